What follows belongs to an exercise in optimizing a design on an open flow for small area, a short achievable clock period and few clock cycles per item; a production flow would make more cautious choices.
Only simulation tests tie the RTL to the original design; equivalence was not proved.
Runs are listed by start time; runs that overlapped did not see each other's results, and the first one shown may already differ from the original design.
The series may have gaps, and a smaller design here may also do less where the tests do not look.

===== flow/config.mk =====
export PLATFORM = sky130hd
export DESIGN_NAME = DT
export DESIGN_NICKNAME = DT
export VERILOG_FILES = /design/flow/design.v
export SDC_FILE = /design/flow/constraint.sdc
export NUM_CORES = 4
export LEC_CHECK = 0
export CAP_MARGIN = 20
export CORE_MARGIN = 2
export CORE_UTILIZATION = 40
export SLEW_MARGIN = 20

===== flow/constraint.sdc =====
create_clock -name core_clock -period 9.0 [get_ports {clk}]
set_input_delay 1.8000 -clock core_clock [delete_from_list [all_inputs] [get_ports {clk}]]
set_output_delay 1.8000 -clock core_clock [all_outputs]
set_load 0.01 [all_outputs]

===== flow/design.v =====
module ctrl(
        input                   clk,
        input                   reset,
        input                   init_en_2,
        input                   init_done,
        input                   for_load_done,
        input                   for_done,
        input                   for_op_done,
        input                   back_load_done,
        input                   back_done,
        output reg              init_en,
        output reg              for_en,
        output reg              for_load_en,
        output reg              back_en,
        output reg              back_load_en,
        output reg              sti_rd,
        output reg              res_wr,
        output reg              res_rd
        );
        parameter IDLE = 3'b000,  INIT = 3'b001, LOAD = 3'b010, FOR = 3'b011, BACK = 3'b100;
        reg [2:0] cstate, nstate;
        always@(posedge clk)begin
                if(!reset)
                        cstate <= 3'b0;
                else
                        cstate <= nstate;
        end
        always@*begin
                case(cstate)
                        IDLE:begin
                                if(!reset) nstate = IDLE;
                                else nstate = INIT;
                        end
                        INIT:begin
                                if(init_done)
                                        nstate = LOAD;
                                else
                                        nstate = INIT;
                        end
                        LOAD:begin
                                if(for_load_done)
                                        nstate = FOR;
                                else if(back_load_done)
                                        nstate = BACK;
                                else
                                        nstate = LOAD;
                        end
                        FOR:begin
                                if(for_done)
                                        nstate = LOAD;
                                else
                                        nstate = FOR;
                        end
                        BACK:begin
                                if(back_done)
                                        nstate = LOAD;
                                else
                                        nstate = BACK;
                        end
                        default: nstate = IDLE;
                endcase
        end
        always@*begin
                case(cstate)
                        IDLE:begin
                                init_en = 1'b0;
                                for_load_en = 1'b0;
                                for_en = 1'b0;
                                back_load_en = 1'b0;
                                back_en = 1'b0;
                                sti_rd = 1'b0;
                                res_wr = 1'b0;
                                res_rd = 1'b0;
                        end
                        INIT:begin
                                init_en = 1'b1;
                                for_load_en = 1'b0;
                                for_en = 1'b0;
                                back_load_en = 1'b0;
                                back_en = 1'b0;
                                sti_rd = 1'b1;   
                                res_wr = init_en_2;
                                res_rd = 1'b0;
                        end
                        LOAD:begin
                                init_en = 1'b0;
                                for_load_en = (!for_op_done);
                                for_en = 1'b0;
                                back_load_en = for_op_done;
                                back_en = 1'b0;
                                sti_rd = 1'b0;
                                res_wr = 1'b0;
                                res_rd = 1'b1;
                        end
                        FOR:begin
                                init_en = 1'b0;
                                for_load_en = 1'b1;
                                for_en = 1'b1;
                                back_load_en = 1'b0;
                                back_en = 1'b0;
                                sti_rd = 1'b0;
                                res_wr = 1'b1;
                                res_rd = 1'b0;
                        end
                        BACK:begin
                                init_en = 1'b0;
                                for_load_en = 1'b0;
                                for_en = 1'b0;
                                back_load_en = 1'b1;
                                back_en = 1'b1;
                                sti_rd = 1'b0;
                                res_wr = 1'b1;
                                res_rd = 1'b0;
                        end
                        default:begin
                                init_en = 1'b0;
                                for_load_en = 1'b0;
                                for_en = 1'b0;
                                back_load_en = 1'b0;
                                back_en = 1'b0;
                                sti_rd = 1'b0;
                                res_wr = 1'b0;
                                res_rd = 1'b0;
                        end
                endcase
        end
endmodule
module init(
        input                   clk,
        input                   reset,
        input                   init_en,
        input                   for_en,
        output  reg             init_en_2,
        output                  init_done,
        output  reg     [9:0]   sti_addr ,
        input           [15:0]  sti_di,
        output  reg     [13:0]  res_addr_init ,
        output  reg     [7:0]   res_do_init
        );
        reg [9:0]       cnt_sti;   
        reg [3:0]       cnt_ini;   
        reg [13:0]      cnt_res;   
        reg [7:0]       sti_tmp15;
        wire [9:0]      sti_addr_tmp;
        assign  init_done = (cnt_res == 14'h3FFF);
        always@(posedge clk)begin
                if(!reset)
                        cnt_ini <= 4'd15;
                else if(init_en)
                        cnt_ini <= cnt_ini - 1;   
        end
        always@(posedge clk)begin
                if(!reset)
                        cnt_sti <= 10'b0;
                else if(init_en && (cnt_ini == 4'd0))
                        cnt_sti <= cnt_sti + 1;
        end
        always@*begin
                if(init_en)
                        sti_addr = cnt_sti;
                else
                        sti_addr = 10'd0;
        end
        always@(posedge clk)begin
                if(init_en)
                        sti_tmp15 <= {6'b0, sti_di[0]};
        end
        always@(posedge clk)begin
                init_en_2 <= init_en;
        end
        always@(posedge clk)begin
                if(!reset)
                        cnt_res <= 14'b0;
                else if(init_en_2)
                        cnt_res <= cnt_res + 1;
        end
        always@*begin
                res_addr_init = cnt_res;
        end
        assign sti_addr_tmp = cnt_ini+1;
        always@*begin
                if(init_en_2)begin
                        if(cnt_ini == 4'hF)
                                res_do_init = 8'h00 | sti_tmp15;   
                        else
                                res_do_init = 8'h00 | {7'b0, sti_di[sti_addr_tmp]};   
                end
                else
                        res_do_init = 8'h00;
        end
endmodule
module forward(
        input                   clk,
        input                   reset,
        input                   for_load_en,
        input                   for_en,
        output                  for_load_done,
        output                  for_done,
        output  reg             for_op_done,
        output  reg     [13:0]  res_addr_for,
        output  reg     [7:0]   res_do_for,
        input           [7:0]   res_di
        );
        reg [13:0]      cur;    
        reg [2:0]       cnt_for;   
        reg [7:0]       pixel_tmp[4:0];
        reg [7:0]      min_tmp0, min_tmp1, for_out;
        assign pass = (cur[6:0] == 7'b0) || (cur[6:0] == 7'h7F) || (cur>= 14'h3F80) || (for_load_en && (cnt_for == 3'd0) && (res_di == 8'd0));
        assign for_load_done = (cnt_for == 4'd4);
        assign for_done = (cnt_for == 3'd5);
        always@(posedge clk)begin
                if(!reset)
                        cur <= 14'd128;   
                else if(pass ||(for_load_en && for_done))
                        cur <= cur + 1;
        end
        always@(posedge clk)begin
                if(!reset)
                        cnt_for <= 3'd0;
                else if(pass || (cnt_for == 3'd6))   
                        cnt_for <= 3'd0;
                else if((!pass) && for_load_en && (!for_op_done))
                        cnt_for <= cnt_for + 1;
        end
        always@(posedge clk)begin
                if(!reset)
                        for_op_done <= 1'b0;
                else if(for_load_en && (cur == 14'h3FFF))
                        for_op_done <= 1'b1;   
        end
        always@*begin
                case(cnt_for)
                        3'd0: res_addr_for = cur;
                        3'd1: res_addr_for = cur - 14'd129;
                        3'd2: res_addr_for = cur - 14'd128;
                        3'd3: res_addr_for = cur - 14'd127;
                        3'd4: res_addr_for = cur - 14'd1;
                        3'd5: res_addr_for = cur;   
                        default: res_addr_for = 14'd0;
                endcase
        end
        always@(posedge clk)begin
                if(!reset)begin
                        pixel_tmp[0] <= 8'hFF;
                        pixel_tmp[1] <= 8'hFF;
                        pixel_tmp[2] <= 8'hFF;
                        pixel_tmp[3] <= 8'hFF;
                        pixel_tmp[4] <= 8'hFF;
                end
                else if(  for_load_en && (!for_op_done))begin
                        pixel_tmp[cnt_for] <= res_di;
                end
        end
        always@*begin
                if(cnt_for == 3'd5)begin
                        min_tmp0 = (pixel_tmp[1] <= pixel_tmp[2])? pixel_tmp[1] : pixel_tmp[2];
                        min_tmp1 = (pixel_tmp[3] <= pixel_tmp[4])? pixel_tmp[3] : pixel_tmp[4];
                        for_out = (min_tmp0 <= min_tmp1)? min_tmp0+1 : min_tmp1+1;
                end
                else begin
                        min_tmp0 = 7'd0;
                        min_tmp1 = 7'd0;
                        for_out = 7'd0;
                end
        end
        always@*begin
                if(cnt_for >= 3'd5)
                        res_do_for = for_out;
                else
                        res_do_for = 7'd0;
        end
endmodule
module backward(
        input                   clk,
        input                   reset,
        input                   back_load_en,
        input                   back_en,
        output                  back_load_done,
        output                  back_done,
        output                  done,
        output  reg     [13:0]  res_addr_back,
        output  reg     [7:0]   res_do_back,
        input           [7:0]   res_di
        );
        reg [13:0]      cur;    
        reg [2:0]       cnt_back;   
        reg [7:0]       pixel_tmp[4:0];
        reg             back_op_done;
        reg [7:0]      min_tmp0, min_tmp1, min_tmp2, back_out;
        assign pass = (cur[6:0] == 7'b0) || (cur[6:0] == 7'h7F);
        assign back_load_done = (cnt_back == 4'd4);
        assign back_done = (cnt_back == 3'd5);
        assign done = back_op_done;
        always@(posedge clk)begin
                if(!reset)
                        cur <= 14'h3F7E;   
                else if(pass || (back_load_en && back_done))
                        cur <= cur - 1;
        end
        always@(posedge clk)begin
                if(!reset)
                        cnt_back <= 3'd0;
                else if(pass || (cnt_back == 3'd6))
                        cnt_back <= 3'd0;
                else if((!pass) && back_load_en && (!back_op_done))
                        cnt_back <= cnt_back + 1;
        end
        always@(posedge clk)begin
                if(!reset)
                        back_op_done <= 1'b0;
                else if(cur == 14'h0001)
                        back_op_done <= 1'b1;
        end
        always@*begin
                case(cnt_back)
                        3'd0: res_addr_back = cur;
                        3'd1: res_addr_back = cur + 1;
                        3'd2: res_addr_back = cur + 127;
                        3'd3: res_addr_back = cur + 128;
                        3'd4: res_addr_back = cur + 129;
                        3'd5: res_addr_back = cur;   
                        default: res_addr_back = 14'd0;
                endcase
        end
        always@(posedge clk)begin
                if(!reset)begin
                        pixel_tmp[0] <= 8'hFF;
                        pixel_tmp[1] <= 8'hFF;
                        pixel_tmp[2] <= 8'hFF;
                        pixel_tmp[3] <= 8'hFF;
                        pixel_tmp[4] <= 8'hFF;
                end
                else if(back_load_en && (!back_op_done))
                        pixel_tmp[cnt_back] <= res_di;
        end
        always@*begin
                if(cnt_back == 3'd5)begin
                        min_tmp0 = (pixel_tmp[0] <= (pixel_tmp[1]+1))? pixel_tmp[0] : (pixel_tmp[1] + 1);
                        min_tmp1 = ((pixel_tmp[2]+1) <= (pixel_tmp[3]+1))? (pixel_tmp[2]+1) : (pixel_tmp[3]+1);
                        min_tmp2 = ((pixel_tmp[4]+1) <= min_tmp1)? (pixel_tmp[4]+1) : min_tmp1;
                        back_out = (min_tmp0 <= min_tmp2)? min_tmp0 : min_tmp2;
                end
                else begin
                        min_tmp0 = 7'd0;
                        min_tmp1 = 7'd0;
                        min_tmp2 = 7'd0;
                        back_out = 7'd0;
                end
        end
        always@*begin
                if(cnt_back >= 3'd5)
                        res_do_back = back_out;
                else
                        res_do_back = 7'd0;
        end
endmodule
module DT(
        input                   clk,
        input                   reset,
        output                  done,
        output                  sti_rd,
        output  [9:0]           sti_addr,
        input   [15:0]          sti_di,
        output                  res_wr,
        output                  res_rd,
        output  reg [13:0]      res_addr,
        output  reg [7:0]       res_do,
        input   [7:0]           res_di
        );
        wire [7:0] res_do_init, res_do_for, res_do_back;
        wire [13:0] res_addr_init, res_addr_for, res_addr_back;
        wire init_en, init_en_2, load_en, for_load_en, for_en, back_load_en, back_en;
        wire init_done, for_load_done, back_load_done, for_done, for_op_done, back_done;
        always@*begin
                case({init_en_2, for_en, back_en})
                        3'b100: res_do = res_do_init;
                        3'b010: res_do = res_do_for;
                        3'b001: res_do = res_do_back;
                        default:res_do = 8'd0;
                endcase
        end
        always@*begin
                case({init_en_2, for_load_en, back_load_en})
                        3'b100: res_addr = res_addr_init;
                        3'b010: res_addr = res_addr_for;
                        3'b001: res_addr = res_addr_back;
                        default:res_addr = 14'b0;
                endcase
        end
        init u_init(.clk(clk),
                    .reset(reset),
                    .init_en(init_en),
                    .for_en(for_en),
                    .init_done(init_done),
                    .init_en_2(init_en_2),
                    .sti_addr(sti_addr),
                    .sti_di(sti_di),
                    .res_addr_init(res_addr_init),
                    .res_do_init(res_do_init)
                    );
        forward u_for(.clk(clk),
                      .reset(reset),
                      .for_load_en(for_load_en),
                      .for_en(for_en),
                      .for_load_done(for_load_done),
                      .for_done(for_done),
                      .for_op_done(for_op_done),
                      .res_addr_for(res_addr_for),
                      .res_do_for(res_do_for),
                      .res_di(res_di)
                      );
        backward u_back(.clk(clk),
                        .reset(reset),
                        .back_load_en(back_load_en),
                        .back_en(back_en),
                        .back_load_done(back_load_done),
                        .back_done(back_done),
                        .done(done),
                        .res_addr_back(res_addr_back),
                        .res_do_back(res_do_back),
                        .res_di(res_di)
                        );
        ctrl u_ctrl(.clk(clk),
                    .reset(reset),
                    .init_en_2(init_en_2),
                    .init_done(init_done),
                    .for_load_done(for_load_done),
                    .for_done(for_done),
                    .for_op_done(for_op_done),
                    .back_load_done(back_load_done),
                    .back_done(back_done),
                    .init_en(init_en),
                    .for_en(for_en),
                    .for_load_en(for_load_en),
                    .back_en(back_en),
                    .back_load_en(back_load_en),
                    .sti_rd(sti_rd),
                    .res_wr(res_wr),
                    .res_rd(res_rd)
                    );
endmodule

===== flow/run.sh =====
#!/bin/bash
# synth_recipe.tcl (not shown) runs the flow's synth.tcl, then flattens the netlist and writes it again
# the make line also repeats each setting of config.mk as NAME=value (left out here)
make -C /OpenROAD-flow-scripts/flow DESIGN_CONFIG=/design/flow/config.mk WORK_HOME=/design/flow/orfs CLKGATE_MAP_FILE= SYNTH_SCRIPT=/design/flow/synth_recipe.tcl finish

==> results.toml, run 1 <==
[floorplan]
die_h_um = 168
core_area_um2 = 26700
core.rowCount = 60
die_x_um = 168
io_pins = 62
initial_utilization_pct = 40.3
die_area_um2 = 28200

[synth]
async_flop_share_pct = 0
yosys.area.top_type = "edfxtp_1"
syn_inst = 1222
yosysWarnings = 7
synth_edf_count = 73
ys_seq_area_share_pct = 33.0
ys_types = 78
ys_ff_latch = 141
synth_area_per_cell_um2 = 8.80
synth_area_leaders = "edfxtp_1 20%, dfxtp_1 13%, ha_1 12%"
yosys.area.top_type_share_pct = 20.4
yosys_most_used_dff = "edfxtp_1"
synth.cell_area_um2 = 10800

[worst_setup_path]
ff2ff_setup_slack_ns = 5.69
critPathLaunchType = "register"
critPathMaxFanout = 5
crit_path_frequent_cell = "ha_1"
cp-end-kind = "output port"
crit_type = "register to output port"
crit_required_ns = 7.20
crit_path_max_incr_delay_ns = 0.48
cpMaxStageDelayCell = "clkdlybuf4s50_1"
critical_path_arrival_ns = 6.86

[sta]
maxSlewViolCount = 0
period_share_pct = 96.2
fmax_mhz = 116
setup_viol = 0
hold_viol_final = 0
period_needed_ns = 8.66
worst-slew-pin-transition_ns = 1.12
clock_skew_ns = 0.0101
fin_ws_ns = 0.343
relSlewSlack_pct = 24.8

[finish]
n_fill_cell = 2547
layout_common_cells = "108 x nand2_1, 100 x ha_1, 78 x nor2_1, 76 x inv_1, 73 x edfxtp_1"
synthToLayoutAreaGrowth_pct = 14.8
fin_nets = 1397
final_cells = 1623
final_common_cell = "nand2_1"
drive_above_1_share_pct = 9.36
antenna_cells = 0
design_area_um2 = 12300

[route]
viasPerCell = 5.53
drc = 0
finalWirelength_um = 27200
drt_iter0_drc = 704
detail-route-antenna-nets = 0
wl_per_cell_um = 16.8
dr.pass1.iters = 6
num_vias = 8969

[placed_design]
portBuffers = 61
dp_cells = 1586
hpwlAfterDp_um = 20400
post_dp_cell_area_um2 = 11700
gp_congestion = 0.869
pre_cts_slack_ns = 0.618

[global_route]
grt_pass1_wl_um = 44600
grtUsageTotal_pct = 19.6
grt_max_degree = 75
grt-ovfl-total = 0
first_global_vias = 8633
antenna_found_initial = 0

[clock_network]
clk_path_buf_depth = 2
clk_latency_ns = 0.43
cts_root_buffer = "clkbuf_16"
cts_tree = "done"
clk_pin_slew_ns = 0.07
clock_sinks = 141
h-tree-depth = 4
cts_buffers = 17

[outcome]
status = "no timing/DRC/antenna violations"

[hold_path]
hp-class = "register to register"

[job]
max_cap_violations = 0
final cells by class:
cell class                 instances  area (µm²)  share of cell area (%)
sequential                       141        3550                    28.8
multi-input combinational        954        6770                    54.8
tap                              341         427                    3.46
inverter                          77         289                    2.34
clock inverter                    15         146                    1.19
clock buffer                      17         425                    3.45
timing repair buffer              78         733                    5.94
timing repair:
action / CTS / global route
hold buffers: 0 / 0
endpoints found under the setup margin: 0 / 6
gates resized for setup: 0 / 10
setup buffers: 0 / 5
synth_stat cells (all sizes together) (39+ instances only):
library cell  instances
and2                 41
or2                  41
edfxtp               73
nor2                 78
dfxtp                68
a21oi                50
inv                  76
clkbuf               44
nand2               108
ha                  100
xnor2                59
mux2i                39
o21ai                56
stage by stage:
stage	util [%]	hold WS, ns	setup TNS [ns]
CTS	46.0	0.498	0
global route	46.3	0.521	-0.0360
detailed placement	43.8	0.486	0
global placement	43.8	0.483	0
finish	46.3	0.501	0
floorplan	-	0.460	0
state kept, by name, summed over array words and instances, names as in the netlist:
register,flops
u_init.cnt_res,14
u_init.sti_tmp15,1
u_back.cnt_back,3
u_init.cnt_ini,4
u_for.pixel_tmp,32
u_back.pixel_tmp,40
u_back.cur,14
u_ctrl.cstate,3
u_init.init_en_2,1
u_for.for_op_done,1
u_back.back_op_done,1
u_for.cur,14
u_init.cnt_sti,10
u_for.cnt_for,3
worst max-delay path: cells and delay by family, from the launching register on:
family	cells	cell delay, ns
AOI/OAI and AO/OA	11	2.23
buffers and inverters	3	0.78
and+or+nand+nor	7	1.06
muxes	2	0.55
DFF	1	0.47
adders and majority gates	4	1.09
xor gates and xnor gates	1	0.22
metal layers:
metal	global-route usage [%]	routed length [µm]	part of all wire, %	vias up
met5	0	0	0	-
met4	6.58	651	2.4	0
met3	3.20	1170	4.3	41
met2	32.5	12600	46	225
met1	26.2	12800	47	4224
li1	-	-	-	4479
kinds of logic (layout without fill, tap and decap cells):
family,Yosys count,after routing,share of synthesized area [%]
simple gates,488,488,24.0
buf+inv,127,187,4.56
flops,141,141,33.0
mux,51,51,5.31
xor+xnor,87,87,7.09
compound gates,226,226,14.0
fa+ha+maj,102,102,12.0
worst paths after layout:
check             depth (start not counted)              startpoint                 to
setup reg to reg                         11        u_for.cnt_for[0]      u_for.cur[13]
setup / recovery                         28  u_back.pixel_tmp[2][0]          res_do[7]
hold reg to reg                           2       u_init.cnt_sti[9]  u_init.cnt_sti[9]
hold / removal                            2       u_init.cnt_sti[9]  u_init.cnt_sti[9]
Testbench counts, summed over its fixed seeds: cycles 4,519,458, images 24.
Power of run 1 is not shown: the default activity estimate is doubtful for this run.
==> run 2: changes to the inputs <==
==> flow/design.v (replaced) <==
module DT(
        input                   clk,
        input                   reset,
        output reg              done,
        output reg              sti_rd,
        output reg [9:0]        sti_addr,
        input      [15:0]       sti_di,
        output reg              res_wr,
        output reg              res_rd,
        output reg [13:0]       res_addr,
        output reg [7:0]        res_do,
        input      [7:0]        res_di
        );
        localparam S_W0 = 2'd0, S_W1 = 2'd1, S_RUN = 2'd2, S_END = 2'd3;
        reg        bwd;           
        reg [1:0]  st;
        reg [6:0]  r, ra;         
        reg [2:0]  q;             
        reg [15:0] rem;           
        reg [15:0] acur, bcur;    
        reg [1:0]  ah, bh;        
        reg        la, la_ok;     
        reg [5:0]  u0, u1, u2;    
        reg [2:0]  v;
        reg [5:0]  fo;            
        reg        fv;
        reg [1:0]  rtgt;          
        reg        pend;          
        reg [6:0]  lastp;         
        wire [15:0] di_rev;
        genvar gi;
        generate for (gi = 0; gi < 16; gi = gi + 1) begin : g_rev
                assign di_rev[gi] = sti_di[15-gi];
        end endgenerate
        wire [15:0] di_scan = bwd ? sti_di : di_rev;
        reg  [15:0] cur;
        wire [15:0] oh  = cur;
        wire        pv  = |cur;
        wire [15:0] oh2 = rem & (~rem + 16'd1);
        wire        pv2 = |rem;
        function [3:0] enc;
                input [15:0] x;
                begin
                        enc[0] = |(x & 16'hAAAA);
                        enc[1] = |(x & 16'hCCCC);
                        enc[2] = |(x & 16'hF0F0);
                        enc[3] = |(x & 16'hFF00);
                end
        endfunction
        wire [3:0]  s   = enc(oh);
        wire [3:0]  s2  = enc(oh2);
        wire [6:0]  p   = {q, s};
        wire [2:0]  qm = q - 3'd1;
        wire [2:0]  qp = q + 3'd1;
        wire [6:0]  pm1  = {oh[0]  ? qm : q, enc({oh[0], oh[15:1]})};
        wire [6:0]  pp1  = {oh[15] ? qp : q, enc({oh[14:0], oh[15]})};
        wire [6:0]  p2   = {q, s2};
        wire [6:0]  p2m1 = {oh2[0]  ? qm : q, enc({oh2[0], oh2[15:1]})};
        wire [6:0]  p2p1 = {oh2[15] ? qp : q, enc({oh2[14:0], oh2[15]})};
        wire [18:0] ea = {la, acur, ah[1], ah[0]};
        wire [17:0] eb = {bcur, bh[1], bh[0]};
        wire [15:0] t1v, lt1v;
        generate for (gi = 0; gi < 16; gi = gi + 1) begin : g_fl
                assign t1v[gi]  = ~(eb[gi+1] & ea[gi+1] & ea[gi+2] & ea[gi+3]);
                assign lt1v[gi] = ~(eb[gi] & ea[gi] & ea[gi+1] & ea[gi+2]);
        end endgenerate
        wire t1  = |(t1v & oh);
        wire lt1 = |(lt1v & oh);
        wire bg  = ~|(bcur & oh);
        wire t1b  = |(t1v & oh2);
        wire lt1b = |(lt1v & oh2);
        wire bgb  = ~|(bcur & oh2);
        wire run    = (st == S_RUN);
        wire pready = run & pv & ~(oh[15] & ~la_ok);
        wire needf = bwd & ~bg & ~t1;
        wire needu = bwd ? (needf & ~lt1) : (~t1 & ~lt1);
        wire needfb = bwd & ~bgb & ~t1b;
        wire needub = bwd ? (needfb & ~lt1b) : (~t1b & ~lt1b);
        wire [2:0] vn  = v | ({3{res_rd}} & {rtgt == 2'd2, rtgt == 2'd1, rtgt == 2'd0});
        wire       fvn = fv | (res_rd & (rtgt == 2'd3));
        wire missf  = needf & ~fvn;
        wire [2:0] missu = {3{needu}} & ~vn;
        wire compute = pready & ~res_rd & ~missf & ~(|missu);
        wire [1:0] tgta = missf ? 2'd3 : missu[0] ? 2'd0 : missu[1] ? 2'd1 : 2'd2;
        wire [6:0] rposa = (tgta == 2'd0) ? pm1 : (tgta == 2'd2) ? pp1 : p;
        wire rda = pready & (missf | (|missu));
        wire       nxc = |(rem & {oh[14:0], 1'b0});        
        wire [2:0] vsh = nxc ? {1'b0, v[2], v[1]} : 3'b000;
        wire [2:0] missub = {3{needub}} & ~vsh;
        wire [1:0] tgtb = needfb ? 2'd3 : missub[0] ? 2'd0 : missub[1] ? 2'd1 : 2'd2;
        wire [6:0] rposb = (tgtb == 2'd0) ? p2m1 : (tgtb == 2'd2) ? p2p1 : p2;
        wire rdb = pv2 & (needfb | (|missub));
        wire rd_next = compute ? rdb : rda;
        wire [1:0] tgt_next = compute ? tgtb : tgta;
        wire [6:0] rpos = compute ? rposb : rposa;
        wire [6:0] rrow = (tgt_next == 2'd3) ? r : ra;
        wire [6:0] rcol = bwd ? ~rpos : rpos;
        wire [6:0] pcol = bwd ? ~p : p;
        wire [6:0] lcol = bwd ? ~lastp : lastp;
        wire [5:0] um0 = needu ? u0 : 6'h3F;
        wire [5:0] um1 = needu ? u1 : 6'h3F;
        wire [5:0] um2 = needu ? u2 : 6'h3F;
        wire [5:0] fm1 = bwd ? fo - 6'd1 : 6'h3F;
        wire [5:0] prev = res_do[5:0];
        wire [5:0] a01 = (um0 < um1) ? um0 : um1;
        wire [5:0] a2p = (um2 < prev) ? um2 : prev;
        wire [5:0] a   = (a01 < a2p) ? a01 : a2p;
        wire [5:0] af  = (a < fm1) ? a : fm1;
        wire [5:0] m   = af + 6'd1;
        wire [5:0] val = (bwd & bg) ? 6'd0 : t1 ? 6'd1 : m;
                wire word_end = run & (compute ? ~pv2 : ~pv);
        wire row_end  = word_end & (q == 3'd7);
        wire last_row = bwd ? (r == 7'd0) : (r == 7'd126);
        wire newpend = compute | pend;
        always @(posedge clk) begin
                if (!reset) begin
                        bwd <= 1'b0;
                        st <= S_W0;
                        r <= 7'd1;
                        ra <= 7'd0;
                        q <= 3'd0;
                        rem <= 16'd0;
                        cur <= 16'd0;
                        ah <= 2'b00;
                        bh <= 2'b00;
                        la_ok <= 1'b0;
                        v <= 3'b000;
                        fv <= 1'b0;
                        pend <= 1'b0;
                        done <= 1'b0;
                        res_wr <= 1'b0;
                        res_rd <= 1'b0;
                        sti_rd <= 1'b0;
                end else begin
                        if (res_rd) begin
                                case (rtgt)
                                2'd0: u0 <= res_di[5:0];
                                2'd1: u1 <= res_di[5:0];
                                2'd2: u2 <= res_di[5:0];
                                default: fo <= res_di[5:0];
                                endcase
                        end
                        v <= vn;
                        fv <= fvn;
                        if (compute) begin
                                res_do <= {2'b00, val};
                                u0 <= u1;
                                u1 <= u2;
                                v <= (nxc | (oh[15] & ~pv2)) ? {1'b0, v[2], v[1]} : 3'b000;
                                fv <= 1'b0;
                                lastp <= p;
                                cur <= oh2;
                                rem <= rem & ~oh2;
                        end
                        res_rd <= rd_next;
                        rtgt <= tgt_next;
                        if (rd_next) begin
                                res_wr <= 1'b0;
                                res_addr <= {rrow, rcol};
                                pend <= newpend;
                        end else if (newpend) begin
                                res_wr <= 1'b1;
                                res_addr <= compute ? {r, pcol} : {r, lcol};
                                pend <= 1'b0;
                        end else begin
                                res_wr <= 1'b0;
                        end
                        sti_rd <= 1'b0;
                        case (st)
                        S_W0: begin
                                if (!sti_rd) begin
                                        sti_rd <= 1'b1;
                                        sti_addr <= {ra, bwd ? 3'd7 : 3'd0};
                                end else begin
                                        acur <= di_scan;
                                        sti_rd <= 1'b1;
                                        sti_addr <= {r, bwd ? 3'd7 : 3'd0};
                                        st <= S_W1;
                                end
                        end
                        S_W1: begin
                                bcur <= di_scan;
                                cur <= bwd ? 16'h0001 : (di_scan & (~di_scan + 16'd1));
                                rem <= bwd ? 16'hFFFE : (di_scan & (di_scan - 16'd1));
                                if (!di_scan[0]) v <= 3'b000;
                                sti_rd <= 1'b1;
                                sti_addr <= {ra, bwd ? ~(q + 3'd1) : (q + 3'd1)};
                                la_ok <= 1'b0;
                                st <= S_RUN;
                        end
                        S_RUN: begin
                                if (!la_ok) begin
                                        la <= di_scan[0];
                                        la_ok <= 1'b1;
                                end
                                if (word_end) begin
                                        la_ok <= 1'b0;
                                        ah <= acur[15:14];
                                        bh <= bcur[15:14];
                                        acur <= di_scan;
                                        if (!row_end) begin
                                                q <= q + 3'd1;
                                                sti_rd <= 1'b1;
                                                sti_addr <= {r, bwd ? ~(q + 3'd1) : (q + 3'd1)};
                                                st <= S_W1;
                                        end else begin
                                                q <= 3'd0;
                                                ah <= 2'b00;
                                                bh <= 2'b00;
                                                v <= 3'b000;
                                                if (last_row) begin
                                                        if (bwd) begin
                                                                st <= S_END;
                                                        end else begin
                                                                bwd <= 1'b1;
                                                                r <= 7'd127;
                                                                ra <= 7'd0;
                                                                sti_rd <= 1'b1;
                                                                sti_addr <= {7'd0, 3'd7};
                                                                st <= S_W0;
                                                        end
                                                end else begin
                                                        r <= bwd ? r - 7'd1 : r + 7'd1;
                                                        ra <= bwd ? r : r;
                                                        sti_rd <= 1'b1;
                                                        sti_addr <= {bwd ? r : r, bwd ? 3'd7 : 3'd0};
                                                        st <= S_W0;
                                                end
                                        end
                                end
                        end
                        S_END: begin
                                if (!newpend)
                                        done <= 1'b1;
                        end
                        endcase
                end
        end
endmodule
==> run 2 against run 1 <==
  * Die area is 5.6% lower
  * Sequential cell count is 20 higher
  * Global-route usage is 4.2 points higher
  * Clock skew is 0.0031 ns higher
  * Design area is 6.5% lower
  * Sequential share of layout area is 7.5 points higher
  * Synthesized area is 5.7% lower
  * Clock-buffer cell count is 2 higher
  * Synthesized cell count is 5.5% lower
  * Routed wire length is 15% higher
  * Worst setup slack better by 0.52 ns
==> results.toml, run 2 <==
[outcome]
status = "no timing/DRC/antenna violations"

[synth]
synth_edf_count = 96
ys_types = 82
yosysMostFrequentCell = "nand2_1"
yosysWarnings = 1
synth-simple-area-share_pct = 23.4
synth_top_family_by_area = "simple AND/OR/NAND/NOR gates"
ys_seq_area_share_pct = 41.3
synth_mux_area_share_pct = 4.31
yosys.area.top_type_share_pct = 28.4
synth_area_leaders = "edfxtp_1 28%, dfxtp_1 13%, nand2_1 5.5%"
post_synth_fa_ha_maj_area_fraction_pct = 4.52
async_flop_share_pct = 0
synth_common_cells = "149 x nand2_1, 108 x nor2_1, 96 x edfxtp_1"
yosys.area.top_type = "edfxtp_1"
synth_area_per_cell_um2 = 8.78
synthXorXnorAreaFrac_pct = 1.21
synth.cell_area_um2 = 10100
syn_inst = 1155
synth_compound_area_share_pct = 20.7
ys_ff_latch = 161
yosys_most_used_dff = "edfxtp_1"

[worst_setup_path]
ff2ff_setup_slack_ns = 0.86
crit_cells = 33
crit_buf_inv = 3
critical_path_arrival_ns = 8.43
critPathLaunchType = "register"
cpMaxStageDelayCell = "or4_1"
crit_path_max_incr_delay_ns = 0.52
rr_worst_depth = 33
cp-end-kind = "register"
crit_type = "register to register"
crit_path_frequent_cell = "a21oi_1"
timing.rr.end = "res_do[4]"
reg2reg_from = "bcur[5]"
critPathTopFamily = "compound AO/OA/AOI/OAI gates"
critPathMaxFanout = 16
crit_required_ns = 9.29

[global_route]
first_global_vias = 8701
grtUsageTotal_pct = 23.9
antenna_found_initial = 0
grt_max_degree = 48
grt-ovfl-total = 0
grt_pass1_wl_um = 49100

[floorplan]
core_area_um2 = 25000
die_area_um2 = 26600
die_x_um = 163
io_pins = 62
die_h_um = 163
initial_utilization_pct = 40.5
core.rowCount = 58

[finish]
final_common_cell = "nand2_1"
drive_above_1_share_pct = 8.17
regArea_um2 = 4190
final_cells = 1517
synthToLayoutAreaGrowth_pct = 13.9
reg_top3 = "acur: 16 flops, bcur: 16 flops, cur: 16 flops"
antenna_cells = 0
multi_input_area_um2 = 5520
fin_nets = 1236
n_fill_cell = 2466
layout_common_cells = "149 x nand2_1, 106 x nor2_1, 96 x edfxtp_1, 86 x a21oi_1, 64 x dfxtp_1"

[route]
viasPerCell = 5.97
detail-route-antenna-nets = 0
finalWirelength_um = 31200
dr.pass1.iters = 7
drt_iter0_drc = 877
wl_per_cell_um = 20.5
num_vias = 9053
drc = 0

[clock_network]
cts_buffers = 17
clk_pin_slew_ns = 0.07
cts_post_setup_buffers_inserted = 0
clk_latency_ns = 0.44
cts_tree = "done"
clock_sinks = 161
clk_path_buf_depth = 2
cts_root_buffer = "clkbuf_16"
h-tree-depth = 4

[hold_path]
hold_path_depth = 2
timing.hold.worst_endpoint = "done"
hp-class = "register to register"
holdCritStartpoint = "done"

[sta]
worst-slew-pin-transition_ns = 0.867
rsz0062_at_grt = "false"
period_share_pct = 90.4
clock_skew_ns = 0.0132
period_needed_ns = 8.14
setup_viol = 0
maxSlewViolCount = 0
relSlewSlack_pct = 41.4
fmax_mhz = 123
tns_ns = 0
hold_viol_final = 0

[placed_design]
dp_cells = 1485
gp_congestion = 1.00
portBuffers = 57
hpwlAfterDp_um = 22700

[job]
max_cap_violations = 0
==> run 2: cell count changes after synthesis, sizes merged, moves of 33 or more <==
cell	previous run	this run
a21oi	50	86
ha	100	35
inv	76	41
nand2	108	149
nor2	78	111
or2	41	6
xnor2	59	11
==> run 2: timing repair <==
item / 4_1_cts / 5_1_grt
gates resized for setup: 0 / 2
hold buffers: 0 / 0
endpoints found under the setup margin: 0 / 2
==> run 2: cell families after synthesis <==
group | Yosys count
buffers and inverters | 115
XOR/XNOR | 14
adder cells (fa/ha/maj) | 36
multiplexers | 41
AO/OA/AOI/OAI | 312
other | 1
flip-flops | 161
AND/OR/NAND/NOR | 475
==> run 2: cell type report <==
class | instances | share of cell area, %
clock buffer | 19 | 3.75
clock inverter | 13 | 1.24
inverter | 41 | 1.33
multi-input combinational | 880 | 47.9
sequential | 161 | 36.3
tap | 330 | 3.58
timing repair buffer | 73 | 5.98
==> run 2: worst reg2reg max path: cells and delay by family, from the launching register on <==
family,cells,cell delay [ns]
AO/OA/AOI/OAI,13,3.14
AND/OR/NAND/NOR,12,2.98
adder cells (fa/ha/maj),4,1.04
flip-flops,1,0.43
multiplexers,1,0.24
buffers and inverters,3,0.19
==> run 2: worst max-delay path by stage <==
stage,startpoint,to
3_3_place_gp,bcur[5],res_do[4]
4_1_cts,acur[5],res_do[4]
5_1_grt,acur[5],res_do[4]
3_5_place_dp,acur[5],res_do[4]
6_report,bcur[5],res_do[4]
2_1_floorplan,acur[2],res_do[4]
==> run 2: metal layers <==
layer / global-route usage [%] / vias up / part of all wire [%]
met1: 32.0 / 4338 / 44
met4: 9.25 / 0 / 3.1
li1: - / 4332 / -
met5: 0 / - / 0
met3: 3.73 / 75 / 5.9
met2: 38.7 / 308 / 47
==> run 2: metrics by stage <==
stage	hold WS, ns	instance area, µm²	setup WS, ns	utilization [%]
floorplan	0.455	10100	1.88	-
global placement	0.449	11000	0.856	43.7
detailed placement	0.459	11000	0.686	43.8
CTS	0.473	11500	0.661	46.1
global route	0.505	11500	0.146	46.1
finish	0.468	11500	0.864	46.1
Testbench counts for the RTL of run 2, summed over its fixed seeds: cycles 992,090, images 24.
Power of run 2 is not shown: the default activity estimate is doubtful for this run.
==> run 3: changes to the inputs <==
--- a/flow/config.mk
+++ b/flow/config.mk
@@ -7,2 +7,3 @@
 export LEC_CHECK = 0
+export ABC_CLOCK_PERIOD_IN_PS = 3000
 export CAP_MARGIN = 20
==> run 3 against run 2 <==
  * Still clean
  * Clock-buffer cell count is the same
  * Routed wire length is the same
  * Design area is the same
  * Clock skew is the same
  * Fmax is the same
  * Hold slack is the same
  * First-iteration DRC count is the same
  * Global-route usage is the same
  * Critical endpoint unchanged
  * Largest cell class unchanged
  * Highest routed layer unchanged
==> results.toml, run 3 <==
[worst_setup_path]
crit_path_max_incr_delay_ns = 0.52
crit_required_ns = 9.29
ff2ff_setup_slack_ns = 0.86
rr_worst_depth = 33
crit_path_frequent_cell = "a21oi_1"
reg2reg_from = "bcur[5]"
cp-end-kind = "register"
startpoint = "bcur[5]"
crit_end = "res_do[4]"
critPathLaunchType = "register"
critical_path_arrival_ns = 8.43
critPathMaxFanout = 16
cpMaxStageDelayCell = "or4_1"
crit_type = "register to register"
timing.rr.end = "res_do[4]"

[global_route]
antenna_found_initial = 0
grtUsageTotal_pct = 23.9
met3_usage_pct = 3.73
grt_max_degree = 48
grt-ovfl-total = 0
first_global_vias = 8701
grt_util_met1_pct = 32.0
grt_pass1_wl_um = 49100
grt-busiest-layer = "met2"
grt_use_met2_pct = 38.7

[synth]
yosys.area.top_type = "edfxtp_1"
yosysWarnings = 1
yosys.area.top_type_share_pct = 28.4
synth_area_leaders = "edfxtp_1 28%, dfxtp_1 13%, nand2_1 5.5%"
post_synth_fa_ha_maj_area_fraction_pct = 4.52
synth_top_family_by_area = "simple AND/OR/NAND/NOR gates"
ys_seq_area_share_pct = 41.3
synth_common_cells = "149 x nand2_1, 108 x nor2_1, 96 x edfxtp_1"
ys_ff_latch = 161
synth-simple-area-share_pct = 23.4
syn_inst = 1155
synth.cell_area_um2 = 10100
synthXorXnorAreaFrac_pct = 1.21
synth_area_per_cell_um2 = 8.78
yosysMostFrequentCell = "nand2_1"
synth_mux_area_share_pct = 4.31
synth_edf_count = 96
synth_compound_area_share_pct = 20.7
ys_types = 82
yosys_most_used_dff = "edfxtp_1"
async_flop_share_pct = 0

[sta]
tns_ns = 0
period_needed_ns = 8.14
rsz0062_at_grt = "false"
maxSlewViolCount = 0
setup_viol = 0
period_share_pct = 90.4
relSlewSlack_pct = 41.4
fmax_mhz = 123
worst-slew-pin-transition_ns = 0.867
clock_skew_ns = 0.0132
fin_ws_ns = 0.864
hold_viol_final = 0

[finish]
n_fill_cell = 2466
final_common_cell = "nand2_1"
reg_top3 = "acur: 16 flops, bcur: 16 flops, cur: 16 flops"
synthToLayoutAreaGrowth_pct = 13.9
layout_common_cells = "149 x nand2_1, 106 x nor2_1, 96 x edfxtp_1, 86 x a21oi_1, 64 x dfxtp_1"
antenna_cells = 0
fin_nets = 1236
drive_above_1_share_pct = 8.17

[route]
dr.pass1.iters = 7
finalWirelength_um = 31200
drt_iter0_drc = 877
num_vias = 9053
wl_per_cell_um = 20.5
viasPerCell = 5.97
drc = 0
detail-route-antenna-nets = 0

[clock_network]
cts_root_buffer = "clkbuf_16"
clk_path_buf_depth = 2
cts_tree = "done"
h-tree-depth = 4
cts_buffers = 17
clk_pin_slew_ns = 0.07
cts_hold_buf = 0
cts_post_setup_buffers_inserted = 0
clk_latency_ns = 0.44
post_cts_resized = 0
clock_sinks = 161

[job]
max_cap_violations = 0

[floorplan]
core.rowCount = 58
die_h_um = 163
initial_utilization_pct = 40.5
io_pins = 62
core_area_um2 = 25000
die_x_um = 163
die_area_um2 = 26600

[outcome]
status = "no timing/DRC/antenna violations"

[placed_design]
pre_cts_slack_ns = 0.686
gp_congestion = 1.00
hpwlAfterDp_um = 22700
portBuffers = 57

[hold_path]
hold_path_depth = 2
hp-class = "register to register"
==> run 3: critical path: cells and delay by family (launching register included) <==
| kind | cells | cell delay, ns |
|---|---|---|
| fa+ha+maj | 4 | 1.04 |
| buf+inv | 3 | 0.19 |
| mux | 1 | 0.24 |
| compound gates | 13 | 3.14 |
| flops | 1 | 0.43 |
| simple gates | 12 | 2.96 |
==> run 3: how the worst min path moves through the flow <==
stage | from | to
after floorplan | ra[0] | ra[0]
after global placement | done | done
after detailed placement | done | done
after CTS | done | done
after global routing | done | done
final | done | done
==> run 3: kinds of logic (layout without fill, tap and decap cells) <==
family,count (synthesis),in the layout
buffers and inverters,115,146
muxes,41,41
AOI/OAI and AO/OA,312,312
other,1,2
xor gates and xnor gates,14,14
DFF,161,161
and+or+nand+nor,475,475
adders and majority gates,36,36
==> run 3: stage by stage <==
stage / util, % / std cells / hold slack (ns) / cell area [µm²]
global placement: 43.7 / 1485 / 0.449 / 11000
detailed placement: 43.8 / 1485 / 0.459 / 11000
finish: 46.1 / 1517 / 0.468 / 11500
CTS: 46.1 / 1517 / 0.473 / 11500
global route: 46.1 / 1517 / 0.505 / 11500
floorplan: - / 1156 / 0.455 / 10100
==> run 3: metal layers <==
metal,wire length [µm],up-vias,part of all wire (%)
met5,0,-,0
met2,14500,308,47
met3,1830,75,5.9
met1,13800,4338,44
li1,-,4332,-
met4,966,0,3.1
==> run 3: area by class of cell <==
class	count	area (µm²)	share of cell area (%)
multi-input combinational	880	5520	47.9
sequential	161	4190	36.3
timing repair buffer	73	691	5.98
clock buffer	19	433	3.75
tap	330	413	3.58
inverter	41	154	1.33
clock inverter	13	143	1.24
Power of run 3 is not shown: the default activity estimate is doubtful for this run.
==> run 4: changes to the inputs <==
--- a/flow/config.mk
+++ b/flow/config.mk
@@ -11,2 +11,3 @@
 export CORE_UTILIZATION = 40
+export SETUP_SLACK_MARGIN = 4.5
 export SLEW_MARGIN = 20
==> run 4 against run 3 <==
  * Still clean on timing, DRC and antenna
  * Via count is 3.7% higher
  * Register-to-register slack improved by 1.1 ns
  * Sequential share of layout area shrank 2.4 points
  * Clock skew rose by 0.0033 ns
  * Cell count grew 3.2%
  * Clock-buffer cell count stayed put
  * Largest cell class unchanged
==> results.toml, run 4 <==
[finish]
reg_top3 = "acur: 16 flops, bcur: 16 flops, cur: 16 flops"
regArea_um2 = 4190
final_common_cell = "nand2_1"
synthToLayoutAreaGrowth_pct = 22.1
drive_above_1_share_pct = 16.8
n_fill_cell = 2406
layout_common_cells = "145 x nand2_1, 103 x nor2_1, 96 x edfxtp_1, 76 x a21oi_1, 61 x dfxtp_1"
fin_nets = 1284
multi_input_area_um2 = 5930
fin_util_pct = 49.4
antenna_cells = 0

[route]
wl_per_cell_um = 21.1
dr.pass1.iters = 6
drc = 0
num_vias = 9387
drt_iter0_drc = 952
detail-route-antenna-nets = 0
finalWirelength_um = 33000
viasPerCell = 6.00

[sta]
period_share_pct = 77.9
clock_skew_ns = 0.0165
rsz0062_at_grt = "true"
period_needed_ns = 7.01
maxSlewViolCount = 0
hold_viol_final = 0
setup_viol = 0
worst-slew-pin-transition_ns = 1.06
tns_ns = 0
fmax_mhz = 143
relSlewSlack_pct = 28.8

[synth]
synth_area_leaders = "edfxtp_1 28%, dfxtp_1 13%, nand2_1 5.5%"
ys_seq_area_share_pct = 41.3
synth_edf_count = 96
yosys_most_used_dff = "edfxtp_1"
yosys.area.top_type = "edfxtp_1"
ys_types = 82
yosysWarnings = 1
syn_inst = 1155
synth_area_per_cell_um2 = 8.78
async_flop_share_pct = 0
yosysMostFrequentCell = "nand2_1"
synth_common_cells = "149 x nand2_1, 108 x nor2_1, 96 x edfxtp_1"
synth.cell_area_um2 = 10100
yosys.area.top_type_share_pct = 28.4
ys_ff_latch = 161

[job]
max_cap_violations = 0

[floorplan]
core_area_um2 = 25000
die_x_um = 163
core.rowCount = 58
die_h_um = 163
io_pins = 62
die_area_um2 = 26600
initial_utilization_pct = 40.5

[clock_network]
clock_sinks = 161
clk_latency_ns = 0.44
h-tree-depth = 4
cts_buffers = 17
clk_path_buf_depth = 2
clk_pin_slew_ns = 0.07
cts_root_buffer = "clkbuf_16"
cts_tree = "done"
cts_hold_buf = 0

[global_route]
grt-busiest-layer = "met2"
grt_util_met1_pct = 32.5
first_global_vias = 8963
grtUsageTotal_pct = 24.7
grt_use_met2_pct = 40.3
grt_max_degree = 51
antenna_found_initial = 0
grt_pass1_wl_um = 50500
grt-ovfl-total = 0
met3_usage_pct = 3.86

[placed_design]
gp_congestion = 1.03
hpwlAfterDp_um = 23000
portBuffers = 57

[worst_setup_path]
startpoint = "acur[4]"
critPathLaunchType = "register"
crit_end = "res_do[4]"
rr_worst_depth = 33
cpMaxStageDelayCell = "or4_1"
cp-end-kind = "register"
crit_path_max_incr_delay_ns = 0.50
crit_path_frequent_cell = "nand4_1"
crit_required_ns = 9.29
reg2reg_from = "acur[4]"
critical_path_arrival_ns = 7.30
critPathMaxFanout = 7
timing.rr.end = "res_do[4]"
crit_type = "register to register"
ff2ff_setup_slack_ns = 1.99

[outcome]
status = "no timing/DRC/antenna violations"

[hold_path]
hp-class = "register to register"
run 4: critical path, delay by kind of cell (launching register included):
kind                       cells  cell delay [ns]
muxes                          1             0.19
buffers and inverters          3             0.31
and+or+nand+nor               11             2.34
adders and majority gates      4             0.86
DFF                            1             0.44
AOI/OAI and AO/OA             14             2.71
run 4: layout make-up:
cell class              instances  area share [%]
multi-input cells             881            47.9
flip-flops and latches        161            33.9
repair buffers                120            8.83
clock buffers                  19            3.75
well taps                     330            3.34
inverters                      41            1.24
clock inverters                13            1.06
run 4: stage by stage:
stage	worst slack (ns)	hold WS, ns	cell area [µm²]	instances
2_1_floorplan	2.42	0.455	10200	1156
5_1_grt	1.72	0.522	12400	1565
3_5_place_dp	1.12	0.470	11000	1486
3_3_place_gp	1.19	0.453	11000	1486
6_report	1.99	0.486	12400	1565
4_1_cts	2.06	0.487	12100	1549
run 4: kinds of logic (layout without fill, tap and decap cells):
| kind of cell | count (synthesis) | after routing | share of synthesized area [%] |
|---|---|---|---|
| flops | 161 | 161 | 41.3 |
| xor+xnor | 14 | 14 | 1.21 |
| other cells | 1 | 2 | 0.0370 |
| mux | 41 | 41 | 4.31 |
| buf+inv | 115 | 193 | 4.57 |
| compound gates | 312 | 312 | 20.7 |
| fa+ha+maj | 36 | 36 | 4.52 |
| simple gates | 475 | 476 | 23.4 |
run 4: repair_timing:
item	in CTS	in global routing
resized for setup	52	36
setup endpoints to repair	14	11
cloned	1	0
buffers inserted	30	16
pin swaps	38	31
run 4: layer usage:
layer	vias up	wire length, µm
met5	-	0
met3	80	1990
li1	4431	-
met2	369	15400
met1	4507	14400
met4	0	1200
run 4: how the worst min path moves through the flow:
stage,endpoint,slack (ns),depth (start not counted),startpoint
2_1_floorplan,ra[0],0.45,2,ra[0]
3_3_place_gp,done,0.45,2,done
3_5_place_dp,done,0.47,2,done
4_1_cts,done,0.49,2,done
5_1_grt,lastp[6],0.52,0,q[2]
6_report,done,0.49,2,done
Power of run 4 is not shown: the default activity estimate is doubtful for this run.
==> run 5: changes to the inputs <==
--- a/flow/design.v
+++ b/flow/design.v
@@ -87,3 +87,3 @@
         wire       nxc = |(rem & {oh[14:0], 1'b0});        
-        wire [2:0] vsh = nxc ? {1'b0, v[2], v[1]} : 3'b000;
+        wire [2:0] vsh = ~compute ? v : nxc ? {1'b0, v[2], v[1]} : 3'b000;
         wire [2:0] missub = {3{needub}} & ~vsh;
@@ -92,5 +92,6 @@
         wire rdb = pv2 & (needfb | (|missub));
-        wire rd_next = compute ? rdb : rda;
-        wire [1:0] tgt_next = compute ? tgtb : tgta;
-        wire [6:0] rpos = compute ? rposb : rposa;
+        wire adv = compute | (run & ~pv & pv2);
+        wire rd_next = adv ? rdb : rda;
+        wire [1:0] tgt_next = adv ? tgtb : tgta;
+        wire [6:0] rpos = adv ? rposb : rposa;
         wire [6:0] rrow = (tgt_next == 2'd3) ? r : ra;
@@ -99,14 +100,18 @@
         wire [6:0] lcol = bwd ? ~lastp : lastp;
-        wire [5:0] um0 = needu ? u0 : 6'h3F;
-        wire [5:0] um1 = needu ? u1 : 6'h3F;
-        wire [5:0] um2 = needu ? u2 : 6'h3F;
-        wire [5:0] fm1 = bwd ? fo - 6'd1 : 6'h3F;
-        wire [5:0] prev = res_do[5:0];
-        wire [5:0] a01 = (um0 < um1) ? um0 : um1;
-        wire [5:0] a2p = (um2 < prev) ? um2 : prev;
-        wire [5:0] a   = (a01 < a2p) ? a01 : a2p;
-        wire [5:0] af  = (a < fm1) ? a : fm1;
-        wire [5:0] m   = af + 6'd1;
-        wire [5:0] val = (bwd & bg) ? 6'd0 : t1 ? 6'd1 : m;
-                wire word_end = run & (compute ? ~pv2 : ~pv);
+        reg  [5:0] lm1;                   
+        wire [5:0] L   = res_do[5:0];
+        wire [5:0] Lp1 = L + 6'd1;
+        wire [5:0] u2p1 = u2 + 6'd1;
+        wire [5:0] fom1 = fo - 6'd1;
+        wire e   = needu & ((u0 == lm1) | (u1 == lm1));
+        wire yl  = needu & (e ? (u2 < lm1) : (u2 < L));
+        wire zx  = e ? (fo <= lm1) : (fo <= L);
+        wire zy  = (fo <= u2);
+        wire zl  = bwd & (yl ? zy : zx);
+        wire [5:0] vmin = zl ? fo : yl ? u2p1 : e ? L : Lp1;
+        wire [5:0] lmin = zl ? fom1 : yl ? u2 : e ? lm1 : L;
+        wire force0 = bwd & bg;
+        wire [5:0] val  = force0 ? 6'd0 : t1 ? 6'd1 : vmin;
+        wire [5:0] lval = (force0 | t1) ? 6'd0 : lmin;
+        wire word_end = run & (compute ? ~pv2 : ~pv & ~pv2);
         wire row_end  = word_end & (q == 3'd7);
@@ -146,2 +151,3 @@
                                 res_do <= {2'b00, val};
+                                lm1 <= lval;
                                 u0 <= u1;
@@ -151,2 +157,4 @@
                                 lastp <= p;
+                        end
+                        if (adv) begin
                                 cur <= oh2;
@@ -182,4 +190,4 @@
                                 bcur <= di_scan;
-                                cur <= bwd ? 16'h0001 : (di_scan & (~di_scan + 16'd1));
-                                rem <= bwd ? 16'hFFFE : (di_scan & (di_scan - 16'd1));
+                                cur <= bwd ? 16'h0001 : 16'h0000;
+                                rem <= bwd ? 16'hFFFE : di_scan;
                                 if (!di_scan[0]) v <= 3'b000;
--- a/flow/config.mk
+++ b/flow/config.mk
@@ -7,3 +7,2 @@
 export LEC_CHECK = 0
-export ABC_CLOCK_PERIOD_IN_PS = 3000
 export CAP_MARGIN = 20
@@ -11,3 +10,2 @@
 export CORE_UTILIZATION = 40
-export SETUP_SLACK_MARGIN = 4.5
 export SLEW_MARGIN = 20
==> run 5 against run 4 <==
  * Worst setup slack better by 2.3 ns
  * Still clean
  * Sequential cell count up 7
  * Global-route usage down 1.2 points
  * Synthesized cell count down 2.3%
  * Utilization down 3.3 points
==> results.toml, run 5 <==
[synth]
post_synth_fa_ha_maj_area_fraction_pct = 5.30
syn_inst = 1128
synth_area_per_cell_um2 = 9.33
async_flop_share_pct = 0
synth_edf_count = 102
ys_seq_area_share_pct = 41.7
synth_compound_area_share_pct = 22.3
yosysWarnings = 1
synth_top_family_by_area = "compound AO/OA/AOI/OAI gates"
synth_mux_area_share_pct = 4.21
yosys_most_used_dff = "edfxtp_1"
yosys.area.top_type = "edfxtp_1"
yosys.area.top_type_share_pct = 29.1
yosysMostFrequentCell = "nor2_1"
synth.cell_area_um2 = 10500
ys_types = 95
synth_area_leaders = "edfxtp_1 29%, dfxtp_1 13%, ha_1 5.1%"
synth_common_cells = "104 x nor2_1, 102 x edfxtp_1, 95 x nand2_1"
ys_ff_latch = 168
synth-simple-area-share_pct = 19.1
synthXorXnorAreaFrac_pct = 2.91

[sta]
fmax_mhz = 214
clock_skew_ns = 0.0130
relSlewSlack_pct = 31.4
maxSlewViolCount = 0
tns_ns = 0
period_share_pct = 51.9
hold_viol_final = 0
worst-slew-pin-transition_ns = 1.02
period_needed_ns = 4.67
rsz0062_at_grt = "false"
setup_viol = 0

[global_route]
first_global_vias = 8875
grt-ovfl-total = 0
antenna_found_initial = 0
grtUsageTotal_pct = 23.4
grt_max_degree = 34
grt_pass1_wl_um = 51100

[finish]
synthToLayoutAreaGrowth_pct = 13.6
antenna_cells = 0
final_cells = 1503
n_fill_cell = 2487
final_common_cell = "nor2_1"
drive_above_1_share_pct = 8.90
fin_nets = 1225
layout_common_cells = "104 x nor2_1, 102 x edfxtp_1, 95 x nand2_1, 85 x a21oi_1, 65 x dfxtp_1"

[placed_design]
portBuffers = 57
gp_congestion = 0.979
hpwlAfterDp_um = 23400
dp_cells = 1471

[job]
max_cap_violations = 0

[floorplan]
die_area_um2 = 27600
core_area_um2 = 25900
die_h_um = 166
die_x_um = 166
initial_utilization_pct = 40.6
core.rowCount = 59
io_pins = 62

[route]
drc = 0
dr.pass1.iters = 6
finalWirelength_um = 32700
viasPerCell = 6.09
num_vias = 9159
wl_per_cell_um = 21.7
drt_iter0_drc = 990
detail-route-antenna-nets = 0

[clock_network]
clk_latency_ns = 0.44
clk_pin_slew_ns = 0.07
cts_post_setup_buffers_inserted = 0
cts_tree = "done"
cts_hold_buf = 0
clk_path_buf_depth = 2
cts_root_buffer = "clkbuf_16"
clock_sinks = 168
cts_buffers = 17
h-tree-depth = 4
post_cts_resized = 0

[hold_path]
hp-class = "register to register"

[worst_setup_path]
critPathLaunchType = "register"
critPathMaxFanout = 26
critical_path_arrival_ns = 4.85
crit_type = "register to register"
crit_required_ns = 9.18
cp-end-kind = "register"

[outcome]
status = "no timing/DRC/antenna violations"
-- run 5: cell types whose count changed in the layout (fill, tap and decap cells not counted), sizes merged, moves of 7 or more --
cell,previous run,this run
a211oi,7,24
a31oi,15,8
and2,14,6
buf,63,14
clkdlybuf4s50,50,57
ha,35,43
nand2,149,97
nand2b,15,8
o31ai,16,6
xnor2,11,28
-- run 5: cell type report --
class | instances | area (µm²) | area share (%)
Multi-Input combinational cell | 849 | 5680 | 47.5
Sequential cell | 168 | 4390 | 36.7
Timing Repair Buffer | 71 | 676 | 5.65
Clock buffer | 19 | 464 | 3.88
Tap cell | 335 | 419 | 3.51
Inverter | 48 | 180 | 1.51
Clock inverter | 13 | 146 | 1.22
-- run 5: critical path, stage by stage (launching register included) --
cell,delay (ns)
dfxtp_1,0.45
nor4_2,0.52
nand2_2,0.16
nor2_2,0.27
or3_1,0.30
nor2_1,0.20
nor2_2,0.69
nand2_2,0.59
nor3_1,0.34
a21oi_1,0.14
a21oi_4,0.34
mux2_2,0.40
-- run 5: final timing paths --
check | start | to | slack [ns] | cells past startpoint
max | cur[14] | res_addr[11] | 4.33 | 11
min | done | done | 0.48 | 2
max reg2reg | cur[14] | res_addr[11] | 4.33 | 11
min reg2reg | done | done | 0.48 | 2
-- run 5: per-stage QoR --
stage | area [µm²] | utilization, % | hold slack (ns) | setup slack, ns
2_1_floorplan | 10500 | - | 0.439 | 5.17
3_3_place_gp | 11300 | 43.8 | 0.464 | 4.46
3_5_place_dp | 11300 | 43.8 | 0.465 | 4.43
4_1_cts | 11900 | 46.1 | 0.487 | 4.41
5_1_grt | 12000 | 46.1 | 0.521 | 3.99
6_report | 12000 | 46.1 | 0.478 | 4.33
-- run 5: metal layers --
| layer | vias to the layer above | wire (µm) | GRT usage, % |
|---|---|---|---|
| met5 | - | 0 | 0 |
| li1 | 4319 | - | - |
| met4 | 0 | 978 | 8.92 |
| met3 | 75 | 2050 | 3.34 |
| met2 | 375 | 15200 | 38.8 |
| met1 | 4390 | 14400 | 31.2 |
-- run 5: cells by family after synthesis --
family	after synthesis
xor+xnor	35
simple gates	395
buf+inv	112
other cells	1
compound gates	332
mux	41
flops	168
fa+ha+maj	44
Testbench counts for the RTL of run 5, summed over its fixed seeds: cycles 1,003,161, images 24.
Power of run 5 is not shown: the default activity estimate is doubtful for this run.
==> run 6: changes to the inputs <==
--- a/flow/config.mk
+++ b/flow/config.mk
@@ -10,2 +10,3 @@
 export CORE_UTILIZATION = 40
+export SETUP_SLACK_MARGIN = 4.5
 export SLEW_MARGIN = 20
==> run 6 against run 5 <==
  * Via count increased by 0.62%
  * Critical endpoint is now res_addr[1]
  * Critical path depth unchanged
  * Still clean on timing, DRC and antenna
  * Synthesized area unchanged
==> results.toml, run 6 <==
[outcome]
status = "no timing/DRC/antenna violations"

[finish]
drive_above_1_share_pct = 8.98
fin_nets = 1226
layout_common_cells = "104 x nor2_1, 102 x edfxtp_1, 95 x nand2_1, 85 x a21oi_1, 65 x dfxtp_1"
final_common_cell = "nor2_1"
regArea_um2 = 4390
antenna_cells = 0
multi_input_area_um2 = 5720
final_cells = 1504
synthToLayoutAreaGrowth_pct = 13.9
n_fill_cell = 2480

[sta]
fmax_mhz = 228
rsz0062_at_grt = "false"
period_share_pct = 48.6
period_needed_ns = 4.38
maxSlewViolCount = 0
hold_viol_final = 0
clock_skew_ns = 0.0123
relSlewSlack_pct = 30.8
tns_ns = 0
setup_viol = 0
worst-slew-pin-transition_ns = 1.03

[clock_network]
clk_latency_ns = 0.44
clk_pin_slew_ns = 0.08
h-tree-depth = 4
cts_buffers = 17
clock_sinks = 168
clk_path_buf_depth = 2
cts_root_buffer = "clkbuf_16"
cts_tree = "done"
cts_hold_buf = 0

[floorplan]
die_x_um = 166
core.rowCount = 59
io_pins = 62
core_area_um2 = 25900
die_area_um2 = 27600
die_h_um = 166
initial_utilization_pct = 40.6

[route]
drc = 0
viasPerCell = 6.13
drt_iter0_drc = 985
detail-route-antenna-nets = 0
num_vias = 9216
finalWirelength_um = 32900
dr.pass1.iters = 6
wl_per_cell_um = 21.9

[synth]
ys_seq_area_share_pct = 41.7
yosysWarnings = 1
yosys_most_used_dff = "edfxtp_1"
yosysMostFrequentCell = "nor2_1"
synth_edf_count = 102
yosys.area.top_type = "edfxtp_1"
synth_area_per_cell_um2 = 9.33
ys_ff_latch = 168
syn_inst = 1128
yosys.area.top_type_share_pct = 29.1
async_flop_share_pct = 0
synth_area_leaders = "edfxtp_1 29%, dfxtp_1 13%, ha_1 5.1%"
ys_types = 95
synth_common_cells = "104 x nor2_1, 102 x edfxtp_1, 95 x nand2_1"
synth.cell_area_um2 = 10500

[global_route]
first_global_vias = 8880
grt_pass1_wl_um = 51200
grtUsageTotal_pct = 23.5
grt_max_degree = 34
antenna_found_initial = 0
grt-ovfl-total = 0

[worst_setup_path]
critical_path_arrival_ns = 4.54
crit_type = "register to register"
crit_required_ns = 9.17
critPathMaxFanout = 14
critPathLaunchType = "register"
cp-end-kind = "register"

[placed_design]
portBuffers = 57
dp_cells = 1471
hpwlAfterDp_um = 23400
gp_congestion = 0.979

[hold_path]
hp-class = "register to register"

[job]
max_cap_violations = 0
-- run 6: cell counts after synthesis --
No cell type changed its count.
-- run 6: routing by layer --
metal,up-vias,global-route usage [%],share of wire (%)
met1,4392,31.1,43
met4,0,9.04,3.5
met2,401,38.8,47
met3,99,3.48,6.4
met5,-,0,0
li1,4324,-,-
-- run 6: per-stage QoR --
stage	hold WS [ns]	util [%]	cell area, µm²	setup WS (ns)
5_1_grt	0.521	46.3	12000	4.48
4_1_cts	0.487	46.1	12000	4.55
3_3_place_gp	0.464	43.8	11300	4.46
3_5_place_dp	0.465	43.8	11300	4.43
6_report	0.477	46.3	12000	4.62
2_1_floorplan	0.439	-	10500	5.17
-- run 6: repair_timing --
| item | 4_1_cts | 5_1_grt |
|---|---|---|
| pin swaps | 0 | 1 |
| setup endpoints to repair | 7 | 15 |
| cloned | 0 | 1 |
| buffers inserted | 0 | 0 |
| gates resized for setup | 1 | 2 |
-- run 6: cell type report --
class	count	area share [%]
Clock buffer	19	3.87
Clock inverter	13	1.22
Inverter	48	1.50
Multi-Input combinational cell	850	47.7
Sequential cell	168	36.6
Tap cell	335	3.50
Timing Repair Buffer	71	5.64
-- run 6: worst max-delay path, stage by stage, from the launching register on --
cell	delay, ns
dfxtp_1	0.46
buf_4	0.28
or4_4	0.59
nor4_4	0.55
and3_1	0.36
a2111oi_2	0.12
o2111ai_2	0.17
o21ai_2	0.19
a32oi_4	0.55
mux2_2	0.40
o211ai_1	0.35
xnor2_1	0.11
-- run 6: final timing paths --
path                            depth (start not counted)  startpoint  slack, ns          end
worst max register to register                         11      rem[0]       4.62  res_addr[1]
worst min register to register                          2        done       0.48         done
worst min-delay path                                    2        done       0.48         done
worst max-delay path                                   11      rem[0]       4.62  res_addr[1]
-- run 6: cell families after synthesis --
family | Yosys count | synth area share (%)
muxes | 41 | 4.21
other | 1 | 0.0356
xor gates and xnor gates | 35 | 2.91
DFF | 168 | 41.7
buffers and inverters | 112 | 4.50
and+or+nand+nor | 395 | 19.1
adders and majority gates | 44 | 5.30
AOI/OAI and AO/OA | 332 | 22.3
Power of run 6 is not shown: the default activity estimate is doubtful for this run.
==> run 7: changes to the inputs <==
--- a/flow/design.v
+++ b/flow/design.v
@@ -18,3 +18,2 @@
         reg [2:0]  q;             
-        reg [15:0] rem;           
         reg [15:0] acur, bcur;    
@@ -22,2 +21,8 @@
         reg        la, la_ok;     
+        reg [15:0] cur, nxt;      
+        reg        pvc, pvn;      
+        reg [15:0] rem;           
+        reg        c_t1, c_lt1, c_bg;    
+        reg        n_t1, n_lt1, n_bg;    
+        reg        n_adj;         
         reg [5:0]  u0, u1, u2;    
@@ -29,2 +34,3 @@
         reg [6:0]  lastp;         
+        reg [5:0]  lm1;           
         wire [15:0] di_rev;
@@ -35,7 +41,2 @@
         wire [15:0] di_scan = bwd ? sti_di : di_rev;
-        reg  [15:0] cur;
-        wire [15:0] oh  = cur;
-        wire        pv  = |cur;
-        wire [15:0] oh2 = rem & (~rem + 16'd1);
-        wire        pv2 = |rem;
         function [3:0] enc;
@@ -49,13 +50,3 @@
         endfunction
-        wire [3:0]  s   = enc(oh);
-        wire [3:0]  s2  = enc(oh2);
-        wire [6:0]  p   = {q, s};
-        wire [2:0]  qm = q - 3'd1;
-        wire [2:0]  qp = q + 3'd1;
-        wire [6:0]  pm1  = {oh[0]  ? qm : q, enc({oh[0], oh[15:1]})};
-        wire [6:0]  pp1  = {oh[15] ? qp : q, enc({oh[14:0], oh[15]})};
-        wire [6:0]  p2   = {q, s2};
-        wire [6:0]  p2m1 = {oh2[0]  ? qm : q, enc({oh2[0], oh2[15:1]})};
-        wire [6:0]  p2p1 = {oh2[15] ? qp : q, enc({oh2[14:0], oh2[15]})};
-        wire [18:0] ea = {la, acur, ah[1], ah[0]};
+        wire [18:0] ea = {1'b1, acur, ah[1], ah[0]};
         wire [17:0] eb = {bcur, bh[1], bh[0]};
@@ -66,14 +57,23 @@
         end endgenerate
-        wire t1  = |(t1v & oh);
-        wire lt1 = |(lt1v & oh);
-        wire bg  = ~|(bcur & oh);
-        wire t1b  = |(t1v & oh2);
-        wire lt1b = |(lt1v & oh2);
-        wire bgb  = ~|(bcur & oh2);
+        wire [15:0] oh3  = rem & (~rem + 16'd1);
+        wire        pv3  = |rem;
+        wire        f3_t1  = |(t1v & oh3);
+        wire        f3_lt1 = |(lt1v & oh3);
+        wire        f3_bg  = ~|(bcur & oh3);
         wire run    = (st == S_RUN);
-        wire pready = run & pv & ~(oh[15] & ~la_ok);
-        wire needf = bwd & ~bg & ~t1;
-        wire needu = bwd ? (needf & ~lt1) : (~t1 & ~lt1);
-        wire needfb = bwd & ~bgb & ~t1b;
-        wire needub = bwd ? (needfb & ~lt1b) : (~t1b & ~lt1b);
+        wire pready = run & pvc & ~(cur[15] & ~la_ok);
+        wire t1    = c_t1 | (cur[15] & ~la);
+        wire needf = bwd & ~c_bg & ~t1;
+        wire needu = bwd ? (needf & ~c_lt1) : (~t1 & ~c_lt1);
+        wire t1n    = n_t1 | (nxt[15] & ~la);
+        wire needfn = bwd & ~n_bg & ~t1n;
+        wire needun = bwd ? (needfn & ~n_lt1) : (~t1n & ~n_lt1);
+        wire [2:0]  qm = q - 3'd1;
+        wire [2:0]  qp = q + 3'd1;
+        wire [6:0]  p    = {q, enc(cur)};
+        wire [6:0]  pm1  = {cur[0]  ? qm : q, enc({cur[0], cur[15:1]})};
+        wire [6:0]  pp1  = {cur[15] ? qp : q, enc({cur[14:0], cur[15]})};
+        wire [6:0]  p2   = {q, enc(nxt)};
+        wire [6:0]  p2m1 = {nxt[0]  ? qm : q, enc({nxt[0], nxt[15:1]})};
+        wire [6:0]  p2p1 = {nxt[15] ? qp : q, enc({nxt[14:0], nxt[15]})};
         wire [2:0] vn  = v | ({3{res_rd}} & {rtgt == 2'd2, rtgt == 2'd1, rtgt == 2'd0});
@@ -82,13 +82,12 @@
         wire [2:0] missu = {3{needu}} & ~vn;
-        wire compute = pready & ~res_rd & ~missf & ~(|missu);
+        wire compute = pready & ~res_rd & ~(needf & ~fv) & ~(needu & ~(&v));
         wire [1:0] tgta = missf ? 2'd3 : missu[0] ? 2'd0 : missu[1] ? 2'd1 : 2'd2;
-        wire [6:0] rposa = (tgta == 2'd0) ? pm1 : (tgta == 2'd2) ? pp1 : p;
+        wire [6:0] rposa = (missu[0] & ~missf) ? pm1 : (missf | missu[1]) ? p : pp1;
         wire rda = pready & (missf | (|missu));
-        wire       nxc = |(rem & {oh[14:0], 1'b0});        
-        wire [2:0] vsh = ~compute ? v : nxc ? {1'b0, v[2], v[1]} : 3'b000;
-        wire [2:0] missub = {3{needub}} & ~vsh;
-        wire [1:0] tgtb = needfb ? 2'd3 : missub[0] ? 2'd0 : missub[1] ? 2'd1 : 2'd2;
-        wire [6:0] rposb = (tgtb == 2'd0) ? p2m1 : (tgtb == 2'd2) ? p2p1 : p2;
-        wire rdb = pv2 & (needfb | (|missub));
-        wire adv = compute | (run & ~pv & pv2);
+        wire adv = compute | (run & ~pvc & pvn);
+        wire [2:0] vsh = ~compute ? v : n_adj ? {1'b0, v[2], v[1]} : 3'b000;
+        wire [2:0] missub = {3{needun}} & ~vsh;
+        wire [1:0] tgtb = needfn ? 2'd3 : missub[0] ? 2'd0 : missub[1] ? 2'd1 : 2'd2;
+        wire [6:0] rposb = missub[0] & ~needfn ? p2m1 : (needfn | missub[1]) ? p2 : p2p1;
+        wire rdb = pvn & (needfn | (|missub));
         wire rd_next = adv ? rdb : rda;
@@ -98,5 +97,4 @@
         wire [6:0] rcol = bwd ? ~rpos : rpos;
-        wire [6:0] pcol = bwd ? ~p : p;
-        wire [6:0] lcol = bwd ? ~lastp : lastp;
-        reg  [5:0] lm1;                   
+        wire [6:0] wpos = compute ? p : lastp;
+        wire [6:0] wcol = bwd ? ~wpos : wpos;
         wire [5:0] L   = res_do[5:0];
@@ -112,9 +110,9 @@
         wire [5:0] lmin = zl ? fom1 : yl ? u2 : e ? lm1 : L;
-        wire force0 = bwd & bg;
+        wire force0 = bwd & c_bg;
         wire [5:0] val  = force0 ? 6'd0 : t1 ? 6'd1 : vmin;
         wire [5:0] lval = (force0 | t1) ? 6'd0 : lmin;
-        wire word_end = run & (compute ? ~pv2 : ~pv & ~pv2);
+        wire word_end = run & ~pvn & ~pv3 & (compute | ~pvc);
         wire row_end  = word_end & (q == 3'd7);
         wire last_row = bwd ? (r == 7'd0) : (r == 7'd126);
-        wire newpend = compute | pend;
+        wire newpend  = compute | pend;
         always @(posedge clk) begin
@@ -127,3 +125,4 @@
                         rem <= 16'd0;
-                        cur <= 16'd0;
+                        pvc <= 1'b0;
+                        pvn <= 1'b0;
                         ah <= 2'b00;
@@ -154,3 +153,3 @@
                                 u1 <= u2;
-                                v <= (nxc | (oh[15] & ~pv2)) ? {1'b0, v[2], v[1]} : 3'b000;
+                                v <= (n_adj | (cur[15] & ~pvn)) ? {1'b0, v[2], v[1]} : 3'b000;
                                 fv <= 1'b0;
@@ -159,4 +158,16 @@
                         if (adv) begin
-                                cur <= oh2;
-                                rem <= rem & ~oh2;
+                                cur <= nxt;
+                                pvc <= pvn;
+                                c_t1 <= n_t1;
+                                c_lt1 <= n_lt1;
+                                c_bg <= n_bg;
+                        end
+                        if (adv | ~pvn) begin
+                                nxt <= oh3;
+                                pvn <= pv3;
+                                n_t1 <= f3_t1;
+                                n_lt1 <= f3_lt1;
+                                n_bg <= f3_bg;
+                                n_adj <= adv & |(rem & {nxt[14:0], 1'b0});
+                                rem <= rem & ~oh3;
                         end
@@ -164,12 +175,9 @@
                         rtgt <= tgt_next;
+                        res_addr <= rd_next ? {rrow, rcol} : {r, wcol};
                         if (rd_next) begin
                                 res_wr <= 1'b0;
-                                res_addr <= {rrow, rcol};
                                 pend <= newpend;
-                        end else if (newpend) begin
-                                res_wr <= 1'b1;
-                                res_addr <= compute ? {r, pcol} : {r, lcol};
+                        end else begin
+                                res_wr <= newpend;
                                 pend <= 1'b0;
-                        end else begin
-                                res_wr <= 1'b0;
                         end
@@ -190,5 +198,21 @@
                                 bcur <= di_scan;
-                                cur <= bwd ? 16'h0001 : 16'h0000;
-                                rem <= bwd ? 16'hFFFE : di_scan;
-                                if (!di_scan[0]) v <= 3'b000;
+                                if (bwd) begin
+                                        cur <= 16'h0001;
+                                        nxt <= 16'h0002;
+                                        pvc <= 1'b1;
+                                        pvn <= 1'b1;
+                                        rem <= 16'hFFFC;
+                                        n_adj <= 1'b1;
+                                        c_t1  <= ~(bh[1] & ah[1] & acur[0] & acur[1]);
+                                        c_lt1 <= ~(bh[0] & ah[0] & ah[1] & acur[0]);
+                                        c_bg  <= ~di_scan[0];
+                                        n_t1  <= ~(di_scan[0] & acur[0] & acur[1] & acur[2]);
+                                        n_lt1 <= ~(bh[1] & ah[1] & acur[0] & acur[1]);
+                                        n_bg  <= ~di_scan[1];
+                                end else begin
+                                        pvc <= 1'b0;
+                                        pvn <= 1'b0;
+                                        rem <= di_scan;
+                                        if (!di_scan[0]) v <= 3'b000;
+                                end
                                 sti_rd <= 1'b1;
@@ -231,5 +255,5 @@
                                                         r <= bwd ? r - 7'd1 : r + 7'd1;
-                                                        ra <= bwd ? r : r;
+                                                        ra <= r;
                                                         sti_rd <= 1'b1;
-                                                        sti_addr <= {bwd ? r : r, bwd ? 3'd7 : 3'd0};
+                                                        sti_addr <= {r, bwd ? 3'd7 : 3'd0};
                                                         st <= S_W0;
--- a/flow/config.mk
+++ b/flow/config.mk
@@ -10,3 +10,4 @@
 export CORE_UTILIZATION = 40
-export SETUP_SLACK_MARGIN = 4.5
+export SETUP_SLACK_MARGIN = 5
 export SLEW_MARGIN = 20
+export TNS_END_PERCENT = 100
==> run 7 against run 6 <==
  * Fmax grew 19%
  * Synthesized area increased by 5.5%
  * Register-to-register slack gained 0.69 ns
  * Highest routed layer unchanged
  * Hold slack got worse by 0.016 ns
  * Non-clock buffer count decreased by 1
  * Die area is 5.4% higher
  * Cell count is 4.0% higher
  * Design area grew 4.7%
  * Synthesized cell count grew 2.3%
  * Clock skew grew 0.0060 ns
  * Worst setup slack better by 0.69 ns
  * Largest cell class unchanged
  * Clock-buffer cell count unchanged
==> results.toml, run 7 <==
[floorplan]
die_h_um = 171
core.rowCount = 60
initial_utilization_pct = 41.0
die_area_um2 = 29100
die_x_um = 171
core_area_um2 = 27100
io_pins = 62

[worst_setup_path]
cp_cell_sequence = "nor2b_2 > nor4b_4 > a2111o_2 > a211oi_4 > o31ai_1 > a21o_1 > mux2_1"
crit_buf_inv = 0
critPathTopFamily = "compound AO/OA/AOI/OAI gates"
crit_required_ns = 9.18
critPathMaxFanout = 23
cp-end-kind = "register"
critPathLaunchType = "register"
crit_type = "register to register"
critical_path_arrival_ns = 3.87
cpMaxStageDelayCell = "o31ai_1"
crit_path_max_incr_delay_ns = 0.59

[finish]
fin_util_pct = 46.3
drive_above_1_share_pct = 6.88
layout_common_cells = "147 x nand2_1, 141 x edfxtp_1, 103 x a21oi_1, 83 x nor2_1, 56 x clkdlybuf4s50_1"
n_fill_cell = 2621
design_area_um2 = 12500
synthToLayoutAreaGrowth_pct = 13.1
final_common_cell = "nand2_1"
fin_nets = 1249
antenna_cells = 0

[sta]
clock_skew_ns = 0.0183
period_needed_ns = 3.69
rsz0062_at_grt = "false"
maxSlewViolCount = 0
hold_viol_final = 0
setup_viol = 0
tns_ns = 0
fin_ws_ns = 5.31
period_share_pct = 41.0
worst-slew-pin-transition_ns = 0.997
relSlewSlack_pct = 33.3
fmax_mhz = 271

[global_route]
first_global_vias = 8668
grtUsageTotal_pct = 20.4
grt_max_degree = 47
grt_pass1_wl_um = 47400
antenna_found_initial = 0
grt-ovfl-total = 0

[synth]
synth_area_leaders = "edfxtp_1 38%, dfxtp_1 9.4%, nand2_1 5.0%"
yosysWarnings = 1
ys_types = 74
async_flop_share_pct = 0
yosys.area.top_type_share_pct = 38.1
synth_common_cells = "147 x nand2_1, 141 x edfxtp_1, 103 x a21oi_1"
yosys.area.top_type = "edfxtp_1"
yosysMostFrequentCell = "nand2_1"
synth.cell_area_um2 = 11100
synth_area_per_cell_um2 = 9.62
ys_ff_latch = 193
synth_edf_count = 141
syn_inst = 1154
yosys_most_used_dff = "edfxtp_1"
ys_seq_area_share_pct = 47.5

[clock_network]
clk_pin_slew_ns = 0.08
cts_tree = "done"
clk_latency_ns = 0.44
cts_buffers = 17
cts_root_buffer = "clkbuf_16"
clk_path_buf_depth = 2
h-tree-depth = 4
clock_sinks = 193

[hold_path]
hp-class = "register to register"

[route]
detail-route-antenna-nets = 0
wl_per_cell_um = 18.6
finalWirelength_um = 29000
dr.pass1.iters = 6
num_vias = 8996
drt_iter0_drc = 785
drc = 0
viasPerCell = 5.75

[job]
max_cap_violations = 0

[placed_design]
pre_cts_slack_ns = 4.76
post_dp_cell_area_um2 = 12000
gp_congestion = 0.889
portBuffers = 57
hpwlAfterDp_um = 20600

[outcome]
status = "no timing/DRC/antenna violations"
-- run 7: final cells by class --
cell class | instances | area [µm²] | area share (%)
Multi-Input combinational cell | 856 | 5420 | 43.2
Sequential cell | 193 | 5280 | 42.0
Timing Repair Buffer | 70 | 666 | 5.30
Tap cell | 372 | 465 | 3.71
Clock buffer | 19 | 454 | 3.62
Inverter | 41 | 154 | 1.23
Clock inverter | 13 | 111 | 0.887
-- run 7: kinds of logic (layout without fill, tap and decap cells) --
| group | Yosys count | in the layout | share of synthesized area, % |
|---|---|---|---|
| adder cells (fa/ha/maj) | 44 | 44 | 5.03 |
| multiplexers | 44 | 44 | 4.25 |
| buffers and inverters | 106 | 143 | 3.82 |
| AND/OR/NAND/NOR | 427 | 427 | 18.8 |
| flip-flops | 193 | 193 | 47.5 |
| XOR/XNOR | 34 | 34 | 2.68 |
| AO/OA/AOI/OAI | 305 | 305 | 17.8 |
| other | 1 | 2 | 0.0338 |
-- run 7: worst paths after layout --
check	start	endpoint	slack (ns)	depth (start not counted)
setup / recovery	cur[15]	res_addr[10]	5.31	7
hold / removal	bh[0]	bh[0]	0.46	2
setup reg to reg	cur[15]	res_addr[10]	5.31	7
hold reg to reg	bh[0]	bh[0]	0.46	2
-- run 7: timing repair --
item / CTS / global route
gates cloned: 0 / 0
resized for setup: 1 / 0
endpoints found under the setup margin: 9 / 11
hold buffers: 0 / 0
setup buffers: 0 / 1
pin swaps: 0 / 1
-- run 7: per-stage QoR --
step                hold WS, ns  std cells
finish                    0.461       1564
global route              0.486       1564
CTS                       0.466       1563
detailed placement        0.455       1531
global placement          0.443       1531
floorplan                 0.432       1155
-- run 7: layer usage --
metal | up-vias | part of all wire [%] | global-route usage [%]
met4 | 0 | 1.0 | 4.65
met5 | - | 0 | 0
li1 | 4374 | - | -
met3 | 22 | 4.0 | 2.75
met2 | 222 | 47 | 32.9
met1 | 4378 | 48 | 29.3
-- run 7: worst min-delay path, cell delays in order, from the launching register on --
cell     delay (ns)
dfxtp_1        0.32
nand2_1        0.05
a21oi_1        0.05
Testbench counts for the RTL of run 7, summed over its fixed seeds: cycles 1,019,793, images 24.
Power of run 7 is not shown: the default activity estimate is doubtful for this run.
==> run 8: changes to the inputs <==
==> flow/design.v: back to that of run 5 <==
==> run 8 against run 7 <==
  * Fmax is 6.0% lower
  * Global-route usage rose by 3.4 points
  * Routed wire length rose by 15%
  * Cell count decreased by 3.2%
  * First-iteration DRC count increased by 24%
  * Critical path type unchanged
==> results.toml, run 8 <==
[outcome]
status = "no timing/DRC/antenna violations"

[floorplan]
core_area_um2 = 25900
die_x_um = 166
io_pins = 62
die_area_um2 = 27600
core.rowCount = 59
initial_utilization_pct = 40.6
die_h_um = 166

[hold_path]
timing.hold.worst_endpoint = "done"
holdCritStartpoint = "done"
hold_path_depth = 2
hp-class = "register to register"

[synth]
synth_area_leaders = "edfxtp_1 29%, dfxtp_1 13%, ha_1 5.1%"
yosys_most_used_dff = "edfxtp_1"
yosys.area.top_type = "edfxtp_1"
syn_inst = 1128
ys_types = 95
ys_ff_latch = 168
yosysWarnings = 1
synth_common_cells = "104 x nor2_1, 102 x edfxtp_1, 95 x nand2_1"
async_flop_share_pct = 0
synth_area_per_cell_um2 = 9.33
yosysMostFrequentCell = "nor2_1"
synth.cell_area_um2 = 10500
yosys.area.top_type_share_pct = 29.1
synth_edf_count = 102
ys_seq_area_share_pct = 41.7

[finish]
n_fill_cell = 2461
fin_nets = 1236
antenna_cells = 0
synthToLayoutAreaGrowth_pct = 15.5
drive_above_1_share_pct = 11.1
regArea_um2 = 4400
multi_input_area_um2 = 5770
layout_common_cells = "102 x nor2_1, 102 x edfxtp_1, 94 x nand2_1, 84 x a21oi_1, 59 x dfxtp_1"
fin_util_pct = 46.9

[worst_setup_path]
critical_path_arrival_ns = 4.09
crit_type = "register to register"
critPathLaunchType = "register"
cp_cell_sequence = "or2_2 > nor4_4 > buf_4 > and3_1 > a2111oi_2 > nand4_1 > o21bai_2 > or2_4 > o41a_1 > o31ai_1 > o211ai_1 > xnor2_1"
cp-end-kind = "register"
crit_buf_inv = 1
rr_worst_depth = 12
crit_required_ns = 9.17
reg2reg_from = "rem[4]"
ff2ff_setup_slack_ns = 5.08
crit_path_max_incr_delay_ns = 0.67
timing.rr.end = "res_addr[3]"
critPathTopFamily = "compound AO/OA/AOI/OAI gates"
cpMaxStageDelayCell = "dfxtp_1"
critPathMaxFanout = 13

[sta]
period_needed_ns = 3.92
setup_viol = 0
tns_ns = 0
period_share_pct = 43.6
worst-slew-pin-transition_ns = 0.912
relSlewSlack_pct = 38.4
maxSlewViolCount = 0
fmax_mhz = 255
hold_viol_final = 0
rsz0062_at_grt = "true"
clock_skew_ns = 0.0117

[placed_design]
hpwlAfterDp_um = 23400
gp_congestion = 0.979
portBuffers = 57

[global_route]
first_global_vias = 8978
grt_pass1_wl_um = 51900
grt-ovfl-total = 0
met3_usage_pct = 3.53
grt-busiest-layer = "met2"
grt_max_degree = 34
grt_util_met1_pct = 31.2
grt_use_met2_pct = 39.9
antenna_found_initial = 0
grtUsageTotal_pct = 23.8

[clock_network]
cts_root_buffer = "clkbuf_16"
cts_buffers = 17
cts_tree = "done"
h-tree-depth = 4
clk_latency_ns = 0.44
clk_pin_slew_ns = 0.07
clk_path_buf_depth = 2
clock_sinks = 168

[route]
num_vias = 9325
finalWirelength_um = 33300
detail-route-antenna-nets = 0
dr.pass1.iters = 7
drt_iter0_drc = 973
wl_per_cell_um = 22.0
viasPerCell = 6.16
drc = 0

[job]
max_cap_violations = 0
==> run 8: per-layer routing <==
layer	part of all wire (%)	wire [µm]	up-vias
met3	6.5	2170	102
met2	47	15700	402
met4	3.5	1170	0
li1	-	-	4357
met5	0	0	-
met1	43	14300	4464
==> run 8: metrics by stage <==
step / hold WS [ns] / cells / setup slack, ns / instance area (µm²)
global placement: 0.464 / 1471 / 4.46 / 11300
global route: 0.521 / 1514 / 5.00 / 12200
CTS: 0.487 / 1511 / 5.00 / 12100
detailed placement: 0.465 / 1471 / 4.43 / 11300
finish: 0.477 / 1514 / 5.08 / 12200
floorplan: 0.439 / 1129 / 5.17 / 10500
==> run 8: worst max path at each step <==
stage          startpoint     endpoint  slack, ns  cells past startpoint
2_1_floorplan       reset      acur[0]       5.17                      3
3_3_place_gp      cur[13]  res_addr[9]       4.46                     11
3_5_place_dp      cur[13]  res_addr[9]       4.43                     11
4_1_cts            rem[6]  res_addr[3]       5.00                     12
5_1_grt            rem[4]  res_addr[2]       5.00                     12
6_report           rem[4]  res_addr[3]       5.08                     12
==> run 8: layout make-up <==
class                           instances  share of cell area, %
Clock buffer                           19                   3.82
Tap cell                              335                   3.45
Timing Repair Buffer                   81                   6.41
Sequential cell                       168                   36.2
Clock inverter                         13                   1.20
Inverter                               48                   1.48
Multi-Input combinational cell        850                   47.5
==> run 8: cell families (layout without fill, tap and decap cells) <==
kind of cell             Yosys count  in the layout  share of synthesized area (%)
multiplexers                      41             41                           4.21
AO/OA/AOI/OAI                    332            333                           22.3
XOR/XNOR                          35             35                           2.91
buffers and inverters            112            161                           4.50
flip-flops                       168            168                           41.7
AND/OR/NAND/NOR                  395            395                           19.1
adder cells (fa/ha/maj)           44             44                           5.30
other                              1              2                         0.0356
==> run 8: worst register-to-register path, stage by stage, from the launching register on <==
cell	delay [ns]
dfxtp_1	0.67
or2_2	0.25
nor4_4	0.05
buf_4	0.16
and3_1	0.23
a2111oi_2	0.46
nand4_1	0.24
o21bai_2	0.31
or2_4	0.32
o41a_1	0.42
o31ai_1	0.12
o211ai_1	0.24
xnor2_1	0.17
==> run 8: timing repair <==
item	4_1_cts	5_1_grt
setup endpoints to repair	40	64
gates cloned	1	0
setup buffers	7	3
pin swaps	3	3
hold buffers	0	0
resized for setup	11	15
Testbench counts for the RTL of run 8, summed over its fixed seeds: cycles 1,003,161, images 24.
Power of run 8 is not shown: the default activity estimate is doubtful for this run.
==> run 9: changes to the inputs <==
==> flow/design.v: back to that of run 7 <==
--- a/flow/config.mk
+++ b/flow/config.mk
@@ -10,2 +10,3 @@
 export CORE_UTILIZATION = 40
+export CTS_BUF_LIST = sky130_fd_sc_hd__clkbuf_8
 export SETUP_SLACK_MARGIN = 5
==> run 9 against run 8 <==
  * Still clean on timing, DRC and antenna
  * Design area grew 1.7%
  * Sequential cell count rose by 25
  * Worst setup slack gained 0.21 ns
  * Cell count increased by 3.3%
  * Register-to-register slack better by 0.21 ns
  * Critical endpoint is now res_addr[10]
==> results.toml, run 9 <==
[clock_network]
cts_root_buffer = "clkbuf_8"
clock_sinks = 193
cts_hold_buf = 0
cts_tree = "done"
clk_path_buf_depth = 2
cts_buffers = 17
clk_pin_slew_ns = 0.11
clk_latency_ns = 0.48
h-tree-depth = 4

[worst_setup_path]
critical_path_arrival_ns = 3.94
cp-end-kind = "register"
critPathLaunchType = "register"
reg2reg_from = "cur[15]"
crit_buf_inv = 0
critPathMaxFanout = 23
rr_worst_depth = 7
cpMaxStageDelayCell = "edfxtp_1"
crit_path_max_incr_delay_ns = 0.60
critPathTopFamily = "compound AO/OA/AOI/OAI gates"
timing.rr.end = "res_addr[10]"
ff2ff_setup_slack_ns = 5.29
cp_cell_sequence = "nor2b_2 > nor4b_4 > a2111o_2 > a211oi_4 > o31ai_1 > a21o_1 > mux2_1"
crit_type = "register to register"
crit_required_ns = 9.23

[sta]
relSlewSlack_pct = 33.2
hold_viol_final = 0
clock_skew_ns = 0.0300
fmax_mhz = 269
period_share_pct = 41.2
setup_viol = 0
period_needed_ns = 3.71
tns_ns = 0
rsz0062_at_grt = "false"
worst-slew-pin-transition_ns = 1.00
maxSlewViolCount = 0

[global_route]
grt_max_degree = 47
grt_pass1_wl_um = 47500
grt-ovfl-total = 0
antenna_found_initial = 0
grtUsageTotal_pct = 20.5
first_global_vias = 8659

[hold_path]
hold_path_depth = 2
holdCritStartpoint = "bh[0]"
timing.hold.worst_endpoint = "bh[0]"
hp-class = "register to register"

[finish]
synthToLayoutAreaGrowth_pct = 11.4
fin_util_pct = 45.6
drive_above_1_share_pct = 6.88
n_fill_cell = 2645
fin_nets = 1249
antenna_cells = 0
multi_input_area_um2 = 5420
regArea_um2 = 5280
layout_common_cells = "147 x nand2_1, 141 x edfxtp_1, 103 x a21oi_1, 83 x nor2_1, 56 x clkdlybuf4s50_1"
final_common_cell = "nand2_1"
design_area_um2 = 12400

[synth]
async_flop_share_pct = 0
ys_seq_area_share_pct = 47.5
syn_inst = 1154
synth_area_per_cell_um2 = 9.62
yosys.area.top_type_share_pct = 38.1
ys_types = 74
yosysMostFrequentCell = "nand2_1"
yosys_most_used_dff = "edfxtp_1"
synth.cell_area_um2 = 11100
synth_area_leaders = "edfxtp_1 38%, dfxtp_1 9.4%, nand2_1 5.0%"
yosys.area.top_type = "edfxtp_1"
synth_edf_count = 141
ys_ff_latch = 193
yosysWarnings = 1
synth_common_cells = "147 x nand2_1, 141 x edfxtp_1, 103 x a21oi_1"

[placed_design]
post_dp_cell_area_um2 = 12000
gp_congestion = 0.889
portBuffers = 57
hpwlAfterDp_um = 20600

[floorplan]
die_area_um2 = 29100
io_pins = 62
die_x_um = 171
die_h_um = 171
core_area_um2 = 27100
core.rowCount = 60
initial_utilization_pct = 41.0

[route]
detail-route-antenna-nets = 0
dr.pass1.iters = 5
viasPerCell = 5.75
drc = 0
wl_per_cell_um = 18.6
num_vias = 8993
finalWirelength_um = 29100
drt_iter0_drc = 818

[outcome]
status = "no timing/DRC/antenna violations"

[job]
max_cap_violations = 0
[run 9: cell types whose count changed in the layout (fill, tap and decap cells not counted), moves of 9 or more]
cell       change
a21oi_1       +19
a22oi_1       -18
a31oi_1        +9
clkbuf_16     -18
clkbuf_8      +16
edfxtp_1      +39
nand2_1       +53
nor2_1        -19
nor4_1        +13
[run 9: timing repair]
item / CTS / global route
pin swaps: 0 / 1
setup endpoints to repair: 9 / 13
cloned: 0 / 0
buffers inserted: 0 / 1
gates resized for setup: 1 / 0
[run 9: cells by family after synthesis]
| family | share of synthesized area, % |
|---|---|
| flops | 47.5 |
| fa+ha+maj | 5.03 |
| simple gates | 18.8 |
| other cells | 0.0338 |
| compound gates | 17.8 |
| xor+xnor | 2.68 |
| buf+inv | 3.82 |
| mux | 4.25 |
[run 9: per-stage QoR]
| step | hold slack, ns | setup slack [ns] | cells |
|---|---|---|---|
| global placement | 0.443 | 4.88 | 1531 |
| global route | 0.491 | 5.02 | 1564 |
| floorplan | 0.432 | 5.58 | 1155 |
| CTS | 0.471 | 5.06 | 1563 |
| finish | 0.465 | 5.29 | 1564 |
| detailed placement | 0.455 | 4.76 | 1531 |
[run 9: metal layers]
| metal | GRT usage (%) | routed length, µm |
|---|---|---|
| met5 | 0 | 0 |
| met4 | 4.68 | 354 |
| met3 | 2.71 | 1170 |
| met2 | 33.0 | 13500 |
| met1 | 29.4 | 14000 |
[run 9: worst register-to-register path: stages (launching register included)]
cell and delay (ns):
edfxtp_1 0.60, nor2b_2 0.29, nor4b_4 0.45, a2111o_2 0.55, a211oi_4 0.20, o31ai_1 0.59
a21o_1 0.43, mux2_1 0.38
[run 9: cell type report]
| cell class | count | share of cell area, % |
|---|---|---|
| sequential | 193 | 42.7 |
| multi-input combinational | 856 | 43.9 |
| timing repair buffer | 70 | 5.38 |
| tap | 372 | 3.76 |
| clock inverter | 15 | 1.17 |
| clock buffer | 17 | 1.89 |
| inverter | 41 | 1.24 |
[run 9: how the worst max path moves through the flow]
stage             from           end  cells past startpoint
2_1_floorplan      bwd       acur[0]                      9
3_3_place_gp   cur[15]  res_addr[10]                      7
3_5_place_dp   cur[15]  res_addr[10]                      7
4_1_cts        cur[15]  res_addr[10]                      7
5_1_grt         lm1[3]     res_do[4]                     15
6_report       cur[15]  res_addr[10]                      7
Testbench counts for the RTL of run 9, summed over its fixed seeds: cycles 1,019,793, images 24.
Power of run 9 is not shown: the default activity estimate is doubtful for this run.
==> run 10: changes to the inputs <==
--- a/flow/design.v
+++ b/flow/design.v
@@ -5,3 +5,3 @@
         output reg              sti_rd,
-        output reg [9:0]        sti_addr,
+        output     [9:0]        sti_addr,
         input      [15:0]       sti_di,
@@ -23,3 +23,3 @@
         reg        pvc, pvn;      
-        reg [15:0] rem;           
+        reg        wst;           
         reg        c_t1, c_lt1, c_bg;    
@@ -57,3 +57,13 @@
         end endgenerate
-        wire [15:0] oh3  = rem & (~rem + 16'd1);
+        wire [15:0] nth, rlo;     
+        generate for (gi = 0; gi < 16; gi = gi + 1) begin : g_th
+                assign nth[gi] = |nxt[15:gi];
+        end endgenerate
+        wire [15:0] bsel = bwd ? 16'hFFFF : bcur;
+        wire [15:0] rem  = ~wst ? bsel : pvn ? (bsel & ~nth) : 16'h0000;
+        assign rlo[0] = 1'b0;
+        generate for (gi = 1; gi < 16; gi = gi + 1) begin : g_lo
+                assign rlo[gi] = |rem[gi-1:0];
+        end endgenerate
+        wire [15:0] oh3  = rem & ~rlo;
         wire        pv3  = |rem;
@@ -117,2 +127,52 @@
         wire newpend  = compute | pend;
+        wire [2:0] wq = (st == S_RUN) ? qp : q;
+        assign sti_addr = {(st == S_W1) ? r : ra, bwd ? ~wq : wq};
+        always @(posedge clk) begin
+                if (res_rd) begin
+                        case (rtgt)
+                        2'd0: u0 <= res_di[5:0];
+                        2'd1: u1 <= res_di[5:0];
+                        2'd2: u2 <= res_di[5:0];
+                        default: fo <= res_di[5:0];
+                        endcase
+                end
+                if (compute) begin
+                        res_do <= {2'b00, val};
+                        lm1 <= lval;
+                        u0 <= u1;
+                        u1 <= u2;
+                        lastp <= p;
+                end
+                if (adv) begin
+                        cur <= nxt;
+                        c_t1 <= n_t1;
+                        c_lt1 <= n_lt1;
+                        c_bg <= n_bg;
+                end
+                if (adv | ~pvn) begin
+                        nxt <= oh3;
+                        n_t1 <= f3_t1;
+                        n_lt1 <= f3_lt1;
+                        n_bg <= f3_bg;
+                        n_adj <= adv & |(rem & {nxt[14:0], 1'b0});
+                end
+                rtgt <= tgt_next;
+                res_addr <= rd_next ? {rrow, rcol} : {r, wcol};
+                if (st == S_W0 || (run && word_end))
+                        acur <= di_scan;
+                if (run && !la_ok)
+                        la <= di_scan[0];
+                if (st == S_W1) begin
+                        bcur <= di_scan;
+                        cur <= 16'h0001;
+                        nxt <= 16'h0002;
+                        n_adj <= 1'b1;
+                        c_t1  <= ~(bh[1] & ah[1] & acur[0] & acur[1]);
+                        c_lt1 <= ~(bh[0] & ah[0] & ah[1] & acur[0]);
+                        c_bg  <= ~di_scan[0];
+                        n_t1  <= ~(di_scan[0] & acur[0] & acur[1] & acur[2]);
+                        n_lt1 <= ~(bh[1] & ah[1] & acur[0] & acur[1]);
+                        n_bg  <= ~di_scan[1];
+                end
+        end
         always @(posedge clk) begin
@@ -124,5 +184,5 @@
                         q <= 3'd0;
-                        rem <= 16'd0;
                         pvc <= 1'b0;
                         pvn <= 1'b0;
+                        wst <= 1'b0;
                         ah <= 2'b00;
@@ -138,10 +198,2 @@
                 end else begin
-                        if (res_rd) begin
-                                case (rtgt)
-                                2'd0: u0 <= res_di[5:0];
-                                2'd1: u1 <= res_di[5:0];
-                                2'd2: u2 <= res_di[5:0];
-                                default: fo <= res_di[5:0];
-                                endcase
-                        end
                         v <= vn;
@@ -149,29 +201,12 @@
                         if (compute) begin
-                                res_do <= {2'b00, val};
-                                lm1 <= lval;
-                                u0 <= u1;
-                                u1 <= u2;
                                 v <= (n_adj | (cur[15] & ~pvn)) ? {1'b0, v[2], v[1]} : 3'b000;
                                 fv <= 1'b0;
-                                lastp <= p;
-                        end
-                        if (adv) begin
-                                cur <= nxt;
+                        end
+                        if (adv)
                                 pvc <= pvn;
-                                c_t1 <= n_t1;
-                                c_lt1 <= n_lt1;
-                                c_bg <= n_bg;
-                        end
                         if (adv | ~pvn) begin
-                                nxt <= oh3;
                                 pvn <= pv3;
-                                n_t1 <= f3_t1;
-                                n_lt1 <= f3_lt1;
-                                n_bg <= f3_bg;
-                                n_adj <= adv & |(rem & {nxt[14:0], 1'b0});
-                                rem <= rem & ~oh3;
+                                wst <= 1'b1;
                         end
                         res_rd <= rd_next;
-                        rtgt <= tgt_next;
-                        res_addr <= rd_next ? {rrow, rcol} : {r, wcol};
                         if (rd_next) begin
@@ -186,27 +221,11 @@
                         S_W0: begin
-                                if (!sti_rd) begin
-                                        sti_rd <= 1'b1;
-                                        sti_addr <= {ra, bwd ? 3'd7 : 3'd0};
-                                end else begin
-                                        acur <= di_scan;
-                                        sti_rd <= 1'b1;
-                                        sti_addr <= {r, bwd ? 3'd7 : 3'd0};
+                                sti_rd <= 1'b1;
+                                if (sti_rd)
                                         st <= S_W1;
-                                end
                         end
                         S_W1: begin
-                                bcur <= di_scan;
                                 if (bwd) begin
-                                        cur <= 16'h0001;
-                                        nxt <= 16'h0002;
                                         pvc <= 1'b1;
                                         pvn <= 1'b1;
-                                        rem <= 16'hFFFC;
-                                        n_adj <= 1'b1;
-                                        c_t1  <= ~(bh[1] & ah[1] & acur[0] & acur[1]);
-                                        c_lt1 <= ~(bh[0] & ah[0] & ah[1] & acur[0]);
-                                        c_bg  <= ~di_scan[0];
-                                        n_t1  <= ~(di_scan[0] & acur[0] & acur[1] & acur[2]);
-                                        n_lt1 <= ~(bh[1] & ah[1] & acur[0] & acur[1]);
-                                        n_bg  <= ~di_scan[1];
+                                        wst <= 1'b1;
                                 end else begin
@@ -214,3 +233,3 @@
                                         pvn <= 1'b0;
-                                        rem <= di_scan;
+                                        wst <= 1'b0;
                                         if (!di_scan[0]) v <= 3'b000;
@@ -218,3 +237,2 @@
                                 sti_rd <= 1'b1;
-                                sti_addr <= {ra, bwd ? ~(q + 3'd1) : (q + 3'd1)};
                                 la_ok <= 1'b0;
@@ -223,6 +241,3 @@
                         S_RUN: begin
-                                if (!la_ok) begin
-                                        la <= di_scan[0];
-                                        la_ok <= 1'b1;
-                                end
+                                la_ok <= 1'b1;
                                 if (word_end) begin
@@ -231,3 +246,2 @@
                                         bh <= bcur[15:14];
-                                        acur <= di_scan;
                                         if (!row_end) begin
@@ -235,3 +249,2 @@
                                                 sti_rd <= 1'b1;
-                                                sti_addr <= {r, bwd ? ~(q + 3'd1) : (q + 3'd1)};
                                                 st <= S_W1;
@@ -242,4 +255,7 @@
                                                 v <= 3'b000;
+                                                sti_rd <= 1'b1;
+                                                st <= S_W0;
                                                 if (last_row) begin
                                                         if (bwd) begin
+                                                                sti_rd <= 1'b0;
                                                                 st <= S_END;
@@ -249,5 +265,2 @@
                                                                 ra <= 7'd0;
-                                                                sti_rd <= 1'b1;
-                                                                sti_addr <= {7'd0, 3'd7};
-                                                                st <= S_W0;
                                                         end
@@ -256,5 +269,2 @@
                                                         ra <= r;
-                                                        sti_rd <= 1'b1;
-                                                        sti_addr <= {r, bwd ? 3'd7 : 3'd0};
-                                                        st <= S_W0;
                                                 end
--- a/flow/config.mk
+++ b/flow/config.mk
@@ -10,3 +10,2 @@
 export CORE_UTILIZATION = 40
-export CTS_BUF_LIST = sky130_fd_sc_hd__clkbuf_8
 export SETUP_SLACK_MARGIN = 5
==> run 10 against run 9 <==
  * Routed wire length is 4.1% lower
  * Register-to-register slack better by 0.05 ns
  * Cell count is 5.2% lower
  * Global-route usage is 0.57 points higher
  * First-iteration DRC count is 9.4% lower
  * Fmax is 4.5% lower
  * Clock skew is 0.013 ns lower
  * Synthesized area is 8.3% lower
  * Largest cell class unchanged
==> results.toml, run 10 <==
[route]
wl_met2_um = 12800
dr.pass1.iters = 5
detail-route-antenna-nets = 0
wl_per_cell_um = 18.8
wl_met3_um = 1300
drt-met1-wl_um = 13200
num_vias = 8617
top_layer = "met4"
drt_iter0_drc = 741
viasPerCell = 5.81
finalWirelength_um = 27900
drc = 0

[finish]
final_common_cell = "nand2_1"
design_area_um2 = 11600
drive_above_1_share_pct = 11.3
synthToLayoutAreaGrowth_pct = 13.7
antenna_cells = 0
fin_nets = 1210
fin_util_pct = 46.1
layout_common_cells = "128 x nand2_1, 87 x dfxtp_1, 79 x a21oi_1, 76 x nor2_1, 75 x edfxtp_1"

[synth]
yosysMostFrequentCell = "nand2_1"
ys_seq_area_share_pct = 40.4
async_flop_share_pct = 0
yosys.area.top_type_share_pct = 22.1
synth_area_per_cell_um2 = 9.13
yosys_most_used_dff = "dfxtp_1"
synth_edf_count = 75
synth_common_cells = "128 x nand2_1, 93 x dfxtp_1, 79 x a21oi_1"
yosysWarnings = 1
syn_inst = 1115
yosys.area.top_type = "edfxtp_1"
synth.cell_area_um2 = 10200
ys_ff_latch = 168
synth_area_leaders = "edfxtp_1 22%, dfxtp_1 18%, ha_1 5.3%"
ys_types = 102

[sta]
worst-slew-pin-transition_ns = 0.887
clock_skew_ns = 0.0169
maxSlewViolCount = 0
tns_ns = 0
period_share_pct = 43.2
rsz0062_at_grt = "false"
relSlewSlack_pct = 40.7
fmax_mhz = 257
fin_ws_ns = 5.12
setup_viol = 0
hold_viol_final = 0
period_needed_ns = 3.88

[floorplan]
die_x_um = 164
initial_utilization_pct = 40.5
core.rowCount = 58
die_area_um2 = 26700
die_h_um = 164
io_pins = 62
core_area_um2 = 25100

[clock_network]
cts_buffers = 17
cts_hold_buf = 0
clk_latency_ns = 0.43
clk_path_buf_depth = 2
h-tree-depth = 4
cts_tree = "done"
clock_sinks = 168
clk_pin_slew_ns = 0.07
cts_root_buffer = "clkbuf_16"

[placed_design]
hpwlAfterDp_um = 19800
gp_congestion = 0.872
post_dp_cell_area_um2 = 10900
pre_cts_slack_ns = 4.92
portBuffers = 57

[job]
max_cap_violations = 0

[global_route]
grt_max_degree = 73
grtUsageTotal_pct = 21.1
grt-ovfl-total = 0
antenna_found_initial = 0
grt_pass1_wl_um = 44500
first_global_vias = 8186

[worst_setup_path]
critical_path_arrival_ns = 2.08
ff2ff_setup_slack_ns = 5.34
cp-end-kind = "output port"
reg2reg_from = "st[0]"
crit_required_ns = 7.20
critPathMaxFanout = 13
rr_worst_depth = 11
critPathLaunchType = "register"
crit_type = "register to output port"
startpoint = "st[1]"

[hold_path]
hold_path_depth = 2
holdCritStartpoint = "lastp[6]"
hp-class = "register to register"

[outcome]
status = "no timing/DRC/antenna violations"
[run 10: cell type report]
| type | count | area (µm²) |
|---|---|---|
| repair buffers | 69 | 701 |
| multi-input cells | 839 | 5620 |
| inverters | 45 | 173 |
| well taps | 330 | 413 |
| flip-flops and latches | 168 | 4120 |
| clock buffers | 18 | 439 |
| fillers | 2485 | 13500 |
| clock inverters | 14 | 100 |
[run 10: worst paths after layout]
| path | to |
|---|---|
| max reg2reg | ra[0] |
| min reg2reg | lastp[6] |
| max | sti_addr[7] |
| min | lastp[6] |
[run 10: cells by family after synthesis]
| group | synth area share (%) |
|---|---|
| DFF | 40.4 |
| adders and majority gates | 5.48 |
| AOI/OAI and AO/OA | 18.7 |
| buffers and inverters | 4.99 |
| and+or+nand+nor | 21.8 |
| other | 0.0369 |
| xor gates and xnor gates | 3.44 |
| muxes | 5.18 |
[run 10: critical path: stages, from the launching register on]
cell	delay, ns
dfxtp_1	0.38
inv_1	0.13
ha_4	0.29
mux2_2	0.37
clkdlybuf4s50_1	0.48
[run 10: what timing repair did]
item | CTS | global route
setup buffers | 1 | 2
pin swaps | 1 | 0
setup endpoints to repair | 26 | 10
gates cloned | 0 | 1
gates resized for setup | 17 | 6
[run 10: metal layers]
layer  GRT usage (%)  up-vias
met5               0        -
met4            6.38        0
met3            3.33       40
met2            32.7      274
met1            30.1     4125
li1                -     4178
[run 10: metrics by stage]
step | std cells | hold WS (ns)
after floorplan | 1116 | 0.419
after global placement | 1447 | 0.432
after detailed placement | 1447 | 0.438
after CTS | 1480 | 0.452
after global routing | 1483 | 0.479
final | 1483 | 0.452
Testbench counts for the RTL of run 10, summed over its fixed seeds: cycles 1,019,793, images 24.
Power of run 10 is not shown: the default activity estimate is doubtful for this run.
==> run 11: changes to the inputs <==
--- a/flow/design.v
+++ b/flow/design.v
@@ -5,3 +5,3 @@
         output reg              sti_rd,
-        output     [9:0]        sti_addr,
+        output reg [9:0]        sti_addr,
         input      [15:0]       sti_di,
@@ -127,4 +127,4 @@
         wire newpend  = compute | pend;
-        wire [2:0] wq = (st == S_RUN) ? qp : q;
-        assign sti_addr = {(st == S_W1) ? r : ra, bwd ? ~wq : wq};
+        wire [2:0] w0  = bwd ? 3'd7 : 3'd0;
+        wire [2:0] wq1 = bwd ? ~qp : qp;
         always @(posedge clk) begin
@@ -164,2 +164,8 @@
                         la <= di_scan[0];
+                case (st)
+                S_W0: sti_addr <= {sti_rd ? r : ra, w0};
+                S_W1: sti_addr <= {ra, wq1};
+                S_RUN: sti_addr <= {row_end ? (last_row ? 7'd0 : r) : r, row_end ? (last_row ? 3'd7 : w0) : wq1};
+                default: ;
+                endcase
                 if (st == S_W1) begin
--- a/flow/config.mk
+++ b/flow/config.mk
@@ -10,2 +10,4 @@
 export CORE_UTILIZATION = 40
+export CTS_BUF_LIST = sky130_fd_sc_hd__clkbuf_8
+export CTS_CLUSTER_SIZE = 16
 export SETUP_SLACK_MARGIN = 5
==> run 11 against run 10 <==
  * Routed wire length increased by 2.1%
  * Cell count grew 1.5%
  * Non-clock buffer count fell by 4
  * Via count up 2.6%
  * Synthesized area is 0.31% higher
  * First-iteration DRC count grew 6.6%
  * Sequential share of layout area up 2.8 points
  * Sequential cell count grew 10
  * Clock skew grew 0.0032 ns
==> results.toml, run 11 <==
[clock_network]
clock_sinks = 178
cts_buffers = 17
clk_path_buf_depth = 2
clk_pin_slew_ns = 0.09
h-tree-depth = 4
cts_root_buffer = "clkbuf_8"
clk_latency_ns = 0.47
cts_hold_buf = 0
cts_tree = "done"

[worst_setup_path]
cpMaxStageDelayCell = "nor4b_4"
critPathLaunchType = "register"
cp_cell_sequence = "and2b_1 > nor4b_4 > a2111o_2 > nand2_2 > nor4_1 > a31oi_1 > a21oi_2 > mux2_2"
critPathTopFamily = "simple AND/OR/NAND/NOR gates"
critical_path_arrival_ns = 4.17
crit_required_ns = 9.36
crit_path_max_incr_delay_ns = 0.59
crit_type = "register to register"
critPathMaxFanout = 24
cp-end-kind = "register"
crit_buf_inv = 0

[sta]
clock_skew_ns = 0.0201
rsz0062_at_grt = "false"
period_needed_ns = 3.82
period_share_pct = 42.4
setup_viol = 0
fin_ws_ns = 5.18
tns_ns = 0
worst-slew-pin-transition_ns = 1.02
hold_viol_final = 0
fmax_mhz = 262
hold_ws_ns = 0.452
maxSlewViolCount = 0
relSlewSlack_pct = 31.7

[job]
max_cap_violations = 0

[finish]
antenna_cells = 0
layout_common_cells = "138 x nand2_1, 97 x nor2_1, 96 x a21oi_1, 91 x dfxtp_1, 85 x edfxtp_1"
n_fill_cell = 2483
drive_above_1_share_pct = 8.94
regArea_um2 = 4420
fin_util_pct = 45.8
multi_input_area_um2 = 5440
fin_nets = 1232
final_common_cell = "nand2_1"
synthToLayoutAreaGrowth_pct = 12.6

[outcome]
status = "no timing/DRC/antenna violations"

[route]
detail-route-antenna-nets = 0
drc = 0
dr.pass1.iters = 5
viasPerCell = 5.88
finalWirelength_um = 28400
wl_per_cell_um = 18.9
num_vias = 8844
drt_iter0_drc = 790

[synth]
synth_edf_count = 85
synth_common_cells = "140 x nand2_1, 99 x nor2_1, 97 x a21oi_1"
ys_types = 87
yosysWarnings = 1
yosys_most_used_dff = "dfxtp_1"
yosys.area.top_type = "edfxtp_1"
yosys.area.top_type_share_pct = 25.0
syn_inst = 1138
synth.cell_area_um2 = 10200
synth_area_leaders = "edfxtp_1 25%, dfxtp_1 18%, ha_1 5.3%"
ys_ff_latch = 178
yosysMostFrequentCell = "nand2_1"
async_flop_share_pct = 0
synth_area_per_cell_um2 = 8.97
ys_seq_area_share_pct = 43.2

[global_route]
grt_pass1_wl_um = 46100
antenna_found_initial = 0
first_global_vias = 8538
grt_max_degree = 64
grt-ovfl-total = 0
grtUsageTotal_pct = 21.6

[floorplan]
core_area_um2 = 25100
die_area_um2 = 26800
die_h_um = 164
die_x_um = 164
core.rowCount = 58
initial_utilization_pct = 40.7
io_pins = 62

[placed_design]
gp_congestion = 0.883
hpwlAfterDp_um = 20100
portBuffers = 57
pre_cts_slack_ns = 4.20

[hold_path]
hp-class = "register to register"
-- run 11: cell count changes after synthesis, moves of 13 or more --
cell	before	now
nor2_1	76	99
a21oi_1	79	97
o21ai_0	36	54
nand3_1	59	42
a21boi_0	15	2
-- run 11: layout make-up --
cell class	instances	share of cell area, %
clock buffers	17	2.03
clock inverters	15	1.49
multi-input cells	851	47.3
inverters	49	1.63
well taps	330	3.59
repair buffers	65	5.52
flip-flops and latches	178	38.4
-- run 11: tightest hold or removal path, stage by stage, from the launching register on --
cell	delay, ns
dfxtp_1	0.31
nand2_1	0.05
nand2_1	0.06
-- run 11: worst paths after layout --
kind | from | endpoint | slack, ns | cells after the start
worst max-delay path | cur[15] | res_addr[8] | 5.18 | 8
worst min-delay path | lastp[6] | lastp[6] | 0.45 | 2
worst min register to register | lastp[6] | lastp[6] | 0.45 | 2
worst max register to register | cur[15] | res_addr[8] | 5.18 | 8
-- run 11: stage by stage --
step                      cell area (µm²)  cells
final                               11500   1505
after global routing                11500   1505
after CTS                           11400   1501
after detailed placement            11000   1469
after global placement              11000   1469
after floorplan                     10200   1139
-- run 11: timing repair --
action | in CTS | in global routing
setup buffers | 0 | 3
hold endpoints to repair | 0 | 0
endpoints found under the setup margin | 65 | 54
pin swaps | 0 | 2
resized for setup | 8 | 11
cloned | 0 | 1
-- run 11: cell families (layout without fill, tap and decap cells) --
| logic type | after synthesis | count (layout) | share of synthesized area (%) |
|---|---|---|---|
| AO/OA/AOI/OAI | 291 | 292 | 18.6 |
| XOR/XNOR | 35 | 35 | 3.00 |
| adder cells (fa/ha/maj) | 44 | 44 | 5.47 |
| buffers and inverters | 111 | 146 | 4.38 |
| flip-flops | 178 | 178 | 43.2 |
| multiplexers | 37 | 37 | 3.93 |
| other | 1 | 2 | 0.0367 |
| AND/OR/NAND/NOR | 441 | 441 | 21.3 |
-- run 11: per-layer routing --
layer,routed length [µm],global-route usage (%),vias up
li1,-,-,4274
met1,13100,29.7,4233
met2,13300,34.8,296
met3,1470,3.18,41
met4,551,7.30,0
met5,0,0,-
Testbench counts for the RTL of run 11, summed over its fixed seeds: cycles 1,019,793, images 24.
Power of run 11 is not shown: the default activity estimate is doubtful for this run.
==> run 12: changes to the inputs <==
--- a/flow/design.v
+++ b/flow/design.v
@@ -5,3 +5,3 @@
         output reg              sti_rd,
-        output reg [9:0]        sti_addr,
+        output     [9:0]        sti_addr,
         input      [15:0]       sti_di,
@@ -127,4 +127,4 @@
         wire newpend  = compute | pend;
-        wire [2:0] w0  = bwd ? 3'd7 : 3'd0;
-        wire [2:0] wq1 = bwd ? ~qp : qp;
+        wire [2:0] wq = (st == S_RUN) ? qp : q;
+        assign sti_addr = {(st == S_W1) ? r : ra, bwd ? ~wq : wq};
         always @(posedge clk) begin
@@ -164,8 +164,2 @@
                         la <= di_scan[0];
-                case (st)
-                S_W0: sti_addr <= {sti_rd ? r : ra, w0};
-                S_W1: sti_addr <= {ra, wq1};
-                S_RUN: sti_addr <= {row_end ? (last_row ? 7'd0 : r) : r, row_end ? (last_row ? 3'd7 : w0) : wq1};
-                default: ;
-                endcase
                 if (st == S_W1) begin
==> run 12 against run 11 <==
  * Cell count shrank 1.6%
  * Clock skew down 0.0018 ns
  * Non-clock buffer count rose by 2
  * Critical path type is now register to output port
  * Utilization shrank 0.63 points
  * Via count is 2.8% lower
  * First-iteration DRC count decreased by 7.0%
  * Highest routed layer unchanged
  * Sequential share of layout area is 2.0 points lower
  * Design area fell by 1.4%
  * Largest cell class unchanged
==> results.toml, run 12 <==
[outcome]
status = "no timing/DRC/antenna violations"

[sta]
rsz0062_at_grt = "false"
period_share_pct = 42.6
clock_skew_ns = 0.0183
maxSlewViolCount = 0
period_needed_ns = 3.84
hold_ws_ns = 0.455
tns_ns = 0
setup_viol = 0
worst-slew-pin-transition_ns = 0.826
relSlewSlack_pct = 44.4
fmax_mhz = 261
hold_viol_final = 0

[finish]
layout_common_cells = "128 x nand2_1, 87 x dfxtp_1, 79 x a21oi_1, 76 x nor2_1, 75 x edfxtp_1"
drive_above_1_share_pct = 11.2
design_area_um2 = 11300
fin_nets = 1208
final_cells = 1481
multi_input_area_um2 = 5610
synthToLayoutAreaGrowth_pct = 11.4
n_fill_cell = 2505
antenna_cells = 0
final_common_cell = "nand2_1"
regArea_um2 = 4130

[floorplan]
core.rowCount = 58
die_h_um = 164
initial_utilization_pct = 40.5
die_x_um = 164
die_area_um2 = 26700
core_area_um2 = 25100
io_pins = 62

[route]
num_vias = 8600
detail-route-antenna-nets = 0
finalWirelength_um = 27600
dr.pass1.iters = 5
viasPerCell = 5.81
wl_per_cell_um = 18.6
drt_iter0_drc = 735
drc = 0

[worst_setup_path]
critical_path_arrival_ns = 2.04
reg2reg_from = "pvn"
ff2ff_setup_slack_ns = 5.33
critPathMaxFanout = 8
crit_required_ns = 7.20
rr_worst_depth = 7
timing.rr.end = "acur[3]"
cp-end-kind = "output port"
crit_type = "register to output port"
critPathLaunchType = "register"

[placed_design]
post_dp_cell_area_um2 = 10900
portBuffers = 57
dp_cells = 1447
hpwlAfterDp_um = 19800
gp_congestion = 0.872

[global_route]
grtUsageTotal_pct = 20.8
first_global_vias = 8137
grt-ovfl-total = 0
grt_pass1_wl_um = 44200
grt_max_degree = 73
antenna_found_initial = 0

[synth]
synth_compound_area_share_pct = 18.7
synth_area_per_cell_um2 = 9.13
synth_area_leaders = "edfxtp_1 22%, dfxtp_1 18%, ha_1 5.3%"
synth.cell_area_um2 = 10200
ys_types = 102
synth-simple-area-share_pct = 21.8
synthXorXnorAreaFrac_pct = 3.44
synth_top_family_by_area = "simple AND/OR/NAND/NOR gates"
synth_mux_area_share_pct = 5.18
yosys.area.top_type_share_pct = 22.1
synth_common_cells = "128 x nand2_1, 93 x dfxtp_1, 79 x a21oi_1"
syn_inst = 1115
ys_seq_area_share_pct = 40.4
yosysMostFrequentCell = "nand2_1"
yosys.area.top_type = "edfxtp_1"
post_synth_fa_ha_maj_area_fraction_pct = 5.48
async_flop_share_pct = 0
yosys_most_used_dff = "dfxtp_1"
synth_edf_count = 75
yosysWarnings = 1
ys_ff_latch = 168

[hold_path]
hold_path_depth = 2
timing.hold.worst_endpoint = "lastp[6]"
holdCritStartpoint = "lastp[6]"
hp-class = "register to register"

[clock_network]
cts_tree = "done"
clk_pin_slew_ns = 0.09
clock_sinks = 168
cts_hold_buf = 0
clk_latency_ns = 0.46
clk_path_buf_depth = 2
h-tree-depth = 4
cts_root_buffer = "clkbuf_8"
cts_buffers = 17

[job]
max_cap_violations = 0
## run 12: worst max-delay path by stage
stage | cells past startpoint | from | to
2_1_floorplan | 5 | st[1] | sti_addr[3]
3_3_place_gp | 7 | wst | acur[7]
3_5_place_dp | 7 | wst | acur[8]
4_1_cts | 5 | q[0] | sti_addr[1]
5_1_grt | 4 | st[1] | sti_addr[4]
6_report | 4 | st[1] | sti_addr[7]
## run 12: layer usage
layer / part of all wire, % / vias to the layer above / track usage (%)
met3: 4.7 / 41 / 2.87
met1: 48 / 4099 / 30.0
met4: 2.0 / 0 / 6.42
met2: 45 / 284 / 32.2
met5: 0 / - / 0
li1: - / 4176 / -
## run 12: cell families (layout without fill, tap and decap cells)
kind of cell,after synthesis,in the layout
and+or+nand+nor,432,432
other,1,2
xor gates and xnor gates,40,40
buffers and inverters,109,144
muxes,48,48
DFF,168,168
AOI/OAI and AO/OA,273,273
adders and majority gates,44,44
## run 12: repair_timing
item / CTS / global route
setup buffers: 1 / 1
setup endpoints to repair: 26 / 16
pin swaps: 0 / 1
gates resized for setup: 19 / 5
cloned: 0 / 0
## run 12: through the flow
| stage | setup WS (ns) | util (%) |
|---|---|---|
| floorplan | 5.29 | - |
| detailed placement | 4.92 | 43.4 |
| global route | 5.05 | 45.2 |
| CTS | 4.94 | 45.1 |
| finish | 5.16 | 45.2 |
| global placement | 4.94 | 43.4 |
## run 12: final cells by class
cell class / count / share of cell area (%)
Multi-Input combinational cell: 839 / 49.5
Clock buffer: 18 / 2.18
Inverter: 45 / 1.52
Tap cell: 330 / 3.64
Sequential cell: 168 / 36.4
Timing Repair Buffer: 67 / 5.87
Clock inverter: 14 / 0.883
## run 12: worst max-delay path, cell delays in order (launching register included)
cell	delay [ns]
dfxtp_1	0.39
inv_1	0.13
ha_4	0.23
mux2_2	0.35
clkdlybuf4s50_1	0.48
Testbench counts for the RTL of run 12, summed over its fixed seeds: cycles 1,019,793, images 24.
Power of run 12 is not shown: the default activity estimate is doubtful for this run.
==> run 13: changes to the inputs <==
--- a/flow/config.mk
+++ b/flow/config.mk
@@ -9,5 +9,6 @@
 export CORE_MARGIN = 2
-export CORE_UTILIZATION = 40
+export CORE_UTILIZATION = 60
 export CTS_BUF_LIST = sky130_fd_sc_hd__clkbuf_8
 export CTS_CLUSTER_SIZE = 16
+export PLACE_DENSITY = 0.75
 export SETUP_SLACK_MARGIN = 5
==> run 13 against run 12 <==
  * Still clean
  * Non-clock buffer count up 2
  * Sequential share of layout area up 0.12 points
  * Fmax decreased by 3.4%
  * Clock skew is 0.00079 ns higher
  * Design area down 0.46%
  * Cell count shrank 7.3%
  * Synthesized area unchanged
  * Highest routed layer unchanged
==> results.toml, run 13 <==
[global_route]
grt_max_degree = 73
first_global_vias = 8041
grtUsageTotal_pct = 29.4
grt_pass1_wl_um = 42000
grt-ovfl-total = 0
antenna_found_initial = 0

[synth]
synth_common_cells = "128 x nand2_1, 93 x dfxtp_1, 79 x a21oi_1"
yosysMostFrequentCell = "nand2_1"
yosys.area.top_type_share_pct = 22.1
yosys_most_used_dff = "dfxtp_1"
async_flop_share_pct = 0
syn_inst = 1115
synth_area_per_cell_um2 = 9.13
synth_edf_count = 75
yosys.area.top_type = "edfxtp_1"
synth_area_leaders = "edfxtp_1 22%, dfxtp_1 18%, ha_1 5.3%"
yosysWarnings = 1
ys_types = 102
ys_seq_area_share_pct = 40.4
ys_ff_latch = 168
synth.cell_area_um2 = 10200

[route]
drt_iter0_drc = 882
viasPerCell = 6.35
detail-route-antenna-nets = 0
drc = 0
finalWirelength_um = 26100
num_vias = 8722
wl_per_cell_um = 19.0
dr.pass1.iters = 6

[finish]
multi_input_area_um2 = 5590
drive_above_1_share_pct = 11.0
n_fill_cell = 1363
regArea_um2 = 4120
layout_common_cells = "128 x nand2_1, 89 x dfxtp_1, 79 x a21oi_1, 76 x nor2_1, 75 x edfxtp_1"
antenna_cells = 0
final_common_cell = "nand2_1"
fin_util_pct = 68.1
fin_nets = 1210
synthToLayoutAreaGrowth_pct = 10.9

[sta]
tns_ns = 0
period_share_pct = 44.2
relSlewSlack_pct = 28.2
setup_viol = 0
worst-slew-pin-transition_ns = 1.05
hold_viol_final = 0
maxSlewViolCount = 0
rsz0062_at_grt = "true"
fmax_mhz = 252
clock_skew_ns = 0.0191
period_needed_ns = 3.97

[worst_setup_path]
critical_path_arrival_ns = 2.17
reg2reg_from = "wst"
critPathLaunchType = "register"
cp-end-kind = "output port"
ff2ff_setup_slack_ns = 5.14
timing.rr.end = "acur[4]"
critPathMaxFanout = 4
crit_required_ns = 7.20
crit_type = "register to output port"
rr_worst_depth = 7

[outcome]
status = "no timing/DRC/antenna violations"

[floorplan]
core_area_um2 = 16600
die_x_um = 134
initial_utilization_pct = 61.4
die_h_um = 134
core.rowCount = 47
io_pins = 62
die_area_um2 = 18000

[placed_design]
hpwlAfterDp_um = 18200
portBuffers = 57
gp_congestion = 0.939

[clock_network]
h-tree-depth = 4
clk_path_buf_depth = 2
cts_buffers = 17
clock_sinks = 168
cts_tree = "done"
clk_latency_ns = 0.49
cts_root_buffer = "clkbuf_8"
clk_pin_slew_ns = 0.08
cts_hold_buf = 0

[job]
max_cap_violations = 0

[hold_path]
holdCritStartpoint = "lastp[6]"
timing.hold.worst_endpoint = "lastp[6]"
hp-class = "register to register"
hold_path_depth = 2
==> run 13: cell counts after synthesis <==
No cell type changed its count.
==> run 13: critical path: stages, from the launching register on <==
cell and delay [ns]:
dfxtp_1 0.46, inv_1 0.15, ha_4 0.22, buf_4 0.16, xnor2_1 0.13, xnor2_1 0.27, dlygate4sd2_1 0.31
==> run 13: through the flow <==
stage | instance area [µm²] | cells | setup WS, ns | hold slack, ns
after floorplan | 10200 | 1116 | 5.29 | 0.419
after global placement | 10700 | 1336 | 4.98 | 0.432
after detailed placement | 10700 | 1336 | 4.89 | 0.440
after CTS | 11300 | 1372 | 4.88 | 0.460
after global routing | 11300 | 1373 | 4.95 | 0.481
final | 11300 | 1373 | 5.03 | 0.461
==> run 13: how the worst max path moves through the flow <==
stage | depth (start not counted) | startpoint | slack [ns] | endpoint
5_1_grt | 6 | st[0] | 4.95 | sti_addr[0]
4_1_cts | 5 | st[1] | 4.88 | sti_addr[3]
3_5_place_dp | 9 | st[0] | 4.89 | acur[8]
2_1_floorplan | 5 | st[1] | 5.29 | sti_addr[3]
6_report | 6 | st[0] | 5.03 | sti_addr[0]
3_3_place_gp | 9 | st[0] | 4.98 | acur[8]
==> run 13: metal layers <==
metal / vias up / track usage (%) / wire [µm]
li1: 4187 / - / -
met1: 4111 / 43.5 / 12000
met2: 384 / 44.1 / 11600
met3: 40 / 5.33 / 2020
met4: 0 / 8.65 / 444
met5: - / 0 / 0
==> run 13: cell type report <==
type / instances / share of cell area (%)
clock buffers: 18 / 2.19
clock inverters: 14 / 1.33
inverters: 45 / 1.50
multi-input cells: 839 / 49.6
flip-flops and latches: 168 / 36.5
well taps: 220 / 2.44
repair buffers: 69 / 6.46
==> run 13: kinds of logic after synthesis <==
family | count (synthesis) | share of synthesized area [%]
buf+inv | 109 | 4.99
compound gates | 273 | 18.7
xor+xnor | 40 | 3.44
flops | 168 | 40.4
other cells | 1 | 0.0369
simple gates | 432 | 21.8
mux | 48 | 5.18
fa+ha+maj | 44 | 5.48
==> run 13: timing repair <==
action,in CTS,in global routing
pin swaps,1,0
endpoints found under the setup margin,26,27
gates resized for setup,15,5
setup buffers,2,1
cloned,2,0
Power of run 13 is not shown: the default activity estimate is doubtful for this run.
==> run 14: changes to the inputs <==
--- a/flow/design.v
+++ b/flow/design.v
@@ -21,3 +21,3 @@
         reg        la, la_ok;     
-        reg [15:0] cur, nxt;      
+        reg [3:0]  cs, ns;        
         reg        pvc, pvn;      
@@ -59,3 +59,3 @@
         generate for (gi = 0; gi < 16; gi = gi + 1) begin : g_th
-                assign nth[gi] = |nxt[15:gi];
+                assign nth[gi] = (ns >= gi);
         end endgenerate
@@ -73,7 +73,9 @@
         wire run    = (st == S_RUN);
-        wire pready = run & pvc & ~(cur[15] & ~la_ok);
-        wire t1    = c_t1 | (cur[15] & ~la);
+        wire c15 = (cs == 4'd15);
+        wire n15 = (ns == 4'd15);
+        wire pready = run & pvc & ~(c15 & ~la_ok);
+        wire t1    = c_t1 | (c15 & ~la);
         wire needf = bwd & ~c_bg & ~t1;
         wire needu = bwd ? (needf & ~c_lt1) : (~t1 & ~c_lt1);
-        wire t1n    = n_t1 | (nxt[15] & ~la);
+        wire t1n    = n_t1 | (n15 & ~la);
         wire needfn = bwd & ~n_bg & ~t1n;
@@ -82,8 +84,8 @@
         wire [2:0]  qp = q + 3'd1;
-        wire [6:0]  p    = {q, enc(cur)};
-        wire [6:0]  pm1  = {cur[0]  ? qm : q, enc({cur[0], cur[15:1]})};
-        wire [6:0]  pp1  = {cur[15] ? qp : q, enc({cur[14:0], cur[15]})};
-        wire [6:0]  p2   = {q, enc(nxt)};
-        wire [6:0]  p2m1 = {nxt[0]  ? qm : q, enc({nxt[0], nxt[15:1]})};
-        wire [6:0]  p2p1 = {nxt[15] ? qp : q, enc({nxt[14:0], nxt[15]})};
+        wire [6:0]  p    = {q, cs};
+        wire [6:0]  pm1  = {(cs == 4'd0) ? qm : q, cs - 4'd1};
+        wire [6:0]  pp1  = {c15 ? qp : q, cs + 4'd1};
+        wire [6:0]  p2   = {q, ns};
+        wire [6:0]  p2m1 = {(ns == 4'd0) ? qm : q, ns - 4'd1};
+        wire [6:0]  p2p1 = {n15 ? qp : q, ns + 4'd1};
         wire [2:0] vn  = v | ({3{res_rd}} & {rtgt == 2'd2, rtgt == 2'd1, rtgt == 2'd0});
@@ -146,3 +148,3 @@
                 if (adv) begin
-                        cur <= nxt;
+                        cs <= ns;
                         c_t1 <= n_t1;
@@ -152,3 +154,3 @@
                 if (adv | ~pvn) begin
-                        nxt <= oh3;
+                        ns <= enc(oh3);
                         n_t1 <= f3_t1;
@@ -156,3 +158,3 @@
                         n_bg <= f3_bg;
-                        n_adj <= adv & |(rem & {nxt[14:0], 1'b0});
+                        n_adj <= adv & ~n15 & rem[ns + 4'd1];
                 end
@@ -166,4 +168,4 @@
                         bcur <= di_scan;
-                        cur <= 16'h0001;
-                        nxt <= 16'h0002;
+                        cs <= 4'd0;
+                        ns <= 4'd1;
                         n_adj <= 1'b1;
@@ -201,3 +203,3 @@
                         if (compute) begin
-                                v <= (n_adj | (cur[15] & ~pvn)) ? {1'b0, v[2], v[1]} : 3'b000;
+                                v <= (n_adj | (c15 & ~pvn)) ? {1'b0, v[2], v[1]} : 3'b000;
                                 fv <= 1'b0;
--- a/flow/config.mk
+++ b/flow/config.mk
@@ -9,6 +9,5 @@
 export CORE_MARGIN = 2
-export CORE_UTILIZATION = 60
+export CORE_UTILIZATION = 40
 export CTS_BUF_LIST = sky130_fd_sc_hd__clkbuf_8
 export CTS_CLUSTER_SIZE = 16
-export PLACE_DENSITY = 0.75
 export SETUP_SLACK_MARGIN = 5
==> run 14 against run 13 <==
  * Critical path type unchanged
  * Global-route usage shrank 8.5 points
  * Cell count increased by 1.6%
  * Utilization down 22 points
  * First-iteration DRC count decreased by 44%
  * Clock skew grew 0.0015 ns
  * Still clean
==> results.toml, run 14 <==
[sta]
clock_skew_ns = 0.0206
period_share_pct = 43.2
relSlewSlack_pct = 36.6
fmax_mhz = 257
worst-slew-pin-transition_ns = 0.951
tns_ns = 0
period_needed_ns = 3.89
rsz0062_at_grt = "false"
maxSlewViolCount = 0
setup_viol = 0
hold_viol_final = 0

[route]
wl_per_cell_um = 18.2
num_vias = 7880
drt_iter0_drc = 493
dr.pass1.iters = 5
wl_met3_um = 1230
drc = 0
top_layer = "met4"
wl_met2_um = 12300
detail-route-antenna-nets = 0
viasPerCell = 5.65
finalWirelength_um = 25400
drt-met1-wl_um = 11300

[floorplan]
core.rowCount = 56
io_pins = 62
core_area_um2 = 23300
die_area_um2 = 24700
die_x_um = 157
initial_utilization_pct = 40.4
die_h_um = 157

[finish]
final_common_cell = "nand2_1"
antenna_cells = 0
fin_util_pct = 45.8
n_fill_cell = 2319
fin_nets = 1141
layout_common_cells = "131 x nand2_1, 75 x edfxtp_1, 71 x nor2_1, 65 x dfxtp_1, 59 x a21oi_1"
synthToLayoutAreaGrowth_pct = 13.4
drive_above_1_share_pct = 11.6
reg_top3 = "acur: 16 flops, bcur: 16 flops, res_addr: 14 flops"
design_area_um2 = 10600

[hold_path]
hp-class = "register to register"
hold_path_depth = 2

[synth]
synth-simple-area-share_pct = 19.7
ys_ff_latch = 144
yosysWarnings = 1
post_synth_fa_ha_maj_area_fraction_pct = 7.01
synth.cell_area_um2 = 9390
ys_types = 97
synth_compound_area_share_pct = 19.1
synthXorXnorAreaFrac_pct = 4.01
yosysMostFrequentCell = "nand2_1"
async_flop_share_pct = 0
synth_area_per_cell_um2 = 9.17
synth_mux_area_share_pct = 6.76
syn_inst = 1024
synth_top_family_by_area = "simple AND/OR/NAND/NOR gates"
yosys.area.top_type_share_pct = 24.0
synth_edf_count = 75
ys_seq_area_share_pct = 38.7
yosys.area.top_type = "edfxtp_1"
synth_common_cells = "131 x nand2_1, 75 x edfxtp_1, 72 x nor2_1"
synth_area_leaders = "edfxtp_1 24%, dfxtp_1 15%, ha_1 6.8%"
yosys_most_used_dff = "edfxtp_1"

[worst_setup_path]
rr_worst_depth = 9
cp-end-kind = "output port"
crit_path_max_incr_delay_ns = 0.48
ff2ff_setup_slack_ns = 5.27
crit_type = "register to output port"
cp_cell_sequence = "inv_2 > ha_4 > buf_12 > mux2_2 > clkdlybuf4s50_1"
critPathLaunchType = "register"
critical_path_arrival_ns = 2.09
crit_required_ns = 7.20
cpMaxStageDelayCell = "clkdlybuf4s50_1"
critPathMaxFanout = 22

[clock_network]
cts_tree = "done"
h-tree-depth = 4
cts_root_buffer = "clkbuf_8"
clk_path_buf_depth = 2
clock_sinks = 144
cts_buffers = 17
cts_hold_buf = 0
clk_latency_ns = 0.47
clk_pin_slew_ns = 0.09

[job]
max_cap_violations = 0

[global_route]
grt-ovfl-total = 0
grt_pass1_wl_um = 40800
antenna_found_initial = 0
first_global_vias = 7705
grt_max_degree = 62
grtUsageTotal_pct = 21.0

[placed_design]
portBuffers = 57
post_dp_cell_area_um2 = 10100
gp_congestion = 0.918
hpwlAfterDp_um = 18500

[outcome]
status = "no timing/DRC/antenna violations"
-- run 14: cell count changes after synthesis, moves of 7 or more --
| cell | previous run | this run |
|---|---|---|
| o22ai_1 | 11 | 2 |
| nor3_1 | 23 | 16 |
| dfxtp_1 | 93 | 69 |
| nand4_1 | 30 | 19 |
| ha_1 | 43 | 51 |
| a21boi_0 | 15 | 4 |
| nor4_1 | 21 | 5 |
| a31oi_1 | 11 | 20 |
| a21oi_1 | 79 | 59 |
| clkbuf_1 | 35 | 20 |
-- run 14: critical path: cells and delay by family (launching register included) --
family	cells	cell delay, ns
mux	1	0.35
flops	1	0.37
fa+ha+maj	1	0.15
buf+inv	3	0.74
-- run 14: kinds of logic (layout without fill, tap and decap cells) --
logic type,count (synthesis),in the layout
and+or+nand+nor,375,375
AOI/OAI and AO/OA,257,257
DFF,144,144
buffers and inverters,98,149
muxes,54,54
adders and majority gates,52,52
xor gates and xnor gates,43,43
other,1,2
-- run 14: path summary, 6_finish.rpt --
check           endpoint  startpoint
max          sti_addr[7]       st[1]
max reg2reg      acur[1]       ns[1]
min             lastp[2]    lastp[2]
min reg2reg     lastp[2]    lastp[2]
-- run 14: repair_timing --
action                     4_1_cts  5_1_grt
pin swaps                        1        0
setup endpoints to repair       38       45
setup buffers                    2        4
gates resized for setup         16        7
cloned                           0        0
-- run 14: metrics by stage --
stage	setup slack (ns)	hold WS [ns]	cells
after floorplan	5.31	0.418	1025
after global placement	4.59	0.431	1357
after detailed placement	4.62	0.440	1357
after CTS	4.99	0.461	1391
after global routing	5.01	0.473	1395
final	5.11	0.459	1395
-- run 14: layout make-up --
cell class                      instances  area (µm²)  share of cell area (%)
Inverter                               48         184                    1.73
Clock inverter                         15         141                    1.33
Multi-Input combinational cell        783        5360                    50.3
Clock buffer                           17         234                    2.20
Timing Repair Buffer                   69         693                    6.51
Sequential cell                       144        3640                    34.2
Tap cell                              319         399                    3.75
-- run 14: routing by layer --
metal	global-route usage [%]	vias up
met5	0	-
met4	6.10	0
met3	3.72	40
met2	35.8	233
met1	27.1	3743
li1	-	3864
Testbench counts for the RTL of run 14, summed over its fixed seeds: cycles 1,019,793, images 24.
Power of run 14 is not shown: the default activity estimate is doubtful for this run.
==> run 15: changes to the inputs <==
--- a/flow/config.mk
+++ b/flow/config.mk
@@ -12,4 +12,2 @@
 export CTS_CLUSTER_SIZE = 16
-export SETUP_SLACK_MARGIN = 5
 export SLEW_MARGIN = 20
-export TNS_END_PERCENT = 100
==> run 15 against run 14 <==
  * Still clean
  * Sequential share of layout area is 0.35 points higher
  * First-iteration DRC count decreased by 1.2%
  * Synthesized area did not move
  * Non-clock buffer count decreased by 6
  * Register-to-register slack worse by 0.73 ns
  * Design area down 1.1%
  * Critical path depth is 1 lower
  * Sequential cell count unchanged
  * Critical endpoint unchanged
  * Largest cell class unchanged
==> results.toml, run 15 <==
[floorplan]
core_area_um2 = 23300
die_h_um = 157
initial_utilization_pct = 40.4
die_x_um = 157
die_area_um2 = 24700
core.rowCount = 56
io_pins = 62

[worst_setup_path]
crit_required_ns = 7.20
crit_type = "register to output port"
critical_path_arrival_ns = 2.71
critPathLaunchType = "register"
cp-end-kind = "output port"
critPathMaxFanout = 22

[finish]
synthToLayoutAreaGrowth_pct = 12.1
multi_input_area_um2 = 5320
final_cells = 1389
fin_nets = 1135
regArea_um2 = 3630
drive_above_1_share_pct = 10.2
antenna_cells = 0
reg_top3 = "acur: 16 flops, bcur: 16 flops, res_addr: 14 flops"
layout_common_cells = "131 x nand2_1, 75 x edfxtp_1, 71 x nor2_1, 68 x dfxtp_1, 59 x a21oi_1"
final_common_cell = "nand2_1"
n_fill_cell = 2323

[placed_design]
pre_cts_slack_ns = 4.62
hpwlAfterDp_um = 18500
portBuffers = 57
gp_congestion = 0.918
dp_cells = 1357

[synth]
yosys.area.top_type_share_pct = 24.0
yosys.area.top_type = "edfxtp_1"
synth.cell_area_um2 = 9390
synth_area_leaders = "edfxtp_1 24%, dfxtp_1 15%, ha_1 6.8%"
synth_common_cells = "131 x nand2_1, 75 x edfxtp_1, 72 x nor2_1"
yosys_most_used_dff = "edfxtp_1"
synth_area_per_cell_um2 = 9.17
async_flop_share_pct = 0
yosysMostFrequentCell = "nand2_1"
syn_inst = 1024
synth_edf_count = 75
ys_ff_latch = 144
ys_types = 97
yosysWarnings = 1
ys_seq_area_share_pct = 38.7

[sta]
period_needed_ns = 4.51
setup_viol = 0
fmax_mhz = 222
relSlewSlack_pct = 36.0
rsz0062_at_grt = "false"
tns_ns = 0
clock_skew_ns = 0.0249
maxSlewViolCount = 0
period_share_pct = 50.1
fin_ws_ns = 4.49
hold_viol_final = 0
worst-slew-pin-transition_ns = 0.960

[route]
drc = 0
viasPerCell = 5.69
num_vias = 7902
finalWirelength_um = 25300
detail-route-antenna-nets = 0
drt_iter0_drc = 487
dr.pass1.iters = 5
wl_per_cell_um = 18.2

[clock_network]
cts_buffers = 17
cts_tree = "done"
cts_post_setup_buffers_inserted = 0
clk_path_buf_depth = 2
post_cts_resized = 0
clock_sinks = 144
h-tree-depth = 4
cts_hold_buf = 0
clk_pin_slew_ns = 0.09
cts_root_buffer = "clkbuf_8"
clk_latency_ns = 0.47

[outcome]
status = "no timing/DRC/antenna violations"

[global_route]
grt-ovfl-total = 0
grt_pass1_wl_um = 40500
grt_max_degree = 62
antenna_found_initial = 0
grtUsageTotal_pct = 20.8
first_global_vias = 7686

[job]
max_cap_violations = 0

[hold_path]
hp-class = "register to register"
run 15: path summary, 6_finish.rpt:
path	start	end	slack, ns	cells after the start
max	st[0]	sti_addr[7]	4.49	4
min	lastp[2]	lastp[2]	0.46	2
max reg2reg	ns[0]	acur[1]	4.54	9
min reg2reg	lastp[2]	lastp[2]	0.46	2
run 15: per-layer routing:
layer / up-vias / routed length, µm / part of all wire, % / global-route usage (%)
met4: 0 / 554 / 2.2 / 6.28
met1: 3787 / 11300 / 45 / 27.1
li1: 3854 / - / - / -
met5: - / 0 / 0 / 0
met3: 34 / 1190 / 4.7 / 3.72
met2: 227 / 12200 / 48 / 35.2
run 15: metrics by stage:
step	hold slack [ns]	utilization, %	instance area (µm²)
floorplan	0.418	-	9390
finish	0.457	45.3	10500
global route	0.473	45.3	10500
CTS	0.461	45.2	10500
detailed placement	0.440	43.6	10100
global placement	0.431	43.6	10100
run 15: layout make-up:
type	instances	area share [%]
Sequential cell	144	34.5
Tap cell	319	3.79
Timing Repair Buffer	63	5.85
Clock inverter	15	1.34
Clock buffer	17	2.22
Multi-Input combinational cell	783	50.6
Inverter	48	1.71
run 15: cells by family (layout without fill, tap and decap cells):
| logic type | count (synthesis) | after routing | synth area share [%] |
|---|---|---|---|
| multiplexers | 54 | 54 | 6.76 |
| flip-flops | 144 | 144 | 38.7 |
| adder cells (fa/ha/maj) | 52 | 52 | 7.01 |
| AND/OR/NAND/NOR | 375 | 375 | 19.7 |
| other | 1 | 2 | 0.0399 |
| buffers and inverters | 98 | 143 | 4.72 |
| XOR/XNOR | 43 | 43 | 4.01 |
| AO/OA/AOI/OAI | 257 | 257 | 19.1 |
run 15: worst max-delay path: stages (launching register included):
cell,delay (ns)
dfxtp_1,0.44
ha_2,0.55
buf_4,0.40
mux2_2,0.38
clkdlybuf4s50_1,0.48
Power of run 15 is not shown: the default activity estimate is doubtful for this run.
==> run 16: changes to the inputs <==
--- a/flow/config.mk
+++ b/flow/config.mk
@@ -8,2 +8,4 @@
 export CAP_MARGIN = 20
+export CELL_PAD_IN_SITES_DETAIL_PLACEMENT = 0
+export CELL_PAD_IN_SITES_GLOBAL_PLACEMENT = 0
 export CORE_MARGIN = 2
@@ -12,2 +14,4 @@
 export CTS_CLUSTER_SIZE = 16
+export SETUP_SLACK_MARGIN = 5
 export SLEW_MARGIN = 20
+export TNS_END_PERCENT = 100
==> run 16 against run 15 <==
  * Clock-buffer cell count unchanged
  * Sequential share of layout area decreased by 0.35 points
  * Via count decreased by 0.28%
  * Non-clock buffer count increased by 6
  * Register-to-register slack better by 0.73 ns
  * Largest cell class unchanged
==> results.toml, run 16 <==
[global_route]
grt_max_degree = 62
grt-ovfl-total = 0
met3_usage_pct = 3.72
grtUsageTotal_pct = 21.0
antenna_found_initial = 0
grt_pass1_wl_um = 40800
grt-busiest-layer = "met2"
grt_util_met1_pct = 27.1
first_global_vias = 7705
grt_use_met2_pct = 35.8

[sta]
rsz0062_at_grt = "false"
period_needed_ns = 3.89
setup_viol = 0
maxSlewViolCount = 0
fmax_mhz = 257
clock_skew_ns = 0.0206
fin_ws_ns = 5.11
relSlewSlack_pct = 36.6
tns_ns = 0
worst-slew-pin-transition_ns = 0.951
hold_viol_final = 0
period_share_pct = 43.2

[finish]
synthToLayoutAreaGrowth_pct = 13.4
layout_common_cells = "131 x nand2_1, 75 x edfxtp_1, 71 x nor2_1, 65 x dfxtp_1, 59 x a21oi_1"
n_fill_cell = 2319
drive_above_1_share_pct = 11.6
final_common_cell = "nand2_1"
reg_top3 = "acur: 16 flops, bcur: 16 flops, res_addr: 14 flops"
fin_nets = 1141
fin_util_pct = 45.8
design_area_um2 = 10600
antenna_cells = 0

[route]
finalWirelength_um = 25400
dr.pass1.iters = 5
num_vias = 7880
drt_iter0_drc = 493
detail-route-antenna-nets = 0
wl_per_cell_um = 18.2
drc = 0
viasPerCell = 5.65

[clock_network]
cts_buffers = 17
cts_hold_buf = 0
h-tree-depth = 4
clock_sinks = 144
cts_tree = "done"
clk_path_buf_depth = 2
cts_root_buffer = "clkbuf_8"
clk_latency_ns = 0.47
clk_pin_slew_ns = 0.09

[synth]
yosysMostFrequentCell = "nand2_1"
synth.cell_area_um2 = 9390
yosysWarnings = 1
yosys.area.top_type_share_pct = 24.0
synth_area_per_cell_um2 = 9.17
yosys.area.top_type = "edfxtp_1"
synth_area_leaders = "edfxtp_1 24%, dfxtp_1 15%, ha_1 6.8%"
ys_seq_area_share_pct = 38.7
async_flop_share_pct = 0
synth_common_cells = "131 x nand2_1, 75 x edfxtp_1, 72 x nor2_1"
ys_ff_latch = 144
yosys_most_used_dff = "edfxtp_1"
synth_edf_count = 75
ys_types = 97
syn_inst = 1024

[placed_design]
pre_cts_slack_ns = 4.62
post_dp_cell_area_um2 = 10100
hpwlAfterDp_um = 18500
portBuffers = 57
gp_congestion = 0.918

[outcome]
status = "no timing/DRC/antenna violations"

[floorplan]
io_pins = 62
die_x_um = 157
die_h_um = 157
core.rowCount = 56
core_area_um2 = 23300
die_area_um2 = 24700
initial_utilization_pct = 40.4

[worst_setup_path]
cpMaxStageDelayCell = "clkdlybuf4s50_1"
crit_path_max_incr_delay_ns = 0.48
startpoint = "st[1]"
critPathLaunchType = "register"
cp-end-kind = "output port"
critical_path_arrival_ns = 2.09
cp_cell_sequence = "inv_2 > ha_4 > buf_12 > mux2_2 > clkdlybuf4s50_1"
reg2reg_from = "ns[1]"
crit_required_ns = 7.20
crit_type = "register to output port"
crit_buf_inv = 3
critPathTopFamily = "buffers and inverters"
critPathMaxFanout = 22

[hold_path]
hp-class = "register to register"
holdCritStartpoint = "lastp[2]"

[job]
max_cap_violations = 0
## run 16: cell counts after synthesis
Identical to the previous run, type by type.
## run 16: repair_timing
item | CTS | global route
resized for setup | 16 | 7
endpoints found under the setup margin | 38 | 45
pin swaps | 1 | 0
endpoints found under the hold margin | 0 | 0
buffers inserted | 2 | 4
cloned | 0 | 0
## run 16: cell families after synthesis
| family | count (synthesis) | synth area share, % |
|---|---|---|
| xor+xnor | 43 | 4.01 |
| buf+inv | 98 | 4.72 |
| mux | 54 | 6.76 |
| other cells | 1 | 0.0399 |
| compound gates | 257 | 19.1 |
| simple gates | 375 | 19.7 |
| fa+ha+maj | 52 | 7.01 |
| flops | 144 | 38.7 |
## run 16: cell type report
cell class / instances / area [µm²] / share of cell area (%)
Tap cell: 319 / 399 / 3.75
Multi-Input combinational cell: 783 / 5360 / 50.3
Inverter: 48 / 184 / 1.73
Clock buffer: 17 / 234 / 2.20
Clock inverter: 15 / 141 / 1.33
Timing Repair Buffer: 69 / 693 / 6.51
Sequential cell: 144 / 3640 / 34.2
## run 16: path summary, 6_finish.rpt
path	cells past startpoint	end	slack (ns)
worst max-delay path	5	sti_addr[7]	5.11
worst min-delay path	2	lastp[2]	0.46
worst max register to register	9	acur[1]	5.27
worst min register to register	2	lastp[2]	0.46
## run 16: layer usage
metal,wire length (µm),vias to the layer above
met4,576,0
met1,11300,3743
met2,12300,233
li1,-,3864
met5,0,-
met3,1230,40
## run 16: stage by stage
| stage | hold slack, ns | instances |
|---|---|---|
| final | 0.459 | 1395 |
| after global routing | 0.473 | 1395 |
| after CTS | 0.461 | 1391 |
| after detailed placement | 0.440 | 1357 |
| after global placement | 0.431 | 1357 |
| after floorplan | 0.418 | 1025 |
## run 16: worst reg2reg max path: stages, from the launching register on
cell and delay, ns:
dfxtp_1 0.62, inv_1 0.21, ha_1 0.26, nand2b_1 0.13
o21ai_1 0.22, a2111oi_2 0.54, and2_1 0.36, and4bb_2 0.46
nand2_1 0.30, nand2b_4 0.31
Power of run 16 is not shown: the default activity estimate is doubtful for this run.
==> run 17: changes to the inputs <==
--- a/flow/design.v
+++ b/flow/design.v
@@ -24,3 +24,8 @@
         reg        wst;           
-        reg        c_t1, c_lt1, c_bg;    
+        reg        c_t1, c_bg;    
+        reg        c_needf, c_needu;   
+        reg        more;          
+        reg        anew;          
+        reg        rsel;          
+        reg [2:0]  sw;            
         reg        n_t1, n_lt1, n_bg;    
@@ -75,6 +80,6 @@
         wire n15 = (ns == 4'd15);
-        wire pready = run & pvc & ~(c15 & ~la_ok);
-        wire t1    = c_t1 | (c15 & ~la);
-        wire needf = bwd & ~c_bg & ~t1;
-        wire needu = bwd ? (needf & ~c_lt1) : (~t1 & ~c_lt1);
+        wire pready = run & pvc;
+        wire t1    = c_t1;
+        wire needf = c_needf;
+        wire needu = c_needu;
         wire t1n    = n_t1 | (n15 & ~la);
@@ -125,3 +130,3 @@
         wire [5:0] lval = (force0 | t1) ? 6'd0 : lmin;
-        wire word_end = run & ~pvn & ~pv3 & (compute | ~pvc);
+        wire word_end = run & ~more & (compute | ~pvc);
         wire row_end  = word_end & (q == 3'd7);
@@ -129,4 +134,5 @@
         wire newpend  = compute | pend;
-        wire [2:0] wq = (st == S_RUN) ? qp : q;
-        assign sti_addr = {(st == S_W1) ? r : ra, bwd ? ~wq : wq};
+        assign sti_addr = {rsel ? r : ra, sw};
+        wire [2:0] w0  = bwd ? 3'd7 : 3'd0;
+        wire [2:0] wq1 = bwd ? ~qp : qp;
         always @(posedge clk) begin
@@ -149,4 +155,5 @@
                         cs <= ns;
-                        c_t1 <= n_t1;
-                        c_lt1 <= n_lt1;
+                        c_t1 <= t1n;
+                        c_needf <= needfn;
+                        c_needu <= needun;
                         c_bg <= n_bg;
@@ -162,3 +169,3 @@
                 res_addr <= rd_next ? {rrow, rcol} : {r, wcol};
-                if (st == S_W0 || (run && word_end))
+                if (st == S_W0 || (run && !more && !anew))
                         acur <= di_scan;
@@ -172,3 +179,4 @@
                         c_t1  <= ~(bh[1] & ah[1] & acur[0] & acur[1]);
-                        c_lt1 <= ~(bh[0] & ah[0] & ah[1] & acur[0]);
+                        c_needf <= di_scan[0] & (bh[1] & ah[1] & acur[0] & acur[1]);
+                        c_needu <= di_scan[0] & (bh[1] & ah[1] & acur[0] & acur[1]) & (bh[0] & ah[0] & ah[1] & acur[0]);
                         c_bg  <= ~di_scan[0];
@@ -192,2 +200,6 @@
                         la_ok <= 1'b0;
+                        more <= 1'b0;
+                        anew <= 1'b0;
+                        rsel <= 1'b0;
+                        sw <= 3'd0;
                         v <= 3'b000;
@@ -210,3 +222,8 @@
                                 pvn <= pv3;
+                                more <= pv3;
                                 wst <= 1'b1;
+                        end
+                        if (run && !more && !anew) begin
+                                anew <= 1'b1;
+                                ah <= acur[15:14];
                         end
@@ -224,2 +241,4 @@
                                 sti_rd <= 1'b1;
+                                sw <= w0;
+                                rsel <= sti_rd;
                                 if (sti_rd)
@@ -228,2 +247,5 @@
                         S_W1: begin
+                                anew <= 1'b0;
+                                sw <= wq1;
+                                rsel <= 1'b0;
                                 if (bwd) begin
@@ -231,2 +253,3 @@
                                         pvn <= 1'b1;
+                                        more <= 1'b1;
                                         wst <= 1'b1;
@@ -235,2 +258,3 @@
                                         pvn <= 1'b0;
+                                        more <= |di_scan;
                                         wst <= 1'b0;
@@ -246,4 +270,4 @@
                                         la_ok <= 1'b0;
-                                        ah <= acur[15:14];
                                         bh <= bcur[15:14];
+                                        rsel <= 1'b1;
                                         if (!row_end) begin
@@ -258,2 +282,4 @@
                                                 sti_rd <= 1'b1;
+                                                rsel <= 1'b0;
+                                                sw <= (last_row | bwd) ? 3'd7 : 3'd0;
                                                 st <= S_W0;
--- a/flow/config.mk
+++ b/flow/config.mk
@@ -8,4 +8,2 @@
 export CAP_MARGIN = 20
-export CELL_PAD_IN_SITES_DETAIL_PLACEMENT = 0
-export CELL_PAD_IN_SITES_GLOBAL_PLACEMENT = 0
 export CORE_MARGIN = 2
==> run 17 against run 16 <==
  * Routed wire length shrank 0.80%
  * Fmax is 3.6% higher
  * Worst setup slack better by 0.13 ns
  * Synthesized cell count shrank 1.9%
  * Critical endpoint is now n_bg
  * Largest cell class unchanged
==> results.toml, run 17 <==
[sta]
hold_viol_final = 0
period_needed_ns = 3.75
relSlewSlack_pct = 40.9
period_share_pct = 41.7
setup_viol = 0
tns_ns = 0
fmax_mhz = 267
maxSlewViolCount = 0
rsz0062_at_grt = "false"
clock_skew_ns = 0.0182
worst-slew-pin-transition_ns = 0.874

[route]
drc = 0
dr.pass1.iters = 6
num_vias = 7815
viasPerCell = 5.72
wl_per_cell_um = 18.4
finalWirelength_um = 25200
drt_iter0_drc = 714
detail-route-antenna-nets = 0

[clock_network]
cts_tree = "done"
clk_latency_ns = 0.47
h-tree-depth = 4
clk_pin_slew_ns = 0.09
cts_buffers = 17
clock_sinks = 151
cts_post_setup_buffers_inserted = 0
clk_path_buf_depth = 2
cts_root_buffer = "clkbuf_8"

[finish]
n_fill_cell = 2222
synthToLayoutAreaGrowth_pct = 13.0
antenna_cells = 0
reg_top3 = "acur: 16 flops, bcur: 16 flops, res_addr: 14 flops"
drive_above_1_share_pct = 9.20
fin_util_pct = 46.4
multi_input_area_um2 = 5190
fin_nets = 1119
regArea_um2 = 3780
design_area_um2 = 10600
layout_common_cells = "107 x nand2_1, 76 x edfxtp_1, 74 x dfxtp_1, 69 x nor2_1, 62 x a21oi_1"
final_common_cell = "nand2_1"

[worst_setup_path]
cpMaxStageDelayCell = "dfxtp_1"
cp_cell_sequence = "clkinvlp_4 > ha_1 > nand2b_1 > a21oi_1 > a211oi_4 > nand3_1 > or2_1 > nor3_2 > a22oi_1 > a32o_1"
cp-end-kind = "register"
critical_path_arrival_ns = 3.95
crit_path_max_incr_delay_ns = 0.61
crit_required_ns = 9.20
critPathLaunchType = "register"
crit_type = "register to register"
critPathMaxFanout = 8

[floorplan]
io_pins = 62
core.rowCount = 55
core_area_um2 = 22800
die_x_um = 157
die_area_um2 = 24600
die_h_um = 157
initial_utilization_pct = 41.0

[synth]
synth_area_per_cell_um2 = 9.30
synth_mux_area_share_pct = 6.32
async_flop_share_pct = 0
ys_types = 90
yosys_most_used_dff = "edfxtp_1"
yosys.area.top_type = "edfxtp_1"
post_synth_fa_ha_maj_area_fraction_pct = 7.04
synth_common_cells = "107 x nand2_1, 76 x edfxtp_1, 75 x dfxtp_1"
synth.cell_area_um2 = 9350
synth_compound_area_share_pct = 20.2
synthXorXnorAreaFrac_pct = 3.75
syn_inst = 1005
ys_ff_latch = 151
yosysMostFrequentCell = "nand2_1"
synth_area_leaders = "edfxtp_1 24%, dfxtp_1 16%, ha_1 6.8%"
yosys.area.top_type_share_pct = 24.4
synth_top_family_by_area = "compound AO/OA/AOI/OAI gates"
synth-simple-area-share_pct = 18.1
synth_edf_count = 76
yosysWarnings = 1
ys_seq_area_share_pct = 40.5

[job]
max_cap_violations = 0

[placed_design]
post_dp_cell_area_um2 = 10200
gp_congestion = 0.952
hpwlAfterDp_um = 18400
portBuffers = 57

[global_route]
grtUsageTotal_pct = 21.2
antenna_found_initial = 0
grt_use_met2_pct = 36.1
grt-ovfl-total = 0
met3_usage_pct = 3.85
grt_pass1_wl_um = 40700
grt_max_degree = 65
first_global_vias = 7673
grt-busiest-layer = "met2"
grt_util_met1_pct = 28.0

[outcome]
status = "no timing/DRC/antenna violations"

[hold_path]
hp-class = "register to register"
[run 17: path summary, 6_finish.rpt]
| kind | from | endpoint | slack, ns | depth (start not counted) |
|---|---|---|---|---|
| worst max-delay path | ns[0] | n_bg | 5.25 | 10 |
| worst min register to register | lastp[3] | lastp[3] | 0.45 | 2 |
| worst min-delay path | lastp[3] | lastp[3] | 0.45 | 2 |
| worst max register to register | ns[0] | n_bg | 5.25 | 10 |
[run 17: routing by layer]
layer	up-vias	part of all wire [%]
li1	3822	-
met1	3748	45
met2	219	49
met3	26	4.5
met4	0	1.2
met5	-	0
[run 17: timing repair]
item / 4_1_cts / 5_1_grt
hold buffers: 0 / 0
setup endpoints to repair: 0 / 28
gates resized for setup: 0 / 6
[run 17: cell type report]
class / instances / share of cell area (%)
inverters: 50 / 1.85
repair buffers: 62 / 5.76
flip-flops and latches: 151 / 35.8
clock buffers: 17 / 2.21
clock inverters: 15 / 1.49
well taps: 313 / 3.71
multi-input cells: 759 / 49.2
[run 17: kinds of logic (layout without fill, tap and decap cells)]
family / count (synthesis) / count (layout)
compound gates: 277 / 277
other cells: 1 / 2
xor+xnor: 40 / 40
mux: 52 / 52
simple gates: 336 / 336
flops: 151 / 151
fa+ha+maj: 52 / 52
buf+inv: 96 / 144
[run 17: per-stage QoR]
step,hold slack [ns],worst slack (ns),instances
2_1_floorplan,0.418,5.88,1006
6_report,0.452,5.25,1367
4_1_cts,0.454,5.10,1367
3_5_place_dp,0.433,4.68,1335
3_3_place_gp,0.434,4.70,1335
5_1_grt,0.487,5.05,1367
[run 17: critical path: cells and delay by family, from the launching register on]
kind	cells	cell delay [ns]
and+or+nand+nor	4	1.09
DFF	1	0.61
buffers and inverters	1	0.37
AOI/OAI and AO/OA	4	1.05
adders and majority gates	1	0.39
Testbench counts for the RTL of run 17, summed over its fixed seeds: cycles 1,019,793, images 24.
Power of run 17 is not shown: the default activity estimate is doubtful for this run.
==> run 18: changes to the inputs <==
==> flow/design.v: back to that of run 14 <==
--- a/flow/config.mk
+++ b/flow/config.mk
@@ -7,2 +7,3 @@
 export LEC_CHECK = 0
+export ABC_AREA = 1
 export CAP_MARGIN = 20
==> run 18 against run 17 <==
  * Clock-buffer cell count rose by 1
  * Synthesized area about the same
  * Highest routed layer unchanged
  * Routed wire length decreased by 0.20%
  * Clock skew is 0.0060 ns lower
  * Sequential share of layout area down 1.5 points
  * Still clean on timing, DRC and antenna
==> results.toml, run 18 <==
[clock_network]
cts_root_buffer = "clkbuf_8"
clk_pin_slew_ns = 0.09
clock_sinks = 144
cts_buffers = 17
clk_path_buf_depth = 2
cts_post_setup_buffers_inserted = 0
clk_latency_ns = 0.45
cts_tree = "done"
h-tree-depth = 4

[synth]
synth_compound_area_share_pct = 14.0
synth_area_leaders = "edfxtp_1 24%, dfxtp_1 15%, nand2_1 13%"
synth_mux_area_share_pct = 0.107
synth_edf_count = 75
yosys_most_used_dff = "edfxtp_1"
synth.cell_area_um2 = 9340
synth_common_cells = "325 x nand2_1, 137 x inv_1, 103 x o21ai_0"
synthXorXnorAreaFrac_pct = 3.75
synth-simple-area-share_pct = 27.8
ys_ff_latch = 144
synth_area_per_cell_um2 = 7.45
syn_inst = 1255
async_flop_share_pct = 0
yosys.area.top_type_share_pct = 24.1
ys_seq_area_share_pct = 38.9
yosysWarnings = 1
synth_top_family_by_area = "simple AND/OR/NAND/NOR gates"
ys_types = 53
yosys.area.top_type = "edfxtp_1"
yosysMostFrequentCell = "nand2_1"
post_synth_fa_ha_maj_area_fraction_pct = 7.04

[placed_design]
post_dp_cell_area_um2 = 10100
hpwlAfterDp_um = 18700
gp_congestion = 0.929
pre_cts_slack_ns = 4.80
portBuffers = 57

[worst_setup_path]
cp-end-kind = "output port"
critPathMaxFanout = 8
crit_type = "register to output port"
ff2ff_setup_slack_ns = 5.38
critPathLaunchType = "register"
critical_path_arrival_ns = 2.25
crit_required_ns = 7.20

[floorplan]
initial_utilization_pct = 41.0
die_x_um = 157
die_area_um2 = 24600
core.rowCount = 55
die_h_um = 157
io_pins = 62
core_area_um2 = 22800

[sta]
period_needed_ns = 4.05
relSlewSlack_pct = 40.1
period_share_pct = 45.0
worst-slew-pin-transition_ns = 0.889
tns_ns = 0
fmax_mhz = 247
clock_skew_ns = 0.0122
rsz0062_at_grt = "true"
maxSlewViolCount = 0
fin_ws_ns = 4.95
setup_viol = 0
hold_viol_final = 0

[finish]
final_common_cell = "nand2_1"
n_fill_cell = 2321
fin_util_pct = 46.6
layout_common_cells = "325 x nand2_1, 137 x inv_1, 101 x o21ai_0, 96 x nor2_1, 86 x nand3_1"
reg_top3 = "acur: 16 flops, bcur: 16 flops, res_addr: 14 flops"
regArea_um2 = 3640
fin_nets = 1378
drive_above_1_share_pct = 7.16
synthToLayoutAreaGrowth_pct = 13.6
multi_input_area_um2 = 4960
design_area_um2 = 10600
antenna_cells = 0

[global_route]
grt-ovfl-total = 0
first_global_vias = 7927
grt_max_degree = 59
antenna_found_initial = 0
grtUsageTotal_pct = 20.9
grt_pass1_wl_um = 40300

[route]
num_vias = 8426
detail-route-antenna-nets = 0
drc = 0
drt_iter0_drc = 608
dr.pass1.iters = 5
wl_per_cell_um = 15.5
viasPerCell = 5.18
finalWirelength_um = 25200

[outcome]
status = "no timing/DRC/antenna violations"

[job]
max_cap_violations = 0

[hold_path]
hp-class = "register to register"
## run 18: cell types whose count changed in the layout (fill, tap and decap cells not counted), sizes merged, moves of 16 or more
cell / delta
mux2: -36
nor2: +31
inv: +101
nand2b: -16
nand3: +64
xor2: +29
xnor2: -29
o21ai: +59
nand2: +228
## run 18: stage by stage
stage,hold slack [ns],cells
finish,0.467,1626
global route,0.485,1626
CTS,0.467,1625
global placement,0.450,1593
floorplan,0.438,1256
detailed placement,0.455,1593
## run 18: final timing paths
| kind | to | startpoint | cells past startpoint |
|---|---|---|---|
| worst min register to register | ra[2] | ra[2] | 2 |
| worst min-delay path | ra[2] | ra[2] | 2 |
| worst max-delay path | sti_addr[1] | q[0] | 6 |
| worst max register to register | n_bg | ns[0] | 18 |
## run 18: cell type report
cell class / instances / share of cell area, %
clock buffers: 18 / 2.33
clock inverters: 14 / 1.40
inverters: 153 / 5.45
multi-input cells: 922 / 46.7
flip-flops and latches: 144 / 34.3
well taps: 313 / 3.69
repair buffers: 62 / 6.08
## run 18: repair_timing
action                                 4_1_cts  5_1_grt
cloned                                       0        1
endpoints found under the hold margin        0        0
hold buffers                                 0        0
gates resized for setup                      7       14
setup endpoints to repair                   10       37
## run 18: worst max-delay path, stage by stage, from the launching register on
cell and delay, ns:
dfxtp_4 0.43, inv_1 0.15, ha_4 0.32, nand2_1 0.05, o21ai_0 0.09, xor2_1 0.19
clkdlybuf4s50_1 0.56
## run 18: cell families after synthesis
kind of cell             count (synthesis)
other                                    1
adder cells (fa/ha/maj)                 52
AO/OA/AOI/OAI                          236
buffers and inverters                  190
multiplexers                             1
AND/OR/NAND/NOR                        591
flip-flops                             144
XOR/XNOR                                40
## run 18: per-layer routing
| layer | GRT usage, % | share of wire [%] | vias to the layer above |
|---|---|---|---|
| met1 | 27.1 | 45 | 3892 |
| met3 | 2.96 | 4.2 | 38 |
| met2 | 35.8 | 48 | 204 |
| met4 | 6.86 | 2.4 | 0 |
| li1 | - | - | 4292 |
| met5 | 0 | 0 | - |
Testbench counts for the RTL of run 18, summed over its fixed seeds: cycles 1,019,793, images 24.
Power of run 18 is not shown: the default activity estimate is doubtful for this run.
==> run 19: changes to the inputs <==
--- a/flow/config.mk
+++ b/flow/config.mk
@@ -7,3 +7,2 @@
 export LEC_CHECK = 0
-export ABC_AREA = 1
 export CAP_MARGIN = 20
@@ -13,2 +12,4 @@
 export CTS_CLUSTER_SIZE = 16
+export GPL_ROUTABILITY_DRIVEN = 0
+export GPL_TIMING_DRIVEN = 1
 export SETUP_SLACK_MARGIN = 5
==> run 19 against run 18 <==
  * Largest cell class unchanged
  * Non-clock buffer count is 5 higher
  * Highest routed layer unchanged
  * Sequential cell count stayed put
  * Utilization is 0.77 points lower
==> results.toml, run 19 <==
[outcome]
status = "no timing/DRC/antenna violations"

[synth]
yosys.area.top_type_share_pct = 24.0
post_synth_fa_ha_maj_area_fraction_pct = 7.01
synth.cell_area_um2 = 9390
yosys_most_used_dff = "edfxtp_1"
ys_ff_latch = 144
synth_common_cells = "131 x nand2_1, 75 x edfxtp_1, 72 x nor2_1"
ys_types = 97
synth_area_per_cell_um2 = 9.17
synth_top_family_by_area = "simple AND/OR/NAND/NOR gates"
synth_area_leaders = "edfxtp_1 24%, dfxtp_1 15%, ha_1 6.8%"
yosys.area.top_type = "edfxtp_1"
yosysMostFrequentCell = "nand2_1"
yosysWarnings = 1
synthXorXnorAreaFrac_pct = 4.01
synth_mux_area_share_pct = 6.76
syn_inst = 1024
ys_seq_area_share_pct = 38.7
synth_edf_count = 75
async_flop_share_pct = 0
synth_compound_area_share_pct = 19.1
synth-simple-area-share_pct = 19.7

[worst_setup_path]
critPathLaunchType = "register"
timing.rr.end = "acur[2]"
ff2ff_setup_slack_ns = 5.30
cp_cell_sequence = "inv_2 > ha_4 > buf_12 > mux2_2 > clkdlybuf4s50_1"
crit_path_max_incr_delay_ns = 0.48
rr_worst_depth = 9
crit_cells = 5
crit_buf_inv = 3
crit_type = "register to output port"
reg2reg_from = "ns[1]"
cpMaxStageDelayCell = "clkdlybuf4s50_1"
crit_end = "sti_addr[7]"
cp-end-kind = "output port"
critPathMaxFanout = 22
critical_path_arrival_ns = 2.08
crit_required_ns = 7.20
critPathTopFamily = "buffers and inverters"
startpoint = "st[1]"

[finish]
final_common_cell = "nand2_1"
fin_nets = 1139
synthToLayoutAreaGrowth_pct = 13.5
antenna_cells = 0
regArea_um2 = 3640
multi_input_area_um2 = 5370
reg_top3 = "acur: 16 flops, bcur: 16 flops, res_addr: 14 flops"
fin_util_pct = 45.8
layout_common_cells = "131 x nand2_1, 75 x edfxtp_1, 71 x nor2_1, 63 x dfxtp_1, 59 x a21oi_1"
n_fill_cell = 2287
drive_above_1_share_pct = 11.5

[sta]
relSlewSlack_pct = 35.9
worst-slew-pin-transition_ns = 0.960
clock_skew_ns = 0.0196
rsz0062_at_grt = "false"
period_share_pct = 43.1
tns_ns = 0
fmax_mhz = 258
hold_viol_final = 0
maxSlewViolCount = 0
setup_viol = 0
hold_ws_ns = 0.457
period_needed_ns = 3.88

[route]
detail-route-antenna-nets = 0
finalWirelength_um = 25100
viasPerCell = 5.66
dr.pass1.iters = 6
drt_iter0_drc = 507
drc = 0
num_vias = 7889
wl_per_cell_um = 18.0

[global_route]
antenna_found_initial = 0
grt_max_degree = 62
grtUsageTotal_pct = 20.8
first_global_vias = 7668
grt_pass1_wl_um = 40700
grt-ovfl-total = 0

[clock_network]
cts_hold_buf = 0
cts_tree = "done"
clk_pin_slew_ns = 0.09
clk_latency_ns = 0.46
clk_path_buf_depth = 2
h-tree-depth = 4
clock_sinks = 144
cts_root_buffer = "clkbuf_8"
cts_buffers = 17

[floorplan]
core_area_um2 = 23300
io_pins = 62
die_x_um = 157
core.rowCount = 56
die_h_um = 157
initial_utilization_pct = 40.4
die_area_um2 = 24700

[placed_design]
hpwlAfterDp_um = 18300
portBuffers = 57

[job]
max_cap_violations = 0

[hold_path]
hp-class = "register to register"
hold_path_depth = 2
run 19: cell count changes after synthesis, moves of 19 or more:
| cell | previous run | this run |
|---|---|---|
| xnor2_1 | 6 | 28 |
| mux2_2 | 0 | 27 |
| xor2_1 | 34 | 15 |
| nand3_1 | 86 | 55 |
| nand2_1 | 325 | 131 |
| inv_1 | 137 | 47 |
| o21ai_0 | 103 | 40 |
| nor2_1 | 96 | 72 |
run 19: worst reg2reg max path, cell delays in order (launching register included):
cell	delay [ns]
dfxtp_1	0.59
inv_1	0.21
ha_1	0.25
nand2b_1	0.13
o21ai_1	0.21
a2111oi_2	0.55
and2_1	0.35
and4bb_2	0.46
nand2_1	0.31
nand2b_4	0.32
run 19: cell families (layout without fill, tap and decap cells):
logic type | count (synthesis) | after routing
AND/OR/NAND/NOR | 375 | 375
adder cells (fa/ha/maj) | 52 | 52
multiplexers | 54 | 54
XOR/XNOR | 43 | 43
buffers and inverters | 98 | 147
other | 1 | 2
AO/OA/AOI/OAI | 257 | 257
flip-flops | 144 | 144
run 19: cell type report:
cell class                 instances  share of cell area (%)
multi-input combinational        783                    50.3
sequential                       144                    34.2
timing repair buffer              67                    6.27
tap                              319                    3.74
clock buffer                      18                    2.32
inverter                          48                    1.73
clock inverter                    14                    1.44
run 19: repair_timing:
item,4_1_cts,5_1_grt
buffers inserted,3,0
pin swaps,1,0
hold endpoints to repair,0,0
gates resized for setup,18,7
setup endpoints to repair,40,45
run 19: per-layer routing:
metal	part of all wire [%]	GRT usage, %	vias to the layer above	wire (µm)
met3	4.2	3.03	43	1070
li1	-	-	3848	-
met5	0	0	-	0
met1	45	27.5	3764	11400
met2	48	34.6	234	12000
met4	2.7	7.71	0	685
run 19: worst min-delay path by stage:
stage | startpoint | end | slack (ns)
2_1_floorplan | lastp[1] | lastp[1] | 0.42
3_3_place_gp | lastp[3] | lastp[3] | 0.43
3_5_place_dp | lastp[3] | lastp[3] | 0.44
4_1_cts | bh[0] | bh[0] | 0.46
5_1_grt | ah[0] | ah[0] | 0.49
6_report | lastp[3] | lastp[3] | 0.46
run 19: through the flow:
step | area [µm²] | setup WS, ns | cells
finish | 10700 | 5.12 | 1393
global route | 10700 | 5.02 | 1393
CTS | 10600 | 4.98 | 1393
detailed placement | 10200 | 4.58 | 1358
global placement | 10200 | 4.63 | 1358
floorplan | 9390 | 5.31 | 1025
Power of run 19 is not shown: the default activity estimate is doubtful for this run.
==> run 20: changes to the inputs <==
==> flow/design.v: back to that of run 17 <==
==> flow/flow/run.sh (new file) <==
#!/bin/bash
set -euo pipefail
MARGIN=5.5
if grep -q 'SETUP_SLACK_MARGIN=' standard.sh; then
  sed -E "s/SETUP_SLACK_MARGIN=[0-9.]+/SETUP_SLACK_MARGIN=${MARGIN}/" standard.sh > standard_margin.sh
else
  sed -E "s/\"\\$\\{@:-finish\\}\"/SETUP_SLACK_MARGIN=${MARGIN} \"\${@:-finish}\"/" standard.sh > standard_margin.sh
fi
grep -q "SETUP_SLACK_MARGIN=${MARGIN}" standard_margin.sh
bash standard_margin.sh finish > layout.log 2>&1
test -s out/final.def
==> flow/standard.sh (new file) <==
#!/bin/bash
# synth_recipe.tcl (not shown) runs the flow's synth.tcl, then flattens the netlist and writes it again
# the make line also repeats each setting of config.mk as NAME=value (left out here)
make -C /OpenROAD-flow-scripts/flow DESIGN_CONFIG=/design/flow/config.mk WORK_HOME=/design/flow/orfs CLKGATE_MAP_FILE= SYNTH_SCRIPT=/design/flow/synth_recipe.tcl "${@:-finish}"
--- a/flow/config.mk
+++ b/flow/config.mk
@@ -12,4 +12,2 @@
 export CTS_CLUSTER_SIZE = 16
-export GPL_ROUTABILITY_DRIVEN = 0
-export GPL_TIMING_DRIVEN = 1
 export SETUP_SLACK_MARGIN = 5
removed: flow/run.sh
==> run 20 against run 19 <==
  * Hold slack got worse by 0.0045 ns
  * Utilization grew 1.0 points
  * Clock skew shrank 0.0018 ns
  * Sequential cell count up 7
  * Critical endpoint is now sti_addr[9]
  * Cell count decreased by 1.4%
  * Synthesized area down 0.43%
  * Fmax grew 14%
  * Sequential share of layout area rose by 1.4 points
  * Die area shrank 0.41%
  * Synthesized cell count is 1.9% lower
==> results.toml, run 20 <==
[worst_setup_path]
crit_type = "register to output port"
crit_cells = 3
cp-end-kind = "output port"
critPathTopFamily = "buffers and inverters"
crit_required_ns = 7.20
cp_cell_sequence = "buf_4 > mux2_2 > dlygate4sd2_1"
critPathMaxFanout = 7
rr_worst_depth = 8
crit_buf_inv = 2
cpMaxStageDelayCell = "dfxtp_4"
crit_path_max_incr_delay_ns = 0.41
crit_end = "sti_addr[9]"
startpoint = "rsel"
reg2reg_from = "ns[3]"
timing.rr.end = "n_bg"
critical_path_arrival_ns = 1.61
ff2ff_setup_slack_ns = 5.65
critPathLaunchType = "register"

[global_route]
antenna_found_initial = 0
grt-busiest-layer = "met2"
grtUsageTotal_pct = 21.3
grt_max_degree = 65
grt_util_met1_pct = 27.9
first_global_vias = 7696
grt-ovfl-total = 0
met3_usage_pct = 3.85
grt_pass1_wl_um = 40700
grt_use_met2_pct = 36.2

[hold_path]
hp-class = "register to register"

[finish]
drive_above_1_share_pct = 10.9
fin_nets = 1126
multi_input_area_um2 = 5260
antenna_cells = 0
synthToLayoutAreaGrowth_pct = 14.2
design_area_um2 = 10700
reg_top3 = "acur: 16 flops, bcur: 16 flops, res_addr: 14 flops"
layout_common_cells = "107 x nand2_1, 76 x edfxtp_1, 71 x dfxtp_1, 67 x nor2_1, 62 x a21oi_1"
final_common_cell = "nand2_1"
n_fill_cell = 2222
regArea_um2 = 3790

[floorplan]
io_pins = 62
die_h_um = 157
core.rowCount = 55
initial_utilization_pct = 41.0
die_x_um = 157
die_area_um2 = 24600
core_area_um2 = 22800

[sta]
maxSlewViolCount = 0
setup_viol = 0
fmax_mhz = 293
period_needed_ns = 3.41
rsz0062_at_grt = "true"
tns_ns = 0
relSlewSlack_pct = 38.8
fin_ws_ns = 5.59
period_share_pct = 37.9
hold_viol_final = 0
clock_skew_ns = 0.0178
worst-slew-pin-transition_ns = 0.905

[placed_design]
portBuffers = 57
pre_cts_slack_ns = 4.68
gp_congestion = 0.952
hpwlAfterDp_um = 18400
post_dp_cell_area_um2 = 10200

[outcome]
status = "no timing/DRC/antenna violations"

[synth]
yosys_most_used_dff = "edfxtp_1"
ys_ff_latch = 151
synth_area_per_cell_um2 = 9.30
synth_edf_count = 76
yosysMostFrequentCell = "nand2_1"
yosys.area.top_type = "edfxtp_1"
yosysWarnings = 1
async_flop_share_pct = 0
synth_common_cells = "107 x nand2_1, 76 x edfxtp_1, 75 x dfxtp_1"
ys_types = 90
synth.cell_area_um2 = 9350
syn_inst = 1005
ys_seq_area_share_pct = 40.5
yosys.area.top_type_share_pct = 24.4
synth_area_leaders = "edfxtp_1 24%, dfxtp_1 16%, ha_1 6.8%"

[clock_network]
clk_latency_ns = 0.47
clk_path_buf_depth = 2
cts_buffers = 17
cts_tree = "done"
clock_sinks = 151
cts_root_buffer = "clkbuf_8"
h-tree-depth = 4
clk_pin_slew_ns = 0.10

[route]
drt_iter0_drc = 597
detail-route-antenna-nets = 0
dr.pass1.iters = 6
viasPerCell = 5.75
drc = 0
num_vias = 7902
finalWirelength_um = 25300
wl_per_cell_um = 18.4

[job]
max_cap_violations = 0
==> run 20: how the worst min path moves through the flow <==
stage               startpoint  endpoint  cells after the start
floorplan             lastp[6]  lastp[6]                      2
global placement      lastp[6]  lastp[6]                      2
detailed placement    lastp[6]  lastp[6]                      2
CTS                   lastp[2]  lastp[2]                      2
global route          lastp[6]  lastp[6]                      2
finish                lastp[3]  lastp[3]                      2
==> run 20: repair_timing <==
action                                  4_1_cts  5_1_grt
setup buffers                                 1        6
resized for setup                            22       12
pin swaps                                     0        2
hold buffers                                  0        0
endpoints found under the setup margin       58       54
==> run 20: logic make-up after synthesis <==
logic type	Yosys count	synth area share (%)
adder cells (fa/ha/maj)	52	7.04
multiplexers	52	6.32
flip-flops	151	40.5
AO/OA/AOI/OAI	277	20.2
AND/OR/NAND/NOR	336	18.1
XOR/XNOR	40	3.75
buffers and inverters	96	4.16
other	1	0.0401
==> run 20: area by class of cell <==
type / count / share of cell area, %
multi-input combinational: 759 / 49.3
tap: 313 / 3.67
timing repair buffer: 69 / 6.11
sequential: 151 / 35.5
inverter: 50 / 1.79
clock inverter: 15 / 1.48
clock buffer: 17 / 2.19
==> run 20: metrics by stage <==
step	hold WS [ns]	instances	utilization (%)
after floorplan	0.418	1006	-
after global placement	0.434	1335	44.6
after detailed placement	0.433	1335	44.6
after CTS	0.454	1368	46.4
after global routing	0.487	1374	46.9
final	0.452	1374	46.9
==> run 20: worst register-to-register path, delay by kind of cell (launching register included) <==
kind,cells,cell delay (ns)
AO/OA/AOI/OAI,6,1.92
flip-flops,1,0.70
AND/OR/NAND/NOR,2,0.49
==> run 20: per-layer routing <==
layer / vias to the layer above / share of wire (%)
met5: - / 0
met2: 247 / 49
met3: 35 / 4.9
li1: 3837 / -
met4: 0 / 1.7
met1: 3783 / 45
Testbench counts for the RTL of run 20, summed over its fixed seeds: cycles 1,019,793, images 24.
Power of run 20 is not shown: the default activity estimate is doubtful for this run.
==> run 21: changes to the inputs <==
--- a/flow/flow/run.sh
+++ b/flow/flow/run.sh
@@ -2,3 +2,3 @@
 set -euo pipefail
-MARGIN=5.5
+MARGIN=5.75
 if grep -q 'SETUP_SLACK_MARGIN=' standard.sh; then
==> run 21 against run 20 <==
  * Critical endpoint unchanged
  * Synthesized area did not move
  * Design area rose by 2.4%
  * Still clean on timing, DRC and antenna
  * Via count rose by 0.16%
  * Highest routed layer unchanged
  * Worst setup slack improved by 0.18 ns
  * Clock-buffer cell count did not move
==> results.toml, run 21 <==
[synth]
synth_common_cells = "107 x nand2_1, 76 x edfxtp_1, 75 x dfxtp_1"
synth.cell_area_um2 = 9350
async_flop_share_pct = 0
yosys_most_used_dff = "edfxtp_1"
synth_area_leaders = "edfxtp_1 24%, dfxtp_1 16%, ha_1 6.8%"
ys_types = 90
ys_seq_area_share_pct = 40.5
synth_area_per_cell_um2 = 9.30
syn_inst = 1005
yosys.area.top_type_share_pct = 24.4
yosysMostFrequentCell = "nand2_1"
yosysWarnings = 1
yosys.area.top_type = "edfxtp_1"
synth_edf_count = 76
ys_ff_latch = 151

[sta]
maxSlewViolCount = 0
hold_viol_final = 0
fmax_mhz = 309
period_needed_ns = 3.23
clock_skew_ns = 0.0174
relSlewSlack_pct = 39.4
rsz0062_at_grt = "true"
period_share_pct = 35.9
tns_ns = 0
worst-slew-pin-transition_ns = 0.896
setup_viol = 0

[global_route]
grt-busiest-layer = "met2"
grt-ovfl-total = 0
grt_pass1_wl_um = 41300
grtUsageTotal_pct = 21.6
antenna_found_initial = 0
met3_usage_pct = 3.93
first_global_vias = 7809
grt_max_degree = 65
grt_use_met2_pct = 36.7
grt_util_met1_pct = 28.2

[worst_setup_path]
crit_type = "register to output port"
critPathMaxFanout = 7
reg2reg_from = "ns[1]"
ff2ff_setup_slack_ns = 5.87
critical_path_arrival_ns = 1.43
rr_worst_depth = 10
crit_required_ns = 7.20
startpoint = "rsel"
timing.rr.end = "n_lt1"
crit_end = "sti_addr[9]"
critPathLaunchType = "register"
cp-end-kind = "output port"

[route]
viasPerCell = 5.68
drc = 0
finalWirelength_um = 25700
dr.pass1.iters = 5
wl_per_cell_um = 18.4
detail-route-antenna-nets = 0
num_vias = 7915
drt_iter0_drc = 581

[clock_network]
cts_buffers = 17
clock_sinks = 151
clk_latency_ns = 0.48
h-tree-depth = 4
cts_tree = "done"
clk_path_buf_depth = 2
clk_pin_slew_ns = 0.10
cts_root_buffer = "clkbuf_8"

[finish]
synthToLayoutAreaGrowth_pct = 17.0
fin_nets = 1146
drive_above_1_share_pct = 14.6
reg_top3 = "acur: 16 flops, bcur: 16 flops, res_addr: 14 flops"
n_fill_cell = 2184
layout_common_cells = "106 x nand2_1, 76 x edfxtp_1, 67 x nor2_1, 66 x dfxtp_1, 60 x a21oi_1"
final_common_cell = "nand2_1"
antenna_cells = 0

[placed_design]
hpwlAfterDp_um = 18400
gp_congestion = 0.952
portBuffers = 57

[outcome]
status = "no timing/DRC/antenna violations"

[floorplan]
core.rowCount = 55
die_h_um = 157
core_area_um2 = 22800
die_x_um = 157
die_area_um2 = 24600
io_pins = 62
initial_utilization_pct = 41.0

[hold_path]
hp-class = "register to register"
holdCritStartpoint = "lastp[3]"

[job]
max_cap_violations = 0
run 21: cell counts after synthesis:
Identical to the previous run, type by type.
run 21: worst min-delay path by stage:
stage               end  slack [ns]  depth (start not counted)
2_1_floorplan  lastp[6]        0.42                          2
4_1_cts        lastp[2]        0.45                          2
5_1_grt        lastp[6]        0.49                          2
3_5_place_dp   lastp[6]        0.43                          2
3_3_place_gp   lastp[6]        0.43                          2
6_report       lastp[3]        0.45                          2
run 21: logic make-up (layout without fill, tap and decap cells):
logic type / after synthesis / after routing / synth area share (%)
xor gates and xnor gates: 40 / 40 / 3.75
DFF: 151 / 151 / 40.5
and+or+nand+nor: 336 / 336 / 18.1
buffers and inverters: 96 / 171 / 4.16
AOI/OAI and AO/OA: 277 / 277 / 20.2
adders and majority gates: 52 / 52 / 7.04
muxes: 52 / 52 / 6.32
other: 1 / 2 / 0.0401
run 21: metrics by stage:
stage	hold WS, ns	utilization [%]	std cells	setup slack, ns	instance area, µm²
2_1_floorplan	0.418	-	1006	5.88	9350
3_3_place_gp	0.434	44.6	1335	4.70	10200
3_5_place_dp	0.433	44.6	1335	4.68	10200
4_1_cts	0.454	47.1	1380	5.75	10700
5_1_grt	0.487	48.0	1394	5.71	10900
6_report	0.452	48.0	1394	5.77	10900
run 21: critical path: stages, from the launching register on:
cell     delay, ns
dfxtp_4       0.42
buf_6         0.12
mux2_4        0.30
buf_6         0.12
run 21: routing by layer:
metal,routed length [µm],vias to the layer above
met2,12300,225
li1,-,3888
met4,499,0
met1,11500,3765
met3,1350,37
met5,0,-
run 21: cell type report:
cell class              count  area (µm²)  share of cell area (%)
clock buffers              17         234                    2.14
clock inverters            15         158                    1.44
inverters                  50         194                    1.77
multi-input cells         759        5330                    48.8
flip-flops and latches    151        3800                    34.8
well taps                 313         392                    3.58
repair buffers             89         825                    7.54
run 21: repair_timing:
action | CTS | global route
resized for setup | 61 | 30
buffers inserted | 13 | 14
setup endpoints to repair | 89 | 57
pin swaps | 2 | 4
hold buffers | 0 | 0
endpoints found under the hold margin | 0 | 0
Power of run 21 is not shown: the default activity estimate is doubtful for this run.
==> run 22: changes to the inputs <==
--- a/flow/design.v
+++ b/flow/design.v
@@ -16,3 +16,4 @@
         reg [1:0]  st;
-        reg [6:0]  r, ra;         
+        reg [6:0]  r;             
+        reg [6:0]  srow;          
         reg [2:0]  q;             
@@ -28,3 +29,2 @@
         reg        anew;          
-        reg        rsel;          
         reg [2:0]  sw;            
@@ -38,3 +38,2 @@
         reg        pend;          
-        reg [6:0]  lastp;         
         reg [5:0]  lm1;           
@@ -112,5 +111,6 @@
         wire [6:0] rpos = adv ? rposb : rposa;
+        wire [6:0] ra   = bwd ? r + 7'd1 : r - 7'd1;    
         wire [6:0] rrow = (tgt_next == 2'd3) ? r : ra;
         wire [6:0] rcol = bwd ? ~rpos : rpos;
-        wire [6:0] wpos = compute ? p : lastp;
+        wire [6:0] wpos = compute ? p : pm1;
         wire [6:0] wcol = bwd ? ~wpos : wpos;
@@ -134,3 +134,3 @@
         wire newpend  = compute | pend;
-        assign sti_addr = {rsel ? r : ra, sw};
+        assign sti_addr = {srow, sw};
         wire [2:0] w0  = bwd ? 3'd7 : 3'd0;
@@ -151,3 +151,2 @@
                         u1 <= u2;
-                        lastp <= p;
                 end
@@ -192,3 +191,2 @@
                         r <= 7'd1;
-                        ra <= 7'd0;
                         q <= 3'd0;
@@ -202,3 +200,3 @@
                         anew <= 1'b0;
-                        rsel <= 1'b0;
+                        srow <= 7'd0;
                         sw <= 3'd0;
@@ -242,3 +240,3 @@
                                 sw <= w0;
-                                rsel <= sti_rd;
+                                srow <= sti_rd ? r : ra;
                                 if (sti_rd)
@@ -249,3 +247,3 @@
                                 sw <= wq1;
-                                rsel <= 1'b0;
+                                srow <= ra;
                                 if (bwd) begin
@@ -271,3 +269,3 @@
                                         bh <= bcur[15:14];
-                                        rsel <= 1'b1;
+                                        srow <= r;
                                         if (!row_end) begin
@@ -282,3 +280,2 @@
                                                 sti_rd <= 1'b1;
-                                                rsel <= 1'b0;
                                                 sw <= (last_row | bwd) ? 3'd7 : 3'd0;
@@ -292,7 +289,5 @@
                                                                 r <= 7'd127;
-                                                                ra <= 7'd0;
-                                                        end
+                                                                                                end
                                                 end else begin
                                                         r <= bwd ? r - 7'd1 : r + 7'd1;
-                                                        ra <= r;
                                                 end
==> run 22 against run 21 <==
  * Cell count rose by 3.9%
  * Sequential cell count fell by 8
  * Clock skew fell by 0.0043 ns
  * Clock-buffer cell count did not move
  * Utilization fell by 2.1 points
  * Still clean on timing, DRC and antenna
  * Worst setup slack improved by 0.033 ns
  * Routed wire length rose by 6.5%
  * Via count rose by 6.2%
  * Hold slack improved by 0.010 ns
==> results.toml, run 22 <==
[outcome]
status = "no timing/DRC/antenna violations"

[clock_network]
clk_pin_slew_ns = 0.09
cts_root_buffer = "clkbuf_8"
clk_latency_ns = 0.46
clock_sinks = 143
h-tree-depth = 4
cts_buffers = 17
cts_hold_buf = 0
clk_path_buf_depth = 2
cts_tree = "done"

[worst_setup_path]
crit_type = "register to output port"
crit_buf_inv = 1
crit_path_max_incr_delay_ns = 0.54
reg2reg_from = "u2[4]"
rr_worst_depth = 13
critPathLaunchType = "register"
cp_cell_sequence = "clkdlybuf4s50_1"
critPathMaxFanout = 8
cp-end-kind = "output port"
crit_required_ns = 7.20
ff2ff_setup_slack_ns = 5.93
critical_path_arrival_ns = 1.40
critPathTopFamily = "buffers and inverters"
cpMaxStageDelayCell = "clkdlybuf4s50_1"
timing.rr.end = "res_do[4]"

[finish]
layout_common_cells = "104 x nand2_1, 88 x nor2_1, 76 x edfxtp_1, 64 x a21oi_1, 62 x dfxtp_1"
fin_util_pct = 45.9
drive_above_1_share_pct = 11.9
fin_nets = 1186
n_fill_cell = 2430
multi_input_area_um2 = 5710
reg_top3 = "acur: 16 flops, bcur: 16 flops, res_addr: 14 flops"
antenna_cells = 0
regArea_um2 = 3630
final_common_cell = "nand2_1"
synthToLayoutAreaGrowth_pct = 13.4
final_cells = 1448

[synth]
synth_area_per_cell_um2 = 9.11
synth.cell_area_um2 = 9750
syn_inst = 1070
synth_common_cells = "104 x nand2_1, 89 x nor2_1, 76 x edfxtp_1"
yosys.area.top_type_share_pct = 23.4
yosysMostFrequentCell = "nand2_1"
async_flop_share_pct = 0
synth_area_leaders = "edfxtp_1 23%, dfxtp_1 14%, ha_1 6.3%"
ys_seq_area_share_pct = 37.2
ys_types = 106
yosysWarnings = 1
ys_ff_latch = 143
synth_edf_count = 76
yosys.area.top_type = "edfxtp_1"
yosys_most_used_dff = "edfxtp_1"

[route]
drt_iter0_drc = 710
detail-route-antenna-nets = 0
drc = 0
wl_per_cell_um = 18.9
viasPerCell = 5.81
finalWirelength_um = 27300
dr.pass1.iters = 5
num_vias = 8407

[floorplan]
initial_utilization_pct = 40.4
core_area_um2 = 24100
core.rowCount = 57
die_area_um2 = 25600
die_x_um = 160
io_pins = 62
die_h_um = 160

[sta]
maxSlewViolCount = 0
worst-slew-pin-transition_ns = 0.888
tns_ns = 0
setup_viol = 0
period_share_pct = 35.6
relSlewSlack_pct = 40.4
fmax_mhz = 312
period_needed_ns = 3.20
rsz0062_at_grt = "true"
hold_viol_final = 0
clock_skew_ns = 0.0131

[global_route]
grt_pass1_wl_um = 43100
first_global_vias = 7776
grtUsageTotal_pct = 20.9
grt-ovfl-total = 0
antenna_found_initial = 0
grt_max_degree = 48

[placed_design]
portBuffers = 57
gp_congestion = 0.898
dp_cells = 1407
hpwlAfterDp_um = 20100

[job]
max_cap_violations = 0

[hold_path]
hold_path_depth = 2
hp-class = "register to register"
holdCritStartpoint = "bh[0]"
timing.hold.worst_endpoint = "bh[0]"
run 22: changes by cell type in the layout (fill, tap and decap cells not counted), moves of 6 or more:
cell | before | now
nor3_1 | 15 | 23
clkdlybuf4s50_1 | 42 | 55
or3_1 | 4 | 10
nor2_1 | 67 | 88
mux2_1 | 7 | 1
a22oi_1 | 15 | 2
o211ai_1 | 10 | 17
a31oi_1 | 10 | 18
buf_4 | 29 | 14
mux2i_1 | 14 | 23
nand3_1 | 22 | 38
run 22: worst max-delay path by stage:
stage / start / to / cells after the start
after detailed placement: reset / v[0] / 5
after CTS: u2[3] / lm1[3] / 9
after global placement: reset / v[1] / 5
after floorplan: res_do[3] / lm1[0] / 10
final: res_rd / res_rd / 1
after global routing: st[0] / ns[0] / 9
run 22: per-layer routing:
metal	GRT usage, %	wire length (µm)
met1	29.2	12800
met2	34.6	12800
met3	2.65	1350
met4	5.12	377
met5	0	0
run 22: area by class of cell:
| class | count | share of cell area, % |
|---|---|---|
| Inverter | 52 | 1.80 |
| Clock buffer | 17 | 2.12 |
| Clock inverter | 15 | 1.67 |
| Sequential cell | 143 | 32.9 |
| Multi-Input combinational cell | 825 | 51.6 |
| Tap cell | 324 | 3.67 |
| Timing Repair Buffer | 72 | 6.26 |
run 22: logic make-up (layout without fill, tap and decap cells):
group                    Yosys count  after routing  share of synthesized area [%]
XOR/XNOR                          45             45                           4.04
adder cells (fa/ha/maj)           49             49                           6.29
AO/OA/AOI/OAI                    300            300                           21.9
multiplexers                      52             52                           5.94
AND/OR/NAND/NOR                  377            377                           19.7
flip-flops                       143            143                           37.2
other                              1              2                         0.0385
buffers and inverters            103            156                           4.94
run 22: stage by stage:
step / area [µm²] / setup slack, ns / hold slack [ns]
floorplan: 9750 / 6.00 / 0.428
global placement: 10500 / 5.18 / 0.446
detailed placement: 10500 / 5.21 / 0.447
CTS: 11000 / 5.67 / 0.460
global route: 11100 / 5.70 / 0.485
finish: 11100 / 5.80 / 0.462
run 22: timing repair:
item                       CTS  global route
gates cloned                 0             0
setup endpoints to repair   25            39
pin swaps                    0             1
setup buffers                4             5
resized for setup            9            14
Testbench counts for the RTL of run 22, summed over its fixed seeds: cycles 1,019,793, images 24.
Power of run 22 is not shown: the default activity estimate is doubtful for this run.

==> port drivers added, routing unchanged <==
In the flow no input, the clock included, has a driving cell. The finished layouts below were timed again as built, in two steps.
Step 1: set_driving_cell puts a clkbuf_16 on clk and a buf_2 on each other input, an assumption about the parent block.
Step 2 adds t to the input delays and takes it off the output delays; t is the mean of the earliest and latest rising clock arrival at the registers after step 1. Input paths then give back, and output paths get back, about the clock's delay inside the block.
a / b / c = no drivers / after step 1 / after step 2; a / b = the first two.
| run | shift t [ns] | setup WS [ns] | latest minus earliest clock arrival (ns) |
|---|---|---|---|
| run 1 | 0.469 | 0.343 / 0.296 / 0.765 | 0.015 / 0.015 |
| run 2 | 0.478 | 0.864 / 0.864 / 0.864 | 0.014 / 0.013 |
| run 3 | 0.478 | 0.864 / 0.864 / 0.864 | 0.014 / 0.013 |
| run 4 | 0.480 | 1.985 / 1.985 / 1.985 | 0.017 / 0.017 |
| run 5 | 0.477 | 4.330 / 4.330 / 4.330 | 0.013 / 0.013 |
| run 6 | 0.479 | 4.622 / 4.622 / 4.622 | 0.013 / 0.012 |
| run 7 | 0.478 | 5.311 / 5.311 / 4.989 | 0.019 / 0.019 |
| run 8 | 0.485 | 5.077 / 5.077 / 4.846 | 0.011 / 0.011 |
| run 9 | 0.511 | 5.289 / 5.289 / 5.002 | 0.030 / 0.030 |
| run 10 | 0.475 | 5.116 / 5.068 / 5.336 | 0.018 / 0.017 |
| run 11 | 0.502 | 5.181 / 5.181 / 4.755 | 0.021 / 0.021 |
| run 12 | 0.499 | 5.162 / 5.117 / 5.332 | 0.019 / 0.020 |
| run 13 | 0.524 | 5.026 / 4.986 / 5.141 | 0.019 / 0.019 |
| run 14 | 0.502 | 5.115 / 5.071 / 5.031 | 0.021 / 0.021 |
| run 15 | 0.498 | 4.493 / 4.450 / 4.543 | 0.025 / 0.025 |
| run 16 | 0.502 | 5.115 / 5.071 / 5.031 | 0.021 / 0.021 |
| run 17 | 0.497 | 5.248 / 5.248 / 4.947 | 0.018 / 0.018 |
| run 18 | 0.485 | 4.946 / 4.904 / 4.805 | 0.013 / 0.012 |
| run 19 | 0.498 | 5.125 / 5.080 / 5.038 | 0.019 / 0.020 |
| run 20 | 0.506 | 5.591 / 5.549 / 5.324 | 0.018 / 0.017 |
| run 21 | 0.508 | 5.767 / 5.725 / 5.388 | 0.017 / 0.018 |
| run 22 | 0.491 | 5.800 / 5.760 / 5.392 | 0.013 / 0.013 |
After both steps setup and hold are still met in every run listed. For run 11, which loses most, drivers alone change the setup slack by 0.000 ns; drivers and shift together by -0.426 ns.
